Context: an optimization exercise on an open-source flow, tuned for small area and a short achievable clock period. The choices shown serve that exercise and are no tape-out recipe. Where RTL was checked, it was by simulation tests only, not by an equivalence proof against the original. Order is by start time. A run may have started before the one above it ended, and the first run may already hold edits. The series may have gaps, and a smaller design here may also do less where the tests do not look. For run 6, only the layout was checked, not whether the RTL still works.

$ cat design/flow/run.sh
#!/bin/bash
# synth_recipe.tcl (not shown) runs the flow's synth.tcl, then flattens the netlist and writes it again
# the make line also repeats each setting of config.mk as NAME=value (left out here)
make -C /OpenROAD-flow-scripts/flow DESIGN_CONFIG=/design/flow/config.mk WORK_HOME=/design/flow/orfs CLKGATE_MAP_FILE= SYNTH_SCRIPT=/design/flow/synth_recipe.tcl finish
$ cat design/flow/config.mk
export PLATFORM = sky130hd
export DESIGN_NAME = opo_locking
export DESIGN_NICKNAME = opo_locking
export VERILOG_FILES = /design/flow/design.v
export SDC_FILE = /design/flow/constraint.sdc
export NUM_CORES = 8
export LEC_CHECK = 0
export CAP_MARGIN = 20
export CORE_MARGIN = 2
export CORE_UTILIZATION = 40
export SLEW_MARGIN = 20
export SYNTH_MEMORY_MAX_BITS = 65536
$ cat design/flow/constraint.sdc
create_clock -name core_clock -period 11.0 [get_ports {clk}]
set_input_delay 2.2000 -clock core_clock [delete_from_list [all_inputs] [get_ports {clk}]]
set_output_delay 2.2000 -clock core_clock [all_outputs]
set_load 0.01 [all_outputs]
$ cat design/flow/design.v
package opo_package;
parameter word_width = 16;
parameter sine_lut_width = 10;
parameter config_reg_width = 128;
endpackage
import opo_package::*;
module sine_lut(
 input wire [sine_lut_width-1:0] addr,
output reg [word_width-1:0] data
);
always @ * begin
case(addr)
10'h000 : data = 16'h0000;
10'h001 : data = 16'h00C9;
10'h002 : data = 16'h0192;
10'h003 : data = 16'h025B;
10'h004 : data = 16'h0324;
10'h005 : data = 16'h03ED;
10'h006 : data = 16'h04B6;
10'h007 : data = 16'h057F;
10'h008 : data = 16'h0648;
10'h009 : data = 16'h0711;
10'h00A : data = 16'h07D9;
10'h00B : data = 16'h08A2;
10'h00C : data = 16'h096A;
10'h00D : data = 16'h0A33;
10'h00E : data = 16'h0AFB;
10'h00F : data = 16'h0BC4;
10'h010 : data = 16'h0C8C;
10'h011 : data = 16'h0D54;
10'h012 : data = 16'h0E1C;
10'h013 : data = 16'h0EE3;
10'h014 : data = 16'h0FAB;
10'h015 : data = 16'h1072;
10'h016 : data = 16'h113A;
10'h017 : data = 16'h1201;
10'h018 : data = 16'h12C8;
10'h019 : data = 16'h138F;
10'h01A : data = 16'h1455;
10'h01B : data = 16'h151C;
10'h01C : data = 16'h15E2;
10'h01D : data = 16'h16A8;
10'h01E : data = 16'h176E;
10'h01F : data = 16'h1833;
10'h020 : data = 16'h18F9;
10'h021 : data = 16'h19BE;
10'h022 : data = 16'h1A82;
10'h023 : data = 16'h1B47;
10'h024 : data = 16'h1C0B;
10'h025 : data = 16'h1CCF;
10'h026 : data = 16'h1D93;
10'h027 : data = 16'h1E57;
10'h028 : data = 16'h1F1A;
10'h029 : data = 16'h1FDD;
10'h02A : data = 16'h209F;
10'h02B : data = 16'h2161;
10'h02C : data = 16'h2223;
10'h02D : data = 16'h22E5;
10'h02E : data = 16'h23A6;
10'h02F : data = 16'h2467;
10'h030 : data = 16'h2528;
10'h031 : data = 16'h25E8;
10'h032 : data = 16'h26A8;
10'h033 : data = 16'h2767;
10'h034 : data = 16'h2826;
10'h035 : data = 16'h28E5;
10'h036 : data = 16'h29A3;
10'h037 : data = 16'h2A61;
10'h038 : data = 16'h2B1F;
10'h039 : data = 16'h2BDC;
10'h03A : data = 16'h2C99;
10'h03B : data = 16'h2D55;
10'h03C : data = 16'h2E11;
10'h03D : data = 16'h2ECC;
10'h03E : data = 16'h2F87;
10'h03F : data = 16'h3041;
10'h040 : data = 16'h30FB;
10'h041 : data = 16'h31B5;
10'h042 : data = 16'h326E;
10'h043 : data = 16'h3326;
10'h044 : data = 16'h33DF;
10'h045 : data = 16'h3496;
10'h046 : data = 16'h354D;
10'h047 : data = 16'h3604;
10'h048 : data = 16'h36BA;
10'h049 : data = 16'h376F;
10'h04A : data = 16'h3824;
10'h04B : data = 16'h38D9;
10'h04C : data = 16'h398C;
10'h04D : data = 16'h3A40;
10'h04E : data = 16'h3AF2;
10'h04F : data = 16'h3BA5;
10'h050 : data = 16'h3C56;
10'h051 : data = 16'h3D07;
10'h052 : data = 16'h3DB8;
10'h053 : data = 16'h3E68;
10'h054 : data = 16'h3F17;
10'h055 : data = 16'h3FC5;
10'h056 : data = 16'h4073;
10'h057 : data = 16'h4121;
10'h058 : data = 16'h41CE;
10'h059 : data = 16'h427A;
10'h05A : data = 16'h4325;
10'h05B : data = 16'h43D0;
10'h05C : data = 16'h447A;
10'h05D : data = 16'h4524;
10'h05E : data = 16'h45CD;
10'h05F : data = 16'h4675;
10'h060 : data = 16'h471C;
10'h061 : data = 16'h47C3;
10'h062 : data = 16'h4869;
10'h063 : data = 16'h490F;
10'h064 : data = 16'h49B4;
10'h065 : data = 16'h4A58;
10'h066 : data = 16'h4AFB;
10'h067 : data = 16'h4B9D;
10'h068 : data = 16'h4C3F;
10'h069 : data = 16'h4CE0;
10'h06A : data = 16'h4D81;
10'h06B : data = 16'h4E20;
10'h06C : data = 16'h4EBF;
10'h06D : data = 16'h4F5D;
10'h06E : data = 16'h4FFB;
10'h06F : data = 16'h5097;
10'h070 : data = 16'h5133;
10'h071 : data = 16'h51CE;
10'h072 : data = 16'h5268;
10'h073 : data = 16'h5302;
10'h074 : data = 16'h539B;
10'h075 : data = 16'h5432;
10'h076 : data = 16'h54C9;
10'h077 : data = 16'h5560;
10'h078 : data = 16'h55F5;
10'h079 : data = 16'h568A;
10'h07A : data = 16'h571D;
10'h07B : data = 16'h57B0;
10'h07C : data = 16'h5842;
10'h07D : data = 16'h58D3;
10'h07E : data = 16'h5964;
10'h07F : data = 16'h59F3;
10'h080 : data = 16'h5A82;
10'h081 : data = 16'h5B0F;
10'h082 : data = 16'h5B9C;
10'h083 : data = 16'h5C28;
10'h084 : data = 16'h5CB3;
10'h085 : data = 16'h5D3E;
10'h086 : data = 16'h5DC7;
10'h087 : data = 16'h5E4F;
10'h088 : data = 16'h5ED7;
10'h089 : data = 16'h5F5D;
10'h08A : data = 16'h5FE3;
10'h08B : data = 16'h6068;
10'h08C : data = 16'h60EB;
10'h08D : data = 16'h616E;
10'h08E : data = 16'h61F0;
10'h08F : data = 16'h6271;
10'h090 : data = 16'h62F1;
10'h091 : data = 16'h6370;
10'h092 : data = 16'h63EE;
10'h093 : data = 16'h646C;
10'h094 : data = 16'h64E8;
10'h095 : data = 16'h6563;
10'h096 : data = 16'h65DD;
10'h097 : data = 16'h6656;
10'h098 : data = 16'h66CF;
10'h099 : data = 16'h6746;
10'h09A : data = 16'h67BC;
10'h09B : data = 16'h6832;
10'h09C : data = 16'h68A6;
10'h09D : data = 16'h6919;
10'h09E : data = 16'h698B;
10'h09F : data = 16'h69FD;
10'h0A0 : data = 16'h6A6D;
10'h0A1 : data = 16'h6ADC;
10'h0A2 : data = 16'h6B4A;
10'h0A3 : data = 16'h6BB7;
10'h0A4 : data = 16'h6C23;
10'h0A5 : data = 16'h6C8E;
10'h0A6 : data = 16'h6CF8;
10'h0A7 : data = 16'h6D61;
10'h0A8 : data = 16'h6DC9;
10'h0A9 : data = 16'h6E30;
10'h0AA : data = 16'h6E96;
10'h0AB : data = 16'h6EFB;
10'h0AC : data = 16'h6F5E;
10'h0AD : data = 16'h6FC1;
10'h0AE : data = 16'h7022;
10'h0AF : data = 16'h7083;
10'h0B0 : data = 16'h70E2;
10'h0B1 : data = 16'h7140;
10'h0B2 : data = 16'h719D;
10'h0B3 : data = 16'h71F9;
10'h0B4 : data = 16'h7254;
10'h0B5 : data = 16'h72AE;
10'h0B6 : data = 16'h7307;
10'h0B7 : data = 16'h735E;
10'h0B8 : data = 16'h73B5;
10'h0B9 : data = 16'h740A;
10'h0BA : data = 16'h745F;
10'h0BB : data = 16'h74B2;
10'h0BC : data = 16'h7504;
10'h0BD : data = 16'h7555;
10'h0BE : data = 16'h75A5;
10'h0BF : data = 16'h75F3;
10'h0C0 : data = 16'h7641;
10'h0C1 : data = 16'h768D;
10'h0C2 : data = 16'h76D8;
10'h0C3 : data = 16'h7722;
10'h0C4 : data = 16'h776B;
10'h0C5 : data = 16'h77B3;
10'h0C6 : data = 16'h77FA;
10'h0C7 : data = 16'h783F;
10'h0C8 : data = 16'h7884;
10'h0C9 : data = 16'h78C7;
10'h0CA : data = 16'h7909;
10'h0CB : data = 16'h794A;
10'h0CC : data = 16'h7989;
10'h0CD : data = 16'h79C8;
10'h0CE : data = 16'h7A05;
10'h0CF : data = 16'h7A41;
10'h0D0 : data = 16'h7A7C;
10'h0D1 : data = 16'h7AB6;
10'h0D2 : data = 16'h7AEE;
10'h0D3 : data = 16'h7B26;
10'h0D4 : data = 16'h7B5C;
10'h0D5 : data = 16'h7B91;
10'h0D6 : data = 16'h7BC5;
10'h0D7 : data = 16'h7BF8;
10'h0D8 : data = 16'h7C29;
10'h0D9 : data = 16'h7C59;
10'h0DA : data = 16'h7C88;
10'h0DB : data = 16'h7CB6;
10'h0DC : data = 16'h7CE3;
10'h0DD : data = 16'h7D0E;
10'h0DE : data = 16'h7D39;
10'h0DF : data = 16'h7D62;
10'h0E0 : data = 16'h7D89;
10'h0E1 : data = 16'h7DB0;
10'h0E2 : data = 16'h7DD5;
10'h0E3 : data = 16'h7DFA;
10'h0E4 : data = 16'h7E1D;
10'h0E5 : data = 16'h7E3E;
10'h0E6 : data = 16'h7E5F;
10'h0E7 : data = 16'h7E7E;
10'h0E8 : data = 16'h7E9C;
10'h0E9 : data = 16'h7EB9;
10'h0EA : data = 16'h7ED5;
10'h0EB : data = 16'h7EEF;
10'h0EC : data = 16'h7F09;
10'h0ED : data = 16'h7F21;
10'h0EE : data = 16'h7F37;
10'h0EF : data = 16'h7F4D;
10'h0F0 : data = 16'h7F61;
10'h0F1 : data = 16'h7F74;
10'h0F2 : data = 16'h7F86;
10'h0F3 : data = 16'h7F97;
10'h0F4 : data = 16'h7FA6;
10'h0F5 : data = 16'h7FB4;
10'h0F6 : data = 16'h7FC1;
10'h0F7 : data = 16'h7FCD;
10'h0F8 : data = 16'h7FD8;
10'h0F9 : data = 16'h7FE1;
10'h0FA : data = 16'h7FE9;
10'h0FB : data = 16'h7FF0;
10'h0FC : data = 16'h7FF5;
10'h0FD : data = 16'h7FF9;
10'h0FE : data = 16'h7FFD;
10'h0FF : data = 16'h7FFE;
10'h100 : data = 16'h7FFF;
10'h101 : data = 16'h7FFE;
10'h102 : data = 16'h7FFD;
10'h103 : data = 16'h7FF9;
10'h104 : data = 16'h7FF5;
10'h105 : data = 16'h7FF0;
10'h106 : data = 16'h7FE9;
10'h107 : data = 16'h7FE1;
10'h108 : data = 16'h7FD8;
10'h109 : data = 16'h7FCD;
10'h10A : data = 16'h7FC1;
10'h10B : data = 16'h7FB4;
10'h10C : data = 16'h7FA6;
10'h10D : data = 16'h7F97;
10'h10E : data = 16'h7F86;
10'h10F : data = 16'h7F74;
10'h110 : data = 16'h7F61;
10'h111 : data = 16'h7F4D;
10'h112 : data = 16'h7F37;
10'h113 : data = 16'h7F21;
10'h114 : data = 16'h7F09;
10'h115 : data = 16'h7EEF;
10'h116 : data = 16'h7ED5;
10'h117 : data = 16'h7EB9;
10'h118 : data = 16'h7E9C;
10'h119 : data = 16'h7E7E;
10'h11A : data = 16'h7E5F;
10'h11B : data = 16'h7E3E;
10'h11C : data = 16'h7E1D;
10'h11D : data = 16'h7DFA;
10'h11E : data = 16'h7DD5;
10'h11F : data = 16'h7DB0;
10'h120 : data = 16'h7D89;
10'h121 : data = 16'h7D62;
10'h122 : data = 16'h7D39;
10'h123 : data = 16'h7D0E;
10'h124 : data = 16'h7CE3;
10'h125 : data = 16'h7CB6;
10'h126 : data = 16'h7C88;
10'h127 : data = 16'h7C59;
10'h128 : data = 16'h7C29;
10'h129 : data = 16'h7BF8;
10'h12A : data = 16'h7BC5;
10'h12B : data = 16'h7B91;
10'h12C : data = 16'h7B5C;
10'h12D : data = 16'h7B26;
10'h12E : data = 16'h7AEE;
10'h12F : data = 16'h7AB6;
10'h130 : data = 16'h7A7C;
10'h131 : data = 16'h7A41;
10'h132 : data = 16'h7A05;
10'h133 : data = 16'h79C8;
10'h134 : data = 16'h7989;
10'h135 : data = 16'h794A;
10'h136 : data = 16'h7909;
10'h137 : data = 16'h78C7;
10'h138 : data = 16'h7884;
10'h139 : data = 16'h783F;
10'h13A : data = 16'h77FA;
10'h13B : data = 16'h77B3;
10'h13C : data = 16'h776B;
10'h13D : data = 16'h7722;
10'h13E : data = 16'h76D8;
10'h13F : data = 16'h768D;
10'h140 : data = 16'h7641;
10'h141 : data = 16'h75F3;
10'h142 : data = 16'h75A5;
10'h143 : data = 16'h7555;
10'h144 : data = 16'h7504;
10'h145 : data = 16'h74B2;
10'h146 : data = 16'h745F;
10'h147 : data = 16'h740A;
10'h148 : data = 16'h73B5;
10'h149 : data = 16'h735E;
10'h14A : data = 16'h7307;
10'h14B : data = 16'h72AE;
10'h14C : data = 16'h7254;
10'h14D : data = 16'h71F9;
10'h14E : data = 16'h719D;
10'h14F : data = 16'h7140;
10'h150 : data = 16'h70E2;
10'h151 : data = 16'h7083;
10'h152 : data = 16'h7022;
10'h153 : data = 16'h6FC1;
10'h154 : data = 16'h6F5E;
10'h155 : data = 16'h6EFB;
10'h156 : data = 16'h6E96;
10'h157 : data = 16'h6E30;
10'h158 : data = 16'h6DC9;
10'h159 : data = 16'h6D61;
10'h15A : data = 16'h6CF8;
10'h15B : data = 16'h6C8E;
10'h15C : data = 16'h6C23;
10'h15D : data = 16'h6BB7;
10'h15E : data = 16'h6B4A;
10'h15F : data = 16'h6ADC;
10'h160 : data = 16'h6A6D;
10'h161 : data = 16'h69FD;
10'h162 : data = 16'h698B;
10'h163 : data = 16'h6919;
10'h164 : data = 16'h68A6;
10'h165 : data = 16'h6832;
10'h166 : data = 16'h67BC;
10'h167 : data = 16'h6746;
10'h168 : data = 16'h66CF;
10'h169 : data = 16'h6656;
10'h16A : data = 16'h65DD;
10'h16B : data = 16'h6563;
10'h16C : data = 16'h64E8;
10'h16D : data = 16'h646C;
10'h16E : data = 16'h63EE;
10'h16F : data = 16'h6370;
10'h170 : data = 16'h62F1;
10'h171 : data = 16'h6271;
10'h172 : data = 16'h61F0;
10'h173 : data = 16'h616E;
10'h174 : data = 16'h60EB;
10'h175 : data = 16'h6068;
10'h176 : data = 16'h5FE3;
10'h177 : data = 16'h5F5D;
10'h178 : data = 16'h5ED7;
10'h179 : data = 16'h5E4F;
10'h17A : data = 16'h5DC7;
10'h17B : data = 16'h5D3E;
10'h17C : data = 16'h5CB3;
10'h17D : data = 16'h5C28;
10'h17E : data = 16'h5B9C;
10'h17F : data = 16'h5B0F;
10'h180 : data = 16'h5A82;
10'h181 : data = 16'h59F3;
10'h182 : data = 16'h5964;
10'h183 : data = 16'h58D3;
10'h184 : data = 16'h5842;
10'h185 : data = 16'h57B0;
10'h186 : data = 16'h571D;
10'h187 : data = 16'h568A;
10'h188 : data = 16'h55F5;
10'h189 : data = 16'h5560;
10'h18A : data = 16'h54C9;
10'h18B : data = 16'h5432;
10'h18C : data = 16'h539B;
10'h18D : data = 16'h5302;
10'h18E : data = 16'h5268;
10'h18F : data = 16'h51CE;
10'h190 : data = 16'h5133;
10'h191 : data = 16'h5097;
10'h192 : data = 16'h4FFB;
10'h193 : data = 16'h4F5D;
10'h194 : data = 16'h4EBF;
10'h195 : data = 16'h4E20;
10'h196 : data = 16'h4D81;
10'h197 : data = 16'h4CE0;
10'h198 : data = 16'h4C3F;
10'h199 : data = 16'h4B9D;
10'h19A : data = 16'h4AFB;
10'h19B : data = 16'h4A58;
10'h19C : data = 16'h49B4;
10'h19D : data = 16'h490F;
10'h19E : data = 16'h4869;
10'h19F : data = 16'h47C3;
10'h1A0 : data = 16'h471C;
10'h1A1 : data = 16'h4675;
10'h1A2 : data = 16'h45CD;
10'h1A3 : data = 16'h4524;
10'h1A4 : data = 16'h447A;
10'h1A5 : data = 16'h43D0;
10'h1A6 : data = 16'h4325;
10'h1A7 : data = 16'h427A;
10'h1A8 : data = 16'h41CE;
10'h1A9 : data = 16'h4121;
10'h1AA : data = 16'h4073;
10'h1AB : data = 16'h3FC5;
10'h1AC : data = 16'h3F17;
10'h1AD : data = 16'h3E68;
10'h1AE : data = 16'h3DB8;
10'h1AF : data = 16'h3D07;
10'h1B0 : data = 16'h3C56;
10'h1B1 : data = 16'h3BA5;
10'h1B2 : data = 16'h3AF2;
10'h1B3 : data = 16'h3A40;
10'h1B4 : data = 16'h398C;
10'h1B5 : data = 16'h38D9;
10'h1B6 : data = 16'h3824;
10'h1B7 : data = 16'h376F;
10'h1B8 : data = 16'h36BA;
10'h1B9 : data = 16'h3604;
10'h1BA : data = 16'h354D;
10'h1BB : data = 16'h3496;
10'h1BC : data = 16'h33DF;
10'h1BD : data = 16'h3326;
10'h1BE : data = 16'h326E;
10'h1BF : data = 16'h31B5;
10'h1C0 : data = 16'h30FB;
10'h1C1 : data = 16'h3041;
10'h1C2 : data = 16'h2F87;
10'h1C3 : data = 16'h2ECC;
10'h1C4 : data = 16'h2E11;
10'h1C5 : data = 16'h2D55;
10'h1C6 : data = 16'h2C99;
10'h1C7 : data = 16'h2BDC;
10'h1C8 : data = 16'h2B1F;
10'h1C9 : data = 16'h2A61;
10'h1CA : data = 16'h29A3;
10'h1CB : data = 16'h28E5;
10'h1CC : data = 16'h2826;
10'h1CD : data = 16'h2767;
10'h1CE : data = 16'h26A8;
10'h1CF : data = 16'h25E8;
10'h1D0 : data = 16'h2528;
10'h1D1 : data = 16'h2467;
10'h1D2 : data = 16'h23A6;
10'h1D3 : data = 16'h22E5;
10'h1D4 : data = 16'h2223;
10'h1D5 : data = 16'h2161;
10'h1D6 : data = 16'h209F;
10'h1D7 : data = 16'h1FDD;
10'h1D8 : data = 16'h1F1A;
10'h1D9 : data = 16'h1E57;
10'h1DA : data = 16'h1D93;
10'h1DB : data = 16'h1CCF;
10'h1DC : data = 16'h1C0B;
10'h1DD : data = 16'h1B47;
10'h1DE : data = 16'h1A82;
10'h1DF : data = 16'h19BE;
10'h1E0 : data = 16'h18F9;
10'h1E1 : data = 16'h1833;
10'h1E2 : data = 16'h176E;
10'h1E3 : data = 16'h16A8;
10'h1E4 : data = 16'h15E2;
10'h1E5 : data = 16'h151C;
10'h1E6 : data = 16'h1455;
10'h1E7 : data = 16'h138F;
10'h1E8 : data = 16'h12C8;
10'h1E9 : data = 16'h1201;
10'h1EA : data = 16'h113A;
10'h1EB : data = 16'h1072;
10'h1EC : data = 16'h0FAB;
10'h1ED : data = 16'h0EE3;
10'h1EE : data = 16'h0E1C;
10'h1EF : data = 16'h0D54;
10'h1F0 : data = 16'h0C8C;
10'h1F1 : data = 16'h0BC4;
10'h1F2 : data = 16'h0AFB;
10'h1F3 : data = 16'h0A33;
10'h1F4 : data = 16'h096A;
10'h1F5 : data = 16'h08A2;
10'h1F6 : data = 16'h07D9;
10'h1F7 : data = 16'h0711;
10'h1F8 : data = 16'h0648;
10'h1F9 : data = 16'h057F;
10'h1FA : data = 16'h04B6;
10'h1FB : data = 16'h03ED;
10'h1FC : data = 16'h0324;
10'h1FD : data = 16'h025B;
10'h1FE : data = 16'h0192;
10'h1FF : data = 16'h00C9;
10'h200 : data = 16'h0000;
10'h201 : data = 16'hFF37;
10'h202 : data = 16'hFE6E;
10'h203 : data = 16'hFDA5;
10'h204 : data = 16'hFCDC;
10'h205 : data = 16'hFC13;
10'h206 : data = 16'hFB4A;
10'h207 : data = 16'hFA81;
10'h208 : data = 16'hF9B8;
10'h209 : data = 16'hF8EF;
10'h20A : data = 16'hF827;
10'h20B : data = 16'hF75E;
10'h20C : data = 16'hF696;
10'h20D : data = 16'hF5CD;
10'h20E : data = 16'hF505;
10'h20F : data = 16'hF43C;
10'h210 : data = 16'hF374;
10'h211 : data = 16'hF2AC;
10'h212 : data = 16'hF1E4;
10'h213 : data = 16'hF11D;
10'h214 : data = 16'hF055;
10'h215 : data = 16'hEF8E;
10'h216 : data = 16'hEEC6;
10'h217 : data = 16'hEDFF;
10'h218 : data = 16'hED38;
10'h219 : data = 16'hEC71;
10'h21A : data = 16'hEBAB;
10'h21B : data = 16'hEAE4;
10'h21C : data = 16'hEA1E;
10'h21D : data = 16'hE958;
10'h21E : data = 16'hE892;
10'h21F : data = 16'hE7CD;
10'h220 : data = 16'hE707;
10'h221 : data = 16'hE642;
10'h222 : data = 16'hE57E;
10'h223 : data = 16'hE4B9;
10'h224 : data = 16'hE3F5;
10'h225 : data = 16'hE331;
10'h226 : data = 16'hE26D;
10'h227 : data = 16'hE1A9;
10'h228 : data = 16'hE0E6;
10'h229 : data = 16'hE023;
10'h22A : data = 16'hDF61;
10'h22B : data = 16'hDE9F;
10'h22C : data = 16'hDDDD;
10'h22D : data = 16'hDD1B;
10'h22E : data = 16'hDC5A;
10'h22F : data = 16'hDB99;
10'h230 : data = 16'hDAD8;
10'h231 : data = 16'hDA18;
10'h232 : data = 16'hD958;
10'h233 : data = 16'hD899;
10'h234 : data = 16'hD7DA;
10'h235 : data = 16'hD71B;
10'h236 : data = 16'hD65D;
10'h237 : data = 16'hD59F;
10'h238 : data = 16'hD4E1;
10'h239 : data = 16'hD424;
10'h23A : data = 16'hD367;
10'h23B : data = 16'hD2AB;
10'h23C : data = 16'hD1EF;
10'h23D : data = 16'hD134;
10'h23E : data = 16'hD079;
10'h23F : data = 16'hCFBF;
10'h240 : data = 16'hCF05;
10'h241 : data = 16'hCE4B;
10'h242 : data = 16'hCD92;
10'h243 : data = 16'hCCDA;
10'h244 : data = 16'hCC21;
10'h245 : data = 16'hCB6A;
10'h246 : data = 16'hCAB3;
10'h247 : data = 16'hC9FC;
10'h248 : data = 16'hC946;
10'h249 : data = 16'hC891;
10'h24A : data = 16'hC7DC;
10'h24B : data = 16'hC727;
10'h24C : data = 16'hC674;
10'h24D : data = 16'hC5C0;
10'h24E : data = 16'hC50E;
10'h24F : data = 16'hC45B;
10'h250 : data = 16'hC3AA;
10'h251 : data = 16'hC2F9;
10'h252 : data = 16'hC248;
10'h253 : data = 16'hC198;
10'h254 : data = 16'hC0E9;
10'h255 : data = 16'hC03B;
10'h256 : data = 16'hBF8D;
10'h257 : data = 16'hBEDF;
10'h258 : data = 16'hBE32;
10'h259 : data = 16'hBD86;
10'h25A : data = 16'hBCDB;
10'h25B : data = 16'hBC30;
10'h25C : data = 16'hBB86;
10'h25D : data = 16'hBADC;
10'h25E : data = 16'hBA33;
10'h25F : data = 16'hB98B;
10'h260 : data = 16'hB8E4;
10'h261 : data = 16'hB83D;
10'h262 : data = 16'hB797;
10'h263 : data = 16'hB6F1;
10'h264 : data = 16'hB64C;
10'h265 : data = 16'hB5A8;
10'h266 : data = 16'hB505;
10'h267 : data = 16'hB463;
10'h268 : data = 16'hB3C1;
10'h269 : data = 16'hB320;
10'h26A : data = 16'hB27F;
10'h26B : data = 16'hB1E0;
10'h26C : data = 16'hB141;
10'h26D : data = 16'hB0A3;
10'h26E : data = 16'hB005;
10'h26F : data = 16'hAF69;
10'h270 : data = 16'hAECD;
10'h271 : data = 16'hAE32;
10'h272 : data = 16'hAD98;
10'h273 : data = 16'hACFE;
10'h274 : data = 16'hAC65;
10'h275 : data = 16'hABCE;
10'h276 : data = 16'hAB37;
10'h277 : data = 16'hAAA0;
10'h278 : data = 16'hAA0B;
10'h279 : data = 16'hA976;
10'h27A : data = 16'hA8E3;
10'h27B : data = 16'hA850;
10'h27C : data = 16'hA7BE;
10'h27D : data = 16'hA72D;
10'h27E : data = 16'hA69C;
10'h27F : data = 16'hA60D;
10'h280 : data = 16'hA57E;
10'h281 : data = 16'hA4F1;
10'h282 : data = 16'hA464;
10'h283 : data = 16'hA3D8;
10'h284 : data = 16'hA34D;
10'h285 : data = 16'hA2C2;
10'h286 : data = 16'hA239;
10'h287 : data = 16'hA1B1;
10'h288 : data = 16'hA129;
10'h289 : data = 16'hA0A3;
10'h28A : data = 16'hA01D;
10'h28B : data = 16'h9F98;
10'h28C : data = 16'h9F15;
10'h28D : data = 16'h9E92;
10'h28E : data = 16'h9E10;
10'h28F : data = 16'h9D8F;
10'h290 : data = 16'h9D0F;
10'h291 : data = 16'h9C90;
10'h292 : data = 16'h9C12;
10'h293 : data = 16'h9B94;
10'h294 : data = 16'h9B18;
10'h295 : data = 16'h9A9D;
10'h296 : data = 16'h9A23;
10'h297 : data = 16'h99AA;
10'h298 : data = 16'h9931;
10'h299 : data = 16'h98BA;
10'h29A : data = 16'h9844;
10'h29B : data = 16'h97CE;
10'h29C : data = 16'h975A;
10'h29D : data = 16'h96E7;
10'h29E : data = 16'h9675;
10'h29F : data = 16'h9603;
10'h2A0 : data = 16'h9593;
10'h2A1 : data = 16'h9524;
10'h2A2 : data = 16'h94B6;
10'h2A3 : data = 16'h9449;
10'h2A4 : data = 16'h93DD;
10'h2A5 : data = 16'h9372;
10'h2A6 : data = 16'h9308;
10'h2A7 : data = 16'h929F;
10'h2A8 : data = 16'h9237;
10'h2A9 : data = 16'h91D0;
10'h2AA : data = 16'h916A;
10'h2AB : data = 16'h9105;
10'h2AC : data = 16'h90A2;
10'h2AD : data = 16'h903F;
10'h2AE : data = 16'h8FDE;
10'h2AF : data = 16'h8F7D;
10'h2B0 : data = 16'h8F1E;
10'h2B1 : data = 16'h8EC0;
10'h2B2 : data = 16'h8E63;
10'h2B3 : data = 16'h8E07;
10'h2B4 : data = 16'h8DAC;
10'h2B5 : data = 16'h8D52;
10'h2B6 : data = 16'h8CF9;
10'h2B7 : data = 16'h8CA2;
10'h2B8 : data = 16'h8C4B;
10'h2B9 : data = 16'h8BF6;
10'h2BA : data = 16'h8BA1;
10'h2BB : data = 16'h8B4E;
10'h2BC : data = 16'h8AFC;
10'h2BD : data = 16'h8AAB;
10'h2BE : data = 16'h8A5B;
10'h2BF : data = 16'h8A0D;
10'h2C0 : data = 16'h89BF;
10'h2C1 : data = 16'h8973;
10'h2C2 : data = 16'h8928;
10'h2C3 : data = 16'h88DE;
10'h2C4 : data = 16'h8895;
10'h2C5 : data = 16'h884D;
10'h2C6 : data = 16'h8806;
10'h2C7 : data = 16'h87C1;
10'h2C8 : data = 16'h877C;
10'h2C9 : data = 16'h8739;
10'h2CA : data = 16'h86F7;
10'h2CB : data = 16'h86B6;
10'h2CC : data = 16'h8677;
10'h2CD : data = 16'h8638;
10'h2CE : data = 16'h85FB;
10'h2CF : data = 16'h85BF;
10'h2D0 : data = 16'h8584;
10'h2D1 : data = 16'h854A;
10'h2D2 : data = 16'h8512;
10'h2D3 : data = 16'h84DA;
10'h2D4 : data = 16'h84A4;
10'h2D5 : data = 16'h846F;
10'h2D6 : data = 16'h843B;
10'h2D7 : data = 16'h8408;
10'h2D8 : data = 16'h83D7;
10'h2D9 : data = 16'h83A7;
10'h2DA : data = 16'h8378;
10'h2DB : data = 16'h834A;
10'h2DC : data = 16'h831D;
10'h2DD : data = 16'h82F2;
10'h2DE : data = 16'h82C7;
10'h2DF : data = 16'h829E;
10'h2E0 : data = 16'h8277;
10'h2E1 : data = 16'h8250;
10'h2E2 : data = 16'h822B;
10'h2E3 : data = 16'h8206;
10'h2E4 : data = 16'h81E3;
10'h2E5 : data = 16'h81C2;
10'h2E6 : data = 16'h81A1;
10'h2E7 : data = 16'h8182;
10'h2E8 : data = 16'h8164;
10'h2E9 : data = 16'h8147;
10'h2EA : data = 16'h812B;
10'h2EB : data = 16'h8111;
10'h2EC : data = 16'h80F7;
10'h2ED : data = 16'h80DF;
10'h2EE : data = 16'h80C9;
10'h2EF : data = 16'h80B3;
10'h2F0 : data = 16'h809F;
10'h2F1 : data = 16'h808C;
10'h2F2 : data = 16'h807A;
10'h2F3 : data = 16'h8069;
10'h2F4 : data = 16'h805A;
10'h2F5 : data = 16'h804C;
10'h2F6 : data = 16'h803F;
10'h2F7 : data = 16'h8033;
10'h2F8 : data = 16'h8028;
10'h2F9 : data = 16'h801F;
10'h2FA : data = 16'h8017;
10'h2FB : data = 16'h8010;
10'h2FC : data = 16'h800B;
10'h2FD : data = 16'h8007;
10'h2FE : data = 16'h8003;
10'h2FF : data = 16'h8002;
10'h300 : data = 16'h8001;
10'h301 : data = 16'h8002;
10'h302 : data = 16'h8003;
10'h303 : data = 16'h8007;
10'h304 : data = 16'h800B;
10'h305 : data = 16'h8010;
10'h306 : data = 16'h8017;
10'h307 : data = 16'h801F;
10'h308 : data = 16'h8028;
10'h309 : data = 16'h8033;
10'h30A : data = 16'h803F;
10'h30B : data = 16'h804C;
10'h30C : data = 16'h805A;
10'h30D : data = 16'h8069;
10'h30E : data = 16'h807A;
10'h30F : data = 16'h808C;
10'h310 : data = 16'h809F;
10'h311 : data = 16'h80B3;
10'h312 : data = 16'h80C9;
10'h313 : data = 16'h80DF;
10'h314 : data = 16'h80F7;
10'h315 : data = 16'h8111;
10'h316 : data = 16'h812B;
10'h317 : data = 16'h8147;
10'h318 : data = 16'h8164;
10'h319 : data = 16'h8182;
10'h31A : data = 16'h81A1;
10'h31B : data = 16'h81C2;
10'h31C : data = 16'h81E3;
10'h31D : data = 16'h8206;
10'h31E : data = 16'h822B;
10'h31F : data = 16'h8250;
10'h320 : data = 16'h8277;
10'h321 : data = 16'h829E;
10'h322 : data = 16'h82C7;
10'h323 : data = 16'h82F2;
10'h324 : data = 16'h831D;
10'h325 : data = 16'h834A;
10'h326 : data = 16'h8378;
10'h327 : data = 16'h83A7;
10'h328 : data = 16'h83D7;
10'h329 : data = 16'h8408;
10'h32A : data = 16'h843B;
10'h32B : data = 16'h846F;
10'h32C : data = 16'h84A4;
10'h32D : data = 16'h84DA;
10'h32E : data = 16'h8512;
10'h32F : data = 16'h854A;
10'h330 : data = 16'h8584;
10'h331 : data = 16'h85BF;
10'h332 : data = 16'h85FB;
10'h333 : data = 16'h8638;
10'h334 : data = 16'h8677;
10'h335 : data = 16'h86B6;
10'h336 : data = 16'h86F7;
10'h337 : data = 16'h8739;
10'h338 : data = 16'h877C;
10'h339 : data = 16'h87C1;
10'h33A : data = 16'h8806;
10'h33B : data = 16'h884D;
10'h33C : data = 16'h8895;
10'h33D : data = 16'h88DE;
10'h33E : data = 16'h8928;
10'h33F : data = 16'h8973;
10'h340 : data = 16'h89BF;
10'h341 : data = 16'h8A0D;
10'h342 : data = 16'h8A5B;
10'h343 : data = 16'h8AAB;
10'h344 : data = 16'h8AFC;
10'h345 : data = 16'h8B4E;
10'h346 : data = 16'h8BA1;
10'h347 : data = 16'h8BF6;
10'h348 : data = 16'h8C4B;
10'h349 : data = 16'h8CA2;
10'h34A : data = 16'h8CF9;
10'h34B : data = 16'h8D52;
10'h34C : data = 16'h8DAC;
10'h34D : data = 16'h8E07;
10'h34E : data = 16'h8E63;
10'h34F : data = 16'h8EC0;
10'h350 : data = 16'h8F1E;
10'h351 : data = 16'h8F7D;
10'h352 : data = 16'h8FDE;
10'h353 : data = 16'h903F;
10'h354 : data = 16'h90A2;
10'h355 : data = 16'h9105;
10'h356 : data = 16'h916A;
10'h357 : data = 16'h91D0;
10'h358 : data = 16'h9237;
10'h359 : data = 16'h929F;
10'h35A : data = 16'h9308;
10'h35B : data = 16'h9372;
10'h35C : data = 16'h93DD;
10'h35D : data = 16'h9449;
10'h35E : data = 16'h94B6;
10'h35F : data = 16'h9524;
10'h360 : data = 16'h9593;
10'h361 : data = 16'h9603;
10'h362 : data = 16'h9675;
10'h363 : data = 16'h96E7;
10'h364 : data = 16'h975A;
10'h365 : data = 16'h97CE;
10'h366 : data = 16'h9844;
10'h367 : data = 16'h98BA;
10'h368 : data = 16'h9931;
10'h369 : data = 16'h99AA;
10'h36A : data = 16'h9A23;
10'h36B : data = 16'h9A9D;
10'h36C : data = 16'h9B18;
10'h36D : data = 16'h9B94;
10'h36E : data = 16'h9C12;
10'h36F : data = 16'h9C90;
10'h370 : data = 16'h9D0F;
10'h371 : data = 16'h9D8F;
10'h372 : data = 16'h9E10;
10'h373 : data = 16'h9E92;
10'h374 : data = 16'h9F15;
10'h375 : data = 16'h9F98;
10'h376 : data = 16'hA01D;
10'h377 : data = 16'hA0A3;
10'h378 : data = 16'hA129;
10'h379 : data = 16'hA1B1;
10'h37A : data = 16'hA239;
10'h37B : data = 16'hA2C2;
10'h37C : data = 16'hA34D;
10'h37D : data = 16'hA3D8;
10'h37E : data = 16'hA464;
10'h37F : data = 16'hA4F1;
10'h380 : data = 16'hA57E;
10'h381 : data = 16'hA60D;
10'h382 : data = 16'hA69C;
10'h383 : data = 16'hA72D;
10'h384 : data = 16'hA7BE;
10'h385 : data = 16'hA850;
10'h386 : data = 16'hA8E3;
10'h387 : data = 16'hA976;
10'h388 : data = 16'hAA0B;
10'h389 : data = 16'hAAA0;
10'h38A : data = 16'hAB37;
10'h38B : data = 16'hABCE;
10'h38C : data = 16'hAC65;
10'h38D : data = 16'hACFE;
10'h38E : data = 16'hAD98;
10'h38F : data = 16'hAE32;
10'h390 : data = 16'hAECD;
10'h391 : data = 16'hAF69;
10'h392 : data = 16'hB005;
10'h393 : data = 16'hB0A3;
10'h394 : data = 16'hB141;
10'h395 : data = 16'hB1E0;
10'h396 : data = 16'hB27F;
10'h397 : data = 16'hB320;
10'h398 : data = 16'hB3C1;
10'h399 : data = 16'hB463;
10'h39A : data = 16'hB505;
10'h39B : data = 16'hB5A8;
10'h39C : data = 16'hB64C;
10'h39D : data = 16'hB6F1;
10'h39E : data = 16'hB797;
10'h39F : data = 16'hB83D;
10'h3A0 : data = 16'hB8E4;
10'h3A1 : data = 16'hB98B;
10'h3A2 : data = 16'hBA33;
10'h3A3 : data = 16'hBADC;
10'h3A4 : data = 16'hBB86;
10'h3A5 : data = 16'hBC30;
10'h3A6 : data = 16'hBCDB;
10'h3A7 : data = 16'hBD86;
10'h3A8 : data = 16'hBE32;
10'h3A9 : data = 16'hBEDF;
10'h3AA : data = 16'hBF8D;
10'h3AB : data = 16'hC03B;
10'h3AC : data = 16'hC0E9;
10'h3AD : data = 16'hC198;
10'h3AE : data = 16'hC248;
10'h3AF : data = 16'hC2F9;
10'h3B0 : data = 16'hC3AA;
10'h3B1 : data = 16'hC45B;
10'h3B2 : data = 16'hC50E;
10'h3B3 : data = 16'hC5C0;
10'h3B4 : data = 16'hC674;
10'h3B5 : data = 16'hC727;
10'h3B6 : data = 16'hC7DC;
10'h3B7 : data = 16'hC891;
10'h3B8 : data = 16'hC946;
10'h3B9 : data = 16'hC9FC;
10'h3BA : data = 16'hCAB3;
10'h3BB : data = 16'hCB6A;
10'h3BC : data = 16'hCC21;
10'h3BD : data = 16'hCCDA;
10'h3BE : data = 16'hCD92;
10'h3BF : data = 16'hCE4B;
10'h3C0 : data = 16'hCF05;
10'h3C1 : data = 16'hCFBF;
10'h3C2 : data = 16'hD079;
10'h3C3 : data = 16'hD134;
10'h3C4 : data = 16'hD1EF;
10'h3C5 : data = 16'hD2AB;
10'h3C6 : data = 16'hD367;
10'h3C7 : data = 16'hD424;
10'h3C8 : data = 16'hD4E1;
10'h3C9 : data = 16'hD59F;
10'h3CA : data = 16'hD65D;
10'h3CB : data = 16'hD71B;
10'h3CC : data = 16'hD7DA;
10'h3CD : data = 16'hD899;
10'h3CE : data = 16'hD958;
10'h3CF : data = 16'hDA18;
10'h3D0 : data = 16'hDAD8;
10'h3D1 : data = 16'hDB99;
10'h3D2 : data = 16'hDC5A;
10'h3D3 : data = 16'hDD1B;
10'h3D4 : data = 16'hDDDD;
10'h3D5 : data = 16'hDE9F;
10'h3D6 : data = 16'hDF61;
10'h3D7 : data = 16'hE023;
10'h3D8 : data = 16'hE0E6;
10'h3D9 : data = 16'hE1A9;
10'h3DA : data = 16'hE26D;
10'h3DB : data = 16'hE331;
10'h3DC : data = 16'hE3F5;
10'h3DD : data = 16'hE4B9;
10'h3DE : data = 16'hE57E;
10'h3DF : data = 16'hE642;
10'h3E0 : data = 16'hE707;
10'h3E1 : data = 16'hE7CD;
10'h3E2 : data = 16'hE892;
10'h3E3 : data = 16'hE958;
10'h3E4 : data = 16'hEA1E;
10'h3E5 : data = 16'hEAE4;
10'h3E6 : data = 16'hEBAB;
10'h3E7 : data = 16'hEC71;
10'h3E8 : data = 16'hED38;
10'h3E9 : data = 16'hEDFF;
10'h3EA : data = 16'hEEC6;
10'h3EB : data = 16'hEF8E;
10'h3EC : data = 16'hF055;
10'h3ED : data = 16'hF11D;
10'h3EE : data = 16'hF1E4;
10'h3EF : data = 16'hF2AC;
10'h3F0 : data = 16'hF374;
10'h3F1 : data = 16'hF43C;
10'h3F2 : data = 16'hF505;
10'h3F3 : data = 16'hF5CD;
10'h3F4 : data = 16'hF696;
10'h3F5 : data = 16'hF75E;
10'h3F6 : data = 16'hF827;
10'h3F7 : data = 16'hF8EF;
10'h3F8 : data = 16'hF9B8;
10'h3F9 : data = 16'hFA81;
10'h3FA : data = 16'hFB4A;
10'h3FB : data = 16'hFC13;
10'h3FC : data = 16'hFCDC;
10'h3FD : data = 16'hFDA5;
10'h3FE : data = 16'hFE6E;
10'h3FF : data = 16'hFF37;
endcase
end
endmodule
module two_clk_accum # (
    parameter integer inc_bits = 32,
    parameter integer count_bits = 32,
    parameter integer out_bits = 32,
    parameter integer out_bus_size = 32,  
    parameter integer zero = 0
	)(
    input wire rst,
    input wire out_clk,
    input wire sync_i,
    input wire [inc_bits-1:0] inc_in,
    output wire [out_bus_size-1:0] count_out
    );
    reg [count_bits-1:0] count_reg;
    reg [inc_bits-1:0] inc_reg;
    reg [inc_bits-1:0] inc_reg2;
    reg [out_bus_size-1:0] out_reg;
    reg [out_bus_size-1:0] out_reg2;
    always @(posedge out_clk or negedge rst) begin
		if (!rst) begin  
			count_reg <= 0;
			inc_reg<=0;
			inc_reg2<=0;
			out_reg2<=0;
			out_reg<=0;
		end
		else begin
			inc_reg<=inc_in;
			inc_reg2<=inc_reg;
			out_reg[out_bits-1:0] <= count_reg[count_bits-1:count_bits-out_bits];
			out_reg2 <= out_reg;
			if (sync_i) begin
				count_reg<=0;
			end
			else begin
				count_reg <=  count_reg + inc_reg2;
			end
		end
end
    assign count_out = out_reg2;
endmodule
module dds_compiler #(
	parameter integer upperbound = 15,
	parameter integer lowerbound = 6
	)
(
	input wire clk, rst,
	input wire [31:0] inc_in,
	input wire sinc_in,
	output wire [15:0] sin_out, cos_out
);
wire [15:0] count_out;
two_clk_accum # (32,32,16,16,0) two_clk_accum_inst
(
	rst, clk,
    sinc_in,      
    inc_in,
    count_out
);
sine_lut sine_table_inst(
	count_out[upperbound:lowerbound], 
	sin_out
);
wire [upperbound-lowerbound:0] cos_index = count_out[upperbound:lowerbound] + (2**8);
sine_lut cos_table_inst(
	cos_index,
	cos_out
);
endmodule
module adc_2comp # (
    parameter integer bits = 14,
	parameter integer zero = 0
    )(
    input wire [bits-1:0] adc_a_i,
    input wire [bits-1:0] adc_b_i,
    input wire clk, rst,
    output wire [bits-1:0] adc_a_o,
    output wire [bits-1:0] adc_b_o
    );
    reg [bits-1:0] adc_a_t;  
    reg [bits-1:0] adc_b_t;
    always @(posedge clk or negedge rst) begin
		if (!rst) begin
			adc_a_t <= 0;  
			adc_b_t <= 0;
		end
		else if (rst) begin
			adc_a_t <= {adc_a_i[bits-1],~adc_a_i[bits-2:0]};  
			adc_b_t <= {adc_b_i[bits-1],~adc_b_i[bits-2:0]};
		end
    end	
    assign adc_a_o = adc_a_t;
    assign adc_b_o = adc_b_t;
endmodule
module adc_muxing(
	input wire [13:0] adc_a_i,
    input wire [13:0] adc_b_i,
    input wire clk,
    input wire user_cntr,
    output wire [13:0] adc_o
	);
	assign adc_o = (user_cntr) ? adc_a_i: adc_b_i;
endmodule
module mul
#(
	parameter a_width = 16,
	parameter b_width = 16,
	parameter msb = 31,
	parameter lsb = 0
)(
	input wire clk, rst,
	input wire signed [a_width-1:0] a,
	input wire signed [b_width-1:0] b,
	output wire signed [msb-lsb+1:0] p
);
reg signed [(a_width+b_width)-1:0] pr;  
assign p = $signed(pr[msb:lsb]);
always @ (posedge clk) begin
	if(!rst) begin
		pr <= 0;
	end
	else begin
		pr <= a * b;
	end
end	
endmodule
module simple_summation # (
    parameter integer dat_in_bits = 16,
    parameter integer cnt_in_bits = 16
    )(
    input wire [dat_in_bits-1:0] in_data,
    input wire [cnt_in_bits-1:0] counter,
    input wire clk, rst,
    output wire [dat_in_bits+cnt_in_bits-1:0] sum_out,
    output wire cnt_timer
    );
    reg [dat_in_bits+cnt_in_bits-1:0] sum;
    reg [dat_in_bits+cnt_in_bits-1:0] out;
    reg [dat_in_bits+cnt_in_bits-1:0] in_data2;
    reg reset;
    always @(posedge clk or negedge rst) begin
		if (!rst) begin
			out<=0;
			sum <=0;
			reset<=0;
			in_data2 <=0;
		end
		else if (rst) begin
        in_data2 <= {{(cnt_in_bits+1){in_data[dat_in_bits-1]}}, in_data[dat_in_bits-2:0]};
        if(reset & ~counter[cnt_in_bits-1]) begin
            out <= sum;
            sum <= in_data2;
        end
        else begin
            sum <= sum+in_data2;
        end
        reset <= counter[cnt_in_bits-1];
    end
	end
    assign sum_out = out;
    assign cnt_timer = ~counter[cnt_in_bits-1];
endmodule
module moving_average # (
    parameter integer in_bits = 16,
    parameter integer out_bits = 16,
    parameter integer log2_samples = 8
    )(
    input wire [in_bits-1:0] in_data,
    input wire clk, cnt_clk, rst,
    output wire [out_bits-1:0] out_data
    );
    localparam integer reg_bits = in_bits+log2_samples;
    reg [reg_bits-1:0] out_data2;
    reg [reg_bits-1:0] in_data2;
    reg state;
    genvar i;
    always @(posedge clk or negedge rst) begin
		if (!rst) begin
		in_data2 <= 0;
        out_data2 <= 0;
		state <= 1;
		end
		else if(state && rst) begin
        in_data2 <= {{(log2_samples+1){in_data[in_bits-1]}}, in_data[in_bits-2:0]};
        out_data2 <= out_data2 + in_data2 - {{(log2_samples+1){out_data2[reg_bits-1]}}, out_data2[reg_bits-2:log2_samples]};
		state <= 0;
		end
		else begin
		state <= 1;
		end
   end
    assign out_data = out_data2[reg_bits-1:reg_bits-out_bits];
endmodule
module lockin
(
	input wire clk, rst,
	input wire signed [13:0] signal_in, 
	input wire [31:0] counter, cnt_inc,
	input wire [15:0] ref_in,
	output wire [23:0] out_data
);
wire signed [28-5+1:0] p1;
mul #(14, 16, 28, 5) mul0(clk, rst, signal_in, ref_in, p1);
wire [24+32-1:0] sum_out;
wire cnt_timer;
simple_summation #(24,32) simple_summation_inst
	(
    p1[24:1],
    counter,
    clk, rst,
    sum_out,
    cnt_timer
);
wire [24:0] p2;
mul #(56, 32, 55, 32) mul1(clk, rst, sum_out, cnt_inc, p2);
moving_average #(24, 24, 6) moving_average_inst(p2[24:1], clk, cnt_timer, rst, out_data);
endmodule
module ch_processing
(
	input wire clk, rst,
	input wire signed [13:0] signal_in,
	input wire [31:0] counter, cnt_inc,
	input wire [15:0] ref_in_sin, ref_in_cos,
	output wire [23:0] x_out, y_out
);
lockin lockin_x_inst
(
	clk, rst,
	signal_in, 
	counter, cnt_inc,
	ref_in_sin,
	x_out
);
lockin lockin_y_inst
(
	clk, rst,
	signal_in, 
	counter, cnt_inc,
	ref_in_cos,
	y_out
);
endmodule
module opo_locking #(
	parameter integer CART_LENGTH = 24,
	parameter integer SINUSOID_LENGTH = 16,
	parameter integer ADC_LENGTH = 14,
	parameter integer COUNTER_LENGTH = 32,
	parameter integer UPPERBOUND_COUNTOUT = 15,
	parameter integer LOWERBOUND_COUNTOUT = 6
)(
input wire [ADC_LENGTH-1:0]adc_dat_a_i,  
input wire [ADC_LENGTH-1:0]adc_dat_b_i,  
input wire clk,  
input wire user_cntr,  
input wire rst,  
input wire [COUNTER_LENGTH-1:0]inc_in,  
input wire sinc_in,  
(* X_INTERFACE_PARAMETER = "FREQ_HZ 250000000"*) output wire [CART_LENGTH-1:0]x_out,  
(* X_INTERFACE_PARAMETER = "FREQ_HZ 250000000"*) output wire [CART_LENGTH-1:0]y_out,
(* X_INTERFACE_PARAMETER = "FREQ_HZ 250000000"*) output wire [SINUSOID_LENGTH-1:0]cos_out,  
(* X_INTERFACE_PARAMETER = "FREQ_HZ 250000000"*) output wire [SINUSOID_LENGTH-1:0]sin_out
);
wire [ADC_LENGTH-1:0]adc_a_o;
wire [ADC_LENGTH-1:0]adc_b_o;
adc_2comp adc_2_comp_inst(
    adc_dat_a_i,
    adc_dat_b_i,
    clk, rst,
    adc_a_o,
    adc_b_o
    );
wire [ADC_LENGTH-1:0]adc_o;
adc_muxing adc_muxing_inst(
	adc_a_o,
	adc_b_o,
    clk,
    user_cntr,
    adc_o
	);
wire [ADC_LENGTH-1:0]signal_in;
assign signal_in = adc_o;
wire sync_i;
assign sync_i = sinc_in;
wire [COUNTER_LENGTH-1:0]count_out;
two_clk_accum 
    two_clk_accum_inst(
    rst,
	clk,
    sync_i, 
    inc_in, 
    count_out
    );
wire [COUNTER_LENGTH-1:0]counter;
assign counter = count_out;
dds_compiler # (UPPERBOUND_COUNTOUT, LOWERBOUND_COUNTOUT) dds_compiler_inst
(
	clk, rst,
	inc_in,  
	sinc_in,  
	sin_out, cos_out
);
wire cos_shift_out [SINUSOID_LENGTH-1:0];
wire [SINUSOID_LENGTH-1:0]ref_in_sin;
wire [SINUSOID_LENGTH-1:0]ref_in_cos;
assign ref_in_sin = sin_out;
assign ref_in_cos = cos_out;
ch_processing ch_processing_inst
(
	clk, rst,
	signal_in,
	counter, 
	inc_in, 
	ref_in_sin, ref_in_cos,
	x_out, y_out
);
endmodule
==> results.toml, run 1 <==
[floorplanning]
coreArea_um2 = 342000
initial_utilization = 0.401
die_w_um = 590
io-pin-count = 144
rows = 215
die_y_um = 590
die_area_um2 = 348000

[routing]
drc = 0
totalWireLength_mm = 508
viasPerCell = 5.42
dr.pass1.iters = 6
antenna_left = 0
drt_iter0_markers = 10500
routedWlPerCell_um = 24.5
num_vias = 112000

[grt]
grt_usage = 0.294
gr-total-overflow = 0
antenna_found_initial = 35
grt_pass1_vias = 116000
grt_first_pass_wirelength_mm = 763
grt_max_degree = 191

[yosys]
ys_seq_elements = 649
synth_warnings = 8
syn-cell-area_um2 = 137000
synth_edf_count = 0
synth_area_per_cell_um2 = 8.65
syn_inst = 15900
ys_types = 108
synth-async-reset-ratio = 0.858
synthesis.nets = 19500
synthFlopType = "dfrtp_1"
seq_area_frac_synth = 0.115

[sta]
tightest_slew_ns = 1.18
fmax_mhz = 93.9
relSlewSlack = 0.215
rsz0062_at_grt = "false"
setup-violations-final = 0
fin_crit_sh = 0.968
fin_skew_ns = 0.0670
hold_violations = 0
finalCriticalPeriod_ns = 10.64
maxSlewViolCount = 0
timing.hold.ws_ns = 0.337

[setup_path]
crit_arrival_ns = 11.36
end_kind = "register"
cpPeakStageDelay_ns = 0.77
slowest_stage = "ha_2"
crit_top_cell = "fa_1"
path_max_fanout = 21
critPathLaunchType = "register"
worstPathRequired_ns = 11.71
worstSetupPathType = "register to register"

[clocking]
cts_sinks = 649
htreeDepth = 3
post_cts.repair.setup_buffers = 0
cts-root-buf = "clkbuf_16"
ctsHoldBuffers = 0
insertion_delay_ns = 0.84
path_clk_slew_ns = 0.07
tritoncts = "yes"
cts_buffers = 86
clk_path_buf_depth = 4
post_cts_resized = 0

[status]
status = "no timing/DRC/antenna violations"

[finish]
final_nets = 19700
final_cells = 20700
drive_gt1_frac = 0.0932
syn2layout_area_growth_pct = 9.88

[hold_path]
hp-class = "register to register"

[placement]
gp_congestion = 1.07
dp.final_hpwl_mm = 402
portBuffers = 143
dp_cells = 20500

[flow_run]
drv_cap = 0
logic make-up after synthesis:
| family | after synthesis | synth area share |
|---|---|---|
| simple gates | 4753 | 0.151 |
| compound gates | 1971 | 0.0916 |
| xor+xnor | 396 | 0.0252 |
| mux | 296 | 0.0268 |
| flops | 649 | 0.115 |
| fa+ha+maj | 3523 | 0.471 |
| buf+inv | 4297 | 0.120 |
per-stage QoR:
stage / area [µm²] / worst slack (ns) / setup TNS [ns] / utilization
floorplan: 137000 / 0.170 / 0 / -
global placement: 148000 / 0.0290 / 0 / 0.432
global route: 151000 / 0.0606 / 0 / 0.441
detailed placement: 148000 / -0.0429 / -0.0694 / 0.433
finish: 151000 / 0.356 / 0 / 0.441
CTS: 151000 / 0.540 / 0 / 0.441
cells in the mapped netlist, types with 77 or more instances:
master	n	share of area
ha_1	779	0.071
fa_1	2744	0.40
dfrtp_1	555	0.10
nor2_1	783	0.021
nand2b_1	128	0.0058
nor2b_1	104	0.0047
a21oi_1	606	0.022
nand3_1	124	0.0045
buf_1	77	0.0021
mux2_2	225	0.018
and2_1	586	0.027
a211oi_1	82	0.0045
clkbuf_1	833	0.023
xnor2_1	259	0.017
nand2_1	2711	0.074
a31oi_1	85	0.0039
o21ai_0	440	0.016
xor2_1	137	0.0087
inv_1	3277	0.090
dfxtp_1	92	0.013
a21o_1	188	0.010
nor3_1	128	0.0047
worst paths after layout:
| kind | from | end | slack (ns) | depth (start not counted) |
|---|---|---|---|---|
| min in group asynchronous | rst | asynchronous set/reset pin | 1.39 | 1 |
| worst max-delay path | dds_compiler_inst.two_clk_accum_inst.out_reg2[7] | ch_processing_inst.lockin_y_inst.mul0.pr[27] | 0.36 | 35 |
| worst max register to register | dds_compiler_inst.two_clk_accum_inst.out_reg2[7] | ch_processing_inst.lockin_y_inst.mul0.pr[27] | 0.36 | 35 |
| worst min register to register | dds_compiler_inst.two_clk_accum_inst.inc_reg[23] | dds_compiler_inst.two_clk_accum_inst.inc_reg2[23] | 0.34 | 0 |
| max in group asynchronous | rst | dds_compiler_inst.two_clk_accum_inst.out_reg2[9] | 7.36 | 3 |
| worst min-delay path | dds_compiler_inst.two_clk_accum_inst.inc_reg[23] | dds_compiler_inst.two_clk_accum_inst.inc_reg2[23] | 0.34 | 0 |
placed cells by master (no fill, tap or decap), drive strengths merged, types with 457 or more instances in the layout:
master | synthesis | layout
a21oi | 608 | 608
and2 | 586 | 586
buf | 180 | 999
dfrtp | 555 | 555
fa | 2744 | 2744
ha | 779 | 779
inv | 3280 | 3287
nand2 | 2712 | 2712
nor2 | 784 | 784
o21ai | 457 | 457
worst max-delay path, delay by kind of cell (launching register included):
kind,cells,cell delay (ns)
AOI/OAI and AO/OA,9,1.82
DFF,1,0.36
muxes,1,0.59
and+or+nand+nor,9,2.33
adders and majority gates,8,4.05
buffers and inverters,8,1.36
cell type report:
class | instances | area [µm²]
timing repair buffer | 1108 | 8960
sequential | 649 | 15800
clock buffer | 112 | 2440
clock inverter | 39 | 387
multi-input combinational | 10900 | 105000
inverter | 3284 | 12300
fill | 34000 | 191000
antenna | 22 | 55.1
tap | 4557 | 5700
metal layers:
layer,track usage,share of wire,vias up
li1,-,-,48600
met4,0.138,0.057,20
met3,0.0679,0.095,1281
met2,0.452,0.44,5252
met5,0,0.00023,-
met1,0.393,0.41,57200
Power of run 1 is not shown: default switching activity piles up to over one toggle a cycle in this logic, so the estimate is an artifact.
==> run 2: too many edits to list; what changed since run 1 <==
design/flow/design.v: 1355 -> 3162 lines; modules unchanged: 0
  sine_q: new, 526 lines
  lockin_mul: new, 320 lines, not shown
  xy_mul: new, 2170 lines, shown in part
  opo_locking: edited, 74 -> 146 lines
  removed: sine_lut, two_clk_accum, dds_compiler, adc_2comp, adc_muxing, mul, simple_summation, moving_average, lockin, ch_processing
  code outside the modules changed too, not shown
==> module sine_q as of run 2 <==
module sine_q (
  input wire [7:0] a,
  output reg [14:0] t1,
  output reg [14:0] t2
);
always @* begin
  case (a)
    8'd0: t1 = 15'd0;
    8'd1: t1 = 15'd201;
    8'd2: t1 = 15'd402;
    8'd3: t1 = 15'd603;
    8'd4: t1 = 15'd804;
    8'd5: t1 = 15'd1005;
    8'd6: t1 = 15'd1206;
    8'd7: t1 = 15'd1407;
    8'd8: t1 = 15'd1608;
    8'd9: t1 = 15'd1809;
    8'd10: t1 = 15'd2009;
    8'd11: t1 = 15'd2210;
    8'd12: t1 = 15'd2410;
    8'd13: t1 = 15'd2611;
    8'd14: t1 = 15'd2811;
    8'd15: t1 = 15'd3012;
    8'd16: t1 = 15'd3212;
    8'd17: t1 = 15'd3412;
    8'd18: t1 = 15'd3612;
    8'd19: t1 = 15'd3811;
    8'd20: t1 = 15'd4011;
    8'd21: t1 = 15'd4210;
    8'd22: t1 = 15'd4410;
    8'd23: t1 = 15'd4609;
    8'd24: t1 = 15'd4808;
    8'd25: t1 = 15'd5007;
    8'd26: t1 = 15'd5205;
    8'd27: t1 = 15'd5404;
    8'd28: t1 = 15'd5602;
    8'd29: t1 = 15'd5800;
    8'd30: t1 = 15'd5998;
    8'd31: t1 = 15'd6195;
    8'd32: t1 = 15'd6393;
    8'd33: t1 = 15'd6590;
    8'd34: t1 = 15'd6786;
    8'd35: t1 = 15'd6983;
    8'd36: t1 = 15'd7179;
    8'd37: t1 = 15'd7375;
    8'd38: t1 = 15'd7571;
    8'd39: t1 = 15'd7767;
    8'd40: t1 = 15'd7962;
    8'd41: t1 = 15'd8157;
    8'd42: t1 = 15'd8351;
    8'd43: t1 = 15'd8545;
    8'd44: t1 = 15'd8739;
    8'd45: t1 = 15'd8933;
    8'd46: t1 = 15'd9126;
    8'd47: t1 = 15'd9319;
    8'd48: t1 = 15'd9512;
    8'd49: t1 = 15'd9704;
    8'd50: t1 = 15'd9896;
    8'd51: t1 = 15'd10087;
    8'd52: t1 = 15'd10278;
    8'd53: t1 = 15'd10469;
    8'd54: t1 = 15'd10659;
    8'd55: t1 = 15'd10849;
    8'd56: t1 = 15'd11039;
    8'd57: t1 = 15'd11228;
    8'd58: t1 = 15'd11417;
    8'd59: t1 = 15'd11605;
    8'd60: t1 = 15'd11793;
    8'd61: t1 = 15'd11980;
    8'd62: t1 = 15'd12167;
    8'd63: t1 = 15'd12353;
    8'd64: t1 = 15'd12539;
    8'd65: t1 = 15'd12725;
    8'd66: t1 = 15'd12910;
    8'd67: t1 = 15'd13094;
    8'd68: t1 = 15'd13279;
    8'd69: t1 = 15'd13462;
    8'd70: t1 = 15'd13645;
    8'd71: t1 = 15'd13828;
    8'd72: t1 = 15'd14010;
    8'd73: t1 = 15'd14191;
    8'd74: t1 = 15'd14372;
    8'd75: t1 = 15'd14553;
    8'd76: t1 = 15'd14732;
    8'd77: t1 = 15'd14912;
    8'd78: t1 = 15'd15090;
    8'd79: t1 = 15'd15269;
    8'd80: t1 = 15'd15446;
    8'd81: t1 = 15'd15623;
    8'd82: t1 = 15'd15800;
    8'd83: t1 = 15'd15976;
    8'd84: t1 = 15'd16151;
    8'd85: t1 = 15'd16325;
    8'd86: t1 = 15'd16499;
    8'd87: t1 = 15'd16673;
    8'd88: t1 = 15'd16846;
    8'd89: t1 = 15'd17018;
    8'd90: t1 = 15'd17189;
    8'd91: t1 = 15'd17360;
    8'd92: t1 = 15'd17530;
    8'd93: t1 = 15'd17700;
    8'd94: t1 = 15'd17869;
    8'd95: t1 = 15'd18037;
    8'd96: t1 = 15'd18204;
    8'd97: t1 = 15'd18371;
    8'd98: t1 = 15'd18537;
    8'd99: t1 = 15'd18703;
    8'd100: t1 = 15'd18868;
    8'd101: t1 = 15'd19032;
    8'd102: t1 = 15'd19195;
    8'd103: t1 = 15'd19357;
    8'd104: t1 = 15'd19519;
    8'd105: t1 = 15'd19680;
    8'd106: t1 = 15'd19841;
    8'd107: t1 = 15'd20000;
    8'd108: t1 = 15'd20159;
    8'd109: t1 = 15'd20317;
    8'd110: t1 = 15'd20475;
    8'd111: t1 = 15'd20631;
    8'd112: t1 = 15'd20787;
    8'd113: t1 = 15'd20942;
    8'd114: t1 = 15'd21096;
    8'd115: t1 = 15'd21250;
    8'd116: t1 = 15'd21403;
    8'd117: t1 = 15'd21554;
    8'd118: t1 = 15'd21705;
    8'd119: t1 = 15'd21856;
    8'd120: t1 = 15'd22005;
    8'd121: t1 = 15'd22154;
    8'd122: t1 = 15'd22301;
    8'd123: t1 = 15'd22448;
    8'd124: t1 = 15'd22594;
    8'd125: t1 = 15'd22739;
    8'd126: t1 = 15'd22884;
    8'd127: t1 = 15'd23027;
    8'd128: t1 = 15'd23170;
    8'd129: t1 = 15'd23311;
    8'd130: t1 = 15'd23452;
    8'd131: t1 = 15'd23592;
    8'd132: t1 = 15'd23731;
    8'd133: t1 = 15'd23870;
    8'd134: t1 = 15'd24007;
    8'd135: t1 = 15'd24143;
    8'd136: t1 = 15'd24279;
    8'd137: t1 = 15'd24413;
    8'd138: t1 = 15'd24547;
    8'd139: t1 = 15'd24680;
    8'd140: t1 = 15'd24811;
    8'd141: t1 = 15'd24942;
    8'd142: t1 = 15'd25072;
    8'd143: t1 = 15'd25201;
    8'd144: t1 = 15'd25329;
    8'd145: t1 = 15'd25456;
    8'd146: t1 = 15'd25582;
    8'd147: t1 = 15'd25708;
    8'd148: t1 = 15'd25832;
    8'd149: t1 = 15'd25955;
    8'd150: t1 = 15'd26077;
    8'd151: t1 = 15'd26198;
    8'd152: t1 = 15'd26319;
    8'd153: t1 = 15'd26438;
    8'd154: t1 = 15'd26556;
    8'd155: t1 = 15'd26674;
    8'd156: t1 = 15'd26790;
    8'd157: t1 = 15'd26905;
    8'd158: t1 = 15'd27019;
    8'd159: t1 = 15'd27133;
    8'd160: t1 = 15'd27245;
    8'd161: t1 = 15'd27356;
    8'd162: t1 = 15'd27466;
    8'd163: t1 = 15'd27575;
    8'd164: t1 = 15'd27683;
    8'd165: t1 = 15'd27790;
    8'd166: t1 = 15'd27896;
    8'd167: t1 = 15'd28001;
    8'd168: t1 = 15'd28105;
    8'd169: t1 = 15'd28208;
    8'd170: t1 = 15'd28310;
    8'd171: t1 = 15'd28411;
    8'd172: t1 = 15'd28510;
    8'd173: t1 = 15'd28609;
    8'd174: t1 = 15'd28706;
    8'd175: t1 = 15'd28803;
    8'd176: t1 = 15'd28898;
    8'd177: t1 = 15'd28992;
    8'd178: t1 = 15'd29085;
    8'd179: t1 = 15'd29177;
    8'd180: t1 = 15'd29268;
    8'd181: t1 = 15'd29358;
    8'd182: t1 = 15'd29447;
    8'd183: t1 = 15'd29534;
    8'd184: t1 = 15'd29621;
    8'd185: t1 = 15'd29706;
    8'd186: t1 = 15'd29791;
    8'd187: t1 = 15'd29874;
    8'd188: t1 = 15'd29956;
    8'd189: t1 = 15'd30037;
    8'd190: t1 = 15'd30117;
    8'd191: t1 = 15'd30195;
    8'd192: t1 = 15'd30273;
    8'd193: t1 = 15'd30349;
    8'd194: t1 = 15'd30424;
    8'd195: t1 = 15'd30498;
    8'd196: t1 = 15'd30571;
    8'd197: t1 = 15'd30643;
    8'd198: t1 = 15'd30714;
    8'd199: t1 = 15'd30783;
    8'd200: t1 = 15'd30852;
    8'd201: t1 = 15'd30919;
    8'd202: t1 = 15'd30985;
    8'd203: t1 = 15'd31050;
    8'd204: t1 = 15'd31113;
    8'd205: t1 = 15'd31176;
    8'd206: t1 = 15'd31237;
    8'd207: t1 = 15'd31297;
    8'd208: t1 = 15'd31356;
    8'd209: t1 = 15'd31414;
    8'd210: t1 = 15'd31470;
    8'd211: t1 = 15'd31526;
    8'd212: t1 = 15'd31580;
    8'd213: t1 = 15'd31633;
    8'd214: t1 = 15'd31685;
    8'd215: t1 = 15'd31736;
    8'd216: t1 = 15'd31785;
    8'd217: t1 = 15'd31833;
    8'd218: t1 = 15'd31880;
    8'd219: t1 = 15'd31926;
    8'd220: t1 = 15'd31971;
    8'd221: t1 = 15'd32014;
    8'd222: t1 = 15'd32057;
    8'd223: t1 = 15'd32098;
    8'd224: t1 = 15'd32137;
    8'd225: t1 = 15'd32176;
    8'd226: t1 = 15'd32213;
    8'd227: t1 = 15'd32250;
    8'd228: t1 = 15'd32285;
    8'd229: t1 = 15'd32318;
    8'd230: t1 = 15'd32351;
    8'd231: t1 = 15'd32382;
    8'd232: t1 = 15'd32412;
    8'd233: t1 = 15'd32441;
    8'd234: t1 = 15'd32469;
    8'd235: t1 = 15'd32495;
    8'd236: t1 = 15'd32521;
    8'd237: t1 = 15'd32545;
    8'd238: t1 = 15'd32567;
    8'd239: t1 = 15'd32589;
    8'd240: t1 = 15'd32609;
    8'd241: t1 = 15'd32628;
    8'd242: t1 = 15'd32646;
    8'd243: t1 = 15'd32663;
    8'd244: t1 = 15'd32678;
    8'd245: t1 = 15'd32692;
    8'd246: t1 = 15'd32705;
    8'd247: t1 = 15'd32717;
    8'd248: t1 = 15'd32728;
    8'd249: t1 = 15'd32737;
    8'd250: t1 = 15'd32745;
    8'd251: t1 = 15'd32752;
    8'd252: t1 = 15'd32757;
    8'd253: t1 = 15'd32761;
    8'd254: t1 = 15'd32765;
    8'd255: t1 = 15'd32766;
    default: t1 = 15'd0;
  endcase
  case (a)
    8'd0: t2 = 15'd32767;
    8'd1: t2 = 15'd32766;
    8'd2: t2 = 15'd32765;
    8'd3: t2 = 15'd32761;
    8'd4: t2 = 15'd32757;
    8'd5: t2 = 15'd32752;
    8'd6: t2 = 15'd32745;
    8'd7: t2 = 15'd32737;
    8'd8: t2 = 15'd32728;
    8'd9: t2 = 15'd32717;
    8'd10: t2 = 15'd32705;
    8'd11: t2 = 15'd32692;
    8'd12: t2 = 15'd32678;
    8'd13: t2 = 15'd32663;
    8'd14: t2 = 15'd32646;
    8'd15: t2 = 15'd32628;
    8'd16: t2 = 15'd32609;
    8'd17: t2 = 15'd32589;
    8'd18: t2 = 15'd32567;
    8'd19: t2 = 15'd32545;
    8'd20: t2 = 15'd32521;
    8'd21: t2 = 15'd32495;
    8'd22: t2 = 15'd32469;
    8'd23: t2 = 15'd32441;
    8'd24: t2 = 15'd32412;
    8'd25: t2 = 15'd32382;
    8'd26: t2 = 15'd32351;
    8'd27: t2 = 15'd32318;
    8'd28: t2 = 15'd32285;
    8'd29: t2 = 15'd32250;
    8'd30: t2 = 15'd32213;
    8'd31: t2 = 15'd32176;
    8'd32: t2 = 15'd32137;
    8'd33: t2 = 15'd32098;
    8'd34: t2 = 15'd32057;
    8'd35: t2 = 15'd32014;
    8'd36: t2 = 15'd31971;
    8'd37: t2 = 15'd31926;
    8'd38: t2 = 15'd31880;
    8'd39: t2 = 15'd31833;
    8'd40: t2 = 15'd31785;
    8'd41: t2 = 15'd31736;
    8'd42: t2 = 15'd31685;
    8'd43: t2 = 15'd31633;
    8'd44: t2 = 15'd31580;
    8'd45: t2 = 15'd31526;
    8'd46: t2 = 15'd31470;
    8'd47: t2 = 15'd31414;
    8'd48: t2 = 15'd31356;
    8'd49: t2 = 15'd31297;
    8'd50: t2 = 15'd31237;
    8'd51: t2 = 15'd31176;
    8'd52: t2 = 15'd31113;
    8'd53: t2 = 15'd31050;
    8'd54: t2 = 15'd30985;
    8'd55: t2 = 15'd30919;
    8'd56: t2 = 15'd30852;
    8'd57: t2 = 15'd30783;
    8'd58: t2 = 15'd30714;
    8'd59: t2 = 15'd30643;
    8'd60: t2 = 15'd30571;
    8'd61: t2 = 15'd30498;
    8'd62: t2 = 15'd30424;
    8'd63: t2 = 15'd30349;
    8'd64: t2 = 15'd30273;
    8'd65: t2 = 15'd30195;
    8'd66: t2 = 15'd30117;
    8'd67: t2 = 15'd30037;
    8'd68: t2 = 15'd29956;
    8'd69: t2 = 15'd29874;
    8'd70: t2 = 15'd29791;
    8'd71: t2 = 15'd29706;
    8'd72: t2 = 15'd29621;
    8'd73: t2 = 15'd29534;
    8'd74: t2 = 15'd29447;
    8'd75: t2 = 15'd29358;
    8'd76: t2 = 15'd29268;
    8'd77: t2 = 15'd29177;
    8'd78: t2 = 15'd29085;
    8'd79: t2 = 15'd28992;
    8'd80: t2 = 15'd28898;
    8'd81: t2 = 15'd28803;
    8'd82: t2 = 15'd28706;
    8'd83: t2 = 15'd28609;
    8'd84: t2 = 15'd28510;
    8'd85: t2 = 15'd28411;
    8'd86: t2 = 15'd28310;
    8'd87: t2 = 15'd28208;
    8'd88: t2 = 15'd28105;
    8'd89: t2 = 15'd28001;
    8'd90: t2 = 15'd27896;
    8'd91: t2 = 15'd27790;
    8'd92: t2 = 15'd27683;
    8'd93: t2 = 15'd27575;
    8'd94: t2 = 15'd27466;
    8'd95: t2 = 15'd27356;
    8'd96: t2 = 15'd27245;
    8'd97: t2 = 15'd27133;
    8'd98: t2 = 15'd27019;
    8'd99: t2 = 15'd26905;
    8'd100: t2 = 15'd26790;
    8'd101: t2 = 15'd26674;
    8'd102: t2 = 15'd26556;
    8'd103: t2 = 15'd26438;
    8'd104: t2 = 15'd26319;
    8'd105: t2 = 15'd26198;
    8'd106: t2 = 15'd26077;
    8'd107: t2 = 15'd25955;
    8'd108: t2 = 15'd25832;
    8'd109: t2 = 15'd25708;
    8'd110: t2 = 15'd25582;
    8'd111: t2 = 15'd25456;
    8'd112: t2 = 15'd25329;
    8'd113: t2 = 15'd25201;
    8'd114: t2 = 15'd25072;
    8'd115: t2 = 15'd24942;
    8'd116: t2 = 15'd24811;
    8'd117: t2 = 15'd24680;
    8'd118: t2 = 15'd24547;
    8'd119: t2 = 15'd24413;
    8'd120: t2 = 15'd24279;
    8'd121: t2 = 15'd24143;
    8'd122: t2 = 15'd24007;
    8'd123: t2 = 15'd23870;
    8'd124: t2 = 15'd23731;
    8'd125: t2 = 15'd23592;
    8'd126: t2 = 15'd23452;
    8'd127: t2 = 15'd23311;
    8'd128: t2 = 15'd23170;
    8'd129: t2 = 15'd23027;
    8'd130: t2 = 15'd22884;
    8'd131: t2 = 15'd22739;
    8'd132: t2 = 15'd22594;
    8'd133: t2 = 15'd22448;
    8'd134: t2 = 15'd22301;
    8'd135: t2 = 15'd22154;
    8'd136: t2 = 15'd22005;
    8'd137: t2 = 15'd21856;
    8'd138: t2 = 15'd21705;
    8'd139: t2 = 15'd21554;
    8'd140: t2 = 15'd21403;
    8'd141: t2 = 15'd21250;
    8'd142: t2 = 15'd21096;
    8'd143: t2 = 15'd20942;
    8'd144: t2 = 15'd20787;
    8'd145: t2 = 15'd20631;
    8'd146: t2 = 15'd20475;
    8'd147: t2 = 15'd20317;
    8'd148: t2 = 15'd20159;
    8'd149: t2 = 15'd20000;
    8'd150: t2 = 15'd19841;
    8'd151: t2 = 15'd19680;
    8'd152: t2 = 15'd19519;
    8'd153: t2 = 15'd19357;
    8'd154: t2 = 15'd19195;
    8'd155: t2 = 15'd19032;
    8'd156: t2 = 15'd18868;
    8'd157: t2 = 15'd18703;
    8'd158: t2 = 15'd18537;
    8'd159: t2 = 15'd18371;
    8'd160: t2 = 15'd18204;
    8'd161: t2 = 15'd18037;
    8'd162: t2 = 15'd17869;
    8'd163: t2 = 15'd17700;
    8'd164: t2 = 15'd17530;
    8'd165: t2 = 15'd17360;
    8'd166: t2 = 15'd17189;
    8'd167: t2 = 15'd17018;
    8'd168: t2 = 15'd16846;
    8'd169: t2 = 15'd16673;
    8'd170: t2 = 15'd16499;
    8'd171: t2 = 15'd16325;
    8'd172: t2 = 15'd16151;
    8'd173: t2 = 15'd15976;
    8'd174: t2 = 15'd15800;
    8'd175: t2 = 15'd15623;
    8'd176: t2 = 15'd15446;
    8'd177: t2 = 15'd15269;
    8'd178: t2 = 15'd15090;
    8'd179: t2 = 15'd14912;
    8'd180: t2 = 15'd14732;
    8'd181: t2 = 15'd14553;
    8'd182: t2 = 15'd14372;
    8'd183: t2 = 15'd14191;
    8'd184: t2 = 15'd14010;
    8'd185: t2 = 15'd13828;
    8'd186: t2 = 15'd13645;
    8'd187: t2 = 15'd13462;
    8'd188: t2 = 15'd13279;
    8'd189: t2 = 15'd13094;
    8'd190: t2 = 15'd12910;
    8'd191: t2 = 15'd12725;
    8'd192: t2 = 15'd12539;
    8'd193: t2 = 15'd12353;
    8'd194: t2 = 15'd12167;
    8'd195: t2 = 15'd11980;
    8'd196: t2 = 15'd11793;
    8'd197: t2 = 15'd11605;
    8'd198: t2 = 15'd11417;
    8'd199: t2 = 15'd11228;
    8'd200: t2 = 15'd11039;
    8'd201: t2 = 15'd10849;
    8'd202: t2 = 15'd10659;
    8'd203: t2 = 15'd10469;
    8'd204: t2 = 15'd10278;
    8'd205: t2 = 15'd10087;
    8'd206: t2 = 15'd9896;
    8'd207: t2 = 15'd9704;
    8'd208: t2 = 15'd9512;
    8'd209: t2 = 15'd9319;
    8'd210: t2 = 15'd9126;
    8'd211: t2 = 15'd8933;
    8'd212: t2 = 15'd8739;
    8'd213: t2 = 15'd8545;
    8'd214: t2 = 15'd8351;
    8'd215: t2 = 15'd8157;
    8'd216: t2 = 15'd7962;
    8'd217: t2 = 15'd7767;
    8'd218: t2 = 15'd7571;
    8'd219: t2 = 15'd7375;
    8'd220: t2 = 15'd7179;
    8'd221: t2 = 15'd6983;
    8'd222: t2 = 15'd6786;
    8'd223: t2 = 15'd6590;
    8'd224: t2 = 15'd6393;
    8'd225: t2 = 15'd6195;
    8'd226: t2 = 15'd5998;
    8'd227: t2 = 15'd5800;
    8'd228: t2 = 15'd5602;
    8'd229: t2 = 15'd5404;
    8'd230: t2 = 15'd5205;
    8'd231: t2 = 15'd5007;
    8'd232: t2 = 15'd4808;
    8'd233: t2 = 15'd4609;
    8'd234: t2 = 15'd4410;
    8'd235: t2 = 15'd4210;
    8'd236: t2 = 15'd4011;
    8'd237: t2 = 15'd3811;
    8'd238: t2 = 15'd3612;
    8'd239: t2 = 15'd3412;
    8'd240: t2 = 15'd3212;
    8'd241: t2 = 15'd3012;
    8'd242: t2 = 15'd2811;
    8'd243: t2 = 15'd2611;
    8'd244: t2 = 15'd2410;
    8'd245: t2 = 15'd2210;
    8'd246: t2 = 15'd2009;
    8'd247: t2 = 15'd1809;
    8'd248: t2 = 15'd1608;
    8'd249: t2 = 15'd1407;
    8'd250: t2 = 15'd1206;
    8'd251: t2 = 15'd1005;
    8'd252: t2 = 15'd804;
    8'd253: t2 = 15'd603;
    8'd254: t2 = 15'd402;
    8'd255: t2 = 15'd201;
    default: t2 = 15'd0;
  endcase
end
endmodule
==> module xy_mul as of run 2, first 39 of 2170 lines <==
module xy_mul (
  input wire clk,
  input wire [39:0] x,
  input wire [31:0] inc,
  output reg [22:0] p
);
  wire [15:0] id_neg, id_one, id_two;
  assign id_neg[0] = inc[1];
  assign id_one[0] = inc[0] ^ 1'b0;
  assign id_two[0] = (inc[1] & ~inc[0] & ~1'b0) | (~inc[1] & inc[0] & 1'b0);
  assign id_neg[1] = inc[3];
  assign id_one[1] = inc[2] ^ inc[1];
  assign id_two[1] = (inc[3] & ~inc[2] & ~inc[1]) | (~inc[3] & inc[2] & inc[1]);
  assign id_neg[2] = inc[5];
  assign id_one[2] = inc[4] ^ inc[3];
  assign id_two[2] = (inc[5] & ~inc[4] & ~inc[3]) | (~inc[5] & inc[4] & inc[3]);
  assign id_neg[3] = inc[7];
  assign id_one[3] = inc[6] ^ inc[5];
  assign id_two[3] = (inc[7] & ~inc[6] & ~inc[5]) | (~inc[7] & inc[6] & inc[5]);
  assign id_neg[4] = inc[9];
  assign id_one[4] = inc[8] ^ inc[7];
  assign id_two[4] = (inc[9] & ~inc[8] & ~inc[7]) | (~inc[9] & inc[8] & inc[7]);
  assign id_neg[5] = inc[11];
  assign id_one[5] = inc[10] ^ inc[9];
  assign id_two[5] = (inc[11] & ~inc[10] & ~inc[9]) | (~inc[11] & inc[10] & inc[9]);
  assign id_neg[6] = inc[13];
  assign id_one[6] = inc[12] ^ inc[11];
  assign id_two[6] = (inc[13] & ~inc[12] & ~inc[11]) | (~inc[13] & inc[12] & inc[11]);
  assign id_neg[7] = inc[15];
  assign id_one[7] = inc[14] ^ inc[13];
  assign id_two[7] = (inc[15] & ~inc[14] & ~inc[13]) | (~inc[15] & inc[14] & inc[13]);
  assign id_neg[8] = inc[17];
  assign id_one[8] = inc[16] ^ inc[15];
  assign id_two[8] = (inc[17] & ~inc[16] & ~inc[15]) | (~inc[17] & inc[16] & inc[15]);
  assign id_neg[9] = inc[19];
  assign id_one[9] = inc[18] ^ inc[17];
  assign id_two[9] = (inc[19] & ~inc[18] & ~inc[17]) | (~inc[19] & inc[18] & inc[17]);
  assign id_neg[10] = inc[21];
  assign id_one[10] = inc[20] ^ inc[19];
==> module opo_locking as of run 2 <==
module opo_locking #(
	parameter integer CART_LENGTH = 24,
	parameter integer SINUSOID_LENGTH = 16,
	parameter integer ADC_LENGTH = 14,
	parameter integer COUNTER_LENGTH = 32,
	parameter integer UPPERBOUND_COUNTOUT = 15,
	parameter integer LOWERBOUND_COUNTOUT = 6
)(
input wire [ADC_LENGTH-1:0]adc_dat_a_i,
input wire [ADC_LENGTH-1:0]adc_dat_b_i,
input wire clk,
input wire user_cntr,
input wire rst,
input wire [COUNTER_LENGTH-1:0]inc_in,
input wire sinc_in,
output wire [CART_LENGTH-1:0]x_out,
output wire [CART_LENGTH-1:0]y_out,
output wire [SINUSOID_LENGTH-1:0]cos_out,
output wire [SINUSOID_LENGTH-1:0]sin_out
);
reg g1, g2, g3;
reg state;
always @(posedge clk or negedge rst) begin
	if (!rst) begin
		g1 <= 1'b0;
		state <= 1'b1;
	end else begin
		g1 <= 1'b1;
		state <= ~state;
	end
end
always @(posedge clk) begin
	g2 <= g1;
	g3 <= g2;
end
reg [13:0] adc_a, adc_b;
always @(posedge clk) begin
	adc_a <= {adc_dat_a_i[13], ~adc_dat_a_i[12:0]};
	adc_b <= {adc_dat_b_i[13], ~adc_dat_b_i[12:0]};
end
wire [13:0] sig_d = g1 ? (user_cntr ? adc_a : adc_b) : 14'd0;
reg [13:0] sig_r;
always @(posedge clk) sig_r <= sig_d;
wire [6:0] bd_neg, bd_one, bd_two;
assign bd_neg[0] = sig_r[1];
assign bd_one[0] = sig_r[0] ^ 1'b0;
assign bd_two[0] = (sig_r[1] & ~sig_r[0] & ~1'b0) | (~sig_r[1] & sig_r[0] & 1'b0);
assign bd_neg[1] = sig_r[3];
assign bd_one[1] = sig_r[2] ^ sig_r[1];
assign bd_two[1] = (sig_r[3] & ~sig_r[2] & ~sig_r[1]) | (~sig_r[3] & sig_r[2] & sig_r[1]);
assign bd_neg[2] = sig_r[5];
assign bd_one[2] = sig_r[4] ^ sig_r[3];
assign bd_two[2] = (sig_r[5] & ~sig_r[4] & ~sig_r[3]) | (~sig_r[5] & sig_r[4] & sig_r[3]);
assign bd_neg[3] = sig_r[7];
assign bd_one[3] = sig_r[6] ^ sig_r[5];
assign bd_two[3] = (sig_r[7] & ~sig_r[6] & ~sig_r[5]) | (~sig_r[7] & sig_r[6] & sig_r[5]);
assign bd_neg[4] = sig_r[9];
assign bd_one[4] = sig_r[8] ^ sig_r[7];
assign bd_two[4] = (sig_r[9] & ~sig_r[8] & ~sig_r[7]) | (~sig_r[9] & sig_r[8] & sig_r[7]);
assign bd_neg[5] = sig_r[11];
assign bd_one[5] = sig_r[10] ^ sig_r[9];
assign bd_two[5] = (sig_r[11] & ~sig_r[10] & ~sig_r[9]) | (~sig_r[11] & sig_r[10] & sig_r[9]);
assign bd_neg[6] = sig_r[13];
assign bd_one[6] = sig_r[12] ^ sig_r[11];
assign bd_two[6] = (sig_r[13] & ~sig_r[12] & ~sig_r[11]) | (~sig_r[13] & sig_r[12] & sig_r[11]);
reg [31:0] inc_q;
reg sd;
reg [31:0] c1;
always @(posedge clk) begin
	inc_q <= inc_in;
	sd <= sinc_in;
	if (sd | ~g1)
		c1 <= 32'd0;
	else
		c1 <= c1 + (g3 ? inc_q : 32'd0);
end
wire [9:0] idx = c1[31:22];
wire [14:0] t1, t2;
sine_q sine_q_inst (.a(idx[7:0]), .t1(t1), .t2(t2));
wire [14:0] mag_s = idx[8] ? t2 : t1;
wire [14:0] mag_c = idx[8] ? t1 : t2;
wire neg_s = idx[9];
wire neg_c = idx[9] ^ idx[8];
wire [15:0] sin_n = neg_s ? -{1'b0, mag_s} : {1'b0, mag_s};
wire [15:0] cos_n = neg_c ? -{1'b0, mag_c} : {1'b0, mag_c};
reg [15:0] sin_r, cos_r, sin_d, cos_d;
always @(posedge clk) begin
	sin_r <= sin_n;
	cos_r <= cos_n;
	sin_d <= sin_r;
	cos_d <= cos_r;
end
assign sin_out = sin_r;
assign cos_out = cos_r;
wire [23:0] xa, xb, ya, yb;
wire xc, yc;
lockin_mul mul_x (.bd_neg(bd_neg), .bd_one(bd_one), .bd_two(bd_two), .ref_i(sin_d), .a_hi(xa), .b_hi(xb), .c6(xc));
lockin_mul mul_y (.bd_neg(bd_neg), .bd_one(bd_one), .bd_two(bd_two), .ref_i(cos_d), .a_hi(ya), .b_hi(yb), .c6(yc));
reg [23:0] pxa, pxb, pya, pyb;
reg pxc, pyc;
always @(posedge clk) begin
	pxa <= xa; pxb <= xb; pxc <= xc;
	pya <= ya; pyb <= yb; pyc <= yc;
end
reg b1, b2;
always @(posedge clk) begin
	b1 <= c1[31];
	b2 <= b1;
end
wire cap = b2 & ~b1;           
wire cap_next = b1 & ~c1[31];  
reg [39:0] sum_x, sum_y;
wire [39:0] base_x = (cap | ~g1) ? 40'd0 : sum_x;
wire [39:0] base_y = (cap | ~g1) ? 40'd0 : sum_y;
localparam [39:0] DOFF = 40'hFF_FF80_0000;  
wire [39:0] nsum_x = base_x + {16'd0, pxa} + {16'd0, pxb} + {39'd0, pxc} + DOFF;
wire [39:0] nsum_y = base_y + {16'd0, pya} + {16'd0, pyb} + {39'd0, pyc} + DOFF;
reg [39:0] ox, oy;
always @(posedge clk) begin
	sum_x <= nsum_x;
	sum_y <= nsum_y;
	if (~g1) ox <= 40'd0; else if (cap_next) ox <= nsum_x;
	if (~g1) oy <= 40'd0; else if (cap) oy <= sum_y;
end
wire [39:0] mx = state ? ox : oy;
wire [22:0] p;
xy_mul xy_mul_inst (.clk(clk), .x(mx), .inc(inc_q), .p(p));
reg [22:0] hx, hy;
always @(posedge clk) begin
	if (state) hx <= p; else hy <= p;
end
reg [29:0] fx, fy;
wire [29:0] nfx = fx + {{7{hx[22]}}, hx} - {{6{fx[29]}}, fx[29:6]};
wire [29:0] nfy = fy + {{7{hy[22]}}, hy} - {{6{fy[29]}}, fy[29:6]};
always @(posedge clk) begin
	if (~g1) begin
		fx <= 30'd0;
		fy <= 30'd0;
	end else if (state) begin
		fx <= nfx;
		fy <= nfy;
	end
end
assign x_out = fx[29:6];
assign y_out = fy[29:6];
endmodule
--- a/design/flow/config.mk
+++ b/design/flow/config.mk
@@ -5,6 +5,7 @@
 export SDC_FILE = /design/flow/constraint.sdc
 export NUM_CORES = 8
 export LEC_CHECK = 0
+export ABC_AREA = 1
 export CAP_MARGIN = 20
 export CORE_MARGIN = 2
 export CORE_UTILIZATION = 40
==> run 2 against run 1 <==
Against the previous run: worst hold slack better by 0.015 ns; setup slack gained 5.0 ns; global-route usage increased by 1.3 points.
==> results.toml, run 2 <==
[floorplanning]
die_y_um = 434
coreArea_um2 = 183000
initial_utilization = 0.404
die_w_um = 434
rows = 157
die_area_um2 = 189000
io-pin-count = 144

[setup_path]
rr_worst_depth = 20
reg2reg_to = "ox[14]"
crit_path_end = "ox[14]"
worstSetupPathType = "register to register"
slowest_stage = "inv_2"
crit_arrival_ns = 6.31
cp_top_family = "buffers and inverters"
worstPathRequired_ns = 11.69
crit_cells = 20
crit_chain = "inv_1 > nand2_1 > inv_2 > nor2_2 > inv_2 > buf_4 > nor2_1 > fa_1 > ha_1 > inv_1 > fa_1 > inv_1 > nand3_1 > nand2_1 > a21oi_1 > o21ai_0 > a21oi_1 > xnor2_1 > o21ai_0 > inv_1"
end_kind = "register"
crit_top_cell = "inv_1"
path_buf_inv = 7
cpPeakStageDelay_ns = 0.80
rrSetupSlack_ns = 5.38
critPathLaunchType = "register"
r2r-start = "b1"
path_max_fanout = 64
cp-startpoint = "b1"

[clocking]
path_clk_slew_ns = 0.06
htreeDepth = 3
cts_sinks = 805
post_cts_resized = 0
post_cts.repair.setup_buffers = 0
cts-root-buf = "clkbuf_16"
cts_buffers = 97
clk_path_buf_depth = 3
tritoncts = "yes"
ctsHoldBuffers = 0
insertion_delay_ns = 0.75

[yosys]
syn_inst = 9475
synth.area.top_cells = "dfxtp_1, fa_1, xor2_1"
synth.most_common_cell = "inv_1"
synth_compound_area_frac = 0.153
yosysTopAreaCellShare = 0.205
yosys.area.top_type = "dfxtp_1"
synth-async-reset-ratio = 0.00248
seq_area_frac_synth = 0.224
synthesis.nets = 10600
synth_area_per_cell_um2 = 7.82
ys_seq_elements = 805
synth_edf_count = 46
ys_types = 62
synth_fa_ha_area_frac = 0.252
synthXorXnorAreaFrac = 0.113
yosys.area_share.simple = 0.140
synth_warnings = 3
synth_mux_area_frac = 0.00108
syn-cell-area_um2 = 74100
synth_top_family_by_area = "adder cells"
yosys-top-cells-count = "inv_1, nand2_1, xor2_1"
synthFlopType = "dfxtp_1"

[routing]
dr.pass1.iters = 8
totalWireLength_mm = 294
antenna_left = 0
viasPerCell = 5.75
num_vias = 67900
drc = 0
routedWlPerCell_um = 24.9
drt_iter0_markers = 8115

[sta]
hold_violations = 0
fin_crit_sh = 0.511
rsz0062_at_grt = "false"
fin_skew_ns = 0.0453
tightest_slew_ns = 1.20
setup_tns_ns = 0
fmax_mhz = 178
maxSlewViolCount = 0
relSlewSlack = 0.197
finalCriticalPeriod_ns = 5.62
setup-violations-final = 0

[hold_path]
hp-class = "register to register"

[grt]
grt_first_pass_wirelength_mm = 436
gr-total-overflow = 0
grt_usage = 0.307
antenna_found_initial = 9
grt_pass1_vias = 68000
grt_max_degree = 99

[flow_run]
drv_cap = 0

[placement]
gp_congestion = 1.04
portBuffers = 143
dp.final_hpwl_mm = 210

[finish]
postLayoutCoreUtil = 0.440
fillCellCount = 18600
final_common_cell = "inv_1"
multi_input_area_um2 = 49000
syn2layout_area_growth_pct = 8.89
mostFrequentLayoutCells = "inv_1, nand2_1, xor2_1"
final_nets = 10400
regArea_um2 = 16600
drive_gt1_frac = 0.0514

[status]
status = "no timing/DRC/antenna violations"
run 2: cell count changes after synthesis, moves of 177 or more:
cell      delta
and2_1     -583
clkbuf_1   -433
dfrtp_1    -554
dfxtp_1    +665
fa_1      -2023
ha_1       -438
inv_1     -1693
mux2_2     -225
nand2_1   -1349
o22ai_1    +699
xnor2_1    -177
xor2_1     +735
run 2: cell type report:
| class | instances | area share |
|---|---|---|
| repair buffers | 295 | 0.0319 |
| flip-flops and latches | 805 | 0.206 |
| well taps | 2464 | 0.0382 |
| clock buffers | 124 | 0.0337 |
| inverters | 1627 | 0.0757 |
| diodes | 1 | 0.0000310 |
| clock inverters | 51 | 0.00710 |
| multi-input cells | 6450 | 0.608 |
run 2: worst min-delay path by stage:
stage                     start  to  slack, ns  depth (start not counted)
after CTS                    b1  b2       0.35                          0
after global placement       b1  b2       0.33                          0
final                        b1  b2       0.35                          0
after detailed placement     b1  b2       0.34                          0
after floorplan              g2  g3       0.31                          0
after global routing         b1  b2       0.36                          0
run 2: metal layers:
metal  part of all wire  routed length, µm  track usage  vias up
li1                   -                  -            -    30000
met1               0.39             116000        0.397    32700
met2               0.43             126000        0.465     4186
met3               0.12              35200       0.0930     1052
met4              0.058              17100        0.155       12
met5            0.00024                 70            0        -
run 2: through the flow:
stage | worst slack [ns] | instances | area, µm² | hold slack (ns)
after detailed placement | 5.40 | 11600 | 77400 | 0.341
after global routing | 4.88 | 11800 | 80700 | 0.360
after global placement | 5.44 | 11600 | 77400 | 0.334
after CTS | 5.40 | 11800 | 80700 | 0.353
final | 5.38 | 11800 | 80700 | 0.352
after floorplan | 6.45 | 9475 | 74100 | 0.310
run 2: worst register-to-register path, delay by kind of cell, from the launching register on:
kind	cells	cell delay (ns)
adders and majority gates	3	1.27
and+or+nand+nor	5	0.79
AOI/OAI and AO/OA	4	0.88
buffers and inverters	7	1.75
DFF	1	0.30
xor gates and xnor gates	1	0.59
run 2: cell families (layout without fill, tap and decap cells):
group,count (synthesis),after routing
AO/OA/AOI/OAI,1939,1939
XOR/XNOR,954,954
adder cells (fa/ha/maj),1062,1062
buffers and inverters,2220,2097
flip-flops,805,805
multiplexers,8,8
other,1,2
AND/OR/NAND/NOR,2486,2486
Power of run 2 is not shown: the default activity estimate is doubtful for this run.
==> run 3, diff against run 2 <==
--- a/design/flow/design.v
+++ b/design/flow/design.v
@@ -1,528 +1,68 @@
 module sine_q (
   input wire [7:0] a,
-  output reg [14:0] t1,
-  output reg [14:0] t2
+  output wire [14:0] t1,
+  output wire [14:0] t2
 );
-always @* begin
-  case (a)
-    8'd0: t1 = 15'd0;
-    8'd1: t1 = 15'd201;
-    8'd2: t1 = 15'd402;
-    8'd3: t1 = 15'd603;
-    8'd4: t1 = 15'd804;
-    8'd5: t1 = 15'd1005;
-    8'd6: t1 = 15'd1206;
-    8'd7: t1 = 15'd1407;
-    8'd8: t1 = 15'd1608;
-    8'd9: t1 = 15'd1809;
-    8'd10: t1 = 15'd2009;
-    8'd11: t1 = 15'd2210;
-    8'd12: t1 = 15'd2410;
-    8'd13: t1 = 15'd2611;
-    8'd14: t1 = 15'd2811;
-    8'd15: t1 = 15'd3012;
-    8'd16: t1 = 15'd3212;
-    8'd17: t1 = 15'd3412;
-    8'd18: t1 = 15'd3612;
-    8'd19: t1 = 15'd3811;
-    8'd20: t1 = 15'd4011;
-    8'd21: t1 = 15'd4210;
-    8'd22: t1 = 15'd4410;
-    8'd23: t1 = 15'd4609;
-    8'd24: t1 = 15'd4808;
-    8'd25: t1 = 15'd5007;
-    8'd26: t1 = 15'd5205;
-    8'd27: t1 = 15'd5404;
-    8'd28: t1 = 15'd5602;
-    8'd29: t1 = 15'd5800;
-    8'd30: t1 = 15'd5998;
-    8'd31: t1 = 15'd6195;
-    8'd32: t1 = 15'd6393;
-    8'd33: t1 = 15'd6590;
-    8'd34: t1 = 15'd6786;
-    8'd35: t1 = 15'd6983;
-    8'd36: t1 = 15'd7179;
-    8'd37: t1 = 15'd7375;
-    8'd38: t1 = 15'd7571;
-    8'd39: t1 = 15'd7767;
-    8'd40: t1 = 15'd7962;
-    8'd41: t1 = 15'd8157;
-    8'd42: t1 = 15'd8351;
-    8'd43: t1 = 15'd8545;
-    8'd44: t1 = 15'd8739;
-    8'd45: t1 = 15'd8933;
-    8'd46: t1 = 15'd9126;
-    8'd47: t1 = 15'd9319;
-    8'd48: t1 = 15'd9512;
-    8'd49: t1 = 15'd9704;
-    8'd50: t1 = 15'd9896;
-    8'd51: t1 = 15'd10087;
-    8'd52: t1 = 15'd10278;
-    8'd53: t1 = 15'd10469;
-    8'd54: t1 = 15'd10659;
-    8'd55: t1 = 15'd10849;
-    8'd56: t1 = 15'd11039;
-    8'd57: t1 = 15'd11228;
-    8'd58: t1 = 15'd11417;
-    8'd59: t1 = 15'd11605;
-    8'd60: t1 = 15'd11793;
-    8'd61: t1 = 15'd11980;
-    8'd62: t1 = 15'd12167;
-    8'd63: t1 = 15'd12353;
-    8'd64: t1 = 15'd12539;
-    8'd65: t1 = 15'd12725;
-    8'd66: t1 = 15'd12910;
-    8'd67: t1 = 15'd13094;
-    8'd68: t1 = 15'd13279;
-    8'd69: t1 = 15'd13462;
-    8'd70: t1 = 15'd13645;
-    8'd71: t1 = 15'd13828;
-    8'd72: t1 = 15'd14010;
-    8'd73: t1 = 15'd14191;
-    8'd74: t1 = 15'd14372;
-    8'd75: t1 = 15'd14553;
-    8'd76: t1 = 15'd14732;
-    8'd77: t1 = 15'd14912;
-    8'd78: t1 = 15'd15090;
-    8'd79: t1 = 15'd15269;
-    8'd80: t1 = 15'd15446;
-    8'd81: t1 = 15'd15623;
-    8'd82: t1 = 15'd15800;
-    8'd83: t1 = 15'd15976;
-    8'd84: t1 = 15'd16151;
-    8'd85: t1 = 15'd16325;
-    8'd86: t1 = 15'd16499;
-    8'd87: t1 = 15'd16673;
-    8'd88: t1 = 15'd16846;
-    8'd89: t1 = 15'd17018;
-    8'd90: t1 = 15'd17189;
-    8'd91: t1 = 15'd17360;
-    8'd92: t1 = 15'd17530;
-    8'd93: t1 = 15'd17700;
-    8'd94: t1 = 15'd17869;
-    8'd95: t1 = 15'd18037;
-    8'd96: t1 = 15'd18204;
-    8'd97: t1 = 15'd18371;
-    8'd98: t1 = 15'd18537;
-    8'd99: t1 = 15'd18703;
-    8'd100: t1 = 15'd18868;
-    8'd101: t1 = 15'd19032;
-    8'd102: t1 = 15'd19195;
-    8'd103: t1 = 15'd19357;
-    8'd104: t1 = 15'd19519;
-    8'd105: t1 = 15'd19680;
-    8'd106: t1 = 15'd19841;
-    8'd107: t1 = 15'd20000;
-    8'd108: t1 = 15'd20159;
-    8'd109: t1 = 15'd20317;
-    8'd110: t1 = 15'd20475;
-    8'd111: t1 = 15'd20631;
-    8'd112: t1 = 15'd20787;
-    8'd113: t1 = 15'd20942;
-    8'd114: t1 = 15'd21096;
-    8'd115: t1 = 15'd21250;
-    8'd116: t1 = 15'd21403;
-    8'd117: t1 = 15'd21554;
-    8'd118: t1 = 15'd21705;
-    8'd119: t1 = 15'd21856;
-    8'd120: t1 = 15'd22005;
-    8'd121: t1 = 15'd22154;
-    8'd122: t1 = 15'd22301;
-    8'd123: t1 = 15'd22448;
-    8'd124: t1 = 15'd22594;
-    8'd125: t1 = 15'd22739;
-    8'd126: t1 = 15'd22884;
-    8'd127: t1 = 15'd23027;
-    8'd128: t1 = 15'd23170;
-    8'd129: t1 = 15'd23311;
-    8'd130: t1 = 15'd23452;
-    8'd131: t1 = 15'd23592;
-    8'd132: t1 = 15'd23731;
-    8'd133: t1 = 15'd23870;
-    8'd134: t1 = 15'd24007;
-    8'd135: t1 = 15'd24143;
-    8'd136: t1 = 15'd24279;
-    8'd137: t1 = 15'd24413;
-    8'd138: t1 = 15'd24547;
-    8'd139: t1 = 15'd24680;
-    8'd140: t1 = 15'd24811;
-    8'd141: t1 = 15'd24942;
-    8'd142: t1 = 15'd25072;
-    8'd143: t1 = 15'd25201;
-    8'd144: t1 = 15'd25329;
-    8'd145: t1 = 15'd25456;
-    8'd146: t1 = 15'd25582;
-    8'd147: t1 = 15'd25708;
-    8'd148: t1 = 15'd25832;
-    8'd149: t1 = 15'd25955;
-    8'd150: t1 = 15'd26077;
-    8'd151: t1 = 15'd26198;
-    8'd152: t1 = 15'd26319;
-    8'd153: t1 = 15'd26438;
-    8'd154: t1 = 15'd26556;
-    8'd155: t1 = 15'd26674;
-    8'd156: t1 = 15'd26790;
-    8'd157: t1 = 15'd26905;
-    8'd158: t1 = 15'd27019;
-    8'd159: t1 = 15'd27133;
-    8'd160: t1 = 15'd27245;
-    8'd161: t1 = 15'd27356;
-    8'd162: t1 = 15'd27466;
-    8'd163: t1 = 15'd27575;
-    8'd164: t1 = 15'd27683;
-    8'd165: t1 = 15'd27790;
-    8'd166: t1 = 15'd27896;
-    8'd167: t1 = 15'd28001;
-    8'd168: t1 = 15'd28105;
-    8'd169: t1 = 15'd28208;
-    8'd170: t1 = 15'd28310;
-    8'd171: t1 = 15'd28411;
-    8'd172: t1 = 15'd28510;
-    8'd173: t1 = 15'd28609;
-    8'd174: t1 = 15'd28706;
-    8'd175: t1 = 15'd28803;
-    8'd176: t1 = 15'd28898;
-    8'd177: t1 = 15'd28992;
-    8'd178: t1 = 15'd29085;
-    8'd179: t1 = 15'd29177;
-    8'd180: t1 = 15'd29268;
-    8'd181: t1 = 15'd29358;
-    8'd182: t1 = 15'd29447;
-    8'd183: t1 = 15'd29534;
-    8'd184: t1 = 15'd29621;
-    8'd185: t1 = 15'd29706;
-    8'd186: t1 = 15'd29791;
-    8'd187: t1 = 15'd29874;
-    8'd188: t1 = 15'd29956;
-    8'd189: t1 = 15'd30037;
-    8'd190: t1 = 15'd30117;
-    8'd191: t1 = 15'd30195;
-    8'd192: t1 = 15'd30273;
-    8'd193: t1 = 15'd30349;
-    8'd194: t1 = 15'd30424;
-    8'd195: t1 = 15'd30498;
-    8'd196: t1 = 15'd30571;
-    8'd197: t1 = 15'd30643;
-    8'd198: t1 = 15'd30714;
-    8'd199: t1 = 15'd30783;
-    8'd200: t1 = 15'd30852;
-    8'd201: t1 = 15'd30919;
-    8'd202: t1 = 15'd30985;
-    8'd203: t1 = 15'd31050;
-    8'd204: t1 = 15'd31113;
-    8'd205: t1 = 15'd31176;
-    8'd206: t1 = 15'd31237;
-    8'd207: t1 = 15'd31297;
-    8'd208: t1 = 15'd31356;
-    8'd209: t1 = 15'd31414;
-    8'd210: t1 = 15'd31470;
-    8'd211: t1 = 15'd31526;
-    8'd212: t1 = 15'd31580;
-    8'd213: t1 = 15'd31633;
-    8'd214: t1 = 15'd31685;
-    8'd215: t1 = 15'd31736;
-    8'd216: t1 = 15'd31785;
-    8'd217: t1 = 15'd31833;
-    8'd218: t1 = 15'd31880;
-    8'd219: t1 = 15'd31926;
-    8'd220: t1 = 15'd31971;
-    8'd221: t1 = 15'd32014;
-    8'd222: t1 = 15'd32057;
-    8'd223: t1 = 15'd32098;
-    8'd224: t1 = 15'd32137;
-    8'd225: t1 = 15'd32176;
-    8'd226: t1 = 15'd32213;
-    8'd227: t1 = 15'd32250;
-    8'd228: t1 = 15'd32285;
-    8'd229: t1 = 15'd32318;
-    8'd230: t1 = 15'd32351;
-    8'd231: t1 = 15'd32382;
-    8'd232: t1 = 15'd32412;
-    8'd233: t1 = 15'd32441;
-    8'd234: t1 = 15'd32469;
-    8'd235: t1 = 15'd32495;
-    8'd236: t1 = 15'd32521;
-    8'd237: t1 = 15'd32545;
-    8'd238: t1 = 15'd32567;
-    8'd239: t1 = 15'd32589;
-    8'd240: t1 = 15'd32609;
-    8'd241: t1 = 15'd32628;
-    8'd242: t1 = 15'd32646;
-    8'd243: t1 = 15'd32663;
-    8'd244: t1 = 15'd32678;
-    8'd245: t1 = 15'd32692;
-    8'd246: t1 = 15'd32705;
-    8'd247: t1 = 15'd32717;
-    8'd248: t1 = 15'd32728;
-    8'd249: t1 = 15'd32737;
-    8'd250: t1 = 15'd32745;
-    8'd251: t1 = 15'd32752;
-    8'd252: t1 = 15'd32757;
-    8'd253: t1 = 15'd32761;
-    8'd254: t1 = 15'd32765;
-    8'd255: t1 = 15'd32766;
-    default: t1 = 15'd0;
-  endcase
-  case (a)
-    8'd0: t2 = 15'd32767;
-    8'd1: t2 = 15'd32766;
-    8'd2: t2 = 15'd32765;
-    8'd3: t2 = 15'd32761;
-    8'd4: t2 = 15'd32757;
-    8'd5: t2 = 15'd32752;
-    8'd6: t2 = 15'd32745;
-    8'd7: t2 = 15'd32737;
-    8'd8: t2 = 15'd32728;
-    8'd9: t2 = 15'd32717;
-    8'd10: t2 = 15'd32705;
-    8'd11: t2 = 15'd32692;
-    8'd12: t2 = 15'd32678;
-    8'd13: t2 = 15'd32663;
-    8'd14: t2 = 15'd32646;
-    8'd15: t2 = 15'd32628;
-    8'd16: t2 = 15'd32609;
-    8'd17: t2 = 15'd32589;
-    8'd18: t2 = 15'd32567;
-    8'd19: t2 = 15'd32545;
-    8'd20: t2 = 15'd32521;
-    8'd21: t2 = 15'd32495;
-    8'd22: t2 = 15'd32469;
-    8'd23: t2 = 15'd32441;
-    8'd24: t2 = 15'd32412;
-    8'd25: t2 = 15'd32382;
-    8'd26: t2 = 15'd32351;
-    8'd27: t2 = 15'd32318;
-    8'd28: t2 = 15'd32285;
-    8'd29: t2 = 15'd32250;
-    8'd30: t2 = 15'd32213;
-    8'd31: t2 = 15'd32176;
-    8'd32: t2 = 15'd32137;
-    8'd33: t2 = 15'd32098;
-    8'd34: t2 = 15'd32057;
-    8'd35: t2 = 15'd32014;
-    8'd36: t2 = 15'd31971;
-    8'd37: t2 = 15'd31926;
-    8'd38: t2 = 15'd31880;
-    8'd39: t2 = 15'd31833;
-    8'd40: t2 = 15'd31785;
-    8'd41: t2 = 15'd31736;
-    8'd42: t2 = 15'd31685;
-    8'd43: t2 = 15'd31633;
-    8'd44: t2 = 15'd31580;
-    8'd45: t2 = 15'd31526;
-    8'd46: t2 = 15'd31470;
-    8'd47: t2 = 15'd31414;
-    8'd48: t2 = 15'd31356;
-    8'd49: t2 = 15'd31297;
-    8'd50: t2 = 15'd31237;
-    8'd51: t2 = 15'd31176;
-    8'd52: t2 = 15'd31113;
-    8'd53: t2 = 15'd31050;
-    8'd54: t2 = 15'd30985;
-    8'd55: t2 = 15'd30919;
-    8'd56: t2 = 15'd30852;
-    8'd57: t2 = 15'd30783;
-    8'd58: t2 = 15'd30714;
-    8'd59: t2 = 15'd30643;
-    8'd60: t2 = 15'd30571;
-    8'd61: t2 = 15'd30498;
-    8'd62: t2 = 15'd30424;
-    8'd63: t2 = 15'd30349;
-    8'd64: t2 = 15'd30273;
-    8'd65: t2 = 15'd30195;
-    8'd66: t2 = 15'd30117;
-    8'd67: t2 = 15'd30037;
-    8'd68: t2 = 15'd29956;
-    8'd69: t2 = 15'd29874;
-    8'd70: t2 = 15'd29791;
-    8'd71: t2 = 15'd29706;
-    8'd72: t2 = 15'd29621;
-    8'd73: t2 = 15'd29534;
-    8'd74: t2 = 15'd29447;
-    8'd75: t2 = 15'd29358;
-    8'd76: t2 = 15'd29268;
-    8'd77: t2 = 15'd29177;
-    8'd78: t2 = 15'd29085;
-    8'd79: t2 = 15'd28992;
-    8'd80: t2 = 15'd28898;
-    8'd81: t2 = 15'd28803;
-    8'd82: t2 = 15'd28706;
-    8'd83: t2 = 15'd28609;
-    8'd84: t2 = 15'd28510;
-    8'd85: t2 = 15'd28411;
-    8'd86: t2 = 15'd28310;
-    8'd87: t2 = 15'd28208;
-    8'd88: t2 = 15'd28105;
-    8'd89: t2 = 15'd28001;
-    8'd90: t2 = 15'd27896;
-    8'd91: t2 = 15'd27790;
-    8'd92: t2 = 15'd27683;
-    8'd93: t2 = 15'd27575;
-    8'd94: t2 = 15'd27466;
-    8'd95: t2 = 15'd27356;
-    8'd96: t2 = 15'd27245;
-    8'd97: t2 = 15'd27133;
-    8'd98: t2 = 15'd27019;
-    8'd99: t2 = 15'd26905;
-    8'd100: t2 = 15'd26790;
-    8'd101: t2 = 15'd26674;
-    8'd102: t2 = 15'd26556;
-    8'd103: t2 = 15'd26438;
-    8'd104: t2 = 15'd26319;
-    8'd105: t2 = 15'd26198;
-    8'd106: t2 = 15'd26077;
-    8'd107: t2 = 15'd25955;
-    8'd108: t2 = 15'd25832;
-    8'd109: t2 = 15'd25708;
-    8'd110: t2 = 15'd25582;
-    8'd111: t2 = 15'd25456;
-    8'd112: t2 = 15'd25329;
-    8'd113: t2 = 15'd25201;
-    8'd114: t2 = 15'd25072;
-    8'd115: t2 = 15'd24942;
-    8'd116: t2 = 15'd24811;
-    8'd117: t2 = 15'd24680;
-    8'd118: t2 = 15'd24547;
-    8'd119: t2 = 15'd24413;
-    8'd120: t2 = 15'd24279;
-    8'd121: t2 = 15'd24143;
-    8'd122: t2 = 15'd24007;
-    8'd123: t2 = 15'd23870;
-    8'd124: t2 = 15'd23731;
-    8'd125: t2 = 15'd23592;
-    8'd126: t2 = 15'd23452;
-    8'd127: t2 = 15'd23311;
-    8'd128: t2 = 15'd23170;
-    8'd129: t2 = 15'd23027;
-    8'd130: t2 = 15'd22884;
-    8'd131: t2 = 15'd22739;
-    8'd132: t2 = 15'd22594;
-    8'd133: t2 = 15'd22448;
-    8'd134: t2 = 15'd22301;
-    8'd135: t2 = 15'd22154;
-    8'd136: t2 = 15'd22005;
-    8'd137: t2 = 15'd21856;
-    8'd138: t2 = 15'd21705;
-    8'd139: t2 = 15'd21554;
-    8'd140: t2 = 15'd21403;
-    8'd141: t2 = 15'd21250;
-    8'd142: t2 = 15'd21096;
-    8'd143: t2 = 15'd20942;
-    8'd144: t2 = 15'd20787;
-    8'd145: t2 = 15'd20631;
-    8'd146: t2 = 15'd20475;
-    8'd147: t2 = 15'd20317;
-    8'd148: t2 = 15'd20159;
-    8'd149: t2 = 15'd20000;
-    8'd150: t2 = 15'd19841;
-    8'd151: t2 = 15'd19680;
-    8'd152: t2 = 15'd19519;
-    8'd153: t2 = 15'd19357;
-    8'd154: t2 = 15'd19195;
-    8'd155: t2 = 15'd19032;
-    8'd156: t2 = 15'd18868;
-    8'd157: t2 = 15'd18703;
-    8'd158: t2 = 15'd18537;
-    8'd159: t2 = 15'd18371;
-    8'd160: t2 = 15'd18204;
-    8'd161: t2 = 15'd18037;
-    8'd162: t2 = 15'd17869;
-    8'd163: t2 = 15'd17700;
-    8'd164: t2 = 15'd17530;
-    8'd165: t2 = 15'd17360;
-    8'd166: t2 = 15'd17189;
-    8'd167: t2 = 15'd17018;
-    8'd168: t2 = 15'd16846;
-    8'd169: t2 = 15'd16673;
-    8'd170: t2 = 15'd16499;
-    8'd171: t2 = 15'd16325;
-    8'd172: t2 = 15'd16151;
-    8'd173: t2 = 15'd15976;
-    8'd174: t2 = 15'd15800;
-    8'd175: t2 = 15'd15623;
-    8'd176: t2 = 15'd15446;
-    8'd177: t2 = 15'd15269;
-    8'd178: t2 = 15'd15090;
-    8'd179: t2 = 15'd14912;
-    8'd180: t2 = 15'd14732;
-    8'd181: t2 = 15'd14553;
-    8'd182: t2 = 15'd14372;
-    8'd183: t2 = 15'd14191;
-    8'd184: t2 = 15'd14010;
-    8'd185: t2 = 15'd13828;
-    8'd186: t2 = 15'd13645;
-    8'd187: t2 = 15'd13462;
-    8'd188: t2 = 15'd13279;
-    8'd189: t2 = 15'd13094;
-    8'd190: t2 = 15'd12910;
-    8'd191: t2 = 15'd12725;
-    8'd192: t2 = 15'd12539;
-    8'd193: t2 = 15'd12353;
-    8'd194: t2 = 15'd12167;
-    8'd195: t2 = 15'd11980;
-    8'd196: t2 = 15'd11793;
-    8'd197: t2 = 15'd11605;
-    8'd198: t2 = 15'd11417;
-    8'd199: t2 = 15'd11228;
-    8'd200: t2 = 15'd11039;
-    8'd201: t2 = 15'd10849;
-    8'd202: t2 = 15'd10659;
-    8'd203: t2 = 15'd10469;
-    8'd204: t2 = 15'd10278;
-    8'd205: t2 = 15'd10087;
-    8'd206: t2 = 15'd9896;
-    8'd207: t2 = 15'd9704;
-    8'd208: t2 = 15'd9512;
-    8'd209: t2 = 15'd9319;
-    8'd210: t2 = 15'd9126;
-    8'd211: t2 = 15'd8933;
-    8'd212: t2 = 15'd8739;
-    8'd213: t2 = 15'd8545;
-    8'd214: t2 = 15'd8351;
-    8'd215: t2 = 15'd8157;
-    8'd216: t2 = 15'd7962;
-    8'd217: t2 = 15'd7767;
-    8'd218: t2 = 15'd7571;
-    8'd219: t2 = 15'd7375;
-    8'd220: t2 = 15'd7179;
-    8'd221: t2 = 15'd6983;
-    8'd222: t2 = 15'd6786;
-    8'd223: t2 = 15'd6590;
-    8'd224: t2 = 15'd6393;
-    8'd225: t2 = 15'd6195;
-    8'd226: t2 = 15'd5998;
-    8'd227: t2 = 15'd5800;
-    8'd228: t2 = 15'd5602;
-    8'd229: t2 = 15'd5404;
-    8'd230: t2 = 15'd5205;
-    8'd231: t2 = 15'd5007;
-    8'd232: t2 = 15'd4808;
-    8'd233: t2 = 15'd4609;
-    8'd234: t2 = 15'd4410;
-    8'd235: t2 = 15'd4210;
-    8'd236: t2 = 15'd4011;
-    8'd237: t2 = 15'd3811;
-    8'd238: t2 = 15'd3612;
-    8'd239: t2 = 15'd3412;
-    8'd240: t2 = 15'd3212;
-    8'd241: t2 = 15'd3012;
-    8'd242: t2 = 15'd2811;
-    8'd243: t2 = 15'd2611;
-    8'd244: t2 = 15'd2410;
-    8'd245: t2 = 15'd2210;
-    8'd246: t2 = 15'd2009;
-    8'd247: t2 = 15'd1809;
-    8'd248: t2 = 15'd1608;
-    8'd249: t2 = 15'd1407;
-    8'd250: t2 = 15'd1206;
-    8'd251: t2 = 15'd1005;
-    8'd252: t2 = 15'd804;
-    8'd253: t2 = 15'd603;
-    8'd254: t2 = 15'd402;
-    8'd255: t2 = 15'd201;
-    default: t2 = 15'd0;
-  endcase
-end
+  wire [255:0] t1_b0 = 256'h76c9fe555360d6b3e54ca999e16197d2a551f5cec4f28a53dde8bef9869866aa;
+  assign t1[0] = t1_b0[a];
+  wire [255:0] t1_b1 = 256'h801c48e8b80e0af88ee1dc3c5ba435f3b23bd14a1353433d4158d5fed27878cc;
+  assign t1[1] = t1_b1[a];
+  wire [255:0] t1_b2 = 256'hd0becdf4285f438275f4142b97cc23e64502b199e53396fe6b38e6aa4e0780f0;
+  assign t1[2] = t1_b2[a];
+  wire [255:0] t1_b3 = 256'he5809bf967953cd606ac1967e55c3aae065671ed530c1b55270707336b5555aa;
+  assign t1[3] = t1_b3[a];
+  wire [255:0] t1_b4 = 256'hf92a47fe4ab300e4ad9c1e4aacc3c334ad31f1f19a5549331f0007c38c6666cc;
+  assign t1[4] = t1_b4[a];
+  wire [255:0] t1_b5 = 256'hfe336aaad98f00f8c9294ad99c3ffc38c9a55b54b6ccc70f00fff803f07878f0;
+  assign t1[5] = t1_b5[a];
+  wire [255:0] t1_b6 = 256'hffc38ccc92d5aa55a49b39c783ffffc0f1c66266db696a55aaaaaaa9552ad5aa;
+  assign t1[6] = t1_b6[a];
+  wire [255:0] t1_b7 = 256'hfffc0f0f1ce63366c92dad6ad5555555ab52d6d24924d933666666673319cc66;
+  assign t1[7] = t1_b7[a];
+  wire [255:0] t1_b8 = 256'hfffff00fe0f83c78f1ce318ce6666666cd9b649b6db6925a4b4b4b4a5a5296b4;
+  assign t1[8] = t1_b8[a];
+  wire [255:0] t1_b9 = 256'hfffffff000ffc07f01f03e0f078787870e1c78e38e38e39c738c738c639ce738;
+  assign t1[9] = t1_b9[a];
+  wire [255:0] t1_b10 = 256'hffffffffff00007ffe003ff007f807f80fe07f03f03f03e07c0f83f07c1f07c0;
+  assign t1[10] = t1_b10[a];
+  wire [255:0] t1_b11 = 256'hffffffffffffff8000003ffff80007fff0007ffc003ffc007ff003ff801ff800;
+  assign t1[11] = t1_b11[a];
+  wire [255:0] t1_b12 = 256'hffffffffffffffffffffc000000007ffffff8000003fffff800003ffffe00000;
+  assign t1[12] = t1_b12[a];
+  wire [255:0] t1_b13 = 256'hfffffffffffffffffffffffffffff80000000000003ffffffffffc0000000000;
+  assign t1[13] = t1_b13[a];
+  wire [255:0] t1_b14 = 256'hffffffffffffffffffffffffffffffffffffffffffc000000000000000000000;
+  assign t1[14] = t1_b14[a];
+  wire [255:0] t2_b0 = 256'haacc32c33efa2f7794a29e46e75f154a97d30d0f332a654f9ad60d9554ff26dd;
+  assign t2[0] = t2_b0[a];
+  wire [255:0] t2_b1 = 256'h663c3c96ff56350579859590a517b89b9f584bb478770ee23ea0e03a2e247003;
+  assign t2[1] = t2_b1[a];
+  wire [255:0] t2_b2 = 256'h1e03c0e4aace39acfed3994f331a8144cf8867d3a8505f5c8385f4285f66fa17;
+  assign t2[2] = t2_b2[a];
+  wire [255:0] t2_b3 = 256'hab5555ad99c1c1c955b061956f1cd4c0eab8754fcd306ac0d67953cd3fb2034f;
+  assign t2[3] = t2_b3[a];
+  wire [255:0] t2_b4 = 256'h66cccc6387c001f1992554b31f1f196a5987866aa4f0736a4e019aa4ffc4a93f;
+  assign t2[4] = t2_b4[a];
+  wire [255:0] t2_b5 = 256'h1e3c3c1f803ffe01e1c666da55b54b26387ff87336a529263e01e336aaad98ff;
+  assign t2[5] = t2_b5[a];
+  wire [255:0] t2_b6 = 256'hab56a9552aaaaaab54ad2db6cc8cc71e07ffff83c739b24b54ab5692666387ff;
+  assign t2[6] = t2_b6[a];
+  wire [255:0] t2_b7 = 256'hcc673199cccccccd9936492496d695ab55555556ad6b6926cd98ce71e1e07fff;
+  assign t2[7] = t2_b7[a];
+  wire [255:0] t2_b8 = 256'h5ad294b4a5a5a5a4b492db6db24db366ccccccce6318e71e3c783e0fe01fffff;
+  assign t2[8] = t2_b8[a];
+  wire [255:0] t2_b9 = 256'h39ce738c639c639c738e38e38e3c70e1c3c3c3c1e0f81f01fc07fe001fffffff;
+  assign t2[9] = t2_b9[a];
+  wire [255:0] t2_b10 = 256'h07c1f07c1f83e07c0f81f81f81fc0fe03fc03fc01ff800fffc0001ffffffffff;
+  assign t2[10] = t2_b10[a];
+  wire [255:0] t2_b11 = 256'h003ff003ff801ffc007ff8007ffc001fffc0003ffff8000003ffffffffffffff;
+  assign t2[11] = t2_b11[a];
+  wire [255:0] t2_b12 = 256'h00000fffff800003fffff8000003ffffffc000000007ffffffffffffffffffff;
+  assign t2[12] = t2_b12[a];
+  wire [255:0] t2_b13 = 256'h00000000007ffffffffff80000000000003fffffffffffffffffffffffffffff;
+  assign t2[13] = t2_b13[a];
+  wire [255:0] t2_b14 = 256'h0000000000000000000007ffffffffffffffffffffffffffffffffffffffffff;
+  assign t2[14] = t2_b14[a];
 endmodule
 module lockin_mul (
   input wire [6:0] bd_neg, bd_one, bd_two,
@@ -3034,6 +2574,7 @@
 output wire [SINUSOID_LENGTH-1:0]cos_out,
 output wire [SINUSOID_LENGTH-1:0]sin_out
 );
+genvar gi;
 reg g1, g2, g3;
 reg state;
 always @(posedge clk or negedge rst) begin
@@ -3055,30 +2596,34 @@
 	adc_b <= {adc_dat_b_i[13], ~adc_dat_b_i[12:0]};
 end
 wire [13:0] sig_d = g1 ? (user_cntr ? adc_a : adc_b) : 14'd0;
-reg [13:0] sig_r;
-always @(posedge clk) sig_r <= sig_d;
-wire [6:0] bd_neg, bd_one, bd_two;
-assign bd_neg[0] = sig_r[1];
-assign bd_one[0] = sig_r[0] ^ 1'b0;
-assign bd_two[0] = (sig_r[1] & ~sig_r[0] & ~1'b0) | (~sig_r[1] & sig_r[0] & 1'b0);
-assign bd_neg[1] = sig_r[3];
-assign bd_one[1] = sig_r[2] ^ sig_r[1];
-assign bd_two[1] = (sig_r[3] & ~sig_r[2] & ~sig_r[1]) | (~sig_r[3] & sig_r[2] & sig_r[1]);
-assign bd_neg[2] = sig_r[5];
-assign bd_one[2] = sig_r[4] ^ sig_r[3];
-assign bd_two[2] = (sig_r[5] & ~sig_r[4] & ~sig_r[3]) | (~sig_r[5] & sig_r[4] & sig_r[3]);
-assign bd_neg[3] = sig_r[7];
-assign bd_one[3] = sig_r[6] ^ sig_r[5];
-assign bd_two[3] = (sig_r[7] & ~sig_r[6] & ~sig_r[5]) | (~sig_r[7] & sig_r[6] & sig_r[5]);
-assign bd_neg[4] = sig_r[9];
-assign bd_one[4] = sig_r[8] ^ sig_r[7];
-assign bd_two[4] = (sig_r[9] & ~sig_r[8] & ~sig_r[7]) | (~sig_r[9] & sig_r[8] & sig_r[7]);
-assign bd_neg[5] = sig_r[11];
-assign bd_one[5] = sig_r[10] ^ sig_r[9];
-assign bd_two[5] = (sig_r[11] & ~sig_r[10] & ~sig_r[9]) | (~sig_r[11] & sig_r[10] & sig_r[9]);
-assign bd_neg[6] = sig_r[13];
-assign bd_one[6] = sig_r[12] ^ sig_r[11];
-assign bd_two[6] = (sig_r[13] & ~sig_r[12] & ~sig_r[11]) | (~sig_r[13] & sig_r[12] & sig_r[11]);
+wire [6:0] be_neg, be_one, be_two;
+assign be_neg[0] = sig_d[1];
+assign be_one[0] = sig_d[0] ^ 1'b0;
+assign be_two[0] = (sig_d[1] & ~sig_d[0] & ~1'b0) | (~sig_d[1] & sig_d[0] & 1'b0);
+assign be_neg[1] = sig_d[3];
+assign be_one[1] = sig_d[2] ^ sig_d[1];
+assign be_two[1] = (sig_d[3] & ~sig_d[2] & ~sig_d[1]) | (~sig_d[3] & sig_d[2] & sig_d[1]);
+assign be_neg[2] = sig_d[5];
+assign be_one[2] = sig_d[4] ^ sig_d[3];
+assign be_two[2] = (sig_d[5] & ~sig_d[4] & ~sig_d[3]) | (~sig_d[5] & sig_d[4] & sig_d[3]);
+assign be_neg[3] = sig_d[7];
+assign be_one[3] = sig_d[6] ^ sig_d[5];
+assign be_two[3] = (sig_d[7] & ~sig_d[6] & ~sig_d[5]) | (~sig_d[7] & sig_d[6] & sig_d[5]);
+assign be_neg[4] = sig_d[9];
+assign be_one[4] = sig_d[8] ^ sig_d[7];
+assign be_two[4] = (sig_d[9] & ~sig_d[8] & ~sig_d[7]) | (~sig_d[9] & sig_d[8] & sig_d[7]);
+assign be_neg[5] = sig_d[11];
+assign be_one[5] = sig_d[10] ^ sig_d[9];
+assign be_two[5] = (sig_d[11] & ~sig_d[10] & ~sig_d[9]) | (~sig_d[11] & sig_d[10] & sig_d[9]);
+assign be_neg[6] = sig_d[13];
+assign be_one[6] = sig_d[12] ^ sig_d[11];
+assign be_two[6] = (sig_d[13] & ~sig_d[12] & ~sig_d[11]) | (~sig_d[13] & sig_d[12] & sig_d[11]);
+reg [6:0] bd_neg, bd_one, bd_two;
+always @(posedge clk) begin
+	bd_neg <= be_neg;
+	bd_one <= be_one;
+	bd_two <= be_two;
+end
 reg [31:0] inc_q;
 reg sd;
 reg [31:0] c1;
@@ -3126,11 +2671,250 @@
 wire cap = b2 & ~b1;           
 wire cap_next = b1 & ~c1[31];  
 reg [39:0] sum_x, sum_y;
-wire [39:0] base_x = (cap | ~g1) ? 40'd0 : sum_x;
-wire [39:0] base_y = (cap | ~g1) ? 40'd0 : sum_y;
+reg clr;
+always @(posedge clk or negedge rst) begin
+	if (!rst) clr <= 1'b1;
+	else clr <= cap_next;
+end
+wire [23:0] dsx = pxa + pxb + {23'd0, pxc};
+wire [23:0] dsy = pya + pyb + {23'd0, pyc};
+wire [39:0] dx = {{17{~dsx[23]}}, dsx[22:0]};
+wire [39:0] dy = {{17{~dsy[23]}}, dsy[22:0]};
 localparam [39:0] DOFF = 40'hFF_FF80_0000;  
-wire [39:0] nsum_x = base_x + {16'd0, pxa} + {16'd0, pxb} + {39'd0, pxc} + DOFF;
-wire [39:0] nsum_y = base_y + {16'd0, pya} + {16'd0, pyb} + {39'd0, pyc} + DOFF;
+wire ax_s1 = sum_x[0] ^ pxa[0];
+wire ax_c2 = sum_x[0] & pxa[0];
+wire ax_s3 = sum_x[1] ^ pxa[1];
+wire ax_c4 = sum_x[1] & pxa[1];
+wire ax_s5 = sum_x[2] ^ pxa[2];
+wire ax_c6 = sum_x[2] & pxa[2];
+wire ax_s7 = sum_x[3] ^ pxa[3];
+wire ax_c8 = sum_x[3] & pxa[3];
+wire ax_s9 = sum_x[4] ^ pxa[4];
+wire ax_c10 = sum_x[4] & pxa[4];
+wire ax_s11 = sum_x[5] ^ pxa[5];
+wire ax_c12 = sum_x[5] & pxa[5];
+wire ax_s13 = sum_x[6] ^ pxa[6];
+wire ax_c14 = sum_x[6] & pxa[6];
+wire ax_s15 = sum_x[7] ^ pxa[7];
+wire ax_c16 = sum_x[7] & pxa[7];
+wire ax_s17 = sum_x[8] ^ pxa[8];
+wire ax_c18 = sum_x[8] & pxa[8];
+wire ax_s19 = sum_x[9] ^ pxa[9];
+wire ax_c20 = sum_x[9] & pxa[9];
+wire ax_s21 = sum_x[10] ^ pxa[10];
+wire ax_c22 = sum_x[10] & pxa[10];
+wire ax_s23 = sum_x[11] ^ pxa[11];
+wire ax_c24 = sum_x[11] & pxa[11];
+wire ax_s25 = sum_x[12] ^ pxa[12];
+wire ax_c26 = sum_x[12] & pxa[12];
+wire ax_s27 = sum_x[13] ^ pxa[13];
+wire ax_c28 = sum_x[13] & pxa[13];
+wire ax_s29 = sum_x[14] ^ pxa[14];
+wire ax_c30 = sum_x[14] & pxa[14];
+wire ax_s31 = sum_x[15] ^ pxa[15];
+wire ax_c32 = sum_x[15] & pxa[15];
+wire ax_s33 = sum_x[16] ^ pxa[16];
+wire ax_c34 = sum_x[16] & pxa[16];
+wire ax_s35 = sum_x[17] ^ pxa[17];
+wire ax_c36 = sum_x[17] & pxa[17];
+wire ax_s37 = sum_x[18] ^ pxa[18];
+wire ax_c38 = sum_x[18] & pxa[18];
+wire ax_s39 = sum_x[19] ^ pxa[19];
+wire ax_c40 = sum_x[19] & pxa[19];
+wire ax_s41 = sum_x[20] ^ pxa[20];
+wire ax_c42 = sum_x[20] & pxa[20];
+wire ax_s43 = sum_x[21] ^ pxa[21];
+wire ax_c44 = sum_x[21] & pxa[21];
+wire ax_s45 = sum_x[22] ^ pxa[22];
+wire ax_c46 = sum_x[22] & pxa[22];
+wire ax_s47 = ~(sum_x[23] ^ pxa[23]);
+wire ax_c48 = sum_x[23] | pxa[23];
+wire ax_s49 = pxb[0] ^ pxc;
+wire ax_c50 = pxb[0] & pxc;
+wire ax_s51 = pxb[1] ^ ax_c2 ^ ax_s3;
+wire ax_c52 = (pxb[1] & ax_c2) | (pxb[1] & ax_s3) | (ax_c2 & ax_s3);
+wire ax_s53 = pxb[2] ^ ax_c4 ^ ax_s5;
+wire ax_c54 = (pxb[2] & ax_c4) | (pxb[2] & ax_s5) | (ax_c4 & ax_s5);
+wire ax_s55 = pxb[3] ^ ax_c6 ^ ax_s7;
+wire ax_c56 = (pxb[3] & ax_c6) | (pxb[3] & ax_s7) | (ax_c6 & ax_s7);
+wire ax_s57 = pxb[4] ^ ax_c8 ^ ax_s9;
+wire ax_c58 = (pxb[4] & ax_c8) | (pxb[4] & ax_s9) | (ax_c8 & ax_s9);
+wire ax_s59 = pxb[5] ^ ax_c10 ^ ax_s11;
+wire ax_c60 = (pxb[5] & ax_c10) | (pxb[5] & ax_s11) | (ax_c10 & ax_s11);
+wire ax_s61 = pxb[6] ^ ax_c12 ^ ax_s13;
+wire ax_c62 = (pxb[6] & ax_c12) | (pxb[6] & ax_s13) | (ax_c12 & ax_s13);
+wire ax_s63 = pxb[7] ^ ax_c14 ^ ax_s15;
+wire ax_c64 = (pxb[7] & ax_c14) | (pxb[7] & ax_s15) | (ax_c14 & ax_s15);
+wire ax_s65 = pxb[8] ^ ax_c16 ^ ax_s17;
+wire ax_c66 = (pxb[8] & ax_c16) | (pxb[8] & ax_s17) | (ax_c16 & ax_s17);
+wire ax_s67 = pxb[9] ^ ax_c18 ^ ax_s19;
+wire ax_c68 = (pxb[9] & ax_c18) | (pxb[9] & ax_s19) | (ax_c18 & ax_s19);
+wire ax_s69 = pxb[10] ^ ax_c20 ^ ax_s21;
+wire ax_c70 = (pxb[10] & ax_c20) | (pxb[10] & ax_s21) | (ax_c20 & ax_s21);
+wire ax_s71 = pxb[11] ^ ax_c22 ^ ax_s23;
+wire ax_c72 = (pxb[11] & ax_c22) | (pxb[11] & ax_s23) | (ax_c22 & ax_s23);
+wire ax_s73 = pxb[12] ^ ax_c24 ^ ax_s25;
+wire ax_c74 = (pxb[12] & ax_c24) | (pxb[12] & ax_s25) | (ax_c24 & ax_s25);
+wire ax_s75 = pxb[13] ^ ax_c26 ^ ax_s27;
+wire ax_c76 = (pxb[13] & ax_c26) | (pxb[13] & ax_s27) | (ax_c26 & ax_s27);
+wire ax_s77 = pxb[14] ^ ax_c28 ^ ax_s29;
+wire ax_c78 = (pxb[14] & ax_c28) | (pxb[14] & ax_s29) | (ax_c28 & ax_s29);
+wire ax_s79 = pxb[15] ^ ax_c30 ^ ax_s31;
+wire ax_c80 = (pxb[15] & ax_c30) | (pxb[15] & ax_s31) | (ax_c30 & ax_s31);
+wire ax_s81 = pxb[16] ^ ax_c32 ^ ax_s33;
+wire ax_c82 = (pxb[16] & ax_c32) | (pxb[16] & ax_s33) | (ax_c32 & ax_s33);
+wire ax_s83 = pxb[17] ^ ax_c34 ^ ax_s35;
+wire ax_c84 = (pxb[17] & ax_c34) | (pxb[17] & ax_s35) | (ax_c34 & ax_s35);
+wire ax_s85 = pxb[18] ^ ax_c36 ^ ax_s37;
+wire ax_c86 = (pxb[18] & ax_c36) | (pxb[18] & ax_s37) | (ax_c36 & ax_s37);
+wire ax_s87 = pxb[19] ^ ax_c38 ^ ax_s39;
+wire ax_c88 = (pxb[19] & ax_c38) | (pxb[19] & ax_s39) | (ax_c38 & ax_s39);
+wire ax_s89 = pxb[20] ^ ax_c40 ^ ax_s41;
+wire ax_c90 = (pxb[20] & ax_c40) | (pxb[20] & ax_s41) | (ax_c40 & ax_s41);
+wire ax_s91 = pxb[21] ^ ax_c42 ^ ax_s43;
+wire ax_c92 = (pxb[21] & ax_c42) | (pxb[21] & ax_s43) | (ax_c42 & ax_s43);
+wire ax_s93 = pxb[22] ^ ax_c44 ^ ax_s45;
+wire ax_c94 = (pxb[22] & ax_c44) | (pxb[22] & ax_s45) | (ax_c44 & ax_s45);
+wire ax_s95 = pxb[23] ^ ax_c46 ^ ax_s47;
+wire ax_c96 = (pxb[23] & ax_c46) | (pxb[23] & ax_s47) | (ax_c46 & ax_s47);
+wire ax_s97 = ~(sum_x[24] ^ ax_c48);
+wire ax_c98 = sum_x[24] | ax_c48;
+wire ax_s99 = ~sum_x[25];
+wire ax_s100 = ~sum_x[26];
+wire ax_s101 = ~sum_x[27];
+wire ax_s102 = ~sum_x[28];
+wire ax_s103 = ~sum_x[29];
+wire ax_s104 = ~sum_x[30];
+wire ax_s105 = ~sum_x[31];
+wire ax_s106 = ~sum_x[32];
+wire ax_s107 = ~sum_x[33];
+wire ax_s108 = ~sum_x[34];
+wire ax_s109 = ~sum_x[35];
+wire ax_s110 = ~sum_x[36];
+wire ax_s111 = ~sum_x[37];
+wire ax_s112 = ~sum_x[38];
+wire ax_s113 = ~sum_x[39];
+wire [39:0] ax_ra = {sum_x[38], sum_x[37], sum_x[36], sum_x[35], sum_x[34], sum_x[33], sum_x[32], sum_x[31], sum_x[30], sum_x[29], sum_x[28], sum_x[27], sum_x[26], sum_x[25], ax_c98, ax_c96, ax_c94, ax_c92, ax_c90, ax_c88, ax_c86, ax_c84, ax_c82, ax_c80, ax_c78, ax_c76, ax_c74, ax_c72, ax_c70, ax_c68, ax_c66, ax_c64, ax_c62, ax_c60, ax_c58, ax_c56, ax_c54, ax_c52, ax_c50, ax_s49};
+wire [39:0] ax_rb = {ax_s113, ax_s112, ax_s111, ax_s110, ax_s109, ax_s108, ax_s107, ax_s106, ax_s105, ax_s104, ax_s103, ax_s102, ax_s101, ax_s100, ax_s99, ax_s97, ax_s95, ax_s93, ax_s91, ax_s89, ax_s87, ax_s85, ax_s83, ax_s81, ax_s79, ax_s77, ax_s75, ax_s73, ax_s71, ax_s69, ax_s67, ax_s65, ax_s63, ax_s61, ax_s59, ax_s57, ax_s55, ax_s53, ax_s51, ax_s1};
+wire [39:0] asum_x = ax_ra + ax_rb;
+wire ay_s1 = sum_y[0] ^ pya[0];
+wire ay_c2 = sum_y[0] & pya[0];
+wire ay_s3 = sum_y[1] ^ pya[1];
+wire ay_c4 = sum_y[1] & pya[1];
+wire ay_s5 = sum_y[2] ^ pya[2];
+wire ay_c6 = sum_y[2] & pya[2];
+wire ay_s7 = sum_y[3] ^ pya[3];
+wire ay_c8 = sum_y[3] & pya[3];
+wire ay_s9 = sum_y[4] ^ pya[4];
+wire ay_c10 = sum_y[4] & pya[4];
+wire ay_s11 = sum_y[5] ^ pya[5];
+wire ay_c12 = sum_y[5] & pya[5];
+wire ay_s13 = sum_y[6] ^ pya[6];
+wire ay_c14 = sum_y[6] & pya[6];
+wire ay_s15 = sum_y[7] ^ pya[7];
+wire ay_c16 = sum_y[7] & pya[7];
+wire ay_s17 = sum_y[8] ^ pya[8];
+wire ay_c18 = sum_y[8] & pya[8];
+wire ay_s19 = sum_y[9] ^ pya[9];
+wire ay_c20 = sum_y[9] & pya[9];
+wire ay_s21 = sum_y[10] ^ pya[10];
+wire ay_c22 = sum_y[10] & pya[10];
+wire ay_s23 = sum_y[11] ^ pya[11];
+wire ay_c24 = sum_y[11] & pya[11];
+wire ay_s25 = sum_y[12] ^ pya[12];
+wire ay_c26 = sum_y[12] & pya[12];
+wire ay_s27 = sum_y[13] ^ pya[13];
+wire ay_c28 = sum_y[13] & pya[13];
+wire ay_s29 = sum_y[14] ^ pya[14];
+wire ay_c30 = sum_y[14] & pya[14];
+wire ay_s31 = sum_y[15] ^ pya[15];
+wire ay_c32 = sum_y[15] & pya[15];
+wire ay_s33 = sum_y[16] ^ pya[16];
+wire ay_c34 = sum_y[16] & pya[16];
+wire ay_s35 = sum_y[17] ^ pya[17];
+wire ay_c36 = sum_y[17] & pya[17];
+wire ay_s37 = sum_y[18] ^ pya[18];
+wire ay_c38 = sum_y[18] & pya[18];
+wire ay_s39 = sum_y[19] ^ pya[19];
+wire ay_c40 = sum_y[19] & pya[19];
+wire ay_s41 = sum_y[20] ^ pya[20];
+wire ay_c42 = sum_y[20] & pya[20];
+wire ay_s43 = sum_y[21] ^ pya[21];
+wire ay_c44 = sum_y[21] & pya[21];
+wire ay_s45 = sum_y[22] ^ pya[22];
+wire ay_c46 = sum_y[22] & pya[22];
+wire ay_s47 = ~(sum_y[23] ^ pya[23]);
+wire ay_c48 = sum_y[23] | pya[23];
+wire ay_s49 = pyb[0] ^ pyc;
+wire ay_c50 = pyb[0] & pyc;
+wire ay_s51 = pyb[1] ^ ay_c2 ^ ay_s3;
+wire ay_c52 = (pyb[1] & ay_c2) | (pyb[1] & ay_s3) | (ay_c2 & ay_s3);
+wire ay_s53 = pyb[2] ^ ay_c4 ^ ay_s5;
+wire ay_c54 = (pyb[2] & ay_c4) | (pyb[2] & ay_s5) | (ay_c4 & ay_s5);
+wire ay_s55 = pyb[3] ^ ay_c6 ^ ay_s7;
+wire ay_c56 = (pyb[3] & ay_c6) | (pyb[3] & ay_s7) | (ay_c6 & ay_s7);
+wire ay_s57 = pyb[4] ^ ay_c8 ^ ay_s9;
+wire ay_c58 = (pyb[4] & ay_c8) | (pyb[4] & ay_s9) | (ay_c8 & ay_s9);
+wire ay_s59 = pyb[5] ^ ay_c10 ^ ay_s11;
+wire ay_c60 = (pyb[5] & ay_c10) | (pyb[5] & ay_s11) | (ay_c10 & ay_s11);
+wire ay_s61 = pyb[6] ^ ay_c12 ^ ay_s13;
+wire ay_c62 = (pyb[6] & ay_c12) | (pyb[6] & ay_s13) | (ay_c12 & ay_s13);
+wire ay_s63 = pyb[7] ^ ay_c14 ^ ay_s15;
+wire ay_c64 = (pyb[7] & ay_c14) | (pyb[7] & ay_s15) | (ay_c14 & ay_s15);
+wire ay_s65 = pyb[8] ^ ay_c16 ^ ay_s17;
+wire ay_c66 = (pyb[8] & ay_c16) | (pyb[8] & ay_s17) | (ay_c16 & ay_s17);
+wire ay_s67 = pyb[9] ^ ay_c18 ^ ay_s19;
+wire ay_c68 = (pyb[9] & ay_c18) | (pyb[9] & ay_s19) | (ay_c18 & ay_s19);
+wire ay_s69 = pyb[10] ^ ay_c20 ^ ay_s21;
+wire ay_c70 = (pyb[10] & ay_c20) | (pyb[10] & ay_s21) | (ay_c20 & ay_s21);
+wire ay_s71 = pyb[11] ^ ay_c22 ^ ay_s23;
+wire ay_c72 = (pyb[11] & ay_c22) | (pyb[11] & ay_s23) | (ay_c22 & ay_s23);
+wire ay_s73 = pyb[12] ^ ay_c24 ^ ay_s25;
+wire ay_c74 = (pyb[12] & ay_c24) | (pyb[12] & ay_s25) | (ay_c24 & ay_s25);
+wire ay_s75 = pyb[13] ^ ay_c26 ^ ay_s27;
+wire ay_c76 = (pyb[13] & ay_c26) | (pyb[13] & ay_s27) | (ay_c26 & ay_s27);
+wire ay_s77 = pyb[14] ^ ay_c28 ^ ay_s29;
+wire ay_c78 = (pyb[14] & ay_c28) | (pyb[14] & ay_s29) | (ay_c28 & ay_s29);
+wire ay_s79 = pyb[15] ^ ay_c30 ^ ay_s31;
+wire ay_c80 = (pyb[15] & ay_c30) | (pyb[15] & ay_s31) | (ay_c30 & ay_s31);
+wire ay_s81 = pyb[16] ^ ay_c32 ^ ay_s33;
+wire ay_c82 = (pyb[16] & ay_c32) | (pyb[16] & ay_s33) | (ay_c32 & ay_s33);
+wire ay_s83 = pyb[17] ^ ay_c34 ^ ay_s35;
+wire ay_c84 = (pyb[17] & ay_c34) | (pyb[17] & ay_s35) | (ay_c34 & ay_s35);
+wire ay_s85 = pyb[18] ^ ay_c36 ^ ay_s37;
+wire ay_c86 = (pyb[18] & ay_c36) | (pyb[18] & ay_s37) | (ay_c36 & ay_s37);
+wire ay_s87 = pyb[19] ^ ay_c38 ^ ay_s39;
+wire ay_c88 = (pyb[19] & ay_c38) | (pyb[19] & ay_s39) | (ay_c38 & ay_s39);
+wire ay_s89 = pyb[20] ^ ay_c40 ^ ay_s41;
+wire ay_c90 = (pyb[20] & ay_c40) | (pyb[20] & ay_s41) | (ay_c40 & ay_s41);
+wire ay_s91 = pyb[21] ^ ay_c42 ^ ay_s43;
+wire ay_c92 = (pyb[21] & ay_c42) | (pyb[21] & ay_s43) | (ay_c42 & ay_s43);
+wire ay_s93 = pyb[22] ^ ay_c44 ^ ay_s45;
+wire ay_c94 = (pyb[22] & ay_c44) | (pyb[22] & ay_s45) | (ay_c44 & ay_s45);
+wire ay_s95 = pyb[23] ^ ay_c46 ^ ay_s47;
+wire ay_c96 = (pyb[23] & ay_c46) | (pyb[23] & ay_s47) | (ay_c46 & ay_s47);
+wire ay_s97 = ~(sum_y[24] ^ ay_c48);
+wire ay_c98 = sum_y[24] | ay_c48;
+wire ay_s99 = ~sum_y[25];
+wire ay_s100 = ~sum_y[26];
+wire ay_s101 = ~sum_y[27];
+wire ay_s102 = ~sum_y[28];
+wire ay_s103 = ~sum_y[29];
+wire ay_s104 = ~sum_y[30];
+wire ay_s105 = ~sum_y[31];
+wire ay_s106 = ~sum_y[32];
+wire ay_s107 = ~sum_y[33];
+wire ay_s108 = ~sum_y[34];
+wire ay_s109 = ~sum_y[35];
+wire ay_s110 = ~sum_y[36];
+wire ay_s111 = ~sum_y[37];
+wire ay_s112 = ~sum_y[38];
+wire ay_s113 = ~sum_y[39];
+wire [39:0] ay_ra = {sum_y[38], sum_y[37], sum_y[36], sum_y[35], sum_y[34], sum_y[33], sum_y[32], sum_y[31], sum_y[30], sum_y[29], sum_y[28], sum_y[27], sum_y[26], sum_y[25], ay_c98, ay_c96, ay_c94, ay_c92, ay_c90, ay_c88, ay_c86, ay_c84, ay_c82, ay_c80, ay_c78, ay_c76, ay_c74, ay_c72, ay_c70, ay_c68, ay_c66, ay_c64, ay_c62, ay_c60, ay_c58, ay_c56, ay_c54, ay_c52, ay_c50, ay_s49};
+wire [39:0] ay_rb = {ay_s113, ay_s112, ay_s111, ay_s110, ay_s109, ay_s108, ay_s107, ay_s106, ay_s105, ay_s104, ay_s103, ay_s102, ay_s101, ay_s100, ay_s99, ay_s97, ay_s95, ay_s93, ay_s91, ay_s89, ay_s87, ay_s85, ay_s83, ay_s81, ay_s79, ay_s77, ay_s75, ay_s73, ay_s71, ay_s69, ay_s67, ay_s65, ay_s63, ay_s61, ay_s59, ay_s57, ay_s55, ay_s53, ay_s51, ay_s1};
+wire [39:0] asum_y = ay_ra + ay_rb;
+wire [39:0] nsum_x = clr ? dx : asum_x;
+wire [39:0] nsum_y = clr ? dy : asum_y;
 reg [39:0] ox, oy;
 always @(posedge clk) begin
 	sum_x <= nsum_x;
@@ -3138,7 +2922,15 @@
 	if (~g1) ox <= 40'd0; else if (cap_next) ox <= nsum_x;
 	if (~g1) oy <= 40'd0; else if (cap) oy <= sum_y;
 end
-wire [39:0] mx = state ? ox : oy;
+reg [7:0] stn;  
+always @(posedge clk or negedge rst) begin
+	if (!rst) stn <= 8'd0;
+	else stn <= ~stn;
+end
+wire [39:0] mx;
+generate for (gi = 0; gi < 40; gi = gi + 1) begin : g_mx
+	assign mx[gi] = stn[gi / 5] ? oy[gi] : ox[gi];
+end endgenerate
 wire [22:0] p;
 xy_mul xy_mul_inst (.clk(clk), .x(mx), .inc(inc_q), .p(p));
 reg [22:0] hx, hy;
==> run 3 against run 2 <==
Against the previous run: highest routed layer unchanged; still clean; sequential cell count shrank 14; maximum frequency grew 0.39%; clock skew grew 0.016 ns; global-route usage shrank 1.3 points; design area grew 7.3%.
==> results.toml, run 3 <==
[grt]
grt_usage = 0.295
grt_use_met1 = 0.383
grt_pass1_vias = 73600
grt_first_pass_wirelength_mm = 457
grt_max_degree = 96
grt_busiest_layer = "met2"
antenna_found_initial = 8
met2_usage = 0.458
grt_use_met3 = 0.0682
gr-total-overflow = 0

[setup_path]
slowest_stage = "clkinv_1"
crit_top_cell = "fa_1"
worstSetupPathType = "register to register"
path_max_fanout = 34
crit_chain = "buf_4 > clkinv_1 > nor2_1 > o21ai_2 > buf_4 > o22ai_1 > xor2_1 > fa_1 > inv_1 > fa_1 > inv_1 > fa_1 > fa_1"
crit_arrival_ns = 6.23
cpPeakStageDelay_ns = 1.00
critPathLaunchType = "register"
end_kind = "register"
worstPathRequired_ns = 11.63

[sta]
hold_violations = 0
tightest_slew_ns = 1.25
setup_tns_ns = 0
setup-violations-final = 0
finalCriticalPeriod_ns = 5.60
fin_crit_sh = 0.509
fmax_mhz = 179
fin_skew_ns = 0.0613
maxSlewViolCount = 0
relSlewSlack = 0.167
rsz0062_at_grt = "false"

[clocking]
insertion_delay_ns = 0.79
post_cts.repair.setup_buffers = 0
path_clk_slew_ns = 0.08
clk_path_buf_depth = 3
cts_buffers = 101
tritoncts = "yes"
post_cts_resized = 0
cts-root-buf = "clkbuf_16"
ctsHoldBuffers = 0
htreeDepth = 3
cts_sinks = 791

[routing]
drt_iter0_markers = 8001
num_vias = 73400
viasPerCell = 5.64
routedWlPerCell_um = 23.5
antenna_left = 0
totalWireLength_mm = 306
drc = 0
dr.pass1.iters = 6

[floorplanning]
die_area_um2 = 201000
rows = 163
die_y_um = 449
initial_utilization = 0.402
coreArea_um2 = 197000
io-pin-count = 144
die_w_um = 449

[yosys]
synth.area.top_cells = "dfxtp_1, fa_1, xor2_1"
synth_warnings = 2
synthesis.nets = 11700
synth_edf_count = 46
yosysTopAreaCellShare = 0.186
ys_types = 57
synth.most_common_cell = "inv_1"
ys_seq_elements = 791
syn_inst = 10500
synthFlopType = "dfxtp_1"
synth_area_per_cell_um2 = 7.55
syn-cell-area_um2 = 79100
seq_area_frac_synth = 0.207
synth-async-reset-ratio = 0.0139
yosys.area.top_type = "dfxtp_1"
yosys-top-cells-count = "inv_1, nand2_1, xor2_1"

[finish]
final_common_cell = "inv_1"
mostFrequentLayoutCells = "inv_1, nand2_1, xor2_1"
drive_gt1_frac = 0.0453
final_nets = 11500
fillCellCount = 20000
postLayoutCoreUtil = 0.439
syn2layout_area_growth_pct = 9.37

[status]
status = "no timing/DRC/antenna violations"

[placement]
dp.final_hpwl_mm = 220
gp_congestion = 1.00
portBuffers = 143

[flow_run]
drv_cap = 0

[hold_path]
hp-class = "register to register"
## run 3: changes by cell type after synthesis, moves of 38 or more
cell and delta:
nand3_1 +119, inv_1 +415, nor2_1 +51, xnor2_1 -38, a21oi_1 +117, o21ai_1 -38
o21ai_0 +132, nand2_1 +87, ha_1 +111
## run 3: cell type report
| type | count | area (µm²) | area share |
|---|---|---|---|
| Tap cell | 2640 | 3300 | 0.0382 |
| Antenna cell | 2 | 5.00 | 0.0000578 |
| Inverter | 2034 | 7640 | 0.0883 |
| Sequential cell | 791 | 16400 | 0.189 |
| Timing Repair Buffer | 292 | 2580 | 0.0298 |
| Clock inverter | 59 | 970 | 0.0112 |
| Multi-Input combinational cell | 7053 | 52900 | 0.611 |
| Clock buffer | 130 | 2770 | 0.0320 |
## run 3: final timing paths
kind                       cells past startpoint      from  slack (ns)                 end
min                                            0        g2        0.34                  g3
min reg2reg                                    0        g2        0.34                  g3
min in group asynchronous                      1       rst        1.95              stn[0]
max in group asynchronous                      1       rst        8.43                  g1
max reg2reg                                   13  inc_q[9]        5.40  xy_mul_inst.b_q997
max                                           13  inc_q[9]        5.40  xy_mul_inst.b_q997
## run 3: kinds of logic (layout without fill, tap and decap cells)
logic type,after synthesis,in the layout,synth area share
AOI/OAI and AO/OA,2150,2150,0.155
adders and majority gates,1179,1179,0.255
DFF,791,791,0.207
muxes,40,40,0.00509
other,1,3,0.0000474
buffers and inverters,2642,2515,0.130
xor gates and xnor gates,947,947,0.105
and+or+nand+nor,2736,2736,0.142
## run 3: worst max-delay path: cells and delay by family (launching register included)
kind / cells / cell delay, ns
AO/OA/AOI/OAI: 2 / 0.54
XOR/XNOR: 1 / 0.12
AND/OR/NAND/NOR: 1 / 0.44
flip-flops: 1 / 0.31
buffers and inverters: 5 / 2.05
adder cells (fa/ha/maj): 4 / 1.97
## run 3: metal layers
metal	vias up	wire, µm
li1	33000	-
met5	-	3
met1	35100	123000
met2	4234	133000
met4	2	18200
met3	1067	31600
## run 3: stage by stage
stage,cell area (µm²),hold slack [ns],worst slack [ns],std cells
2_1_floorplan,79100,0.310,7.03,10500
3_3_place_gp,82800,0.314,5.71,12800
3_5_place_dp,82800,0.313,5.64,12800
4_1_cts,86500,0.351,5.56,13000
5_1_grt,86500,0.344,5.35,13000
6_report,86500,0.335,5.40,13000
Power of run 3 is not shown: the default activity estimate is doubtful for this run.
==> run 4, diff against run 3 <==
==> design/flow/flow/run.sh (new file) <==
#!/bin/bash
# Standard layout, used to inspect the work folder.
set -e
ls -la > ls.log 2>&1
cat standard.sh > standard_copy.log
bash standard.sh > standard.log 2>&1
==> design/flow/standard.sh (new file) <==
#!/bin/bash
# synth_recipe.tcl (not shown) runs the flow's synth.tcl, then flattens the netlist and writes it again
# the make line also repeats each setting of config.mk as NAME=value (left out here)
make -C /OpenROAD-flow-scripts/flow DESIGN_CONFIG=/design/flow/config.mk WORK_HOME=/design/flow/orfs CLKGATE_MAP_FILE= SYNTH_SCRIPT=/design/flow/synth_recipe.tcl "${@:-finish}"
removed: design/flow/run.sh
==> run 4 against run 3 <==
Against the previous run: still clean on timing, DRC and antenna; non-clock buffer count unchanged; core utilization unchanged; cell count unchanged; design area unchanged; wire length unchanged; die area unchanged; clock skew unchanged; global-route usage unchanged; sequential cell count unchanged.
==> results.toml, run 4 <==
[status]
status = "no timing/DRC/antenna violations"

[yosys]
synth_top_family_by_area = "adder cells"
synth-async-reset-ratio = 0.0139
synth_warnings = 2
seq_area_frac_synth = 0.207
synth_edf_count = 46
ys_seq_elements = 791
yosys.area.top_type = "dfxtp_1"
synthFlopType = "dfxtp_1"
synthesis.nets = 11700
yosys.area_share.simple = 0.142
syn-cell-area_um2 = 79100
yosys-top-cells-count = "inv_1, nand2_1, xor2_1"
synth_fa_ha_area_frac = 0.255
synth.most_common_cell = "inv_1"
synthXorXnorAreaFrac = 0.105
synth_compound_area_frac = 0.155
ys_types = 57
synth.area.top_cells = "dfxtp_1, fa_1, xor2_1"
yosysTopAreaCellShare = 0.186
synth_area_per_cell_um2 = 7.55
syn_inst = 10500
synth_mux_area_frac = 0.00509

[setup_path]
cp_top_family = "buffers and inverters"
critPathLaunchType = "register"
path_buf_inv = 5
crit_arrival_ns = 6.23
slowest_stage = "clkinv_1"
crit_top_cell = "fa_1"
worstSetupPathType = "register to register"
cpPeakStageDelay_ns = 1.00
worstPathRequired_ns = 11.63
path_max_fanout = 34
crit_chain = "buf_4 > clkinv_1 > nor2_1 > o21ai_2 > buf_4 > o22ai_1 > xor2_1 > fa_1 > inv_1 > fa_1 > inv_1 > fa_1 > fa_1"
cp-startpoint = "inc_q[9]"
end_kind = "register"
r2r-start = "inc_q[9]"

[sta]
finalCriticalPeriod_ns = 5.60
fmax_mhz = 179
relSlewSlack = 0.167
maxSlewViolCount = 0
fin_skew_ns = 0.0613
rsz0062_at_grt = "false"
setup-violations-final = 0
setup_tns_ns = 0
fin_crit_sh = 0.509
setup_slack_ns = 5.40
tightest_slew_ns = 1.25
hold_violations = 0

[clocking]
cts_buffers = 101
post_cts.repair.setup_buffers = 0
post_cts_resized = 0
ctsHoldBuffers = 0
cts_sinks = 791
cts-root-buf = "clkbuf_16"
clk_path_buf_depth = 3
tritoncts = "yes"
htreeDepth = 3
insertion_delay_ns = 0.79
path_clk_slew_ns = 0.08

[floorplanning]
coreArea_um2 = 197000
initial_utilization = 0.402
die_y_um = 449
die_w_um = 449
die_area_um2 = 201000
io-pin-count = 144
rows = 163

[grt]
met2_usage = 0.458
grt_usage = 0.295
grt_max_degree = 96
grt_first_pass_wirelength_mm = 457
grt_use_met3 = 0.0682
grt_busiest_layer = "met2"
antenna_found_initial = 8
gr-total-overflow = 0
grt_use_met1 = 0.383
grt_pass1_vias = 73600

[routing]
dr.pass1.iters = 6
viasPerCell = 5.64
drt_iter0_markers = 8001
routedWlPerCell_um = 23.5
num_vias = 73400
drc = 0
totalWireLength_mm = 306
antenna_left = 0

[flow_run]
drv_cap = 0

[placement]
place_area_um2 = 82800
dp.final_hpwl_mm = 220
dp_slack_ns = 5.64
gp_congestion = 1.00
portBuffers = 143
dp_cells = 12800

[hold_path]
hp-start = "g2"
hp-class = "register to register"

[finish]
syn2layout_area_growth_pct = 9.37
mostFrequentLayoutCells = "inv_1, nand2_1, xor2_1"
final_cells = 13000
drive_gt1_frac = 0.0453
final_cell_area_um2 = 86500
regArea_um2 = 16400
multi_input_area_um2 = 52900
fillCellCount = 20000
final_nets = 11500
final_common_cell = "inv_1"
==> run 4: cell counts in the layout (fill, tap and decap cells not counted) <==
Identical to the previous run, type by type.
==> run 4: metal layers <==
| layer | up-vias | wire (µm) | share of wire |
|---|---|---|---|
| li1 | 33000 | - | - |
| met1 | 35100 | 123000 | 0.40 |
| met2 | 4234 | 133000 | 0.43 |
| met3 | 1067 | 31600 | 0.10 |
| met4 | 2 | 18200 | 0.060 |
| met5 | - | 3 | 0.0000098 |
==> run 4: logic make-up after synthesis <==
group / Yosys count
xor gates and xnor gates: 947
DFF: 791
buffers and inverters: 2642
muxes: 40
adders and majority gates: 1179
and+or+nand+nor: 2736
other: 1
AOI/OAI and AO/OA: 2150
==> run 4: stage by stage <==
step,util,hold slack (ns)
detailed placement,0.420,0.313
CTS,0.439,0.351
finish,0.439,0.335
global placement,0.420,0.314
global route,0.439,0.344
floorplan,-,0.310
==> run 4: cell type report <==
type | count | area share
clock inverters | 59 | 0.0112
multi-input cells | 7053 | 0.611
well taps | 2640 | 0.0382
repair buffers | 292 | 0.0298
clock buffers | 130 | 0.0320
diodes | 2 | 0.0000578
inverters | 2034 | 0.0883
flip-flops and latches | 791 | 0.189
==> run 4: worst paths after layout <==
check | end | slack, ns | depth (start not counted)
max in group asynchronous | g1 | 8.43 | 1
max | xy_mul_inst.b_q997 | 5.40 | 13
min reg2reg | g3 | 0.34 | 0
min in group asynchronous | stn[0] | 1.95 | 1
max reg2reg | xy_mul_inst.b_q997 | 5.40 | 13
min | g3 | 0.34 | 0
Power of run 4 is not shown: the default activity estimate is doubtful for this run.
==> run 5, diff against run 4 <==
==> design/flow/flow/run.sh (replaced) <==
#!/bin/bash
set -euo pipefail
bash standard.sh SETUP_SLACK_MARGIN=7.0 finish > standard_make.log 2>&1
==> run 5 against run 4 <==
Against the previous run: still clean; area after synthesis unchanged; synthesized cell count stayed put; wire length increased by 2.1%.
==> results.toml, run 5 <==
[routing]
viasPerCell = 5.67
dr.pass1.iters = 10
num_vias = 74100
antenna_left = 0
totalWireLength_mm = 312
drt_iter0_markers = 8612
drc = 0
routedWlPerCell_um = 23.9

[placement]
gp_congestion = 1.00
dp.final_hpwl_mm = 220
portBuffers = 143

[finish]
final_common_cell = "inv_1"
mostFrequentLayoutCells = "inv_1, nand2_1, xor2_1"
drive_gt1_frac = 0.0630
final_nets = 11600
syn2layout_area_growth_pct = 11.6

[yosys]
synthFlopType = "dfxtp_1"
syn_inst = 10500
synth.area.top_cells = "dfxtp_1, fa_1, xor2_1"
synth_edf_count = 46
yosysTopAreaCellShare = 0.186
syn-cell-area_um2 = 79100
synth_area_per_cell_um2 = 7.55
yosys.area.top_type = "dfxtp_1"
synth-async-reset-ratio = 0.0139
yosys-top-cells-count = "inv_1, nand2_1, xor2_1"
synth_warnings = 2
seq_area_frac_synth = 0.207
ys_types = 57
ys_seq_elements = 791
synth.most_common_cell = "inv_1"
synthesis.nets = 11700

[setup_path]
critPathLaunchType = "register"
worstPathRequired_ns = 11.65
crit_arrival_ns = 4.66
crit_top_cell = "fa_1"
end_kind = "register"
worstSetupPathType = "register to register"
cpPeakStageDelay_ns = 0.54
path_max_fanout = 17
rr_worst_depth = 13
slowest_stage = "fa_1"
crit_chain = "buf_12 > clkinv_8 > nor2_2 > o21ai_4 > buf_12 > clkbuf_16 > o22ai_1 > xor2_1 > fa_1 > fa_1 > inv_1 > fa_1 > fa_1"

[sta]
setup-violations-final = 0
setup_tns_ns = 0
rsz0062_at_grt = "true"
fin_crit_sh = 0.364
hold_violations = 0
finalCriticalPeriod_ns = 4.01
fin_skew_ns = 0.0600
relSlewSlack = 0.304
maxSlewViolCount = 0
tightest_slew_ns = 1.04
fmax_mhz = 250

[floorplanning]
die_w_um = 449
coreArea_um2 = 197000
die_y_um = 449
io-pin-count = 144
initial_utilization = 0.402
die_area_um2 = 201000
rows = 163

[grt]
grt_pass1_vias = 73900
grt_usage = 0.296
grt_first_pass_wirelength_mm = 459
antenna_found_initial = 9
gr-total-overflow = 0
grt_max_degree = 96

[clocking]
cts_buffers = 101
htreeDepth = 3
cts_sinks = 791
tritoncts = "yes"
clk_path_buf_depth = 3
cts-root-buf = "clkbuf_16"
insertion_delay_ns = 0.79
path_clk_slew_ns = 0.08

[flow_run]
drv_cap = 0

[hold_path]
holdPathStages = 0
hp-class = "register to register"

[status]
status = "no timing/DRC/antenna violations"
==> run 5: layer usage <==
metal | part of all wire | track usage
met2 | 0.43 | 0.460
met4 | 0.060 | 0.150
met1 | 0.40 | 0.385
met3 | 0.10 | 0.0694
met5 | 0.00034 | 0
==> run 5: final timing paths <==
| kind | slack (ns) | startpoint | endpoint |
|---|---|---|---|
| worst max-delay path | 6.99 | inc_q[9] | xy_mul_inst.b_q1033 |
| worst min-delay path | 0.33 | g2 | g3 |
| worst max register to register | 6.99 | inc_q[9] | xy_mul_inst.b_q1033 |
| worst min register to register | 0.33 | g2 | g3 |
| max in group asynchronous | 8.36 | rst | stn[5] |
| min in group asynchronous | 1.96 | rst | stn[0] |
==> run 5: logic make-up after synthesis <==
family,synth area share
buffers and inverters,0.130
XOR/XNOR,0.105
AND/OR/NAND/NOR,0.142
multiplexers,0.00509
flip-flops,0.207
other,0.0000474
adder cells (fa/ha/maj),0.255
AO/OA/AOI/OAI,0.155
==> run 5: cell type report <==
cell class | count | area, µm²
multi-input combinational | 7056 | 53200
sequential | 791 | 16500
timing repair buffer | 351 | 3820
fill | 19800 | 109000
tap | 2640 | 3300
clock inverter | 59 | 970
antenna | 3 | 7.51
clock buffer | 130 | 2770
inverter | 2034 | 7750
==> run 5: metrics by stage <==
step | setup WS [ns] | std cells | hold WS, ns | cell area [µm²] | util
6_report | 6.99 | 13100 | 0.334 | 88300 | 0.448
5_1_grt | 6.89 | 13100 | 0.338 | 88300 | 0.448
4_1_cts | 6.98 | 13000 | 0.351 | 87100 | 0.442
3_5_place_dp | 5.64 | 12800 | 0.313 | 82800 | 0.420
3_3_place_gp | 5.71 | 12800 | 0.314 | 82800 | 0.420
2_1_floorplan | 7.03 | 10500 | 0.310 | 79100 | -
==> run 5: critical path: cells and delay by family (launching register included) <==
family,cells,cell delay (ns)
compound gates,2,0.22
xor+xnor,1,0.24
fa+ha+maj,4,1.95
buf+inv,5,0.81
flops,1,0.41
simple gates,1,0.22
==> run 5: what timing repair did <==
item                                    CTS  global route
resized for setup                       183           128
hold buffers                              0             0
pin swaps                                 3             9
endpoints found under the setup margin  248           141
gates cloned                              4            19
setup buffers                             8            32
Power of run 5 is not shown: the default activity estimate is doubtful for this run.
==> run 6, diff against run 5 <==
--- a/design/flow/design.v
+++ b/design/flow/design.v
@@ -388,7 +388,7 @@
   input wire clk,
   input wire [39:0] x,
   input wire [31:0] inc,
-  output reg [22:0] p
+  output wire [22:0] p
 );
   wire [15:0] id_neg, id_one, id_two;
   assign id_neg[0] = inc[1];
@@ -2552,7 +2552,7 @@
   wire [55:0] ra = {b_c1299, b_c1297, b_c1295, b_c1293, b_c1291, b_c1289, b_c1287, b_c1285, b_c1283, b_c1281, b_c1279, b_c1277, b_c1275, b_c1273, b_c1271, b_c1269, b_c1267, b_c1265, b_c1263, b_c1261, b_c1259, b_c1257, b_c1255, b_c1253, b_c1251, b_c1249, b_c1247, b_c1245, b_c1243, b_c1241, b_c1239, b_c1237, b_c1235, b_c1233, b_c1231, b_c1229, b_c1227, b_c1225, b_c1223, b_c1221, b_c1219, b_c1217, b_c1215, b_c1213, b_c1211, b_c1209, b_c1207, b_c1205, b_c1203, b_c1201, b_c1199, b_c1197, b_c1195, b_s1194, b_q877, b_q875};
   wire [55:0] rb = {b_s1300, b_s1298, b_s1296, b_s1294, b_s1292, b_s1290, b_s1288, b_s1286, b_s1284, b_s1282, b_s1280, b_s1278, b_s1276, b_s1274, b_s1272, b_s1270, b_s1268, b_s1266, b_s1264, b_s1262, b_s1260, b_s1258, b_s1256, b_s1254, b_s1252, b_s1250, b_s1248, b_s1246, b_s1244, b_s1242, b_s1240, b_s1238, b_s1236, b_s1234, b_s1232, b_s1230, b_s1228, b_s1226, b_s1224, b_s1222, b_s1220, b_s1218, b_s1216, b_s1214, b_s1212, b_s1210, b_s1208, b_s1206, b_s1204, b_s1202, b_s1200, b_s1198, b_s1196, b_q880, 1'b0, b_q876};
   wire [55:0] s = ra + rb;
-  always @(posedge clk) p <= s[55:33];
+  assign p = s[55:33];
 endmodule
 module opo_locking #(
 	parameter integer CART_LENGTH = 24,
@@ -2670,65 +2670,65 @@
 end
 wire cap = b2 & ~b1;           
 wire cap_next = b1 & ~c1[31];  
-reg [39:0] sum_x, sum_y;
 reg clr;
 always @(posedge clk or negedge rst) begin
 	if (!rst) clr <= 1'b1;
 	else clr <= cap_next;
 end
-wire [23:0] dsx = pxa + pxb + {23'd0, pxc};
-wire [23:0] dsy = pya + pyb + {23'd0, pyc};
-wire [39:0] dx = {{17{~dsx[23]}}, dsx[22:0]};
-wire [39:0] dy = {{17{~dsy[23]}}, dsy[22:0]};
-localparam [39:0] DOFF = 40'hFF_FF80_0000;  
-wire ax_s1 = sum_x[0] ^ pxa[0];
-wire ax_c2 = sum_x[0] & pxa[0];
-wire ax_s3 = sum_x[1] ^ pxa[1];
-wire ax_c4 = sum_x[1] & pxa[1];
-wire ax_s5 = sum_x[2] ^ pxa[2];
-wire ax_c6 = sum_x[2] & pxa[2];
-wire ax_s7 = sum_x[3] ^ pxa[3];
-wire ax_c8 = sum_x[3] & pxa[3];
-wire ax_s9 = sum_x[4] ^ pxa[4];
-wire ax_c10 = sum_x[4] & pxa[4];
-wire ax_s11 = sum_x[5] ^ pxa[5];
-wire ax_c12 = sum_x[5] & pxa[5];
-wire ax_s13 = sum_x[6] ^ pxa[6];
-wire ax_c14 = sum_x[6] & pxa[6];
-wire ax_s15 = sum_x[7] ^ pxa[7];
-wire ax_c16 = sum_x[7] & pxa[7];
-wire ax_s17 = sum_x[8] ^ pxa[8];
-wire ax_c18 = sum_x[8] & pxa[8];
-wire ax_s19 = sum_x[9] ^ pxa[9];
-wire ax_c20 = sum_x[9] & pxa[9];
-wire ax_s21 = sum_x[10] ^ pxa[10];
-wire ax_c22 = sum_x[10] & pxa[10];
-wire ax_s23 = sum_x[11] ^ pxa[11];
-wire ax_c24 = sum_x[11] & pxa[11];
-wire ax_s25 = sum_x[12] ^ pxa[12];
-wire ax_c26 = sum_x[12] & pxa[12];
-wire ax_s27 = sum_x[13] ^ pxa[13];
-wire ax_c28 = sum_x[13] & pxa[13];
-wire ax_s29 = sum_x[14] ^ pxa[14];
-wire ax_c30 = sum_x[14] & pxa[14];
-wire ax_s31 = sum_x[15] ^ pxa[15];
-wire ax_c32 = sum_x[15] & pxa[15];
-wire ax_s33 = sum_x[16] ^ pxa[16];
-wire ax_c34 = sum_x[16] & pxa[16];
-wire ax_s35 = sum_x[17] ^ pxa[17];
-wire ax_c36 = sum_x[17] & pxa[17];
-wire ax_s37 = sum_x[18] ^ pxa[18];
-wire ax_c38 = sum_x[18] & pxa[18];
-wire ax_s39 = sum_x[19] ^ pxa[19];
-wire ax_c40 = sum_x[19] & pxa[19];
-wire ax_s41 = sum_x[20] ^ pxa[20];
-wire ax_c42 = sum_x[20] & pxa[20];
-wire ax_s43 = sum_x[21] ^ pxa[21];
-wire ax_c44 = sum_x[21] & pxa[21];
-wire ax_s45 = sum_x[22] ^ pxa[22];
-wire ax_c46 = sum_x[22] & pxa[22];
-wire ax_s47 = ~(sum_x[23] ^ pxa[23]);
-wire ax_c48 = sum_x[23] | pxa[23];
+reg [39:0] sum_x, sum_y;
+wire [39:0] base_x, base_y;
+generate for (gi = 0; gi < 40; gi = gi + 1) begin : g_base
+	assign base_x[gi] = ~clr & sum_x[gi];
+	assign base_y[gi] = ~clr & sum_y[gi];
+end endgenerate
+wire ax_s1 = base_x[0] ^ pxa[0];
+wire ax_c2 = base_x[0] & pxa[0];
+wire ax_s3 = base_x[1] ^ pxa[1];
+wire ax_c4 = base_x[1] & pxa[1];
+wire ax_s5 = base_x[2] ^ pxa[2];
+wire ax_c6 = base_x[2] & pxa[2];
+wire ax_s7 = base_x[3] ^ pxa[3];
+wire ax_c8 = base_x[3] & pxa[3];
+wire ax_s9 = base_x[4] ^ pxa[4];
+wire ax_c10 = base_x[4] & pxa[4];
+wire ax_s11 = base_x[5] ^ pxa[5];
+wire ax_c12 = base_x[5] & pxa[5];
+wire ax_s13 = base_x[6] ^ pxa[6];
+wire ax_c14 = base_x[6] & pxa[6];
+wire ax_s15 = base_x[7] ^ pxa[7];
+wire ax_c16 = base_x[7] & pxa[7];
+wire ax_s17 = base_x[8] ^ pxa[8];
+wire ax_c18 = base_x[8] & pxa[8];
+wire ax_s19 = base_x[9] ^ pxa[9];
+wire ax_c20 = base_x[9] & pxa[9];
+wire ax_s21 = base_x[10] ^ pxa[10];
+wire ax_c22 = base_x[10] & pxa[10];
+wire ax_s23 = base_x[11] ^ pxa[11];
+wire ax_c24 = base_x[11] & pxa[11];
+wire ax_s25 = base_x[12] ^ pxa[12];
+wire ax_c26 = base_x[12] & pxa[12];
+wire ax_s27 = base_x[13] ^ pxa[13];
+wire ax_c28 = base_x[13] & pxa[13];
+wire ax_s29 = base_x[14] ^ pxa[14];
+wire ax_c30 = base_x[14] & pxa[14];
+wire ax_s31 = base_x[15] ^ pxa[15];
+wire ax_c32 = base_x[15] & pxa[15];
+wire ax_s33 = base_x[16] ^ pxa[16];
+wire ax_c34 = base_x[16] & pxa[16];
+wire ax_s35 = base_x[17] ^ pxa[17];
+wire ax_c36 = base_x[17] & pxa[17];
+wire ax_s37 = base_x[18] ^ pxa[18];
+wire ax_c38 = base_x[18] & pxa[18];
+wire ax_s39 = base_x[19] ^ pxa[19];
+wire ax_c40 = base_x[19] & pxa[19];
+wire ax_s41 = base_x[20] ^ pxa[20];
+wire ax_c42 = base_x[20] & pxa[20];
+wire ax_s43 = base_x[21] ^ pxa[21];
+wire ax_c44 = base_x[21] & pxa[21];
+wire ax_s45 = base_x[22] ^ pxa[22];
+wire ax_c46 = base_x[22] & pxa[22];
+wire ax_s47 = ~(base_x[23] ^ pxa[23]);
+wire ax_c48 = base_x[23] | pxa[23];
 wire ax_s49 = pxb[0] ^ pxc;
 wire ax_c50 = pxb[0] & pxc;
 wire ax_s51 = pxb[1] ^ ax_c2 ^ ax_s3;
@@ -2777,74 +2777,74 @@
 wire ax_c94 = (pxb[22] & ax_c44) | (pxb[22] & ax_s45) | (ax_c44 & ax_s45);
 wire ax_s95 = pxb[23] ^ ax_c46 ^ ax_s47;
 wire ax_c96 = (pxb[23] & ax_c46) | (pxb[23] & ax_s47) | (ax_c46 & ax_s47);
-wire ax_s97 = ~(sum_x[24] ^ ax_c48);
-wire ax_c98 = sum_x[24] | ax_c48;
-wire ax_s99 = ~sum_x[25];
-wire ax_s100 = ~sum_x[26];
-wire ax_s101 = ~sum_x[27];
-wire ax_s102 = ~sum_x[28];
-wire ax_s103 = ~sum_x[29];
-wire ax_s104 = ~sum_x[30];
-wire ax_s105 = ~sum_x[31];
-wire ax_s106 = ~sum_x[32];
-wire ax_s107 = ~sum_x[33];
-wire ax_s108 = ~sum_x[34];
-wire ax_s109 = ~sum_x[35];
-wire ax_s110 = ~sum_x[36];
-wire ax_s111 = ~sum_x[37];
-wire ax_s112 = ~sum_x[38];
-wire ax_s113 = ~sum_x[39];
-wire [39:0] ax_ra = {sum_x[38], sum_x[37], sum_x[36], sum_x[35], sum_x[34], sum_x[33], sum_x[32], sum_x[31], sum_x[30], sum_x[29], sum_x[28], sum_x[27], sum_x[26], sum_x[25], ax_c98, ax_c96, ax_c94, ax_c92, ax_c90, ax_c88, ax_c86, ax_c84, ax_c82, ax_c80, ax_c78, ax_c76, ax_c74, ax_c72, ax_c70, ax_c68, ax_c66, ax_c64, ax_c62, ax_c60, ax_c58, ax_c56, ax_c54, ax_c52, ax_c50, ax_s49};
+wire ax_s97 = ~(base_x[24] ^ ax_c48);
+wire ax_c98 = base_x[24] | ax_c48;
+wire ax_s99 = ~base_x[25];
+wire ax_s100 = ~base_x[26];
+wire ax_s101 = ~base_x[27];
+wire ax_s102 = ~base_x[28];
+wire ax_s103 = ~base_x[29];
+wire ax_s104 = ~base_x[30];
+wire ax_s105 = ~base_x[31];
+wire ax_s106 = ~base_x[32];
+wire ax_s107 = ~base_x[33];
+wire ax_s108 = ~base_x[34];
+wire ax_s109 = ~base_x[35];
+wire ax_s110 = ~base_x[36];
+wire ax_s111 = ~base_x[37];
+wire ax_s112 = ~base_x[38];
+wire ax_s113 = ~base_x[39];
+wire [39:0] ax_ra = {base_x[38], base_x[37], base_x[36], base_x[35], base_x[34], base_x[33], base_x[32], base_x[31], base_x[30], base_x[29], base_x[28], base_x[27], base_x[26], base_x[25], ax_c98, ax_c96, ax_c94, ax_c92, ax_c90, ax_c88, ax_c86, ax_c84, ax_c82, ax_c80, ax_c78, ax_c76, ax_c74, ax_c72, ax_c70, ax_c68, ax_c66, ax_c64, ax_c62, ax_c60, ax_c58, ax_c56, ax_c54, ax_c52, ax_c50, ax_s49};
 wire [39:0] ax_rb = {ax_s113, ax_s112, ax_s111, ax_s110, ax_s109, ax_s108, ax_s107, ax_s106, ax_s105, ax_s104, ax_s103, ax_s102, ax_s101, ax_s100, ax_s99, ax_s97, ax_s95, ax_s93, ax_s91, ax_s89, ax_s87, ax_s85, ax_s83, ax_s81, ax_s79, ax_s77, ax_s75, ax_s73, ax_s71, ax_s69, ax_s67, ax_s65, ax_s63, ax_s61, ax_s59, ax_s57, ax_s55, ax_s53, ax_s51, ax_s1};
 wire [39:0] asum_x = ax_ra + ax_rb;
-wire ay_s1 = sum_y[0] ^ pya[0];
-wire ay_c2 = sum_y[0] & pya[0];
-wire ay_s3 = sum_y[1] ^ pya[1];
-wire ay_c4 = sum_y[1] & pya[1];
-wire ay_s5 = sum_y[2] ^ pya[2];
-wire ay_c6 = sum_y[2] & pya[2];
-wire ay_s7 = sum_y[3] ^ pya[3];
-wire ay_c8 = sum_y[3] & pya[3];
-wire ay_s9 = sum_y[4] ^ pya[4];
-wire ay_c10 = sum_y[4] & pya[4];
-wire ay_s11 = sum_y[5] ^ pya[5];
-wire ay_c12 = sum_y[5] & pya[5];
-wire ay_s13 = sum_y[6] ^ pya[6];
-wire ay_c14 = sum_y[6] & pya[6];
-wire ay_s15 = sum_y[7] ^ pya[7];
-wire ay_c16 = sum_y[7] & pya[7];
-wire ay_s17 = sum_y[8] ^ pya[8];
-wire ay_c18 = sum_y[8] & pya[8];
-wire ay_s19 = sum_y[9] ^ pya[9];
-wire ay_c20 = sum_y[9] & pya[9];
-wire ay_s21 = sum_y[10] ^ pya[10];
-wire ay_c22 = sum_y[10] & pya[10];
-wire ay_s23 = sum_y[11] ^ pya[11];
-wire ay_c24 = sum_y[11] & pya[11];
-wire ay_s25 = sum_y[12] ^ pya[12];
-wire ay_c26 = sum_y[12] & pya[12];
-wire ay_s27 = sum_y[13] ^ pya[13];
-wire ay_c28 = sum_y[13] & pya[13];
-wire ay_s29 = sum_y[14] ^ pya[14];
-wire ay_c30 = sum_y[14] & pya[14];
-wire ay_s31 = sum_y[15] ^ pya[15];
-wire ay_c32 = sum_y[15] & pya[15];
-wire ay_s33 = sum_y[16] ^ pya[16];
-wire ay_c34 = sum_y[16] & pya[16];
-wire ay_s35 = sum_y[17] ^ pya[17];
-wire ay_c36 = sum_y[17] & pya[17];
-wire ay_s37 = sum_y[18] ^ pya[18];
-wire ay_c38 = sum_y[18] & pya[18];
-wire ay_s39 = sum_y[19] ^ pya[19];
-wire ay_c40 = sum_y[19] & pya[19];
-wire ay_s41 = sum_y[20] ^ pya[20];
-wire ay_c42 = sum_y[20] & pya[20];
-wire ay_s43 = sum_y[21] ^ pya[21];
-wire ay_c44 = sum_y[21] & pya[21];
-wire ay_s45 = sum_y[22] ^ pya[22];
-wire ay_c46 = sum_y[22] & pya[22];
-wire ay_s47 = ~(sum_y[23] ^ pya[23]);
-wire ay_c48 = sum_y[23] | pya[23];
+wire ay_s1 = base_y[0] ^ pya[0];
+wire ay_c2 = base_y[0] & pya[0];
+wire ay_s3 = base_y[1] ^ pya[1];
+wire ay_c4 = base_y[1] & pya[1];
+wire ay_s5 = base_y[2] ^ pya[2];
+wire ay_c6 = base_y[2] & pya[2];
+wire ay_s7 = base_y[3] ^ pya[3];
+wire ay_c8 = base_y[3] & pya[3];
+wire ay_s9 = base_y[4] ^ pya[4];
+wire ay_c10 = base_y[4] & pya[4];
+wire ay_s11 = base_y[5] ^ pya[5];
+wire ay_c12 = base_y[5] & pya[5];
+wire ay_s13 = base_y[6] ^ pya[6];
+wire ay_c14 = base_y[6] & pya[6];
+wire ay_s15 = base_y[7] ^ pya[7];
+wire ay_c16 = base_y[7] & pya[7];
+wire ay_s17 = base_y[8] ^ pya[8];
+wire ay_c18 = base_y[8] & pya[8];
+wire ay_s19 = base_y[9] ^ pya[9];
+wire ay_c20 = base_y[9] & pya[9];
+wire ay_s21 = base_y[10] ^ pya[10];
+wire ay_c22 = base_y[10] & pya[10];
+wire ay_s23 = base_y[11] ^ pya[11];
+wire ay_c24 = base_y[11] & pya[11];
+wire ay_s25 = base_y[12] ^ pya[12];
+wire ay_c26 = base_y[12] & pya[12];
+wire ay_s27 = base_y[13] ^ pya[13];
+wire ay_c28 = base_y[13] & pya[13];
+wire ay_s29 = base_y[14] ^ pya[14];
+wire ay_c30 = base_y[14] & pya[14];
+wire ay_s31 = base_y[15] ^ pya[15];
+wire ay_c32 = base_y[15] & pya[15];
+wire ay_s33 = base_y[16] ^ pya[16];
+wire ay_c34 = base_y[16] & pya[16];
+wire ay_s35 = base_y[17] ^ pya[17];
+wire ay_c36 = base_y[17] & pya[17];
+wire ay_s37 = base_y[18] ^ pya[18];
+wire ay_c38 = base_y[18] & pya[18];
+wire ay_s39 = base_y[19] ^ pya[19];
+wire ay_c40 = base_y[19] & pya[19];
+wire ay_s41 = base_y[20] ^ pya[20];
+wire ay_c42 = base_y[20] & pya[20];
+wire ay_s43 = base_y[21] ^ pya[21];
+wire ay_c44 = base_y[21] & pya[21];
+wire ay_s45 = base_y[22] ^ pya[22];
+wire ay_c46 = base_y[22] & pya[22];
+wire ay_s47 = ~(base_y[23] ^ pya[23]);
+wire ay_c48 = base_y[23] | pya[23];
 wire ay_s49 = pyb[0] ^ pyc;
 wire ay_c50 = pyb[0] & pyc;
 wire ay_s51 = pyb[1] ^ ay_c2 ^ ay_s3;
@@ -2893,49 +2893,57 @@
 wire ay_c94 = (pyb[22] & ay_c44) | (pyb[22] & ay_s45) | (ay_c44 & ay_s45);
 wire ay_s95 = pyb[23] ^ ay_c46 ^ ay_s47;
 wire ay_c96 = (pyb[23] & ay_c46) | (pyb[23] & ay_s47) | (ay_c46 & ay_s47);
-wire ay_s97 = ~(sum_y[24] ^ ay_c48);
-wire ay_c98 = sum_y[24] | ay_c48;
-wire ay_s99 = ~sum_y[25];
-wire ay_s100 = ~sum_y[26];
-wire ay_s101 = ~sum_y[27];
-wire ay_s102 = ~sum_y[28];
-wire ay_s103 = ~sum_y[29];
-wire ay_s104 = ~sum_y[30];
-wire ay_s105 = ~sum_y[31];
-wire ay_s106 = ~sum_y[32];
-wire ay_s107 = ~sum_y[33];
-wire ay_s108 = ~sum_y[34];
-wire ay_s109 = ~sum_y[35];
-wire ay_s110 = ~sum_y[36];
-wire ay_s111 = ~sum_y[37];
-wire ay_s112 = ~sum_y[38];
-wire ay_s113 = ~sum_y[39];
-wire [39:0] ay_ra = {sum_y[38], sum_y[37], sum_y[36], sum_y[35], sum_y[34], sum_y[33], sum_y[32], sum_y[31], sum_y[30], sum_y[29], sum_y[28], sum_y[27], sum_y[26], sum_y[25], ay_c98, ay_c96, ay_c94, ay_c92, ay_c90, ay_c88, ay_c86, ay_c84, ay_c82, ay_c80, ay_c78, ay_c76, ay_c74, ay_c72, ay_c70, ay_c68, ay_c66, ay_c64, ay_c62, ay_c60, ay_c58, ay_c56, ay_c54, ay_c52, ay_c50, ay_s49};
+wire ay_s97 = ~(base_y[24] ^ ay_c48);
+wire ay_c98 = base_y[24] | ay_c48;
+wire ay_s99 = ~base_y[25];
+wire ay_s100 = ~base_y[26];
+wire ay_s101 = ~base_y[27];
+wire ay_s102 = ~base_y[28];
+wire ay_s103 = ~base_y[29];
+wire ay_s104 = ~base_y[30];
+wire ay_s105 = ~base_y[31];
+wire ay_s106 = ~base_y[32];
+wire ay_s107 = ~base_y[33];
+wire ay_s108 = ~base_y[34];
+wire ay_s109 = ~base_y[35];
+wire ay_s110 = ~base_y[36];
+wire ay_s111 = ~base_y[37];
+wire ay_s112 = ~base_y[38];
+wire ay_s113 = ~base_y[39];
+wire [39:0] ay_ra = {base_y[38], base_y[37], base_y[36], base_y[35], base_y[34], base_y[33], base_y[32], base_y[31], base_y[30], base_y[29], base_y[28], base_y[27], base_y[26], base_y[25], ay_c98, ay_c96, ay_c94, ay_c92, ay_c90, ay_c88, ay_c86, ay_c84, ay_c82, ay_c80, ay_c78, ay_c76, ay_c74, ay_c72, ay_c70, ay_c68, ay_c66, ay_c64, ay_c62, ay_c60, ay_c58, ay_c56, ay_c54, ay_c52, ay_c50, ay_s49};
 wire [39:0] ay_rb = {ay_s113, ay_s112, ay_s111, ay_s110, ay_s109, ay_s108, ay_s107, ay_s106, ay_s105, ay_s104, ay_s103, ay_s102, ay_s101, ay_s100, ay_s99, ay_s97, ay_s95, ay_s93, ay_s91, ay_s89, ay_s87, ay_s85, ay_s83, ay_s81, ay_s79, ay_s77, ay_s75, ay_s73, ay_s71, ay_s69, ay_s67, ay_s65, ay_s63, ay_s61, ay_s59, ay_s57, ay_s55, ay_s53, ay_s51, ay_s1};
 wire [39:0] asum_y = ay_ra + ay_rb;
-wire [39:0] nsum_x = clr ? dx : asum_x;
-wire [39:0] nsum_y = clr ? dy : asum_y;
-reg [39:0] ox, oy;
+wire [39:0] nsum_x = asum_x;
+wire [39:0] nsum_y = asum_y;
+reg [39:0] oy;
 always @(posedge clk) begin
 	sum_x <= nsum_x;
 	sum_y <= nsum_y;
-	if (~g1) ox <= 40'd0; else if (cap_next) ox <= nsum_x;
 	if (~g1) oy <= 40'd0; else if (cap) oy <= sum_y;
 end
-reg [7:0] stn;  
-always @(posedge clk or negedge rst) begin
-	if (!rst) stn <= 8'd0;
-	else stn <= ~stn;
+reg selx;      
+reg capd1, capd2;
+always @(posedge clk) begin
+	selx <= cap_next;
+	capd1 <= cap;
+	capd2 <= capd1;
 end
-wire [39:0] mx;
-generate for (gi = 0; gi < 40; gi = gi + 1) begin : g_mx
-	assign mx[gi] = stn[gi / 5] ? oy[gi] : ox[gi];
-end endgenerate
+wire [39:0] mx = selx ? sum_x : oy;
 wire [22:0] p;
 xy_mul xy_mul_inst (.clk(clk), .x(mx), .inc(inc_q), .p(p));
-reg [22:0] hx, hy;
+reg [22:0] q1x, q1y, hx, hy;
 always @(posedge clk) begin
-	if (state) hx <= p; else hy <= p;
+	if (~g1) begin
+		q1x <= 23'd0;
+		q1y <= 23'd0;
+		hx <= 23'd0;
+		hy <= 23'd0;
+	end else begin
+		if (capd1) q1x <= p;
+		if (capd2) q1y <= p;
+		if (state) hx <= q1x;
+		if (~state) hy <= q1y;
+	end
 end
 reg [29:0] fx, fy;
 wire [29:0] nfx = fx + {{7{hx[22]}}, hx} - {{6{fx[29]}}, fx[29:6]};
==> design/flow/flow/run.sh (replaced) <==
#!/bin/bash
set -euo pipefail
bash standard.sh SETUP_SLACK_MARGIN=7.2 MATCH_CELL_FOOTPRINT=0 "BUFFER_PORTS_ARGS=-buffer_cell sky130_fd_sc_hd__buf_4" finish > standard_make.log 2>&1
==> run 6 against run 5 <==
Against the previous run: sequential cell count fell by 22; still clean; area after synthesis fell by 4.0%; critical endpoint is now xy_mul_inst.b_q1037; synthesized cell count fell by 4.6%; clock-buffer cell count fell by 11; design area fell by 2.5%; register-to-register slack improved by 0.24 ns; clock skew rose by 0.0069 ns; global-route usage rose by 0.40 points; sequential share of layout area fell by 0.67 points; via count fell by 5.5%; worst hold slack got worse by 0.036 ns; core utilization rose by 0.94 points.
==> results.toml, run 6 <==
[placement]
portBuffers = 143
dp.final_hpwl_mm = 209
gp_congestion = 0.998

[yosys]
synth_warnings = 2
yosys-top-cells-count = "inv_1, nand2_1, xor2_1"
synth_mux_area_frac = 0.000824
syn_inst = 10000
synth-async-reset-ratio = 0.00390
synth_edf_count = 0
synth_top_family_by_area = "adder cells"
synth_compound_area_frac = 0.153
synth_fa_ha_area_frac = 0.259
synth.area.top_cells = "dfxtp_1, fa_1, xor2_1"
synthFlopType = "dfxtp_1"
synth_area_per_cell_um2 = 7.59
syn-cell-area_um2 = 76000
synthesis.nets = 11200
synth.most_common_cell = "inv_1"
seq_area_frac_synth = 0.203
ys_seq_elements = 769
yosys.area_share.simple = 0.136
synthXorXnorAreaFrac = 0.114
yosysTopAreaCellShare = 0.202
ys_types = 57
yosys.area.top_type = "dfxtp_1"

[finish]
fillCellCount = 18800
final_nets = 11100
reg.largest.list = "oy (40), sum_x (40), sum_y (40)"
mostFrequentLayoutCells = "inv_1, nand2_1, xor2_1"
final_common_cell = "inv_1"
drive_gt1_frac = 0.102
syn2layout_area_growth_pct = 13.4

[setup_path]
path_buf_inv = 5
worstPathRequired_ns = 11.63
crit_chain = "buf_12 > inv_8 > nor2_2 > o21ai_4 > clkbuf_16 > buf_4 > o22ai_4 > xor2_2 > fa_1 > fa_1 > inv_1 > fa_2 > fa_1"
critPathLaunchType = "register"
crit_top_cell = "fa_1"
crit_arrival_ns = 4.40
slowest_stage = "fa_2"
path_max_fanout = 16
r2r-start = "inc_q[7]"
cpPeakStageDelay_ns = 0.52
worstSetupPathType = "register to register"
cp-startpoint = "inc_q[7]"
end_kind = "register"
cp_top_family = "adder cells"

[routing]
routedWlPerCell_um = 24.0
drc = 0
drt_iter0_markers = 7466
totalWireLength_mm = 299
dr.pass1.iters = 9
antenna_left = 0
viasPerCell = 5.60
num_vias = 70000

[clocking]
ctsHoldBuffers = 0
tritoncts = "yes"
clk_path_buf_depth = 3
cts_sinks = 769
insertion_delay_ns = 0.79
cts_buffers = 96
htreeDepth = 3
cts-root-buf = "clkbuf_16"
path_clk_slew_ns = 0.07

[grt]
grt_usage = 0.300
grt_first_pass_wirelength_mm = 442
antenna_found_initial = 10
grt_max_degree = 99
grt_pass1_vias = 69400
gr-total-overflow = 0

[floorplanning]
coreArea_um2 = 188000
rows = 159
io-pin-count = 144
initial_utilization = 0.404
die_y_um = 440
die_area_um2 = 193000
die_w_um = 440

[sta]
fmax_mhz = 265
setup-violations-final = 0
relSlewSlack = 0.246
finalCriticalPeriod_ns = 3.77
tightest_slew_ns = 1.13
fin_crit_sh = 0.343
fin_skew_ns = 0.0670
rsz0062_at_grt = "true"
hold_violations = 0
maxSlewViolCount = 0
setup_tns_ns = 0

[flow_run]
drv_cap = 0

[hold_path]
hp-class = "register to register"
hp-start = "g2"

[status]
status = "no timing/DRC/antenna violations"
run 6: logic make-up after synthesis:
group                    count (synthesis)
buffers and inverters                 2584
AND/OR/NAND/NOR                       2507
AO/OA/AOI/OAI                         2010
adder cells (fa/ha/maj)               1139
XOR/XNOR                               987
flip-flops                             769
multiplexers                             6
other                                    1
run 6: repair_timing:
item / 4_1_cts / 5_1_grt
resized for setup: 288 / 289
endpoints found under the setup margin: 304 / 192
setup buffers: 59 / 58
gates cloned: 26 / 11
pin swaps: 16 / 70
run 6: path summary, 6_finish.rpt:
check,to,slack [ns],cells after the start
worst max-delay path,xy_mul_inst.b_q1037,7.23,13
max in group asynchronous,state,9.54,1
worst max register to register,xy_mul_inst.b_q1037,7.23,13
min in group asynchronous,g1,1.25,1
worst min register to register,g3,0.30,0
worst min-delay path,g3,0.30,0
run 6: worst register-to-register path: cells and delay by family, from the launching register on:
family,cells,cell delay [ns]
buffers and inverters,5,0.74
adder cells (fa/ha/maj),4,1.94
AND/OR/NAND/NOR,1,0.09
flip-flops,1,0.36
AO/OA/AOI/OAI,2,0.32
XOR/XNOR,1,0.19
run 6: layer usage:
layer	global-route usage	routed length, µm
met5	0	80
met4	0.151	18000
met3	0.0726	30200
met2	0.473	133000
met1	0.383	119000
run 6: cell type report:
class | count | area, µm² | area share
sequential | 769 | 15500 | 0.180
antenna | 5 | 12.5 | 0.000145
clock inverter | 58 | 747 | 0.00867
tap | 2495 | 3120 | 0.0362
timing repair inverter | 3 | 17.5 | 0.000203
inverter | 1969 | 7520 | 0.0873
timing repair buffer | 429 | 4600 | 0.0534
multi-input combinational | 6653 | 52100 | 0.604
clock buffer | 119 | 2590 | 0.0301
run 6: through the flow:
stage          instance area (µm²)  hold WS, ns  worst slack (ns)   util  cells
3_5_place_dp                 78700        0.314              6.08  0.418  12200
5_1_grt                      86100        0.294              7.11  0.458  12500
3_3_place_gp                 78700        0.319              6.07  0.418  12200
4_1_cts                      84100        0.296              7.03  0.447  12400
6_report                     86100        0.298              7.23  0.458  12500
2_1_floorplan                76000        0.310              7.20      -  10000
Power of run 6 is not shown: the default activity estimate is doubtful for this run.

what the ideal ports hide:
In the flow no input, the clock included, has a driving cell. The finished layouts below were timed again as built, in two steps. Step 1 (the two cells are an assumption about what drives the block):
set clk [get_ports {clk}]
set_driving_cell -lib_cell sky130_fd_sc_hd__clkbuf_16 $clk
set_driving_cell -lib_cell sky130_fd_sc_hd__buf_2 [delete_from_list [all_inputs] $clk]
Step 2 times the ports against the registers' clock, not the clock port: input delays grow and output delays shrink by t, the midpoint of the rising clock arrivals with the driver on. Three values: no drivers, after step 1, after step 2; two values: the first two.
run	t, ns	setup WS [ns]	worst setup path after step 2	pins driven straight from the clock port
run 1	0.901	0.356 / 0.356 / -0.220	input to register	1
run 2	0.808	5.381 / 5.381 / 5.381	register to register	1
run 3	0.843	5.403 / 5.403 / 5.403	register to register	1
run 4	0.843	5.403 / 5.403 / 5.403	register to register	1
run 5	0.843	6.994 / 6.960 / 6.506	input to register	1
run 6	0.834	7.232 / 7.232 / 7.153	input to register	1
With both steps, setup timing fails in run 1, where it was met with ideal ports. The setup slack of run 1, which loses most, moves by 0.000 ns with the drivers and by -0.576 ns with both steps.
